Source: an optimization exercise on an open RTL-to-GDS flow (aim: a short achievable clock period and few clock cycles per item). Production flows keep margins and buffers that such runs may drop.
At most, simulation tests tie the RTL to the original design; equivalence was not proved.
The runs stand in the order in which they began. Some may have run side by side, so a run need not build on the results above it, and the first need not be the original design.
Not every run is shown, and edits may drop behaviour that the tests do not exercise.
The RTL of run 2 was laid out without a check of its function.
Power and IR drop assume default switching activity.

==> flow/design.v <==
module add2(Pc, PcPrime);
   input [15:0] Pc;
   output [15:0] PcPrime;
   wire 	 foo;    
   adder16 a16(.A(Pc), .B (16'd2), .Cin(1'b0), .S(PcPrime), .Cout(foo));
endmodule  
module adder1(A, B, Cin, S, Cout);
   input A, B, Cin;
   output S, Cout;
   assign S = (A ^ B) ^ Cin;
   assign Cout = (A & B) | (B & Cin) | (A & Cin);
endmodule  
module adder16(A, B, Cin, S, Cout);
   input [15:0] A, B;
   input 	Cin;
   output [15:0] S;
   output 	 Cout;
   wire [3:0] 	 G, P;
   wire [2:0] 	 C;
   fourbitlookahead f1(A[3:0], B[3:0], G[0], P[0]);
   fourbitlookahead f2(A[7:4], B[7:4], G[1], P[1]);
   fourbitlookahead f3(A[11:8], B[11:8], G[2], P[2]);
   fourbitlookahead f4(A[15:12], B[15:12], G[3], P[3]);
   assign C[0] = G[0] | (P[0] & Cin);
   assign C[1] = G[1] | (P[1] & G[0]) | (P[1] & P[0] & Cin);
   assign C[2] = G[2] | (P[2] & G[1]) | (P[2] & P[1] & G[0]) | (P[2] & P[1] & P[0] & Cin);
   assign Cout = G[3] | (P[3] & G[2]) | (P[3] & P[2] & G[1]) | (P[3] & P[2] & P[1] & G[0]) | (P[3] & P[2] & P[1] & P[0] & Cin);
   adder4 a1(A[3:0], B[3:0], Cin, S[3:0]);
   adder4 a2(A[7:4], B[7:4], C[0], S[7:4]);
   adder4 a3(A[11:8], B[11:8], C[1], S[11:8]);
   adder4 a4(A[15:12], B[15:12], C[2], S[15:12]);
endmodule
module adder4(A, B, Cin, S);
   input [3:0] A, B;
   input       Cin;
   output [3:0] S;
   wire [3:0] 	C;
   adder1 a1(A[0], B[0], Cin, S[0], C[0]);
   adder1 a2(A[1], B[1], C[0], S[1], C[1]);
   adder1 a3(A[2], B[2], C[1], S[2], C[2]);
   adder1 a4(A[3], B[3], C[2], S[3], C[3]);
endmodule
module alu (A, B, Cin, Op, invA, invB, sign, Out, Ofl, Z, Cout, resultSign, pcPlusTwo);
   input [15:0] A;
   input [15:0] B;
   input 	Cin;
   input [3:0]	Op;
   input 	invA;
   input 	invB;
   input 	sign;
   input [15:0] pcPlusTwo;
   output [15:0] Out;
   output 	 Ofl;
   output 	 Z;
   output	resultSign;
	output Cout;
   wire     PG, GG, CintoMSB, sub_ofl;
   wire SignedOverflow;
   wire overflow;
   wire [15:0] out_shift, out_add, out_or, out_xor, 
                  out_and, mux4_out, out_btr, out_sub,
	       out_slbi, mux2_slbi_out;
   wire [15:0] A_new, B_new;  
   assign A_new = invA? ~A: A;
   assign B_new = invB? ~B: B;
   cla16b adder(.A(A_new), .B(B_new), .Cin(Cin), .Sum(out_add), .Cout(Cout),
                         .PG(PG), .GG(GG), .CintoMSB(CintoMSB));
   sub16b subtractor(.A(A_new), .B(B_new), .Out(out_sub), .ofl(sub_ofl));
   slbi slbi0(.Rs(A), .Imm(B), .Out(out_slbi));
  btr16b btr(.In(A_new), .Out(out_btr));
   assign out_xor = A ^ B;
   assign out_and = A & (~B);  
   shifter shift1(.In(A_new), .Cnt(B_new[3:0]), .Op(Op[1:0]), 
                      .Out(out_shift));
   mux16b4_1 muxlogic (.InA(out_add), .InB(out_sub), .InC(out_xor),
                        .InD(out_and), .S(Op[1:0]), .Out(mux4_out));
   mux16b4_1 muxlogic1 (.InA(B_new), .InB(16'b0), .InC(out_slbi), .InD(pcPlusTwo), .S(Op[1:0]), .Out(mux2_slbi_out));
   mux16b4_1 muxshift (.InA(out_shift), .InB(mux4_out), .InC(out_btr), 
          .InD(mux2_slbi_out), .S(Op[3:2]), .Out(Out));
	assign resultSign = Out[15];	 
   assign SignedOverflow = Cout ^ CintoMSB;
   assign overflow = (~sign & Cout) | (sign & SignedOverflow);
   reg oflResult;                    
   always @(*)begin
	case(Op)
	  4'b0100: oflResult = overflow;
	  4'b0101: oflResult = sub_ofl;
	  default: oflResult = 1'b0;
	endcase
   end
   assign Ofl = oflResult;
   assign Z = ~|(Out);
endmodule
module branchlogic(branchCode, A, Out);
	input [2:0] branchCode;
	input [15:0] A;
	output Out;
	reg    OutTemp;
	wire zero;
	assign zero = (|A) ? 1'b0: 1'b1;		 
	always @(*)begin
		casex(branchCode)
			3'b100: OutTemp = zero;				 
			3'b101: OutTemp = ~zero;			 
			3'b110: OutTemp = (A[15]) ? 1'b1: 1'b0;		 
			3'b111: OutTemp = (~A[15]) ? 1'b1: 1'b0;	 
			default: OutTemp = 1'b0;
		endcase
	end
   assign Out = OutTemp;
endmodule
module btr16b(In, Out);
  input [15:0] In;
  output [15:0] Out;
  assign Out = {In[0], In[1], In[2], In[3], In[4], In[5], In[6], In[7], In[8], In[9], In[10], In[11], In[12], In[13], In[14], In[15]};
endmodule
module cla16b(A, B, Cin, Sum, Cout, PG, GG, CintoMSB);
  input [15:0] A, B;
  input Cin;
  output [15:0] Sum;
  output Cout, PG, GG, CintoMSB;
  wire c4, c8, c12;
  wire [2:0] cMSB;
  wire p0, g0, p4, g4, p8, g8, p12, g12;
  assign c4 = g0 | (p0 & Cin);
  assign c8 = g4 | (p4 & c4);
  assign c12 = g8 | (p8 & c8);
  assign Cout = g12 | (p12 & c12);
  cla4b add0 (.A(A[3:0]), .B(B[3:0]), .Cin(Cin), .Sum(Sum[3:0]), 
                      .PG(p0), .GG(g0), .CintoMSB(cMSB[0]));
  cla4b add1 (.A(A[7:4]), .B(B[7:4]), .Cin(c4), .Sum(Sum[7:4]), 
                      .PG(p4), .GG(g4), .CintoMSB(cMSB[1]));
  cla4b add2 (.A(A[11:8]), .B(B[11:8]), .Cin(c8), .Sum(Sum[11:8]), 
                      .PG(p8), .GG(g8), .CintoMSB(cMSB[2]));
  cla4b add3 (.A(A[15:12]), .B(B[15:12]), .Cin(c12), .Sum(Sum[15:12]), 
                      .PG(p12), .GG(g12), .CintoMSB(CintoMSB));   
  assign PG = p0 & p4 & p8 & p12;
  assign GG = g12 | (g8 & p12) | (g4 & p12 & p8) | (g0 & p12 & p8 & p4);
endmodule
module  cla4b(A, B, Cin, Sum, PG, GG, CintoMSB);
  input [3:0] A, B;
  input Cin;
  output [3:0] Sum;
  output PG, GG, CintoMSB;
  wire c1, c2, c3;
  wire [3:0] Cout;
  wire p0, g0, p1, g1, p2, g2, p3, g3;
  assign p0 = A[0] ^ B[0];
  assign p1 = A[1] ^ B[1];
  assign p2 = A[2] ^ B[2];
  assign p3 = A[3] ^ B[3];
  assign g0 = A[0] & B[0];
  assign g1 = A[1] & B[1];
  assign g2 = A[2] & B[2];
  assign g3 = A[3] & B[3];
  assign c1 = g0 | (p0 & Cin);
  assign c2 = g1 | (p1 & c1);
  assign c3 = g2 | (p2 & c2);
  fulladder1 add0(.A(A[0]), .B(B[0]), .Cin(Cin), .S(Sum[0]), .Cout(Cout[0]));
  fulladder1 add1(.A(A[1]), .B(B[1]), .Cin(c1), .S(Sum[1]), .Cout(Cout[1]));
  fulladder1 add2(.A(A[2]), .B(B[2]), .Cin(c2), .S(Sum[2]), .Cout(Cout[2]));
  fulladder1 add3(.A(A[3]), .B(B[3]), .Cin(c3), .S(Sum[3]), .Cout(Cout[3]));
  assign PG = p0 & p1 & p2 & p3;
  assign GG = (g3 | (g2 & p3) | (g1 & p3 & p2) | (g0 & p3 & p2 & p1));
  assign CintoMSB = c3;
endmodule
module cond_set(In, Control, Zero, Ofl, Cout, Sign, Out);
   input [15:0] In;
   input [2:0] 	Control;
   input 	Zero, Ofl, Sign, Cout;
   output [15:0] Out;
   reg [15:0] 	 outTemp;
	wire lessThan;
	assign lessThan = (((~Sign) & (~Ofl)) | (Sign & Ofl)) & ~Zero;
   always @* 
	casex (Control)
      default: outTemp = In;
      3'b100: outTemp = {15'b0, Zero};
      3'b101: outTemp = {15'b0, lessThan};
      3'b110: outTemp = {15'b0, (Zero | lessThan)};
      3'b111: outTemp = {15'b0, Cout};
   endcase
   assign Out = outTemp;
endmodule  
module control(instruction, RegDst, RegWrite, ALUSrc, MemRead, MemWrite, RType,
                     MemToReg, ALUOpcode, Immediate, SetCode, BranchCode, isJump, isJumpRegister, err);
  input [15:0] instruction;
  wire [4:0] opcode;
  output reg ALUSrc, MemRead, MemWrite, MemToReg, RegWrite;
  output reg [3:0] ALUOpcode;
  output reg [1:0] RegDst;
  output reg [2:0] BranchCode;
  output reg [2:0] SetCode;
  output reg [15:0] Immediate;
  output reg isJump;
  output reg isJumpRegister;
  output reg err;
  output reg RType;
  assign opcode = instruction[15:11];
  always@(*)begin
     err = 0;
     RType = 1'b0;
     RegDst = 2'b00;
     RegWrite = 1'b0;
     ALUSrc = 1'b0;
     MemWrite = 1'b0;
     MemRead = 1'b0;
     MemToReg = 1'b0;
     Immediate = 16'b0;
     ALUOpcode = 4'b0000;
     SetCode = 3'b000;
     BranchCode = 3'b000;
     isJump = 1'b0;
     isJumpRegister = 1'b0;
    casex(opcode)
      5'b00000:begin
		RType = 1'b0;
	 	RegWrite = 1'b0;
    	 	MemWrite = 1'b0;
	 	SetCode = 3'b000;
	 	BranchCode = 3'b000;
		isJump = 1'b0;
		isJumpRegister = 1'b0;
	 MemRead = 1'b0;
      end
      5'b00001:begin
		RType = 1'b0;
	 	RegWrite = 1'b0;
        	MemWrite = 1'b0;
       	 	MemRead = 1'b0;
		SetCode = 3'b000;
		BranchCode = 3'b000;
		isJump = 1'b0;
		isJumpRegister = 1'b0;
      end
      5'b0100x:begin
		RType = 1'b0;
        	RegDst = 2'b01;
        	RegWrite = 1'b1;
        	ALUSrc = 1'b1;
        	MemWrite = 1'b0;
        	MemRead = 1'b0;
        	MemToReg = 1'b0;
        	Immediate = {{11{instruction[4]}}, instruction[4:0]};
        	ALUOpcode = {2'b01, opcode[1:0]};
		SetCode = 3'b000;
		BranchCode = 3'b000;
		isJump = 1'b0;
		isJumpRegister = 1'b0;
      end
      5'b0101x:begin
		RType = 1'b0;
        	RegDst = 2'b01;
        	RegWrite = 1'b1;
        	ALUSrc = 1'b1;
        	MemWrite = 1'b0;
        	MemRead = 1'b0;
        	MemToReg = 1'b0;
        	Immediate = {11'b0, instruction[4:0]};
        	ALUOpcode = {2'b01, opcode[1:0]};
		SetCode = 3'b000;
		BranchCode = 3'b000;
		isJump = 1'b0;
		isJumpRegister = 1'b0;
      end
      5'b101xx:begin
		RType = 1'b0;
        	RegDst = 2'b01;
        	RegWrite = 1'b1;
        	ALUSrc = 1'b1;
        	MemWrite = 1'b0;
        	MemRead = 1'b0;
        	MemToReg = 1'b0;
        	Immediate = {12'b0, instruction[3:0]};
        	ALUOpcode = {2'b00, opcode[1:0]};
		SetCode = 3'b000;
		BranchCode = 3'b000;
		isJump = 1'b0;
		isJumpRegister = 1'b0;
      end
      5'b10000:begin
		RType = 1'b1;
        	RegWrite = 1'b0;
        	ALUSrc = 1'b1;
        	MemWrite = 1'b1;
        	MemRead = 1'b0;
        	MemToReg = 1'b0;
        	Immediate = {{11{instruction[4]}}, instruction[4:0]};
        	ALUOpcode = 4'b0100;
		SetCode = 3'b000;
		BranchCode = 3'b000;
		isJump = 1'b0;
		isJumpRegister = 1'b0;	  
	  end
      5'b10001:begin
		RType = 1'b0;
		RegDst = 2'b01;
        	RegWrite = 1'b1;
        	ALUSrc = 1'b1;
        	MemWrite = 1'b0;
        	MemRead = 1'b1;
        	MemToReg = 1'b1;
        	Immediate = {{11{instruction[4]}}, instruction[4:0]};
        	ALUOpcode = 4'b0100;
		SetCode = 3'b000;
		BranchCode = 3'b000;
		isJump = 1'b0;
		isJumpRegister = 1'b0;
	 end
      5'b10011:begin
		RType = 1'b1;
		RegDst = 2'b00;
        	RegWrite = 1'b1;
        	ALUSrc = 1'b1;
        	MemWrite = 1'b1;
        	MemRead = 1'b0;
        	MemToReg = 1'b0;
        	Immediate = {{11{instruction[4]}}, instruction[4:0]};
        	ALUOpcode = 4'b0100;
		SetCode = 3'b000;
		BranchCode = 3'b000;
		isJump = 1'b0;
		isJumpRegister = 1'b0;
	end
      5'b11001:begin
		RType = 1'b1;
        	RegDst = 2'b10;
		RegWrite = 1'b1;
        	MemWrite = 1'b0;
        	MemRead = 1'b0;
        	MemToReg = 1'b0;
		ALUOpcode = 4'b1000;
		SetCode = 3'b000;
		BranchCode = 3'b000;
		isJump = 1'b0;
		isJumpRegister = 1'b0;
      end
      5'b11011:begin
		RType = 1'b1;
        	RegDst = 2'b10;
        	RegWrite = 1'b1;
        	ALUSrc = 1'b0;
        	MemWrite = 1'b0;
        	MemRead = 1'b0;
        	MemToReg = 1'b0;
        	ALUOpcode = {2'b01, instruction[1:0]};
		SetCode = 3'b000;
		BranchCode = 3'b000;
		isJump = 1'b0;
		isJumpRegister = 1'b0;
      end
      5'b11010:begin
		RType = 1'b1;
        	RegDst = 2'b10;
        	RegWrite = 1'b1;
        	ALUSrc = 1'b0;
        	MemWrite = 1'b0;
        	MemRead = 1'b0;
        	MemToReg = 1'b0;
        	ALUOpcode = {2'b00, instruction[1:0]};
		SetCode = 3'b000;
		BranchCode = 3'b000;
		isJump = 1'b0;
		isJumpRegister = 1'b0;
      end
	  5'b111x0:begin
		RType = 1'b1;
		RegDst = 2'b10;
		RegWrite = 1'b1;
        	ALUSrc = 1'b0;
        	MemWrite = 1'b0;
        	MemRead = 1'b0;
        	MemToReg = 1'b0;
		SetCode = instruction[13:11];	 
        	ALUOpcode = 4'b0101;	 
		BranchCode = 3'b000;
		isJump = 1'b0;
		isJumpRegister = 1'b0;
	  end
	  5'b11101:begin
		RType = 1'b1;
		RegDst = 2'b10;
		RegWrite = 1'b1;
        	ALUSrc = 1'b0;
        	MemWrite = 1'b0;
        	MemRead = 1'b0;
        	MemToReg = 1'b0;
		SetCode = instruction[13:11];	 
        	ALUOpcode = 4'b0101;	 
		BranchCode = 3'b000;
		isJump = 1'b0;
		isJumpRegister = 1'b0;
	  end
	  5'b11111:begin
		RType = 1'b1;
		RegDst = 2'b10;
		RegWrite = 1'b1;
        	ALUSrc = 1'b0;
        	MemWrite = 1'b0;
        	MemRead = 1'b0;
        	MemToReg = 1'b0;
		SetCode = instruction[13:11];	 
        	ALUOpcode = 4'b0100;	 
		BranchCode = 3'b000;
		isJump = 1'b0;
		isJumpRegister = 1'b0;
	  end
	  	5'b011xx:begin
		RType = 1'b0;
		RegWrite = 1'b0;
        	MemWrite = 1'b0;
       	 	MemRead = 1'b0;
                Immediate = {{8{instruction[7]}}, instruction[7:0]};
		SetCode = 3'b000;
		BranchCode = opcode[2:0];
		isJump = 1'b0;
		isJumpRegister = 1'b0;
	  end
	  5'b11000:begin
		RType = 1'b0;
		RegDst = 2'b00;
		RegWrite = 1'b1;
        	ALUSrc = 1'b1;
        	MemWrite = 1'b0;
        	MemRead = 1'b0;
        	MemToReg = 1'b0;
                Immediate = {{8{instruction[7]}}, instruction[7:0]};
        	ALUOpcode = 4'b1100;
		SetCode = 3'b000;
		BranchCode = 3'b000;
		isJump = 1'b0;
		isJumpRegister = 1'b0;
	  end
	  5'b10010:begin
		RType = 1'b0;
	     RegDst = 2'b00;
	     RegWrite = 1'b1;
	     ALUSrc = 1'b1;
	     MemWrite = 1'b0;
	     MemRead = 1'b0;
             MemToReg = 1'b0;
             Immediate = {{8{instruction[7]}}, instruction[7:0]};
             ALUOpcode = 4'b1110;
	     SetCode = 3'b000;
	     BranchCode = 3'b000;
		isJump = 1'b0;
		isJumpRegister = 1'b0;
	  end
	5'b001x0:begin
		RType = 1'b0;
		RegDst = 2'b11;
		RegWrite = instruction[12];
		ALUSrc = 1'b1;
		MemWrite = 1'b0;
		MemRead = 1'b0;
		MemToReg = 1'b0;
		Immediate = {{5{instruction[10]}}, instruction[10:0]};
		ALUOpcode = 4'b1111;
		SetCode = 3'b000;
		BranchCode = 3'b000;
		isJump = 1'b1;
		isJumpRegister = 1'b0;
	end
	5'b001x1:begin
		RType = 1'b0;
		RegDst = 2'b11;
		RegWrite = instruction[12];
		ALUSrc = 1'b1;
		MemWrite = 1'b0;
		MemRead = 1'b0;
		MemToReg = 1'b0;
		Immediate = {{8{instruction[7]}}, instruction[7:0]};
		ALUOpcode = 4'b1111;
		SetCode = 3'b000;
		BranchCode = 3'b000;
		isJump = 1'b1;
		isJumpRegister = 1'b1;
	end
      default:begin
        err = 1'b1;
      end
    endcase
  end  
endmodule
module control_ff(input [35:0] control_in,
		  input [15:0] Inst_in,
		  input clk,
		  input rst,
		  input Stall,
		  input Halt_in,
		  input RType_in,
		  output [35:0] control_out,
		  output [15:0] Inst_out,
		  output Halt_out,
		  output RType_out);
   wire [9:0] 			foo;
   reg16 r0(.readdata(control_out[15:0]), .clk(clk), .rst(rst), .writedata(control_in[15:0]), .write(~Stall));
   reg16 r1(.readdata(control_out[31:16]), .clk(clk), .rst(rst), .writedata(control_in[31:16]), .write(~Stall));
   reg16 r2(.readdata({foo, RType_out, Halt_out, control_out[35:32]}), .clk(clk), .rst(rst), .writedata({10'b0, RType_in, Halt_in, control_in[35:32]}), .write(~Stall));
   reg16 r3(.readdata(Inst_out[15:0]), .clk(clk), .rst(rst), .writedata(Inst_in[15:0]), .write(~Stall));   
endmodule  
module control_ff2(input [35:0] control_in,
		  input [15:0] Inst_in,
		  input clk,
		  input rst,
		  input Stall,
		  input Halt_in,
		  output [35:0] control_out,
		  output [15:0] Inst_out,
		  output Halt_out);
   wire [10:0] 			foo;
   reg16 r0(.readdata(control_out[15:0]), .clk(clk), .rst(rst), .writedata(control_in[15:0]), .write(~Stall));
   reg16 r1(.readdata(control_out[31:16]), .clk(clk), .rst(rst), .writedata(control_in[31:16]), .write(~Stall));
   reg16 r2(.readdata({foo, Halt_out, control_out[35:32]}), .clk(clk), .rst(rst), .writedata({11'b0, Halt_in, control_in[35:32]}), .write(~Stall));
   reg16 r3(.readdata(Inst_out[15:0]), .clk(clk), .rst(rst), .writedata(Inst_in[15:0]), .write(~Stall));   
endmodule  
module decode(Clk, Rst, Reg1, Reg2, Reg3, regToWriteTo, PcSrc, BranchCode,
		pc, imm, newPC, isJumpRegister,
	      RegWrite, RegDest, WriteData, RegVal1, RegVal2, nxtRegToWriteTo);
	wire err;
   input Clk, Rst, RegWrite;
   input [1:0] RegDest;
   input [2:0] Reg1, Reg2, Reg3;
   input [15:0] WriteData;
   input [2:0] BranchCode;
   input [15:0] pc, imm;
   input isJumpRegister;
   output [15:0] RegVal1, RegVal2;
   output [2:0]  nxtRegToWriteTo;
   output PcSrc;
   output [15:0] newPC;
   reg [2:0] 	 writeReg;
   input [2:0] 	 regToWriteTo;
	wire [15:0] JumpNewPc;
	wire [15:0] BranchNewPc;
   rf_bypass rf0(.read1data(RegVal1), .read2data(RegVal2), .clk(Clk), .rst(Rst),
		.read1regsel(Reg1), .read2regsel(Reg2), .err(err),
		.writeregsel(regToWriteTo), .writedata(WriteData), 
		.write(RegWrite)
                );
   always@(*) begin
      case(RegDest)
	2'b00:writeReg = Reg1;
	2'b01:writeReg = Reg2;
	2'b10:writeReg = Reg3;
	2'b11:writeReg = 3'b111;
      endcase
   end
   assign nxtRegToWriteTo = writeReg;
   branchlogic branchlogic0(.branchCode(BranchCode), 
			    .A(RegVal1), .Out(PcSrc));
   wire foo1, foo2, foo3, foo4;
   cla16b addjumpaddress(.A(imm), .B(RegVal1), .Cin(1'b0), .Sum(JumpNewPc), 
				.Cout(foo1), .PG(foo2), .GG(foo3), .CintoMSB(foo4));
   pc_plus2_plusimm calcbranchaddr(.pc(pc), .imm(imm), .branchAddr(BranchNewPc));
   assign newPC = isJumpRegister ? JumpNewPc : BranchNewPc;
endmodule  
module decode2execute(input [15:0] RegVal1, input[15:0] RegVal2, input[2:0] Reg2Write2, input [15:0] pcplustwoin,
		      input Clk, input Rst, input Stall, input [2:0] Reg1Sel, input [2:0] Reg2Sel,
		      output[15:0] nextRV1, output[15:0] nextRV2, output[2:0] nxtReg2Write2,
		      output [2:0] nextReg1Sel, output [2:0] nextReg2Sel, output [15:0] pcplustwoout);
      wire [6:0] foo;
     reg16 pcplus(.readdata(pcplustwoout), .clk(Clk), .rst(Rst), .writedata(pcplustwoin), .write(~Stall));
     reg16 r0(.readdata(nextRV1), .clk(Clk), .rst(Rst), .writedata(RegVal1), .write(~Stall));
     reg16 r1(.readdata(nextRV2), .clk(Clk), .rst(Rst), .writedata(RegVal2), .write(~Stall));
     reg16 r2(.readdata({foo, nextReg1Sel, nextReg2Sel, nxtReg2Write2}), .clk(Clk), .rst(Rst), .writedata({7'b0, Reg1Sel, Reg2Sel, Reg2Write2}), .write(~Stall));
endmodule  
module dff (q, d, clk, rst);
    output         q;
    input          d;
    input          clk;
    input          rst;
    reg            state;
    assign q = state;
    always @(posedge clk) begin
      state <= rst? 1'b0 : d;
    end
endmodule
module execute(Clk, Rst, Reg1, Reg2, Imm, AluSrc, AluOp, CondOp, Output, pcPlusTwo);
   input Clk, Rst;
   input [15:0] Reg1, Reg2;
   input [15:0] Imm;
   input 	AluSrc;
   input [3:0] 	AluOp;
   input [2:0] 	CondOp;
   input [15:0] pcPlusTwo;
   wire Cout;
   output [15:0] Output;
   wire [15:0] 	 aluInput2, aluOut;
   wire 	 ofl, z, resultSign;
   assign aluInput2 = AluSrc ? Imm : Reg2;
   alu alu0(.A(Reg1), .B(aluInput2), .Cin(1'b0), .Op(AluOp), 
	    .invA(1'b0), .invB(1'b0), .sign(1'b1), .Out(aluOut), 
	    .Ofl(ofl), .Z(z), .Cout(Cout), .resultSign(resultSign),
		.pcPlusTwo(pcPlusTwo));
   cond_set cond_set0(.In(aluOut), .Control(CondOp), .Zero(z), .Ofl(ofl), .Cout(Cout), .Sign(resultSign), 
			.Out(Output));
endmodule  
module execute2memory(input [15:0] AluOut, input [15:0] RegVal1, input [15:0] RegVal2,
		      input [2:0] Reg2Write2, input Clk, input Rst, input Stall,
		      output[15:0] nxtAluOut, output[15:0] nxtRV1, output[15:0] nxtRV2,
		      output[2:0] nxtReg2Write2);
   wire [12:0] 			   foo;
   reg16 r0(.readdata(nxtAluOut), .clk(Clk), .rst(Rst), .writedata(AluOut), .write(~Stall));
   reg16 r1(.readdata({foo, nxtReg2Write2}), .clk(Clk), .rst(Rst), .writedata({13'b0, Reg2Write2}), .write(~Stall));
   reg16 r2(.readdata(nxtRV1), .clk(Clk), .rst(Rst), .writedata(RegVal1), .write(~Stall));
   reg16 r3(.readdata(nxtRV2), .clk(Clk), .rst(Rst), .writedata(RegVal2), .write(~Stall));
endmodule  
module fetch(Clk, Rst, PcSrc, Immediate, Instruction, pcPlusTwo, regRS, isJumpRegister, newPC, pc, Stall, StallOut,
	     ImemAddr, ImemData, ImemReady);
   input Clk, Rst, PcSrc;
	input [15:0]	Immediate;
	input isJumpRegister, Stall;
	input [15:0]	regRS;
	input [15:0] newPC;
	output [15:0]	Instruction;
	output [15:0] pcPlusTwo;	 
	output StallOut;
	output [15:0] ImemAddr;
	input [15:0] ImemData;
	input ImemReady;
   output [15:0] pc;            
   wire [15:0] nextPc;   
   wire [15:0] realPC;
   assign realPC = PcSrc ? newPC: pc;
   assign ImemAddr = realPC;
   assign Instruction = ImemData;
   assign StallOut = ~ImemReady;
   add2 pcIncrementer(.Pc (realPC), .PcPrime (pcPlusTwo));
   assign nextPc = PcSrc ? newPC : pcPlusTwo;
   reg16 r16(.readdata(pc), .clk(Clk), .rst(Rst), .writedata(nextPc), .write(~Stall));
endmodule  
module fetch2decode(Clk, Rst,
		    RegDestIn, Reg1In, Reg2In, Reg3In,
		    Stall, Instruction, pcIn, immIn, pcplustwoin,
		    RegDestOut, Reg1Out, Reg2Out, Reg3Out,
			pcOut, immOut, pcplustwoout
		    );
   input Clk, Rst, Stall;
   input [1:0] RegDestIn;
   input [2:0] Reg1In, Reg2In, Reg3In;
   input [15:0] Instruction;
   input [15:0] pcIn;
   input [15:0] immIn;
   input [15:0] pcplustwoin;
   output [15:0] pcplustwoout;
   output [15:0] immOut;
   output [15:0] pcOut;
   output [1:0] RegDestOut;
   output [2:0] Reg1Out, Reg2Out, Reg3Out;
   wire [4:0] 	foo;
   wire [15:0] 	nextInstruction;   
   reg16 pcpls(.writedata(pcplustwoin), .readdata(pcplustwoout), .write(~Stall), .clk(Clk), .rst(Rst));
   reg16 pcreg(.writedata(pcIn), .readdata(pcOut), .write(~Stall), .clk(Clk), .rst(Rst));
   reg16 immreg(.writedata(immIn), .readdata(immOut), .write(~Stall), .clk(Clk), .rst(Rst));
   reg16 controlSignals(
			.writedata({5'b0, RegDestIn, Reg1In, Reg2In, Reg3In}), 
			.clk(Clk), .rst(Rst), 
			.readdata({foo, RegDestOut, Reg1Out, Reg2Out, Reg3Out}), 
			.write(~Stall));
   reg16 instruction(.readdata(nextInstruction), .clk(Clk), .rst(Rst), .writedata(Instruction), .write(~Stall));
endmodule  
module forwarder(MRd, WRd, XRs, XRt, MRegWrite, WRegWrite,
		 XRegVal1, XRegVal2, MRegVal, WRegVal,
		 RegVal1, RegVal2);
   input [2:0] MRd, WRd, XRs, XRt;
   input [15:0] XRegVal1, XRegVal2, MRegVal, WRegVal;
   input 	MRegWrite, WRegWrite;
   output reg [15:0] RegVal1, RegVal2;
   wire [1:0] ForwardA, ForwardB;
   assign ForwardA =  
		     (MRegWrite & MRd == XRs) ? 2'b10 :
		     (WRegWrite &   WRd == XRs) ? 2'b01 :
		     2'b00;
   assign ForwardB =  
		     (MRegWrite &   MRd == XRt) ? 2'b10 :
		     (WRegWrite &   WRd == XRt) ? 2'b01 :
		     2'b00;
   always @(*) begin
      case (ForwardA)
	2'b00: RegVal1 = XRegVal1;
	2'b01: RegVal1 = WRegVal;
	2'b10: RegVal1 = MRegVal;
	2'b11: RegVal1 = XRegVal1;
      endcase  
   end
   always @(*) begin
      case (ForwardB)
	2'b00: RegVal2 = XRegVal2;
	2'b01: RegVal2 = WRegVal;
	2'b10: RegVal2 = MRegVal;
	2'b11: RegVal2 = XRegVal2;
      endcase  
   end
endmodule  
module fourbitlookahead (A, B, G, P);
   input[3:0] A, B;
   output     G, P;
   wire [3:0] gPartial, pPartial;
   onebitlookahead o1(A[0], B[0], gPartial[0], pPartial[0]);
   onebitlookahead o2(A[1], B[1], gPartial[1], pPartial[1]);
   onebitlookahead o3(A[2], B[2], gPartial[2], pPartial[2]);
   onebitlookahead o4(A[3], B[3], gPartial[3], pPartial[3]);
   assign P = pPartial[0] & pPartial[1] & pPartial[2] & pPartial[3];
   assign G = gPartial[3] | (gPartial[2] & pPartial[3]) | (gPartial[1] & pPartial[2] & pPartial[3]) | (gPartial[0] & pPartial[1] & pPartial[2] & pPartial[3]);
endmodule
module fulladder1( A, B, Cin, S, Cout);
    input A, B, Cin;
    output S, Cout;
    wire x1_out, n1_out, n2_out;   
    xor2 x1(.in1(A), .in2(B), .out(x1_out));
    xor2 x2(.in1(x1_out), .in2(Cin), .out(S));
    nand2 n3(.in1(n2_out), .in2(n1_out), .out(Cout));
    nand2 n1(.in1(A), .in2(B), .out(n1_out));
    nand2 n2(.in1(x1_out), .in2(Cin), .out(n2_out));
endmodule
module hazarddetector(XMemRead, XRt, DRs, DRt, MRd, XRd,MRegWrite, XRegWrite, RType, IsNOP, Stall);
   input XMemRead, MRegWrite, XRegWrite, RType, IsNOP;
   input [2:0] XRt, DRs, DRt, MRd, XRd;
   output Stall;
   wire   fmem, fex;
   assign fex = XRegWrite & (XRd == DRs | (XRd == DRt && RType));
   assign fmem= MRegWrite & (MRd == DRs | (MRd == DRt && RType));
   assign Stall = ~IsNOP & ((XMemRead & (XRt == DRs | (XRt == DRt && RType))) | fex | fmem);
endmodule  
module memory(Clk, Rst, Addr, Data, MemWrite, MemRead, ReadData, Stall, Err, CacheHit,
	      DmemAddr, DmemWData, DmemRd, DmemWr, DmemRData, DmemReady);
   input Clk, Rst;
   input [15:0] Addr, Data;
   input 	MemWrite, MemRead;
   output [15:0] ReadData;
   output 	 Stall, Err, CacheHit;
   output [15:0] DmemAddr, DmemWData;
   output 	 DmemRd, DmemWr;
   input [15:0]  DmemRData;
   input 	 DmemReady;
   wire [15:0] 	 readTemp;
   wire 	 Done, readOK, writeOK;
   wire 	 laststall, lastDone;
   wire 	 actuallyDoWrite, actuallyDoRead, memStall;
   assign DmemAddr = Addr;
   assign DmemWData = Data;
   assign DmemRd = MemRead;
   assign DmemWr = MemWrite;
   assign readTemp = DmemRData;
   assign Done = (MemWrite | MemRead) & DmemReady;
   assign Stall = (MemWrite | MemRead) & ~DmemReady;
   assign CacheHit = 1'b0;
   assign Err = Done & Addr[0];
   assign ReadData = readTemp;
   assign readOK = MemRead & Done;
   assign writeOK = MemWrite & Done;
   onebitreg r0( 
		.readdata		(laststall),
		.clk			(Clk),
		.rst			(Rst),
		.writedata		(Stall),
		.write			(1'b1));
   onebitreg r1( 
		.readdata		(lastDone),
		.clk			(Clk),
		.rst			(Rst),
		.writedata		(Done),
		.write			(1'b1));
endmodule  
module memory2writeback(Clk, Rst, 
			RegWriteIn, ReadDataIn, ALUResultIn, DestRegIn, MemToRegIn, InstructionIn, Stall,
			RegWriteOut, ReadDataOut, ALUResultOut, DestRegOut, MemToRegOut, InstructionOut);
	input Clk, Rst, RegWriteIn, MemToRegIn;
	input [15:0] ReadDataIn, ALUResultIn, InstructionIn;
	input [2:0] DestRegIn;
	input Stall;
	output RegWriteOut, MemToRegOut;
	output [15:0] ReadDataOut, ALUResultOut, InstructionOut;
	output [2:0] DestRegOut;
   wire [10:0] 	     garbage;
	reg16 readData(.clk(Clk), .rst(Rst), .write(~Stall), .readdata(ReadDataOut), .writedata(ReadDataIn));
	reg16 ALUData(.clk(Clk), .rst(Rst), .write(~Stall), .readdata(ALUResultOut), .writedata(ALUResultIn));
	reg16 instruction(.clk(Clk), .rst(Rst), .write(~Stall), .readdata(InstructionOut), .writedata(InstructionIn));
	reg16 writeAndDest(.clk(Clk), .rst(Rst), .write(~Stall), 
				.readdata({garbage, MemToRegOut, DestRegOut, RegWriteOut}),
				.writedata({11'b0, MemToRegIn, DestRegIn, RegWriteIn}));
endmodule
module mux16b2_1(InA, InB, S, Out);
    input [15:0] InA, InB;
    input S;
    output [15:0] Out;
    mux4b2_1 mux0(.InA(InA[3:0]), .InB(InB[3:0]),
                    .S(S), .Out(Out[3:0]));
    mux4b2_1 mux1(.InA(InA[7:4]), .InB(InB[7:4]),
                    .S(S), .Out(Out[7:4]));
    mux4b2_1 mux2(.InA(InA[11:8]), .InB(InB[11:8]),
                    .S(S), .Out(Out[11:8]));
    mux4b2_1 mux3(.InA(InA[15:12]), .InB(InB[15:12]),
                    .S(S), .Out(Out[15:12]));
endmodule
module mux16b4_1(InA, InB, InC, InD, S, Out);
    input [15:0] InA, InB, InC, InD;
    input [1:0] S;
    output [15:0] Out;
    quadmux4_1 mux0(.InA(InA[3:0]), .InB(InB[3:0]), .InC(InC[3:0]), 
                  .InD(InD[3:0]), .S(S[1:0]), .Out(Out[3:0]));
    quadmux4_1 mux1(.InA(InA[7:4]), .InB(InB[7:4]), .InC(InC[7:4]), 
                  .InD(InD[7:4]), .S(S[1:0]), .Out(Out[7:4]));
    quadmux4_1 mux2(.InA(InA[11:8]), .InB(InB[11:8]), .InC(InC[11:8]), 
                  .InD(InD[11:8]), .S(S[1:0]), .Out(Out[11:8]));
    quadmux4_1 mux3(.InA(InA[15:12]), .InB(InB[15:12]), .InC(InC[15:12]), 
                  .InD(InD[15:12]), .S(S[1:0]), .Out(Out[15:12]));
endmodule
module mux2_1( InA, InB, S, Out);
input InA, InB, S;
output Out;
wire n3_in1, n3_in2, s_n;
not1 not_s(.in1(S), .out(s_n));
nand2 nand_1(.in1(InA), .in2(s_n), .out(n3_in1));
nand2 nand_2(.in1(InB), .in2(S), .out(n3_in2));
nand2 nand_3(.in1(n3_in1), .in2(n3_in2), .out(Out));
endmodule
module mux4_1(InA, InB, InC, InD, S, Out);
    input InA, InB, InC, InD;
    input [1:0] S;
    output Out;
    wire mux3_in1, mux3_in2;
    mux2_1 mux1(.InA(InA), .InB(InB), .S(S[0]), .Out(mux3_in1));
    mux2_1 mux2(.InA(InC), .InB(InD), .S(S[0]), .Out(mux3_in2));
    mux2_1 mux3(.InA(mux3_in1), .InB(mux3_in2), .S(S[1]), .Out(Out));
endmodule
module mux4b2_1(InA, InB, S, Out);
    input [3:0] InA, InB;
    input S;
    output [3:0] Out;
    mux2_1 mux0(.InA(InA[0]), .InB(InB[0]),
                    .S(S), .Out(Out[0]));
    mux2_1 mux1(.InA(InA[1]), .InB(InB[1]),
                    .S(S), .Out(Out[1]));
    mux2_1 mux2(.InA(InA[2]), .InB(InB[2]), 
                    .S(S), .Out(Out[2]));
    mux2_1 mux3(.InA(InA[3]), .InB(InB[3]), 
                    .S(S), .Out(Out[3]));
endmodule
module nand2 (in1,in2,out);
input in1,in2;
output out;
assign out = ~(in1 & in2);
endmodule
module not1 (in1,out);
input in1;
output out;
assign out = ~in1;
endmodule
module onebitlookahead (A, B, G, P);
	input A, B;
	output G, P;
	assign G = A & B;
	assign P = A ^ B;
endmodule
module onebitreg(readdata, clk, rst, writedata, write);
   output readdata;
   input  clk, rst, writedata, write;
   wire   actualWrite;
   assign actualWrite = (write & writedata) | (~write & readdata);
   dff data(.q (readdata), .d(actualWrite), .clk (clk), .rst (rst));
endmodule  
module pc_plus2_plusimm(pc, imm, branchAddr);
	input [15:0] pc, imm;
	output [15:0] branchAddr;
	wire [15:0] between;
	wire foo1, foo2, foo3, foo4, foo5, foo6, foo7, foo8;
	cla16b add1(.A(pc), .B(16'd2), .Cin(1'b0), .Sum(between), .Cout(foo1), 
			.PG(foo2), .GG(foo3), .CintoMSB(foo4));
	cla16b add2(.A(between), .B(imm), .Cin(1'b0), .Sum(branchAddr), .Cout(foo5), 
			.PG(foo6), .GG(foo7), .CintoMSB(foo8));
endmodule
module quadmux4_1(InA, InB, InC, InD, S, Out);
    input [3:0] InA, InB, InC, InD;
    input [1:0] S;
    output [3:0] Out;
    mux4_1 mux0(.InA(InA[0]), .InB(InB[0]), .InC(InC[0]), 
                  .InD(InD[0]), .S(S[1:0]), .Out(Out[0]));
    mux4_1 mux1(.InA(InA[1]), .InB(InB[1]), .InC(InC[1]), 
                  .InD(InD[1]), .S(S[1:0]), .Out(Out[1]));
    mux4_1 mux2(.InA(InA[2]), .InB(InB[2]), .InC(InC[2]), 
                  .InD(InD[2]), .S(S[1:0]), .Out(Out[2]));
    mux4_1 mux3(.InA(InA[3]), .InB(InB[3]), .InC(InC[3]), 
                  .InD(InD[3]), .S(S[1:0]), .Out(Out[3]));
endmodule
module reg16(readdata, clk, rst, writedata, write);
   output [15:0] readdata;
   input 	clk, rst, write;
   input [15:0] writedata;
   onebitreg r0 (.readdata(readdata[0]), .clk(clk), .rst(rst), .writedata(writedata[0]), .write(write));
   onebitreg r1 (.readdata(readdata[1]), .clk(clk), .rst(rst), .writedata(writedata[1]), .write(write));
   onebitreg r2 (.readdata(readdata[2]), .clk(clk), .rst(rst), .writedata(writedata[2]), .write(write));
   onebitreg r3 (.readdata(readdata[3]), .clk(clk), .rst(rst), .writedata(writedata[3]), .write(write));
   onebitreg r4 (.readdata(readdata[4]), .clk(clk), .rst(rst), .writedata(writedata[4]), .write(write));
   onebitreg r5 (.readdata(readdata[5]), .clk(clk), .rst(rst), .writedata(writedata[5]), .write(write));
   onebitreg r6 (.readdata(readdata[6]), .clk(clk), .rst(rst), .writedata(writedata[6]), .write(write));
   onebitreg r7 (.readdata(readdata[7]), .clk(clk), .rst(rst), .writedata(writedata[7]), .write(write));
   onebitreg r8 (.readdata(readdata[8]), .clk(clk), .rst(rst), .writedata(writedata[8]), .write(write));
   onebitreg r9 (.readdata(readdata[9]), .clk(clk), .rst(rst), .writedata(writedata[9]), .write(write));
   onebitreg r10(.readdata(readdata[10]), .clk(clk), .rst(rst), .writedata(writedata[10]), .write(write));
   onebitreg r11(.readdata(readdata[11]), .clk(clk), .rst(rst), .writedata(writedata[11]), .write(write));
   onebitreg r12(.readdata(readdata[12]), .clk(clk), .rst(rst), .writedata(writedata[12]), .write(write));
   onebitreg r13(.readdata(readdata[13]), .clk(clk), .rst(rst), .writedata(writedata[13]), .write(write));
   onebitreg r14(.readdata(readdata[14]), .clk(clk), .rst(rst), .writedata(writedata[14]), .write(write));
   onebitreg r15(.readdata(readdata[15]), .clk(clk), .rst(rst), .writedata(writedata[15]), .write(write));
endmodule  
module rf (
           read1data, read2data, err,
           clk, rst, read1regsel, read2regsel, writeregsel, writedata, write
           );
   input clk, rst;
   input [2:0] read1regsel;
   input [2:0] read2regsel;
   input [2:0] writeregsel;
   input [15:0] writedata;
   input        write;
   output [15:0] read1data;
   output [15:0] read2data;
   output        err;
   assign err = 1'b0;
   wire[127:0] readDatas;
   wire [7:0] 	 writeEnable;
   reg [15:0] 	 readDataReg1, readDataReg2;
   assign writeEnable[0] = write & (3'b000 == writeregsel);
   assign writeEnable[1] = write & (3'b001 == writeregsel);
   assign writeEnable[2] = write & (3'b010 == writeregsel);
   assign writeEnable[3] = write & (3'b011 == writeregsel);
   assign writeEnable[4] = write & (3'b100 == writeregsel);
   assign writeEnable[5] = write & (3'b101 == writeregsel);
   assign writeEnable[6] = write & (3'b110 == writeregsel);
   assign writeEnable[7] = write & (3'b111 == writeregsel);
   reg16 r0(.readdata(readDatas[15:0]), .clk(clk), .rst(rst), .writedata(writedata), .write(writeEnable[0]));
   reg16 r1(.readdata(readDatas[31:16]), .clk(clk), .rst(rst), .writedata(writedata), .write(writeEnable[1]));
   reg16 r2(.readdata(readDatas[47:32]), .clk(clk), .rst(rst), .writedata(writedata), .write(writeEnable[2]));
   reg16 r3(.readdata(readDatas[63:48]), .clk(clk), .rst(rst), .writedata(writedata), .write(writeEnable[3]));
   reg16 r4(.readdata(readDatas[79:64]), .clk(clk), .rst(rst), .writedata(writedata), .write(writeEnable[4]));
   reg16 r5(.readdata(readDatas[95:80]), .clk(clk), .rst(rst), .writedata(writedata), .write(writeEnable[5]));
   reg16 r6(.readdata(readDatas[111:96]), .clk(clk), .rst(rst), .writedata(writedata), .write(writeEnable[6]));
   reg16 r7(.readdata(readDatas[127:112]), .clk(clk), .rst(rst), .writedata(writedata), .write(writeEnable[7]));
   always @* case (read1regsel)
	       3'b000: readDataReg1 = readDatas[15:0];
	       3'b001: readDataReg1 = readDatas[31:16];
	       3'b010: readDataReg1 = readDatas[47:32];
	       3'b011: readDataReg1 = readDatas[63:48];
	       3'b100: readDataReg1 = readDatas[79:64];
	       3'b101: readDataReg1 = readDatas[95:80];
	       3'b110: readDataReg1 = readDatas[111:96];
	       3'b111: readDataReg1 = readDatas[127:112];
	     endcase  
   always @* case (read2regsel)
	       3'b000: readDataReg2 = readDatas[15:0];
	       3'b001: readDataReg2 = readDatas[31:16];
	       3'b010: readDataReg2 = readDatas[47:32];
	       3'b011: readDataReg2 = readDatas[63:48];
	       3'b100: readDataReg2 = readDatas[79:64];
	       3'b101: readDataReg2 = readDatas[95:80];
	       3'b110: readDataReg2 = readDatas[111:96];
	       3'b111: readDataReg2 = readDatas[127:112];
	     endcase  
   assign read1data = readDataReg1;
   assign read2data = readDataReg2;
endmodule
module rf_bypass (
           read1data, read2data, err,
           clk, rst, read1regsel, read2regsel, writeregsel, writedata, write
           );
   input clk, rst, write;   
   input [2:0] read1regsel, read2regsel, writeregsel;
   input [15:0] writedata;
   wire [15:0] 	read1temp, read2temp;
   output [15:0] read1data, read2data;
   output        err;
   rf rf0(.read1data (read1temp), .read2data(read2temp), .err(err), .clk(clk), .rst(rst), .read1regsel (read1regsel), .read2regsel(read2regsel), .writeregsel(writeregsel), .writedata(writedata), .write(write));
   assign read1data = (read1regsel == writeregsel) && write ? writedata : read1temp;
   assign read2data = (read2regsel == writeregsel) && write ? writedata : read2temp;
endmodule  
module shifter (In, Cnt, Op, Out);
   input [15:0] In;
   input [3:0]  Cnt;
   input [1:0]  Op;
   output [15:0] Out;
   wire [15:0] S0, S1, S2;   
   wire [15:0] mux4a_in1, mux4a_in2, mux4a_in3, mux4a_in4, mux4a_out;
   wire [15:0] mux4b_in1, mux4b_in2, mux4b_in3, mux4b_in4, mux4b_out;
   wire [15:0] mux4c_in1, mux4c_in2, mux4c_in3, mux4c_in4, mux4c_out;
   wire [15:0] mux4d_in1, mux4d_in2, mux4d_in3, mux4d_in4, mux4d_out;
   assign mux4a_in1 = {In[14:0], In[15]};
   assign mux4a_in2 = {In[14:0], 1'b0};
   assign mux4a_in3 = {In[0], In[15:1]};                   
   assign mux4a_in4 = {1'b0, In[15:1]};
   mux16b4_1 muxa(.InA(mux4a_in1), .InB(mux4a_in2), .InC(mux4a_in3),
                    .InD(mux4a_in4), .S(Op), .Out(mux4a_out));
   mux16b2_1 muxa2(.InA(In[15:0]), .InB(mux4a_out[15:0]), .S(Cnt[0]),
                    .Out(S0));      
   assign mux4b_in1 = {S0[13:0], S0[15:14]};
   assign mux4b_in2 = {S0[13:0], 2'b00};
   assign mux4b_in3 = {S0[1:0], S0[15:2]};                   
   assign mux4b_in4 = {2'b00, S0[15:2]}; 
   mux16b4_1 muxb(.InA(mux4b_in1), .InB(mux4b_in2), .InC(mux4b_in3),
                    .InD(mux4b_in4), .S(Op), .Out(mux4b_out));
   mux16b2_1 muxb2(.InA(S0[15:0]), .InB(mux4b_out[15:0]), .S(Cnt[1]),
                    .Out(S1));
   assign mux4c_in1 = {S1[11:0], S1[15:12]};	 
   assign mux4c_in2 = {S1[11:0], 4'b0000};		 
   assign mux4c_in3 = {S1[3:0], S1[15:4]};       
   assign mux4c_in4 = {4'b0000, S1[15:4]};  	 
   mux16b4_1 muxc(.InA(mux4c_in1), .InB(mux4c_in2), .InC(mux4c_in3),
                    .InD(mux4c_in4), .S(Op), .Out(mux4c_out));
   mux16b2_1 muxc2(.InA(S1[15:0]), .InB(mux4c_out[15:0]), .S(Cnt[2]),
                    .Out(S2)); 
   assign mux4d_in1 = {S2[7:0], S2[15:8]};
   assign mux4d_in2 = {S2[7:0], 8'b0000_0000};
   assign mux4d_in3 = {S2[7:0], S2[15:8]};                   
   assign mux4d_in4 = {8'b0000_0000, S2[15:8]};
   mux16b4_1 muxd(.InA(mux4d_in1), .InB(mux4d_in2), .InC(mux4d_in3),
                    .InD(mux4d_in4), .S(Op), .Out(mux4d_out));
   mux16b2_1 muxd2(.InA(S2[15:0]), .InB(mux4d_out[15:0]), .S(Cnt[3]),
                    .Out(Out));                                 
endmodule
module slbi(Rs, Imm, Out);
   input [15:0] Rs;
   input [15:0] 	Imm;
   output [15:0] Out;
   wire [15:0] 	 extImm;
   assign extImm = {8'b0, Imm[7:0]};   
   assign Out = (Rs << 4'd8) | extImm;
endmodule  
module sub16b(A, B, Out, ofl);
  input [15:0] A, B;
  output [15:0] Out;
  output ofl;
  wire foo, foo1;
  wire cout, cintomsb;
  cla16b adder1(.A(~A), .B(B), .Cin(1'b1), .Sum(Out), .Cout(cout), .PG(foo), .GG(foo1), .CintoMSB(cintomsb));
  assign ofl = cout ^ cintomsb;
endmodule
module wisc_pipe (
   imem_addr, dmem_addr, dmem_wdata, dmem_rd, dmem_wr, halt,
   clk, rst, imem_rdata, dmem_rdata, mem_ready
   );
   input clk;
   input rst;
   output [15:0] imem_addr;
   input [15:0]  imem_rdata;
   output [15:0] dmem_addr;
   output [15:0] dmem_wdata;
   output        dmem_rd;
   output        dmem_wr;
   input [15:0]  dmem_rdata;
   input         mem_ready;
   output        halt;
   wire [15:0] pcfromfetch;
   wire [15:0] pcF2D;
   wire [15:0] immF2D;
   wire [15:0] newPCfromdecode;
   wire [15:0] instrOrNop;
   wire [15:0] pcplustwof2d;
   wire [15:0] pcplustwod2e;
   wire [2:0]  ctlBranchCode;
   wire        ctlRegWrite;
   wire [1:0]  ctlRegDest;
   wire 	ctlAluSrc;
   wire [3:0] 	ctlAluOp;
   wire [2:0] 	ctlCondOp;
   wire		isJump;
   wire		isJumpRegister;
   wire 	ctlMemWrite;
   wire 	ctlMemRead;
   wire	[15:0]	pcPlusTwo;
   wire 	ctlMemToReg;
   wire [15:0] instruction;
   wire [15:0] readData1, readData2,
	       immExtend;
   wire [15:0] aluResult;
   wire        pcSrc;
   wire [15:0] memReadData;
   wire [15:0] regWriteData;
   wire Stall;
   wire [1:0] ctlRegDestNext;
   wire [2:0] ctlReg1Next, ctlReg2Next, ctlReg3Next, xReg1Sel, xReg2Sel;
   wire [35:0] controlSignals, ctlF2D, ctlD2E, ctlE2M;
   wire [31:0] d2ewire, d2mwire;
   wire [15:0] aluwire, fRegVal1, fRegVal2;
   wire        pcSrcWire, stallFD;
   wire [2:0]  reg2write2de, reg2write2em, reg2write2mw, reg2write2wd;
   wire [15:0] ALUResultm2wb, ReadDatam2wb, Instructionm2wb;
   wire 	RegWritem2wb, MemToRegm2wb, haltfd, haltde, haltem, haltmw;
   wire [15:0] instfd, instde, instem, instmw;
   wire        rtypefd, rtypede, rtypeem, rtypemw;  
   wire        stallMem, stallFetch, cacheHitMem, cacheHitFetch;
   wire        dmemErr, ctlErrWB;
   assign Stall = stallMem | stallFetch;
   assign halt = haltmw;
   fetch fetch0(.Clk(clk), .Rst(rst), .pcPlusTwo(pcPlusTwo), .pc(pcfromfetch), .StallOut(stallFetch),
		.Instruction(instruction), .Immediate(immExtend), .newPC(newPCfromdecode),
		.PcSrc(pcSrcWire|ctlF2D[34]), .regRS(readData1), .Stall(stallFD | Stall),
		.isJumpRegister(isJumpRegister),
		.ImemAddr(imem_addr), .ImemData(imem_rdata), .ImemReady(mem_ready));
   control control0(.instruction(instrOrNop), 
	   .RegDst(controlSignals[1:0]), 
	   .RegWrite(controlSignals[2]), 
	   .ALUSrc(controlSignals[3]), 
	   .MemRead(controlSignals[4]), 
	   .MemWrite(controlSignals[5]),
	   .MemToReg(controlSignals[6]), 
	   .ALUOpcode(controlSignals[10:7]), 
	   .Immediate(controlSignals[26:11]), 
	   .SetCode(controlSignals[29:27]),
           .BranchCode(controlSignals[32:30]),
	   .isJumpRegister(controlSignals[33]),
	   .isJump(controlSignals[34]),
	   .err(controlSignals[35]),
	   .RType(rtypefd));
	mux16b2_1 instrNopMux(.InA(instruction), .InB(16'b0000100000000000), 
			.S(pcSrcWire|ctlF2D[34]), .Out(instrOrNop)); 
   fetch2decode f2d(.Clk(clk), .Rst(rst), .pcIn(pcfromfetch), .pcOut(pcF2D), .pcplustwoin(pcPlusTwo),
		    .RegDestIn(controlSignals[1:0]), .immIn(controlSignals[26:11]), .immOut(immF2D),
		    .Reg1In(instruction[10:8]), .Reg2In(instruction[7:5]), .Reg3In(instruction[4:2]),
		    .Stall(stallFD | Stall), .Instruction(instrOrNop),
		    .RegDestOut(ctlRegDestNext), .pcplustwoout(pcplustwof2d),
		    .Reg1Out(ctlReg1Next), .Reg2Out(ctlReg2Next), .Reg3Out(ctlReg3Next)
		    );
   control_ff control_ff0(.control_in(controlSignals), .Inst_in(instrOrNop),
			  .clk(clk), .rst(rst), .Stall(stallFD | Stall), .Halt_in(instruction[15:11] == 5'b0),
			  .RType_in(rtypefd),
			  .control_out(ctlF2D), .Inst_out(instfd), .Halt_out(haltfd),
			  .RType_out(rtypede));
   decode decode0(.Clk(clk), .Rst(rst), .isJumpRegister(ctlF2D[33]),
		 .Reg1(ctlReg1Next), .Reg2(ctlReg2Next), .Reg3(ctlReg3Next),
		 .regToWriteTo(reg2write2wd),
		 .RegWrite(ctlRegWrite), .RegDest(ctlRegDestNext),
		 .WriteData(regWriteData),
		 .RegVal1(d2ewire[15:0]),
		 .RegVal2(d2ewire[31:16]),
		 .nxtRegToWriteTo(reg2write2de),
		 .BranchCode(ctlF2D[32:30]),
		 .PcSrc(pcSrcWire), .pc(pcF2D),
		 .imm(immF2D), .newPC(newPCfromdecode));
   decode2execute d2e(.RegVal1(d2ewire[15:0]), .RegVal2(d2ewire[31:16]), .Reg2Write2(reg2write2de),
		      .Reg1Sel(ctlReg1Next), .Reg2Sel(ctlReg2Next), .pcplustwoin(pcplustwof2d),
		      .Clk(clk), .Rst(rst), .Stall(stallFD | Stall),
		      .nextRV1(d2mwire[15:0]), .nextRV2(d2mwire[31:16]), .nxtReg2Write2(reg2write2em),
		      .nextReg1Sel(xReg1Sel), .nextReg2Sel(xReg2Sel), .pcplustwoout(pcplustwod2e));
   control_ff2 control_ff1(.control_in({36{~stallFD}} & ctlF2D), .clk(clk), .rst(rst), .Stall(Stall),
			  .Inst_in(instfd), .Halt_in(haltfd), 
			  .control_out(ctlD2E), .Inst_out(instde), .Halt_out(haltde));
   forwarder forwarder0(.MRd(reg2write2mw), .WRd(reg2write2wd), .XRs(xReg1Sel), .XRt(xReg2Sel), 
			.MRegWrite(ctlE2M[2]), .WRegWrite(ctlRegWrite),
			.XRegVal1(d2mwire[15:0]), .XRegVal2(d2mwire[31:16]), .MRegVal(aluResult), 
			.WRegVal(regWriteData), .RegVal1(fRegVal1), .RegVal2(fRegVal2));
   hazarddetector hazarddetector0(.XMemRead(ctlD2E[4]), .XRt(xReg2Sel), .DRs(ctlReg1Next),			  
				  .DRt(ctlReg2Next), .MRd(reg2write2mw), .XRd(reg2write2em), 
				  .MRegWrite(ctlE2M[2]), .XRegWrite(ctlD2E[2]), .RType(rtypede), .IsNOP(1'b0),
				  .Stall(stallFD));
   execute execute0(.Clk(clk), .Rst(rst), 
		    .Reg1(fRegVal1),
		    .Reg2(fRegVal2), 
		    .Imm(ctlD2E[26:11]),
		    .AluSrc(ctlD2E[3]), 
		    .AluOp(ctlD2E[10:7]),    
		    .CondOp(ctlD2E[29:27]),  
		    .Output(aluwire),
		    .pcPlusTwo(pcplustwod2e));
   execute2memory e2m0(.AluOut(aluwire), .RegVal1(fRegVal1), .RegVal2(fRegVal2),   
		       .Reg2Write2(reg2write2em), .Clk(clk), .Rst(rst), .Stall(Stall),
		       .nxtAluOut(aluResult), .nxtRV1(readData1), .nxtRV2(readData2),
		       .nxtReg2Write2(reg2write2mw));
   control_ff2 control_ff2(.control_in(ctlD2E), .clk(clk), .rst(rst),
			  .Inst_in(instde), .Stall(Stall), .Halt_in(haltde),
			  .control_out(ctlE2M), .Halt_out(haltem), .Inst_out(instem));
   memory memory0(.Clk(clk), .Rst(rst), 
		  .Addr(aluResult), 
		  .Data(readData2), 
		  .MemWrite((ctlE2M[5])&(~haltmw)), 
		  .MemRead(ctlE2M[4]), 
		  .ReadData(memReadData),
		  .Stall(stallMem),
		  .Err(dmemErr),
		  .CacheHit(cacheHitMem),
		  .DmemAddr(dmem_addr), .DmemWData(dmem_wdata), .DmemRd(dmem_rd),
		  .DmemWr(dmem_wr), .DmemRData(dmem_rdata), .DmemReady(mem_ready));
   control_ff2 control_ff3(.control_in(ctlE2M), .clk(clk), .rst(rst),
			  .Inst_in(instem), .Stall(Stall), .Halt_in(haltem),
			  .control_out({ctlErrWB,
					isJump,
					isJumpRegister,
					ctlBranchCode,
					ctlCondOp,
					immExtend,
					ctlAluOp,
					ctlMemToReg,
					ctlMemWrite,
					ctlMemRead,
					ctlAluSrc,
					ctlRegWrite,
					ctlRegDest}),
			   .Inst_out(instmw), .Halt_out(haltmw)					
			   );
    memory2writeback m2wb (.Clk(clk), .Rst(rst), .Stall(Stall),
            .RegWriteIn(ctlRegWrite), .ReadDataIn(memReadData), .ALUResultIn(aluResult),
            .DestRegIn(reg2write2mw), .MemToRegIn(ctlMemToReg), .InstructionIn(instmw),
            .RegWriteOut(RegWritem2wb), .ReadDataOut(ReadDatam2wb),
            .ALUResultOut(ALUResultm2wb), .DestRegOut(reg2write2wd),
            .MemToRegOut(MemToRegm2wb), .InstructionOut(Instructionm2wb));
   writeback writeback0(.AluData(ALUResultm2wb), 
			.MemoryData(ReadDatam2wb), 
			.MemToReg(ctlMemToReg),
			.Halt(haltmw),
			.WriteData(regWriteData));
endmodule  
module writeback(AluData, MemoryData, MemToReg, Halt, WriteData);
   input [15:0] AluData, MemoryData;
   input 	MemToReg;
   input 	Halt;    
   output 	[15:0] WriteData;
   assign WriteData = MemToReg ? MemoryData : AluData;
endmodule
module xor2 (in1,in2,out);
input in1,in2;
output out;
assign out = in1 ^ in2;
endmodule
==> flow/run.sh <==
#!/bin/bash
# synth_recipe.tcl (not shown) runs the flow's synth.tcl, then flattens the netlist and writes it again
# the make line also repeats each setting of config.mk as NAME=value (left out here)
make -C /OpenROAD-flow-scripts/flow DESIGN_CONFIG=/design/flow/config.mk WORK_HOME=/design/flow/orfs CLKGATE_MAP_FILE= SYNTH_SCRIPT=/design/flow/synth_recipe.tcl finish
==> flow/config.mk <==
export PLATFORM = sky130hd
export DESIGN_NAME = wisc_pipe
export DESIGN_NICKNAME = wisc_pipe
export VERILOG_FILES = /design/flow/design.v
export SDC_FILE = /design/flow/constraint.sdc
export NUM_CORES = 4
export LEC_CHECK = 0
export CAP_MARGIN = 20
export CORE_MARGIN = 2
export CORE_UTILIZATION = 40
export SLEW_MARGIN = 20
==> flow/constraint.sdc <==
create_clock -name core_clock -period 10.0 [get_ports {clk}]
set_input_delay 2.0000 -clock core_clock [delete_from_list [all_inputs] [get_ports {clk}]]
set_output_delay 2.0000 -clock core_clock [all_outputs]
set_load 0.01 [all_outputs]
==> results of run 1 <==
==> routing by layer <==
metal  global-route usage (%)  wire, um  vias to the layer above
met5                        0        10                        -
met3                     4.59      6770                      240
met1                     40.1     41300                    11347
met4                     17.1      6100                        2
li1                         -         -                    10590
met2                     47.0     43700                      964
==> synth_stat cells, drive strengths merged (17+ instances only) <==
master,number,area [sq um]
nand2b,27,169
fa,44,881
a211oi,210,1580
xnor2,41,382
dfxtp,371,7430
ha,91,1140
a41oi,20,183
nor3,51,255
clkbuf,205,771
a21oi,221,1110
nand3,36,180
nor2b,33,206
o21ai,100,504
mux4,43,968
buf,106,652
nand2,295,1110
o211ai,49,373
mux2i,105,1050
a22oi,43,328
mux2,26,293
a21o,23,173
xor2,23,216
inv,118,445
nand4,26,178
and2,17,106
nor2,380,1430
a211o,22,194
==> stage by stage <==
stage | worst slack [ps] | cells
floorplan | 2560 | 3002
global placement | 1580 | 3623
detailed placement | 1500 | 3623
CTS | 875 | 3705
global route | 239 | 3705
finish | 837 | 3706
==> final timing paths <==
| path | from | to | slack [ps] |
|---|---|---|---|
| worst max-delay path | register | imem_addr[15] | 840 |
| worst min-delay path | register | register | 460 |
| worst max register to register | register | register | 2120 |
| worst min register to register | register | register | 460 |
==> where the power goes <==
group | switching (mW) | internal (mW)
combinational | 0.553 | 0.311
sequential | 0.0646 | 1.53
clock | 0.705 | 1.10
total | 1.32 | 2.94
==> logic make-up after synthesis <==
logic type	Yosys count	synth area share, %
AO/OA/AOI/OAI	912	25.9
XOR/XNOR	64	2.43
adder cells (fa/ha/maj)	135	8.20
buffers and inverters	431	7.62
flip-flops	371	30.2
multiplexers	174	9.40
AND/OR/NAND/NOR	915	16.3
==> cell type report <==
cell class	count	area [sq um]
Clock inverter	26	393
Clock buffer	56	1250
Multi-Input combinational cell	2200	15400
Sequential cell	371	7440
Antenna cell	1	2.50
Inverter	120	453
Timing Repair Buffer	150	1350
Tap cell	782	978
Fill cell	5902	33300
==> critical path, cell delays in order (launching register included) <==
cell	delay, ps
dfxtp_2	670
buf_4	380
nor2b_1	440
a221o_1	230
nand2_1	50
o2bb2ai_1	140
a21oi_1	530
a31o_2	240
a21oi_1	60
o21bai_1	160
a21oi_1	90
o21ai_0	290
nand2_1	100
a2111oi_0	410
a211oi_1	160
fa_1	480
fa_1	460
fa_1	450
xnor2_1	140
a21oi_1	190
xnor2_1	180
mux2_2	220
clkdlybuf4s50_1	530
==> out/results.tsv, run 1 <==
metric	value	unit
status	finished clean	
setup_tns	0	ps
criticalPathCategory	reg -> out	
yosysWarnings	8	
grt_pass1_vias	21960	
p_per_area	156	nW/um^2
overflow	0	
fin_nets	3057	
clkTransAtPathRegs	60	ps
grt_pass1_wl	146	mm
drive_gt1_share	9.44	%
clockBufferDepth	3	
coreArea	60600	sq um
cts_tree	yes	
ir_worst_vdd	0.000123	V
power_leakage	9.84	nW
antenna_found_initial	1	
clk_latency	600	ps
r2r_cells	25	
final_common_cell	nor2_1	
finalWeightedCongestion	1.03	
ys_async_sr_fraction	0	%
drv_slew	0	
relSlewSlack	21.8	%
vias	23143	
io_buffers	85	
drtAntennaViolNets	0	
syn_area_per_cell	8.20	sq um
via_per_inst	6.24	
synth.yosys.seq_area_share	30.2	%
dpl_cell_area	25600	sq um
syn_inst	3002	
clock-root-buffer	clkbuf_16	
crit_fanout	21	
synth_edf_count	0	
wl_per_cell	26.4	um
die_area	63600	sq um
synth-seq-cells	371	
cts_resized	0	
tightest_slew	1140	ps
rows	90	
holdBufCountCts	0	
drv_cap	0	
yosysUniqueCellTypes	97	
synth_ff_type	dfxtp_1	
final_cell_area	27300	sq um
clock_skew	35.5	ps
fin_crit	9160	ps
cts.sinks	371	
drt_drc_violations_left	0	
start_util	40.7	%
startpoint_type	register	
areaGrowthSynthToFinish	10.8	%
setup_viol	0	
whs	456	ps
grt_max_degree	205	
setup.worst_path.end_class	output port	
hold_depth	2	
firstDrtPassIters	6	
synth_area	24600	sq um
grtUsageTotal	30.2	%
hold_path_class	reg -> reg	
hold_viol	0	
worstPathRequired	8000	ps
numCtsBuffers	44	
fin_crit_sh	91.6	%
drtIter0Drc	2430	
fin_util	45.0	%
finalWirelength	97.8	mm
htree_num_levels	2	
post_cts.repair.setup_buffers	0	
die_h	252	um
power	4.26	mW
final_cell_mix	373 x nor2_1, 364 x dfxtp_1, 294 x nand2_1, 220 x a21oi_1, 210 x a211oi_1	
critPathArrivalTime	7160	ps
fmax	109	MHz
ios	86	
dieWidth	252	um
grt_setup_unrepaired	no	
dpl.hpwl	71.5	mm
Testbench counts, summed over its fixed seeds: cycles 62,453, instrs 39,926.
==> run 2: changes to the inputs <==
==> flow/design.v (replaced) <==
module wisc_pipe (
   imem_addr, dmem_addr, dmem_wdata, dmem_rd, dmem_wr, halt,
   clk, rst, imem_rdata, dmem_rdata, mem_ready
   );
   input clk;
   input rst;
   output [15:0] imem_addr;
   input [15:0]  imem_rdata;
   output [15:0] dmem_addr;
   output [15:0] dmem_wdata;
   output        dmem_rd;
   output        dmem_wr;
   input [15:0]  dmem_rdata;
   input         mem_ready;
   output        halt;
   reg [15:0] pc;
   reg        stopped;           
   reg        halt_q;
   reg        d_v;               
   reg [15:0] d_ir;
   reg [15:0] d_pc2;             
   reg        d_pt;              
   reg        x_v;               
   reg        x_we;
   reg [2:0]  x_dst;
   reg        x_rd, x_wr;
   reg [15:0] x_a, x_b, x_imm, x_addr, x_eval;
   reg        x_useimm, x_inva, x_invb;
   reg        x_early;           
   reg        x_addt;            
   reg        r_add, r_xor, r_andn, r_rol, r_sll, r_ror, r_srl, r_btr,
              r_seq, r_slt, r_sle, r_sco, r_slbi, r_ev, r_ld;
   reg [15:0] rf [0:7];
   wire [15:0] xop  = x_useimm ? x_imm : x_b;
   wire [15:0] xa   = x_a ^ {16{x_inva}};
   wire [15:0] xb   = xop ^ {16{x_invb}};
   wire        xcin = x_inva | x_invb;
   wire [16:0] xsum = {1'b0, xa} + {1'b0, xb} + {16'b0, xcin};
   wire [3:0]  xsh  = xop[3:0];
   wire [31:0] rol2 = {x_a, x_a} << xsh;
   wire [31:0] ror2 = {x_a, x_a} >> xsh;
   wire        xeq  = (x_a == x_b);
   wire        xlt  = (x_a[15] ^ x_b[15]) ? x_a[15] : xsum[15];
   reg  [15:0] xbtr;
   integer     k;
   always @(*) for (k = 0; k < 16; k = k + 1) xbtr[k] = x_a[15-k];
   wire [15:0] x_res =
        ({16{r_add}}  & xsum[15:0])
      | ({16{r_xor}}  & (x_a ^ xop))
      | ({16{r_andn}} & (x_a & ~xop))
      | ({16{r_rol}}  & rol2[31:16])
      | ({16{r_sll}}  & (x_a << xsh))
      | ({16{r_ror}}  & ror2[15:0])
      | ({16{r_srl}}  & (x_a >> xsh))
      | ({16{r_btr}}  & xbtr)
      | ({16{r_seq}}  & {15'b0, xeq})
      | ({16{r_slt}}  & {15'b0, xlt})
      | ({16{r_sle}}  & {15'b0, xlt | xeq})
      | ({16{r_sco}}  & {15'b0, xsum[16]})
      | ({16{r_slbi}} & {x_a[7:0], x_imm[7:0]})
      | ({16{r_ev}}   & x_eval)
      | ({16{r_ld}}   & dmem_rdata);
   wire [15:0] xp = xa ^ xb;
   wire [15:0] xo = xa | xb;
   wire        xsum_zero = (xp[0] == xcin) & (xp[15:1] == xo[14:0]);
   wire x_mem   = x_rd | x_wr;
   wire stall_x = x_mem & ~mem_ready;
   wire [4:0] op  = d_ir[15:11];
   wire [2:0] rs  = d_ir[10:8];
   wire [2:0] rt  = d_ir[7:5];
   wire [2:0] rdr = d_ir[4:2];
   wire [15:0] s5 = {{11{d_ir[4]}}, d_ir[4:0]};
   wire [15:0] z5 = {11'b0, d_ir[4:0]};
   wire [15:0] s8 = {{8{d_ir[7]}}, d_ir[7:0]};
   wire i_halt  = (op == 5'b00000);
   wire i_addi  = (op == 5'b01000);
   wire i_subi  = (op == 5'b01001);
   wire i_xori  = (op == 5'b01010);
   wire i_andni = (op == 5'b01011);
   wire i_shi   = (op[4:2] == 3'b101);
   wire i_st    = (op == 5'b10000);
   wire i_ld    = (op == 5'b10001);
   wire i_stu   = (op == 5'b10011);
   wire i_btr   = (op == 5'b11001);
   wire i_arith = (op == 5'b11011);
   wire i_shr   = (op == 5'b11010);
   wire i_set   = (op[4:2] == 3'b111);
   wire i_br    = (op[4:2] == 3'b011);
   wire i_lbi   = (op == 5'b11000);
   wire i_slbi  = (op == 5'b10010);
   wire i_jal   = (op == 5'b00110);
   wire i_jr    = (op == 5'b00101);
   wire i_jalr  = (op == 5'b00111);
   wire i_mem   = i_st | i_ld | i_stu;
   wire i_jreg  = i_jr | i_jalr;
   wire i_link  = i_jal | i_jalr;
   wire use_rs = i_addi | i_subi | i_xori | i_andni | i_shi | i_mem | i_btr |
                 i_arith | i_shr | i_set | i_br | i_slbi | i_jreg;
   wire use_rt = i_st | i_stu | i_arith | i_shr | i_set;
   reg        d_we;
   reg [2:0]  d_dst;
   always @(*) begin
      d_we  = 1'b0;
      d_dst = rt;
      if (i_addi | i_subi | i_xori | i_andni | i_shi | i_ld) begin
         d_we = 1'b1; d_dst = rt;
      end else if (i_btr | i_arith | i_shr | i_set) begin
         d_we = 1'b1; d_dst = rdr;
      end else if (i_stu | i_lbi | i_slbi) begin
         d_we = 1'b1; d_dst = rs;
      end else if (i_link) begin
         d_we = 1'b1; d_dst = 3'd7;
      end
   end
   wire xw    = x_v & x_we;
   wire xw_rs = xw & (x_dst == rs);
   wire xw_rt = xw & (x_dst == rt);
   wire [15:0] rf_rs = rf[rs];
   wire [15:0] rf_rt = rf[rt];
   wire [15:0] rsv   = xw_rs ? x_eval : rf_rs;    
   wire br_eqne  = ~op[1];                         
   wire rs_zero  = (xw_rs & ~x_early) ? xsum_zero : (rsv == 16'h0000);
   wire rs_neg   = rsv[15];
   reg  br_taken;
   always @(*) begin
      case (op[1:0])
         2'b00: br_taken = rs_zero;
         2'b01: br_taken = ~rs_zero;
         2'b10: br_taken = rs_neg;
         default: br_taken = ~rs_neg;
      endcase
   end
   wire rs_late = xw_rs & ~x_early;
   wire haz_d   = d_v & rs_late &
                  (i_mem | i_jreg | (i_br & ~(br_eqne & x_addt)));
   wire [15:0] agu     = rsv + s5;
   wire [15:0] jr_tgt  = rsv + s8;
   wire [15:0] br_tgt  = d_pc2 + s8;
   wire        br_miss = i_br & (br_taken != d_pt) & (d_ir[7:0] != 8'h00);
   wire        redir_d = d_v & ~rs_late & (br_miss | i_jreg) |
                         d_v & rs_late & i_br & br_eqne & x_addt & br_miss;
   wire [15:0] tgt_d   = i_jreg ? jr_tgt : (br_taken ? br_tgt : d_pc2);
   wire hold_d = haz_d | stall_x;
   wire [15:0] iw   = imem_rdata;
   wire [15:0] pc2  = pc + 16'd2;
   wire        f_j  = (iw[15:13] == 3'b001) & ~iw[11];    
   wire        f_br = (iw[15:13] == 3'b011);
   wire        f_pt = f_j | (f_br & (iw[7] | iw[11]));
   wire [15:0] f_tj = pc2 + {{5{iw[10]}}, iw[10:0]};
   wire [15:0] f_tb = pc2 + {{8{iw[7]}}, iw[7:0]};
   wire [15:0] f_tgt = f_j ? f_tj : f_tb;
   wire f_go = ~stopped & ~haz_d & mem_ready;     
   always @(posedge clk) begin
      if (rst) begin
         pc      <= 16'h0000;
         stopped <= 1'b0;
         halt_q  <= 1'b0;
         d_v     <= 1'b0;
         d_pt    <= 1'b0;
      end else begin
         if (redir_d)
            pc <= tgt_d;
         else if (f_go)
            pc <= f_pt ? f_tgt : pc2;
         if (~hold_d) begin
            d_v  <= mem_ready & ~redir_d & ~stopped & ~(d_v & i_halt);
            d_ir <= iw;
            d_pc2 <= pc2;
            d_pt <= f_pt;
            if (d_v & i_halt) begin
               stopped <= 1'b1;
               halt_q  <= 1'b1;
            end
         end
      end
   end
   always @(posedge clk) begin
      if (rst) begin
         x_v  <= 1'b0;
         x_we <= 1'b0;
         x_rd <= 1'b0;
         x_wr <= 1'b0;
         x_early <= 1'b0;
         x_addt <= 1'b0;
      end else if (~stall_x) begin
         x_v  <= d_v & ~haz_d;
         x_we <= d_v & ~haz_d & d_we;
         x_rd <= d_v & ~haz_d & i_ld;
         x_wr <= d_v & ~haz_d & (i_st | i_stu);
         x_early <= i_lbi | i_link | i_stu;
         x_addt  <= i_addi | i_subi | i_arith & (d_ir[1:0] == 2'b00 || d_ir[1:0] == 2'b01);
      end
   end
   always @(posedge clk) begin
      if (~stall_x) begin
         x_dst  <= d_dst;
         x_a    <= xw_rs ? x_res : rf_rs;
         x_b    <= xw_rt ? x_res : rf_rt;
         x_addr <= agu;
         x_eval <= i_lbi ? s8 : i_link ? d_pc2 : agu;
         x_imm  <= i_shi ? {12'b0, d_ir[3:0]} :
                   (i_xori | i_andni) ? z5 :
                   i_slbi ? {8'b0, d_ir[7:0]} : s5;
         x_useimm <= ~(i_arith | i_shr | i_set);
         x_inva <= i_subi | (i_arith & d_ir[1:0] == 2'b01);
         x_invb <= i_set & (op[1:0] != 2'b11);
         r_add  <= i_addi | i_subi | (i_arith & ~d_ir[1]);
         r_xor  <= i_xori | (i_arith & d_ir[1:0] == 2'b10);
         r_andn <= i_andni | (i_arith & d_ir[1:0] == 2'b11);
         r_rol  <= (i_shi & op[1:0] == 2'b00) | (i_shr & d_ir[1:0] == 2'b00);
         r_sll  <= (i_shi & op[1:0] == 2'b01) | (i_shr & d_ir[1:0] == 2'b01);
         r_ror  <= (i_shi & op[1:0] == 2'b10) | (i_shr & d_ir[1:0] == 2'b10);
         r_srl  <= (i_shi & op[1:0] == 2'b11) | (i_shr & d_ir[1:0] == 2'b11);
         r_btr  <= i_btr;
         r_seq  <= i_set & op[1:0] == 2'b00;
         r_slt  <= i_set & op[1:0] == 2'b01;
         r_sle  <= i_set & op[1:0] == 2'b10;
         r_sco  <= i_set & op[1:0] == 2'b11;
         r_slbi <= i_slbi;
         r_ev   <= i_lbi | i_link | i_stu;
         r_ld   <= i_ld;
      end
   end
   always @(posedge clk) begin
      if (x_we)
         rf[x_dst] <= x_res;
   end
   assign imem_addr  = pc;
   assign dmem_addr  = x_addr;
   assign dmem_wdata = x_b;
   assign dmem_rd    = x_rd;
   assign dmem_wr    = x_wr;
   assign halt       = halt_q;
endmodule
==> out/results.tsv, run 2 <==
metric	value	unit	change
status	finished clean		
drt_drc_violations_left	0		unchanged
top_register	rf		
setup.worst_path.end_class	register		
tightest_slew	1210	ps	+65.7 ps
dieWidth	227	um	-10%
n_antenna_cell	0		-1
final_cell_area	22500	sq um	-18%
drtAntennaViolNets	0		unchanged
clkTransAtPathRegs	60	ps	about the same
synth.yosys.seq_area_share	41.4	%	+11 points
grt_pass1_wl	98.1	mm	-33%
met2_length	31.7	mm	-27%
startpoint_type	register		
synth_edf_count	254		+254
ys_top_cells_by_count	254 x edfxtp_1, 193 x nand2_1, 159 x nor2_1, 148 x mux2i_1, 128 x a21oi_1		
yosysUniqueCellTypes	77		-21%
cp_slowest_stage_delay	660	ps	about the same
wl_met3	4.03	mm	-41%
cts.sinks	285		-23%
vias	16114		-30%
fmax	185	MHz	+70%
dpl.hpwl	48.1	mm	-33%
final_common_cell	edfxtp_1		
fin_nets	2143		-30%
syn_inst	1970		-34%
fin_crit	5390	ps	-3770 ps
criticalPathCategory	reg -> reg		
hold_depth	2		unchanged
die_h	227	um	-10%
synth_area	19900	sq um	-19%
clock-root-buffer	clkbuf_16		
grt_pass1_vias	15706		-28%
drv_slew	0		unchanged
finalWirelength	66.2	mm	-32%
met1Wirelength	28.1	mm	-32%
via_per_inst	5.99		-4.1%
cts_tree	yes		
synth-seq-cells	285		-23%
synth_area_leader_cell	edfxtp_1		
firstDrtPassIters	5		-1
yosysMostFrequentCell	edfxtp_1		
power_switching	1.38	mW	+4.4%
grt_max_degree	79		-61%
synth.top_cell.area_share	38.3	%	+8.2 points
drive_gt1_share	7.90	%	-1.5 points
grt_setup_unrepaired	no		
p_per_area	180	nW/um^2	+15%
critPathArrivalTime	5660	ps	-1500 ps
r2r_cells	15		-40%
post_cts.repair.setup_buffers	0		unchanged
setup_tns	0	ps	unchanged
numCtsBuffers	30		-32%
relSlewSlack	18.9	%	-2.9 points
power	4.05	mW	-5.1%
largest_reg_flops	128		
areaGrowthSynthToFinish	13.0	%	
power_frac_clock	29.7	%	-13 points
pwr-share-seq	40.7	%	+3.3 points
swShare	34.1	%	+3.1 points
setup_viol	0		unchanged
final_cell_mix	254 x edfxtp_1, 193 x nand2_1, 159 x nor2_1, 147 x mux2i_1, 128 x a21oi_1		
clk_latency	580	ps	-20 ps
routed.top_layer	met4		
drv_cap	0		unchanged
slowest_stage	edfxtp_1		
finalWeightedCongestion	0.933		-9.4%
fin_crit_sh	53.9	%	-38 points
clockBufferDepth	3		unchanged
htree_num_levels	1		-1
clock_skew	12.5	ps	-23.1 ps
crit_fanout	36		+71%
io_buffers	85		unchanged
worstPathRequired	10270	ps	+2270 ps
overflow	0		unchanged
grtUsageTotal	25.4	%	-4.8 points
hold_viol	0		unchanged
holdBufCountCts	0		unchanged
power_leakage	8.76	nW	-11%
coreArea	49100	sq um	-19%
start_util	40.6	%	-0.083 points
power_frac_comb	29.6	%	+9.3 points
ys_async_sr_fraction	0	%	unchanged
yosys-top-cells-area	edfxtp_1 38%, mux2i_1 7.4%, ha_1 6.4%		
antenna_found_initial	1		unchanged
p_int	2.67	mW	-9.3%
rows	81		-10%
dpl_cell_area	21400	sq um	-17%
hold_path_class	reg -> reg		
drtIter0Drc	1460		-40%
synth_ff_type	edfxtp_1		
die_area	51500	sq um	-19%
cts_resized	0		unchanged
path_cells	mux2i_4 -> buf_4 -> xnor2_1 -> fa_1 -> fa_1 -> nand3_1 -> a21o_1 -> a21oi_1 -> o21ai_0 -> a31oi_1 -> o41ai_1 -> o31a_1 -> a21oi_1 -> a211oi_1 -> inv_1		
yosysWarnings	1		-7
wl_per_cell	24.6	um	-6.8%
ir_worst_vdd	0.000189	V	+54%
ios	86		unchanged
syn_area_per_cell	10.1	sq um	+23%
run 2: layout make-up:
type / count / area [sq um]
fillers: 4665 / 26600
repair buffers: 119 / 1110
clock inverters: 17 / 240
well taps: 664 / 831
clock buffers: 39 / 836
multi-input cells: 1496 / 10900
flip-flops and latches: 285 / 8250
inverters: 70 / 265
run 2: power groups by stage:
stage | Combinational, mW | Clock (mW) | Sequential, mW
6_report | 1.20 | 1.20 | 1.65
5_1_grt | 1.31 | 1.27 | 1.65
4_1_cts | 1.19 | 1.22 | 1.63
3_5_place_dp | 1.18 | 0 | 1.66
3_3_place_gp | 1.17 | 0 | 1.66
2_1_floorplan | 0.809 | 0 | 1.55
run 2: stage by stage:
step | util [%] | setup WS (ps) | cells | hold slack [ps]
finish | 45.8 | 4610 | 2690 | 472
global route | 45.8 | 4270 | 2690 | 483
CTS | 45.8 | 4650 | 2690 | 476
detailed placement | 43.6 | 4230 | 2634 | 464
global placement | 43.6 | 4270 | 2633 | 440
floorplan | - | 4560 | 1970 | 427
run 2: worst paths after layout:
kind	from	endpoint	slack, ps
setup reg to reg	x_useimm$_DFFE_PN_	rf[6][0]$_DFFE_PP_	4610
hold / removal	x_addt$_SDFFE_PP0N_	x_addt$_SDFFE_PP0N_	470
hold reg to reg	x_addt$_SDFFE_PP0N_	x_addt$_SDFFE_PP0N_	470
setup / recovery	x_useimm$_DFFE_PN_	rf[6][0]$_DFFE_PP_	4610
run 2: worst max-delay path, delay by kind of cell (launching register included):
kind / cells / cell delay [ps]
AO/OA/AOI/OAI: 8 / 1980
adder cells (fa/ha/maj): 2 / 990
XOR/XNOR: 1 / 200
AND/OR/NAND/NOR: 1 / 140
multiplexers: 1 / 300
buffers and inverters: 2 / 770
flip-flops: 1 / 660
run 2: per-layer routing:
metal,up-vias,global-route usage [%]
li1,7437,-
met1,7982,34.0
met2,565,43.0
met3,130,2.92
met4,0,8.69
met5,-,0
run 2: cells by family (layout without fill, tap and decap cells):
kind of cell             Yosys count  in the layout  share of synthesized area [%]
AO/OA/AOI/OAI                    477            477                           15.6
multiplexers                     207            207                           13.0
AND/OR/NAND/NOR                  564            564                           13.0
adder cells (fa/ha/maj)          107            107                           6.90
XOR/XNOR                         141            141                           6.21
buffers and inverters            189            245                           3.85
flip-flops                       285            285                           41.4
==> run 3: changes to the inputs <==
==> flow/design.v (replaced) <==
module wisc_pipe (
   imem_addr, dmem_addr, dmem_wdata, dmem_rd, dmem_wr, halt,
   clk, rst, imem_rdata, dmem_rdata, mem_ready
   );
   input clk;
   input rst;
   output [15:0] imem_addr;
   input [15:0]  imem_rdata;
   output [15:0] dmem_addr;
   output [15:0] dmem_wdata;
   output        dmem_rd;
   output        dmem_wr;
   input [15:0]  dmem_rdata;
   input         mem_ready;
   output        halt;
   function [11:0] pdec;
      input [15:0] w;
      reg we, br, ld, st, stu, jreg, hlt, lbi, link;
      reg [2:0] dst;
      reg [4:0] o;
      begin
         o    = w[15:11];
         br   = (o[4:2] == 3'b011);
         ld   = (o == 5'b10001);
         st   = (o == 5'b10000) | (o == 5'b10011);
         stu  = (o == 5'b10011);
         jreg = (o == 5'b00101) | (o == 5'b00111);
         hlt  = (o == 5'b00000);
         lbi  = (o == 5'b11000);
         link = (o == 5'b00110) | (o == 5'b00111);
         we   = 1'b0;
         dst  = w[7:5];
         if ((o[4:2] == 3'b010) | (o[4:2] == 3'b101) | ld) begin
            we = 1'b1; dst = w[7:5];
         end else if ((o == 5'b11001) | (o[4:1] == 4'b1101) | (o[4:2] == 3'b111)) begin
            we = 1'b1; dst = w[4:2];
         end else if (stu | lbi | (o == 5'b10010)) begin
            we = 1'b1; dst = w[10:8];
         end else if (link) begin
            we = 1'b1; dst = 3'd7;
         end
         pdec = {we, dst, br, ld, st, stu, jreg, hlt, lbi, link};
      end
   endfunction
   reg [15:0] pc;
   reg        stopped;           
   reg        halt_q;
   reg        d_v;               
   reg [15:0] d_ir;
   reg [15:0] d_pc2;             
   reg        d_pt;              
   reg        d_we, d_br, d_ld, d_st, d_stu, d_jreg, d_halt, d_lbi, d_link;
   reg [2:0]  d_dst;
   reg [7:0]  d_rs_oh, d_rt_oh;  
   reg        d_fxrs, d_fxrt;    
   reg        x_v;               
   reg        x_we;
   reg [2:0]  x_dst;
   reg        x_rd, x_wr;
   reg [15:0] x_a, x_b, x_sd, x_imm, x_addr, x_eval;
   reg        x_useimm, x_inva, x_invb;
   reg        x_early;           
   reg        x_addt;            
   reg        r_add, r_xor, r_andn, r_rol, r_sll, r_ror, r_srl, r_btr,
              r_seq, r_slt, r_sle, r_sco, r_slbi, r_ev, r_ld;
   reg [15:0] rf [0:7];
   wire [15:0] xop  = x_useimm ? x_imm : x_b;
   wire [15:0] xa   = x_a ^ {16{x_inva}};
   wire [15:0] xb   = xop ^ {16{x_invb}};
   wire        xcin = x_inva | x_invb;
   wire [16:0] xsum = {1'b0, xa} + {1'b0, xb} + {16'b0, xcin};
   wire [3:0]  xsh  = xop[3:0];
   wire [31:0] rol2 = {x_a, x_a} << xsh;
   wire [31:0] ror2 = {x_a, x_a} >> xsh;
   wire        xeq  = (x_a == x_b);
   wire        xlt  = (x_a[15] ^ x_b[15]) ? x_a[15] : xsum[15];
   reg  [15:0] xbtr;
   integer     k;
   always @(*) for (k = 0; k < 16; k = k + 1) xbtr[k] = x_a[15-k];
   wire [15:0] x_res =
        ({16{r_add}}  & xsum[15:0])
      | ({16{r_xor}}  & (x_a ^ xop))
      | ({16{r_andn}} & (x_a & ~xop))
      | ({16{r_rol}}  & rol2[31:16])
      | ({16{r_sll}}  & (x_a << xsh))
      | ({16{r_ror}}  & ror2[15:0])
      | ({16{r_srl}}  & (x_a >> xsh))
      | ({16{r_btr}}  & xbtr)
      | ({16{r_seq}}  & {15'b0, xeq})
      | ({16{r_slt}}  & {15'b0, xlt})
      | ({16{r_sle}}  & {15'b0, xlt | xeq})
      | ({16{r_sco}}  & {15'b0, xsum[16]})
      | ({16{r_slbi}} & {x_a[7:0], x_imm[7:0]})
      | ({16{r_ev}}   & x_eval)
      | ({16{r_ld}}   & dmem_rdata);
   wire [15:0] xp = xa ^ xb;
   wire [15:0] xo = xa | xb;
   wire        xsum_zero = (xp[0] == xcin) & (xp[15:1] == xo[14:0]);
   wire x_mem   = x_rd | x_wr;
   wire stall_x = x_mem & ~mem_ready;
   wire [4:0] op  = d_ir[15:11];
   wire [15:0] s5 = {{11{d_ir[4]}}, d_ir[4:0]};
   wire [15:0] z5 = {11'b0, d_ir[4:0]};
   wire [15:0] s8 = {{8{d_ir[7]}}, d_ir[7:0]};
   wire i_addi  = (op == 5'b01000);
   wire i_subi  = (op == 5'b01001);
   wire i_xori  = (op == 5'b01010);
   wire i_andni = (op == 5'b01011);
   wire i_shi   = (op[4:2] == 3'b101);
   wire i_btr   = (op == 5'b11001);
   wire i_arith = (op == 5'b11011);
   wire i_shr   = (op == 5'b11010);
   wire i_set   = (op[4:2] == 3'b111);
   wire i_slbi  = (op == 5'b10010);
   reg [15:0] rf_rs, rf_rt;
   integer j;
   always @(*) begin
      rf_rs = 16'h0000;
      rf_rt = 16'h0000;
      for (j = 0; j < 8; j = j + 1) begin
         rf_rs = rf_rs | (rf[j] & {16{d_rs_oh[j]}});
         rf_rt = rf_rt | (rf[j] & {16{d_rt_oh[j]}});
      end
   end
   wire [15:0] rsv = d_fxrs ? x_eval : rf_rs;    
   wire rs_late    = d_fxrs & ~x_early;
   wire br_eqne  = ~op[1];                         
   wire rs_zero  = rs_late ? xsum_zero : (rsv == 16'h0000);
   wire rs_neg   = rsv[15];
   reg  br_taken;
   always @(*) begin
      case (op[1:0])
         2'b00: br_taken = rs_zero;
         2'b01: br_taken = ~rs_zero;
         2'b10: br_taken = rs_neg;
         default: br_taken = ~rs_neg;
      endcase
   end
   wire haz_d = d_v & rs_late &
                (d_ld | d_st | d_jreg | (d_br & ~(br_eqne & x_addt)));
   wire [5:0]  agu_lo  = {1'b0, rsv[4:0]} + {1'b0, d_ir[4:0]};
   wire [10:0] agu_hi  = (agu_lo[5] & ~d_ir[4]) ? rsv[15:5] + 11'd1 :
                         (~agu_lo[5] & d_ir[4]) ? rsv[15:5] - 11'd1 :
                         rsv[15:5];
   wire [15:0] agu     = {agu_hi, agu_lo[4:0]};
   wire [8:0]  jr_lo   = {1'b0, rsv[7:0]} + {1'b0, d_ir[7:0]};
   wire [7:0]  jr_hi   = (jr_lo[8] & ~d_ir[7]) ? rsv[15:8] + 8'd1 :
                         (~jr_lo[8] & d_ir[7]) ? rsv[15:8] - 8'd1 :
                         rsv[15:8];
   wire [15:0] jr_tgt  = {jr_hi, jr_lo[7:0]};
   wire [15:0] br_tgt  = d_pc2 + s8;
   wire        br_miss = d_br & (br_taken != d_pt) & (d_ir[7:0] != 8'h00);
   wire        redir_d = d_v & ~rs_late & (br_miss | d_jreg) |
                         d_v & rs_late & d_br & br_eqne & x_addt & br_miss;
   wire [15:0] tgt_d   = d_jreg ? jr_tgt : (br_taken ? br_tgt : d_pc2);
   wire hold_d = haz_d | stall_x;
   wire [15:0] iw   = imem_rdata;
   wire [11:0] f_dec = pdec(iw);
   wire [15:0] pc2  = pc + 16'd2;
   wire        f_j  = (iw[15:13] == 3'b001) & ~iw[11];    
   wire        f_br = (iw[15:13] == 3'b011);
   wire        f_pt = f_j | (f_br & (iw[7] | iw[11]));
   wire [8:0]  fb_lo = {1'b0, pc2[7:0]} + {1'b0, iw[7:0]};
   wire [7:0]  fb_hi = (fb_lo[8] & ~iw[7]) ? pc2[15:8] + 8'd1 :
                       (~fb_lo[8] & iw[7]) ? pc2[15:8] - 8'd1 :
                       pc2[15:8];
   wire [11:0] fj_lo = {1'b0, pc2[10:0]} + {1'b0, iw[10:0]};
   wire [4:0]  fj_hi = (fj_lo[11] & ~iw[10]) ? pc2[15:11] + 5'd1 :
                       (~fj_lo[11] & iw[10]) ? pc2[15:11] - 5'd1 :
                       pc2[15:11];
   wire [15:0] f_tgt = f_j ? {fj_hi, fj_lo[10:0]} : {fb_hi, fb_lo[7:0]};
   wire f_go = ~stopped & ~haz_d & mem_ready;     
   always @(posedge clk) begin
      if (rst) begin
         pc      <= 16'h0000;
         stopped <= 1'b0;
         halt_q  <= 1'b0;
         d_v     <= 1'b0;
         d_fxrs  <= 1'b0;
         d_fxrt  <= 1'b0;
      end else begin
         if (redir_d)
            pc <= tgt_d;
         else if (f_go)
            pc <= f_pt ? f_tgt : pc2;
         if (~hold_d) begin
            d_v  <= mem_ready & ~redir_d & ~stopped & ~(d_v & d_halt);
            if (d_v & d_halt) begin
               stopped <= 1'b1;
               halt_q  <= 1'b1;
            end
         end
         if (~stall_x) begin
            d_fxrs <= ~haz_d & d_v & d_we & (d_dst == iw[10:8]);
            d_fxrt <= ~haz_d & d_v & d_we & (d_dst == iw[7:5]);
         end
      end
   end
   always @(posedge clk) begin
      if (~hold_d) begin
         d_ir  <= iw;
         d_pc2 <= pc2;
         d_pt  <= f_pt;
         {d_we, d_dst, d_br, d_ld, d_st, d_stu, d_jreg, d_halt, d_lbi, d_link} <= f_dec;
         d_rs_oh <= 8'b1 << iw[10:8];
         d_rt_oh <= 8'b1 << iw[7:5];
      end
   end
   always @(posedge clk) begin
      if (rst) begin
         x_v  <= 1'b0;
         x_we <= 1'b0;
         x_rd <= 1'b0;
         x_wr <= 1'b0;
         x_early <= 1'b0;
         x_addt <= 1'b0;
      end else if (~stall_x) begin
         x_v  <= d_v & ~haz_d;
         x_we <= d_v & ~haz_d & d_we;
         x_rd <= d_v & ~haz_d & d_ld;
         x_wr <= d_v & ~haz_d & d_st;
         x_early <= d_lbi | d_link | d_stu;
         x_addt  <= i_addi | i_subi | i_arith & ~d_ir[1];
      end
   end
   always @(posedge clk) begin
      if (~stall_x) begin
         x_dst  <= d_dst;
         x_a    <= d_fxrs ? x_res : rf_rs;
         x_b    <= d_fxrt ? x_res : rf_rt;
         x_addr <= agu;
         x_eval <= d_lbi ? s8 : d_link ? d_pc2 : agu;
         x_imm  <= i_shi ? {12'b0, d_ir[3:0]} :
                   (i_xori | i_andni) ? z5 :
                   i_slbi ? {8'b0, d_ir[7:0]} : s5;
         x_useimm <= ~(i_arith | i_shr | i_set);
         x_inva <= i_subi | (i_arith & d_ir[1:0] == 2'b01);
         x_invb <= i_set & (op[1:0] != 2'b11);
         r_add  <= i_addi | i_subi | (i_arith & ~d_ir[1]);
         r_xor  <= i_xori | (i_arith & d_ir[1:0] == 2'b10);
         r_andn <= i_andni | (i_arith & d_ir[1:0] == 2'b11);
         r_rol  <= (i_shi & op[1:0] == 2'b00) | (i_shr & d_ir[1:0] == 2'b00);
         r_sll  <= (i_shi & op[1:0] == 2'b01) | (i_shr & d_ir[1:0] == 2'b01);
         r_ror  <= (i_shi & op[1:0] == 2'b10) | (i_shr & d_ir[1:0] == 2'b10);
         r_srl  <= (i_shi & op[1:0] == 2'b11) | (i_shr & d_ir[1:0] == 2'b11);
         r_btr  <= i_btr;
         r_seq  <= i_set & op[1:0] == 2'b00;
         r_slt  <= i_set & op[1:0] == 2'b01;
         r_sle  <= i_set & op[1:0] == 2'b10;
         r_sco  <= i_set & op[1:0] == 2'b11;
         r_slbi <= i_slbi;
         r_ev   <= d_lbi | d_link | d_stu;
         r_ld   <= d_ld;
      end
   end
   always @(posedge clk) begin
      if (~stall_x & d_st)
         x_sd <= d_fxrt ? x_res : rf_rt;
   end
   always @(posedge clk) begin
      if (x_we)
         rf[x_dst] <= x_res;
   end
   assign imem_addr  = pc;
   assign dmem_addr  = x_addr;
   assign dmem_wdata = x_sd;
   assign dmem_rd    = x_rd;
   assign dmem_wr    = x_wr;
   assign halt       = halt_q;
endmodule
--- a/flow/config.mk
+++ b/flow/config.mk
@@ -8,4 +8,5 @@
 export CAP_MARGIN = 20
 export CORE_MARGIN = 2
 export CORE_UTILIZATION = 40
+export SETUP_SLACK_MARGIN = 5
 export SLEW_MARGIN = 20
==> out/results.tsv, run 3 <==
metric	value	unit	change
path_cells	buf_4 -> mux2i_4 -> buf_12 -> xor2_1 -> fa_1 -> inv_1 -> fa_1 -> a21o_1 -> a21o_1 -> a2111oi_1 -> o31ai_1 -> a21o_1 -> a21o_1 -> a31oi_1 -> xnor2_1 -> a221oi_2 -> inv_1		
drv_cap	0		unchanged
final_cell_area	23400	sq um	+4.1%
clock_skew	10.8	ps	-1.63 ps
antenna_found_initial	0		-1
cp_top_family	compound AO/OA/AOI/OAI gates		
coreArea	51400	sq um	+4.8%
grt_pass1_vias	16456		+4.8%
synth.top_cell.area_share	42.7	%	+4.3 points
final_common_cell	edfxtp_1		
fmax	203	MHz	+9.7%
grt_max_degree	83		+5.1%
die_area	53900	sq um	+4.6%
clkTransAtPathRegs	60	ps	about the same
firstDrtPassIters	9		+4
regToRegSetupSlack	5080	ps	+480 ps
htree_num_levels	1		unchanged
die_h	232	um	+2.3%
criticalPathCategory	reg -> reg		
yosys.area_share.xor_xnor	6.38	%	+0.17 points
areaGrowthSynthToFinish	12.2	%	
holdBufCountCts	0		unchanged
rows	83		+2.5%
start_util	40.5	%	about the same
r2r-end	rf[2][14]$_DFFE_PP_		
startpoint_type	register		
numCtsBuffers	31		+3.3%
syn_inst	2038		+3.5%
synth_area_leader_cell	edfxtp_1		
fin_util	45.5	%	-0.33 points
grt_pass1_wl	106	mm	+8.4%
drt_drc_violations_left	0		unchanged
largest_reg_flops	128		unchanged
relSlewSlack	26.8	%	+7.8 points
fin_crit	4920	ps	-478 ps
power_leakage	8.82	nW	+0.59%
fin_nets	2187		+2.1%
synth-seq-cells	321		+13%
overflow	0		unchanged
synth_edf_count	296		+17%
cts.sinks	321		+13%
finalWeightedCongestion	0.982		+5.3%
slowest_stage	a2111oi_1		
top_register	rf		
final_cell_mix	296 x edfxtp_1, 148 x nand2_1, 128 x nor2_1, 118 x o21ai_0, 116 x a21oi_1		
setup.worst_path.end_class	register		
use_met2	40.4	%	-2.6 points
hold_depth	2		unchanged
worstPathRequired	10290	ps	+20 ps
p_per_area	177	nW/um^2	-1.5%
synthAdderAreaFrac	6.03	%	-0.88 points
synthSimpleGateAreaFrac	13.2	%	+0.25 points
crit_fanout	47		+31%
place_ws	4340	ps	+109 ps
dpl.hpwl	51.6	mm	+7.2%
dieWidth	232	um	+2.3%
ir_worst_vdd	0.000159	V	-16%
io_buffers	85		unchanged
via_per_inst	6.23		+4.1%
status	finished clean		
n_antenna_cell	0		unchanged
grtUsageTotal	26.3	%	+0.82 points
synth_ff_type	edfxtp_1		
hold_start	x_addt$_SDFFE_PP0N_		
synth.yosys.seq_area_share	45.1	%	+3.6 points
synth_area	20800	sq um	+4.7%
hold-path-endpoint	x_addt$_SDFFE_PP0N_		
hold_path_class	reg -> reg		
grt_setup_unrepaired	yes		
critPathBufInv	4		+2
ios	86		unchanged
ys_async_sr_fraction	0	%	unchanged
ys_top_cells_by_count	296 x edfxtp_1, 148 x nand2_1, 129 x nor2_1, 118 x o21ai_0, 116 x a21oi_1		
cts_tree	yes		
wl_per_cell	26.2	um	+6.5%
synth-compound-area-share	19.1	%	+3.5 points
setup_viol	0		unchanged
clockBufferDepth	3		unchanged
vias	17210		+6.8%
drtAntennaViolNets	0		unchanged
yosysUniqueCellTypes	91		+18%
yosysMostFrequentCell	edfxtp_1		
gr-usage-met3	3.19	%	+0.28 points
drv_slew	0		unchanged
fin_cells	2761		+2.6%
grt_use_met1	36.9	%	+2.9 points
setup_tns	0	ps	unchanged
drive_gt1_share	7.11	%	-0.79 points
critPathMostFrequentCell	a21o_1		
clk_latency	590	ps	about the same
dp.cells	2695		+2.3%
r2r-start	x_useimm$_DFFE_PN_		
setup_slack	5080	ps	+478 ps
syn_area_per_cell	10.2	sq um	+1.2%
yosys-top-cells-area	edfxtp_1 43%, ha_1 5.4%, mux2i_1 4.8%		
synthMuxAreaShare	5.61	%	-7.4 points
startpoint	x_useimm$_DFFE_PN_		
finalWirelength	72.3	mm	+9.3%
r2r_cells	17		+2
fin_crit_sh	49.2	%	-4.8 points
dpl_cell_area	22200	sq um	+3.9%
yosysWarnings	1		unchanged
hold_viol	0		unchanged
tightest_slew	1100	ps	-110 ps
critPathArrivalTime	5210	ps	-450 ps
clock-root-buffer	clkbuf_16		
synth_top_family_by_area	compound AO/OA/AOI/OAI gates		
grt-busiest-layer	met2		
drtIter0Drc	2285		+57%
cp_slowest_stage_delay	560	ps	-100 ps
## run 3: cell types whose count changed after synthesis, moves of 23 or more
cell | before | now
nor2_1 | 159 | 129
o21ai_0 | 90 | 118
mux2i_1 | 148 | 100
nand2_1 | 193 | 148
inv_1 | 69 | 92
edfxtp_1 | 254 | 296
a22oi_1 | 38 | 107
mux4_2 | 40 | 0
nand4_1 | 8 | 37
## run 3: worst max path at each step
stage,endpoint,slack [ps],depth (start not counted)
6_report,rf[2][14]$_DFFE_PP_,5080,17
4_1_cts,rf[1][13]$_DFFE_PP_,4970,13
3_5_place_dp,pc[9]$_SDFFE_PP0P_,4340,10
2_1_floorplan,rf[0][14]$_DFFE_PP_,5090,19
5_1_grt,pc[13]$_SDFFE_PP0P_,4980,13
3_3_place_gp,pc[9]$_SDFFE_PP0P_,4400,10
## run 3: per-layer routing
metal	wire length [um]	part of all wire, %
met1	31000	43
met2	31900	44
met3	5910	8.2
met4	3530	4.9
met5	0	0
## run 3: what timing repair did
action	CTS	global route
setup endpoints to repair	80	68
gates resized for setup	6	15
setup buffers	7	2
pin swaps	1	1
## run 3: kinds of logic after synthesis
| group | after synthesis |
|---|---|
| AO/OA/AOI/OAI | 575 |
| XOR/XNOR | 148 |
| adder cells (fa/ha/maj) | 98 |
| buffers and inverters | 235 |
| flip-flops | 321 |
| multiplexers | 115 |
| AND/OR/NAND/NOR | 546 |
## run 3: final cells by class
cell class	instances	area, sq um
multi-input cells	1482	10600
well taps	680	851
repair buffers	129	1200
inverters	92	349
clock inverters	20	198
fillers	4842	28000
clock buffers	37	798
flip-flops and latches	321	9390
## run 3: power breakdown
| part | switching (mW) | internal, mW |
|---|---|---|
| logic | 0.742 | 0.467 |
| clock network | 0.512 | 0.650 |
| registers | 0.157 | 1.62 |
| total | 1.41 | 2.74 |
## run 3: worst reg2reg max path: stages (launching register included)
cell       delay (ps)
edfxtp_1          340
buf_4             190
mux2i_4           270
buf_12            260
xor2_1            270
fa_1              240
inv_1              60
fa_1              400
a21o_1            170
a21o_1            210
a2111oi_1         560
o31ai_1           220
a21o_1            220
a21o_1            210
a31oi_1           220
xnor2_1           140
a221oi_2          430
inv_1             230
## run 3: metrics by stage
step	hold slack, ps	total power, mW
6_report	470	4.15
5_1_grt	493	4.32
4_1_cts	464	4.13
3_3_place_gp	442	2.95
2_1_floorplan	432	2.51
3_5_place_dp	449	2.96
Testbench counts for the RTL of run 3, summed over its fixed seeds: cycles 42,736, instrs 39,926.
==> run 4: changes to the inputs <==
==> flow/flow/run.sh (new file) <==
#!/bin/bash
set -euo pipefail
bash standard.sh SETUP_SLACK_MARGIN=${MARGIN:-7} TNS_END_PERCENT=100 finish > standard_finish.log 2>&1
==> flow/standard.sh (new file) <==
#!/bin/bash
# synth_recipe.tcl (not shown) runs the flow's synth.tcl, then flattens the netlist and writes it again
# the make line also repeats each setting of config.mk as NAME=value (left out here)
make -C /OpenROAD-flow-scripts/flow DESIGN_CONFIG=/design/flow/config.mk WORK_HOME=/design/flow/orfs CLKGATE_MAP_FILE= SYNTH_SCRIPT=/design/flow/synth_recipe.tcl "${@:-finish}"
--- a/flow/config.mk
+++ b/flow/config.mk
@@ -8,5 +8,4 @@
 export CAP_MARGIN = 20
 export CORE_MARGIN = 2
 export CORE_UTILIZATION = 40
-export SETUP_SLACK_MARGIN = 5
 export SLEW_MARGIN = 20
removed: flow/run.sh
==> out/results.tsv, run 4 <==
metric	value	unit	change
status	finished clean		
firstDrtPassIters	6		-3
synth-seq-cells	321		unchanged
worstPathRequired	10460	ps	+170 ps
cp_slowest_stage_delay	380	ps	-180 ps
clkTransAtPathRegs	70	ps	about the same
gr-usage-met3	3.70	%	+0.50 points
synth_area_leader_cell	edfxtp_1		
nFillCells	4462		-7.8%
setup_tns	0	ps	unchanged
relSlewSlack	27.6	%	+0.83 points
critPathBufInv	4		unchanged
start_util	40.5	%	unchanged
use_met2	43.2	%	+2.9 points
regToRegSetupSlack	5790	ps	+710 ps
syn_area_per_cell	10.2	sq um	unchanged
dpl.hpwl	51.9	mm	+0.64%
ir_worst_vdd	0.000149	V	-6.3%
power_frac_clock	27.9	%	about the same
antenna_found_initial	0		unchanged
clockBufferDepth	3		unchanged
power_leakage	10.2	nW	+16%
dp.cells	2691		-0.15%
cts_tree	yes		
synth_ff_type	edfxtp_1		
synth.yosys.seq_area_share	45.1	%	unchanged
yosysWarnings	1		unchanged
yosysUniqueCellTypes	91		unchanged
numCtsBuffers	31		unchanged
fin_crit	4230	ps	-686 ps
finalWeightedCongestion	1.00		+2.3%
die_h	232	um	unchanged
p_int	3.17	mW	+16%
finalWirelength	78.8	mm	+8.9%
yosysMostFrequentCell	edfxtp_1		
cts.sinks	321		unchanged
wl_per_cell	26.9	um	+2.8%
pwr-share-seq	37.1	%	-5.7 points
htree_num_levels	1		unchanged
tightest_slew	1090	ps	-12.4 ps
dpl_cell_area	22600	sq um	+1.6%
ios	86		unchanged
hold_viol	0		unchanged
clock-root-buffer	clkbuf_16		
drive_gt1_share	28.5	%	+21 points
yosys-top-cells-area	edfxtp_1 43%, ha_1 5.4%, mux2i_1 4.8%		
drt_drc_violations_left	0		unchanged
clock_skew	32.8	ps	+21.9 ps
regArea	9440	sq um	+0.56%
final_cell_area	27000	sq um	+16%
fin_nets	2349		+7.4%
dieWidth	232	um	unchanged
setup.worst_path.end_class	register		
drv_slew	0		unchanged
overflow	0		unchanged
fin_crit_sh	42.3	%	-6.9 points
die_area	53900	sq um	unchanged
clk_latency	600	ps	about the same
drtAntennaViolNets	0		unchanged
ys_top_cells_by_count	296 x edfxtp_1, 148 x nand2_1, 129 x nor2_1, 118 x o21ai_0, 116 x a21oi_1		
via_per_inst	6.27		+0.60%
startpoint_type	input pin		
ys_async_sr_fraction	0	%	unchanged
drtIter0Drc	2293		+0.35%
slowest_stage	fa_2		
final_common_cell	edfxtp_1		
grt-busiest-layer	met2		
criticalPathCategory	in -> reg		
grt_use_met1	38.8	%	+1.9 points
rows	83		unchanged
synth_edf_count	296		unchanged
multi_input_area	12400	sq um	+17%
synth_area	20800	sq um	unchanged
power_switching	1.64	mW	+16%
power_frac_comb	34.9	%	+5.8 points
crit_fanout	4		-91%
power	4.81	mW	+16%
critPathArrivalTime	4690	ps	-520 ps
cp_top_family	compound AO/OA/AOI/OAI gates		
n_antenna_cell	0		unchanged
grt_setup_unrepaired	yes		
grtUsageTotal	28.0	%	+1.8 points
fin_cells	2924		+5.9%
drv_cap	0		unchanged
holdBufCountCts	0		unchanged
p_per_area	178	nW/um^2	+0.38%
top_register	rf		
fmax	236	MHz	+16%
grt_pass1_vias	17658		+7.3%
syn_inst	2038		unchanged
final_cell_mix	296 x edfxtp_1, 143 x nand2_1, 131 x buf_4, 120 x nor2_1, 103 x a22oi_1		
largest_reg_flops	128		unchanged
grt_pass1_wl	113	mm	+6.7%
setup_viol	0		unchanged
io_buffers	85		unchanged
path_cells	buf_6 -> ha_4 -> fa_2 -> a21oi_4 -> o21bai_2 -> buf_6 -> nor4_4 -> buf_4 -> buf_4 -> nor4_2 -> a32o_1 -> nor3_2 -> xor2_1 -> nor2_1 -> xnor2_1 -> o22ai_1		
coreArea	51400	sq um	unchanged
vias	18336		+6.5%
synth.top_cell.area_share	42.7	%	unchanged
hold_path_class	reg -> reg		
areaGrowthSynthToFinish	29.6	%	
swShare	34.0	%	about the same
grt_max_degree	59		-29%
==> run 4: changes by cell type in the layout (fill, tap and decap cells not counted), sizes merged, moves of 6 or more <==
| cell | change |
|---|---|
| clkbuf | +7 |
| clkinvlp | +7 |
| clkdlybuf4s50 | -65 |
| clkinv | -6 |
| buf | +204 |
==> run 4: logic make-up after synthesis <==
kind of cell               count (synthesis)  synth area share [%]
muxes                                    115                  5.61
adders and majority gates                 98                  6.03
xor gates and xnor gates                 148                  6.38
and+or+nand+nor                          546                  13.2
DFF                                      321                  45.1
buffers and inverters                    235                  4.62
AOI/OAI and AO/OA                        575                  19.1
==> run 4: path summary, 6_finish.rpt <==
| kind | cells past startpoint | to | startpoint |
|---|---|---|---|
| worst max-delay path | 16 | pc[13]$_SDFFE_PP0P_ | imem_rdata[0] |
| worst min-delay path | 2 | x_addt$_SDFFE_PP0N_ | x_addt$_SDFFE_PP0N_ |
| worst max register to register | 18 | rf[0][14]$_DFFE_PP_ | x_useimm$_DFFE_PN_ |
| worst min register to register | 2 | x_addt$_SDFFE_PP0N_ | x_addt$_SDFFE_PP0N_ |
==> run 4: area by class of cell <==
cell class	instances	area share, %
timing repair buffer	287	10.1
tap	680	3.15
multi-input combinational	1485	45.9
clock inverter	22	1.25
inverter	92	1.55
timing repair inverter	1	0.0324
sequential	321	34.9
clock buffer	36	3.14
==> run 4: power by group through the flow <==
stage               clock [mW]  sequential [mW]  combinational, mW
floorplan                    0             1.70              0.872
detailed placement           0             1.81               1.21
CTS                       1.36             1.77               1.49
finish                    1.34             1.78               1.68
global route              1.41             1.78               1.78
global placement             0             1.81               1.20
==> run 4: what timing repair did <==
action                     in CTS  in global routing
gates cloned                    9                  3
gates resized for setup       498                183
setup endpoints to repair     440                372
setup buffers                 124                 39
pin swaps                      83                 81
==> run 4: worst min-delay path, stage by stage (launching register included) <==
cell and delay [ps]:
dfxtp_1 310, nand2_1 50, a21oi_1 50
==> run 4: per-layer routing <==
layer | routed length [um] | up-vias
met5 | 0 | -
met4 | 4350 | 0
met3 | 7030 | 223
met2 | 35200 | 1103
met1 | 32200 | 8938
li1 | - | 8072
==> run 4: metrics by stage <==
| stage | worst slack [ps] | hold WS [ps] | utilization (%) |
|---|---|---|---|
| floorplan | 5490 | 432 | - |
| global placement | 4510 | 444 | 44.0 |
| detailed placement | 4390 | 455 | 44.0 |
| CTS | 5740 | 466 | 50.5 |
| global route | 5680 | 500 | 52.6 |
| finish | 5770 | 465 | 52.6 |
==> run 5: changes to the inputs <==
--- a/flow/design.v
+++ b/flow/design.v
@@ -42,6 +42,24 @@
          pdec = {we, dst, br, ld, st, stu, jreg, hlt, lbi, link};
       end
    endfunction
+   function [12:0] ksadd12;
+      input [11:0] a, b;
+      reg [11:0] g, p, gn, pn;
+      integer i, d;
+      begin
+         g = a & b;
+         p = a ^ b;
+         for (d = 1; d < 12; d = d * 2) begin
+            gn = g; pn = p;
+            for (i = d; i < 12; i = i + 1) begin
+               gn[i] = g[i] | (p[i] & g[i-d]);
+               pn[i] = p[i] & p[i-d];
+            end
+            g = gn; p = pn;
+         end
+         ksadd12 = {g[11], (a ^ b) ^ {g[10:0], 1'b0}};
+      end
+   endfunction
    reg [15:0] pc;
    reg        stopped;           
    reg        halt_q;
@@ -53,34 +71,36 @@
    reg [2:0]  d_dst;
    reg [7:0]  d_rs_oh, d_rt_oh;  
    reg        d_fxrs, d_fxrt;    
+   reg        d_fwrs, d_fwrt;    
+   reg        w_we;              
+   reg [2:0]  w_dst;
+   reg [15:0] w_val;
    reg        x_v;               
    reg        x_we;
    reg [2:0]  x_dst;
    reg        x_rd, x_wr;
-   reg [15:0] x_a, x_b, x_sd, x_imm, x_addr, x_eval;
-   reg        x_useimm, x_inva, x_invb;
+   reg [15:0] x_a, x_b, x_sd, x_addr, x_eval;
    reg        x_early;           
    reg        x_addt;            
-   reg        r_add, r_xor, r_andn, r_rol, r_sll, r_ror, r_srl, r_btr,
+   reg        r_add, r_sub, r_xor, r_andn, r_rol, r_sll, r_ror, r_srl, r_btr,
               r_seq, r_slt, r_sle, r_sco, r_slbi, r_ev, r_ld;
    reg [15:0] rf [0:7];
-   wire [15:0] xop  = x_useimm ? x_imm : x_b;
-   wire [15:0] xa   = x_a ^ {16{x_inva}};
-   wire [15:0] xb   = xop ^ {16{x_invb}};
-   wire        xcin = x_inva | x_invb;
-   wire [16:0] xsum = {1'b0, xa} + {1'b0, xb} + {16'b0, xcin};
-   wire [3:0]  xsh  = xop[3:0];
+   wire [16:0] xs_add = {1'b0, x_a} + {1'b0, x_b};
+   wire [15:0] xs_dif = x_a + ~x_b + 16'd1;
+   wire [15:0] xs_sub = ~(x_a + ~x_b);
+   wire [3:0]  xsh  = x_b[3:0];
    wire [31:0] rol2 = {x_a, x_a} << xsh;
    wire [31:0] ror2 = {x_a, x_a} >> xsh;
    wire        xeq  = (x_a == x_b);
-   wire        xlt  = (x_a[15] ^ x_b[15]) ? x_a[15] : xsum[15];
+   wire        xlt  = (x_a[15] ^ x_b[15]) ? x_a[15] : xs_dif[15];
    reg  [15:0] xbtr;
    integer     k;
    always @(*) for (k = 0; k < 16; k = k + 1) xbtr[k] = x_a[15-k];
    wire [15:0] x_res =
-        ({16{r_add}}  & xsum[15:0])
-      | ({16{r_xor}}  & (x_a ^ xop))
-      | ({16{r_andn}} & (x_a & ~xop))
+        ({16{r_add}}  & xs_add[15:0])
+      | ({16{r_sub}}  & xs_sub)
+      | ({16{r_xor}}  & (x_a ^ x_b))
+      | ({16{r_andn}} & (x_a & ~x_b))
       | ({16{r_rol}}  & rol2[31:16])
       | ({16{r_sll}}  & (x_a << xsh))
       | ({16{r_ror}}  & ror2[15:0])
@@ -89,13 +109,13 @@
       | ({16{r_seq}}  & {15'b0, xeq})
       | ({16{r_slt}}  & {15'b0, xlt})
       | ({16{r_sle}}  & {15'b0, xlt | xeq})
-      | ({16{r_sco}}  & {15'b0, xsum[16]})
-      | ({16{r_slbi}} & {x_a[7:0], x_imm[7:0]})
+      | ({16{r_sco}}  & {15'b0, xs_add[16]})
+      | ({16{r_slbi}} & {x_a[7:0], x_b[7:0]})
       | ({16{r_ev}}   & x_eval)
       | ({16{r_ld}}   & dmem_rdata);
-   wire [15:0] xp = xa ^ xb;
-   wire [15:0] xo = xa | xb;
-   wire        xsum_zero = (xp[0] == xcin) & (xp[15:1] == xo[14:0]);
+   wire [15:0] xp = x_a ^ x_b;
+   wire [15:0] xo = x_a | x_b;
+   wire        xsum_zero = r_sub ? xeq : (~xp[0] & (xp[15:1] == xo[14:0]));
    wire x_mem   = x_rd | x_wr;
    wire stall_x = x_mem & ~mem_ready;
    wire [4:0] op  = d_ir[15:11];
@@ -122,7 +142,9 @@
          rf_rt = rf_rt | (rf[j] & {16{d_rt_oh[j]}});
       end
    end
-   wire [15:0] rsv = d_fxrs ? x_eval : rf_rs;    
+   wire [15:0] rs_rw = d_fwrs ? w_val : rf_rs;
+   wire [15:0] rt_rw = d_fwrt ? w_val : rf_rt;
+   wire [15:0] rsv = d_fxrs ? x_eval : rs_rw;    
    wire rs_late    = d_fxrs & ~x_early;
    wire br_eqne  = ~op[1];                         
    wire rs_zero  = rs_late ? xsum_zero : (rsv == 16'h0000);
@@ -160,11 +182,13 @@
    wire        f_j  = (iw[15:13] == 3'b001) & ~iw[11];    
    wire        f_br = (iw[15:13] == 3'b011);
    wire        f_pt = f_j | (f_br & (iw[7] | iw[11]));
-   wire [8:0]  fb_lo = {1'b0, pc2[7:0]} + {1'b0, iw[7:0]};
+   wire [12:0] fb_s  = ksadd12({4'b0, pc2[7:0]}, {4'b0, iw[7:0]});
+   wire [8:0]  fb_lo = fb_s[8:0];
    wire [7:0]  fb_hi = (fb_lo[8] & ~iw[7]) ? pc2[15:8] + 8'd1 :
                        (~fb_lo[8] & iw[7]) ? pc2[15:8] - 8'd1 :
                        pc2[15:8];
-   wire [11:0] fj_lo = {1'b0, pc2[10:0]} + {1'b0, iw[10:0]};
+   wire [12:0] fj_s  = ksadd12({1'b0, pc2[10:0]}, {1'b0, iw[10:0]});
+   wire [11:0] fj_lo = fj_s[11:0];
    wire [4:0]  fj_hi = (fj_lo[11] & ~iw[10]) ? pc2[15:11] + 5'd1 :
                        (~fj_lo[11] & iw[10]) ? pc2[15:11] - 5'd1 :
                        pc2[15:11];
@@ -178,6 +202,8 @@
          d_v     <= 1'b0;
          d_fxrs  <= 1'b0;
          d_fxrt  <= 1'b0;
+         d_fwrs  <= 1'b0;
+         d_fwrt  <= 1'b0;
       end else begin
          if (redir_d)
             pc <= tgt_d;
@@ -190,9 +216,19 @@
                halt_q  <= 1'b1;
             end
          end
-         if (~stall_x) begin
-            d_fxrs <= ~haz_d & d_v & d_we & (d_dst == iw[10:8]);
-            d_fxrt <= ~haz_d & d_v & d_we & (d_dst == iw[7:5]);
+         if (stall_x) begin
+            d_fwrs <= 1'b0;
+            d_fwrt <= 1'b0;
+         end else if (haz_d) begin
+            d_fxrs <= 1'b0;
+            d_fxrt <= 1'b0;
+            d_fwrs <= d_fxrs;
+            d_fwrt <= d_fxrt;
+         end else begin
+            d_fxrs <= d_v & d_we & (d_dst == iw[10:8]);
+            d_fxrt <= d_v & d_we & (d_dst == iw[7:5]);
+            d_fwrs <= x_v & x_we & (x_dst == iw[10:8]);
+            d_fwrt <= x_v & x_we & (x_dst == iw[7:5]);
          end
       end
    end
@@ -226,17 +262,10 @@
    always @(posedge clk) begin
       if (~stall_x) begin
          x_dst  <= d_dst;
-         x_a    <= d_fxrs ? x_res : rf_rs;
-         x_b    <= d_fxrt ? x_res : rf_rt;
          x_addr <= agu;
          x_eval <= d_lbi ? s8 : d_link ? d_pc2 : agu;
-         x_imm  <= i_shi ? {12'b0, d_ir[3:0]} :
-                   (i_xori | i_andni) ? z5 :
-                   i_slbi ? {8'b0, d_ir[7:0]} : s5;
-         x_useimm <= ~(i_arith | i_shr | i_set);
-         x_inva <= i_subi | (i_arith & d_ir[1:0] == 2'b01);
-         x_invb <= i_set & (op[1:0] != 2'b11);
-         r_add  <= i_addi | i_subi | (i_arith & ~d_ir[1]);
+         r_add  <= i_addi | (i_arith & d_ir[1:0] == 2'b00);
+         r_sub  <= i_subi | (i_arith & d_ir[1:0] == 2'b01);
          r_xor  <= i_xori | (i_arith & d_ir[1:0] == 2'b10);
          r_andn <= i_andni | (i_arith & d_ir[1:0] == 2'b11);
          r_rol  <= (i_shi & op[1:0] == 2'b00) | (i_shr & d_ir[1:0] == 2'b00);
@@ -254,12 +283,26 @@
       end
    end
    always @(posedge clk) begin
+      x_a <= d_fxrs ? x_res : rs_rw;
+      x_b <= i_shi ? {12'b0, d_ir[3:0]} :
+             (i_xori | i_andni) ? z5 :
+             i_slbi ? {8'b0, d_ir[7:0]} :
+             (i_addi | i_subi) ? s5 :
+             d_fxrt ? x_res : rt_rw;
+   end
+   always @(posedge clk) begin
       if (~stall_x & d_st)
-         x_sd <= d_fxrt ? x_res : rf_rt;
-   end
-   always @(posedge clk) begin
-      if (x_we)
-         rf[x_dst] <= x_res;
+         x_sd <= d_fxrt ? x_res : rt_rw;
+   end
+   always @(posedge clk) begin
+      if (rst)
+         w_we <= 1'b0;
+      else
+         w_we <= x_we & ~stall_x;
+      w_dst <= x_dst;
+      w_val <= x_res;
+      if (w_we)
+         rf[w_dst] <= w_val;
    end
    assign imem_addr  = pc;
    assign dmem_addr  = x_addr;
==> flow/flow/run.sh (replaced) <==
#!/bin/bash
# The standard layout (standard.sh: standard synthesis and ORFS steps),
# with two knobs changed for a faster layout; the SDC is unchanged:
#  - the port buffers are buf_4 cells (the default choice is a weak
#    delay buffer, slow on the output paths).
set -euo pipefail
bash standard.sh SETUP_SLACK_MARGIN=7 TNS_END_PERCENT=100 \
  "BUFFER_PORTS_ARGS=-buffer_cell sky130_fd_sc_hd__buf_4" finish > standard_finish.log 2>&1
==> out/results.tsv, run 5 <==
metric	value	unit	change
status	finished clean		
clock_skew	28.6	ps	-4.11 ps
power_leakage	10.8	nW	+5.3%
start_util	40.7	%	+0.15 points
cts_tree	yes		
relSlewSlack	28.5	%	+0.94 points
criticalPathCategory	in -> reg		
critPathArrivalTime	4480	ps	-210 ps
power_frac_clock	26.9	%	-1.0 points
via_per_inst	6.34		+1.2%
final_cell_area	28400	sq um	+5.0%
yosysUniqueCellTypes	96		+5.5%
p_per_area	180	nW/um^2	+0.89%
clkTransAtPathRegs	60	ps	about the same
fin_crit_sh	40.5	%	-1.8 points
synth.yosys.seq_area_share	42.8	%	-2.2 points
final_cell_mix	253 x edfxtp_1, 225 x buf_4, 156 x nand2_1, 150 x nor2_1, 127 x a22oi_1		
n_antenna_cell	0		unchanged
multi_input_area	13200	sq um	+6.2%
grtUsageTotal	29.6	%	+1.6 points
numCtsBuffers	37		+19%
vias	20036		+9.3%
largest_reg_flops	128		unchanged
fin_util	53.8	%	+1.2 points
cp_slowest_stage_delay	340	ps	-40 ps
syn_area_per_cell	9.75	sq um	-4.6%
htree_num_levels	2		+1
tightest_slew	1070	ps	-14.1 ps
ys_async_sr_fraction	0	%	unchanged
holdBufCountCts	0		unchanged
critPathMostFrequentCell	buf_4		
nFillCells	4517		+1.2%
dp.cells	2853		+6.0%
drtAntennaViolNets	0		unchanged
rows	84		+1.2%
yosys-top-cells-area	edfxtp_1 35%, dfxtp_1 7.5%, ha_1 5.3%		
dieWidth	236	um	+1.5%
fmax	247	MHz	+4.5%
grt_pass1_vias	19568		+11%
hold_viol	0		unchanged
die_area	55500	sq um	+3.0%
cts.sinks	333		+3.7%
synth.top_cell.area_share	35.4	%	-7.3 points
finalWeightedCongestion	0.975		-3.0%
grt_max_degree	51		-14%
startpoint_type	input pin		
wl_per_cell	26.9	um	-0.21%
fin_nets	2573		+9.5%
yosysMostFrequentCell	edfxtp_1		
drv_slew	0		unchanged
areaGrowthSynthToFinish	32.2	%	
crit_fanout	5		+1
ios	86		unchanged
cp_top_family	compound AO/OA/AOI/OAI gates		
p_int	3.30	mW	+3.9%
drt_drc_violations_left	0		unchanged
power_switching	1.80	mW	+10%
clk_latency	570	ps	-30 ps
final_common_cell	edfxtp_1		
die_h	236	um	+1.5%
grt_setup_unrepaired	yes		
ir_worst_vdd	0.000139	V	-7.0%
drive_gt1_share	31.4	%	+2.9 points
critPathBufInv	4		unchanged
syn_inst	2201		+8.0%
swShare	35.3	%	+1.3 points
top_register	rf		
hold_path_class	reg -> reg		
synth_ff_type	edfxtp_1		
synth-seq-cells	333		+3.7%
path_cells	buf_8 -> ha_4 -> fa_2 -> a21oi_2 -> nand4b_1 -> and3_4 -> buf_4 -> o21ai_2 -> o22a_1 -> buf_4 -> buf_4 -> nor3_1 -> a21oi_1 -> xnor2_1 -> o211ai_1 -> a21oi_1		
synth_edf_count	253		-15%
antenna_found_initial	1		+1
grt_pass1_wl	125	mm	+10%
fin_cells	3158		+8.0%
regArea	9330	sq um	-1.2%
finalWirelength	84.9	mm	+7.8%
drtIter0Drc	2683		+17%
yosysWarnings	1		unchanged
io_buffers	85		unchanged
ys_top_cells_by_count	253 x edfxtp_1, 165 x nand2_1, 157 x nor2_1, 149 x a21oi_1, 149 x a22oi_1		
synth_area_leader_cell	edfxtp_1		
dpl.hpwl	53.8	mm	+3.6%
clock-root-buffer	clkbuf_16		
fin_crit	4050	ps	-180 ps
overflow	0		unchanged
setup_viol	0		unchanged
worstPathRequired	10430	ps	-30 ps
setup_tns	0	ps	unchanged
synth_area	21500	sq um	+3.0%
firstDrtPassIters	6		unchanged
dpl_cell_area	23100	sq um	+2.1%
slowest_stage	fa_2		
clockBufferDepth	3		unchanged
setup.worst_path.end_class	register		
pwr-share-seq	36.2	%	-0.9 points
whs	462	ps	-2.76 ps
drv_cap	0		unchanged
coreArea	52800	sq um	+2.6%
power_frac_comb	36.9	%	+2.0 points
[run 5: worst paths after layout]
path                       startpoint                   to  slack, ps  depth (start not counted)
max                     imem_rdata[0]  pc[13]$_SDFFE_PP0P_       5950                         16
min                x_dst[0]$_DFFE_PN_     w_dst[0]$_DFF_P_        460                          0
max reg2reg  d_rs_oh[0]$_SDFFCE_PP0N_  pc[13]$_SDFFE_PP0P_       6080                         16
min reg2reg        x_dst[0]$_DFFE_PN_     w_dst[0]$_DFF_P_        460                          0
[run 5: kinds of logic after synthesis]
group,after synthesis,share of synthesized area (%)
xor gates and xnor gates,111,4.59
DFF,333,42.8
muxes,106,5.96
and+or+nand+nor,631,14.5
AOI/OAI and AO/OA,666,21.3
adders and majority gates,96,5.77
buffers and inverters,258,4.99
[run 5: timing repair]
item,4_1_cts,5_1_grt
pin swaps,140,75
setup endpoints to repair,228,157
gates cloned,11,0
setup buffers,195,32
gates resized for setup,406,95
[run 5: metal layers]
layer  global-route usage, %  wire length, um
met5                       0               13
met4                    15.4             4730
met3                    5.43             7550
met2                    47.2            38400
met1                    38.4            34200
[run 5: layout make-up]
class	count	area share, %
Timing Repair inverter	1	0.0265
Inverter	100	1.46
Timing Repair Buffer	352	12.0
Tap cell	688	3.03
Multi-Input combinational cell	1617	46.4
Clock buffer	51	3.59
Sequential cell	333	32.9
Clock inverter	16	0.666
[run 5: power by group through the flow]
stage | logic, mW | registers, mW | clock network [mW]
after floorplan | 0.923 | 1.77 | 0
after global placement | 1.22 | 1.89 | 0
after detailed placement | 1.22 | 1.90 | 0
after CTS | 1.73 | 1.83 | 1.39
after global routing | 1.97 | 1.85 | 1.44
final | 1.88 | 1.84 | 1.37
[run 5: stage by stage]
stage / worst slack, ps / total power, mW
floorplan: 5750 / 2.69
global placement: 5030 / 3.11
detailed placement: 4890 / 3.12
finish: 5950 / 5.10
global route: 5800 / 5.26
CTS: 6030 / 4.95
Testbench counts for the RTL of run 5, summed over its fixed seeds: cycles 42,736, instrs 39,926.
==> run 6: changes to the inputs <==
--- a/flow/design.v
+++ b/flow/design.v
@@ -42,24 +42,6 @@
          pdec = {we, dst, br, ld, st, stu, jreg, hlt, lbi, link};
       end
    endfunction
-   function [12:0] ksadd12;
-      input [11:0] a, b;
-      reg [11:0] g, p, gn, pn;
-      integer i, d;
-      begin
-         g = a & b;
-         p = a ^ b;
-         for (d = 1; d < 12; d = d * 2) begin
-            gn = g; pn = p;
-            for (i = d; i < 12; i = i + 1) begin
-               gn[i] = g[i] | (p[i] & g[i-d]);
-               pn[i] = p[i] & p[i-d];
-            end
-            g = gn; p = pn;
-         end
-         ksadd12 = {g[11], (a ^ b) ^ {g[10:0], 1'b0}};
-      end
-   endfunction
    reg [15:0] pc;
    reg        stopped;           
    reg        halt_q;
@@ -67,6 +49,7 @@
    reg [15:0] d_ir;
    reg [15:0] d_pc2;             
    reg        d_pt;              
+   reg [15:0] d_btgt;            
    reg        d_we, d_br, d_ld, d_st, d_stu, d_jreg, d_halt, d_lbi, d_link;
    reg [2:0]  d_dst;
    reg [7:0]  d_rs_oh, d_rt_oh;  
@@ -81,13 +64,18 @@
    reg        x_rd, x_wr;
    reg [15:0] x_a, x_b, x_sd, x_addr, x_eval;
    reg        x_early;           
+   reg        x_jr;              
+   reg [15:0] x_jt;
    reg        x_addt;            
    reg        r_add, r_sub, r_xor, r_andn, r_rol, r_sll, r_ror, r_srl, r_btr,
-              r_seq, r_slt, r_sle, r_sco, r_slbi, r_ev, r_ld;
+              r_seq, r_slt, r_sle, r_sco, r_slbi, r_ev, r_stu, r_ld;
    reg [15:0] rf [0:7];
-   wire [16:0] xs_add = {1'b0, x_a} + {1'b0, x_b};
-   wire [15:0] xs_dif = x_a + ~x_b + 16'd1;
-   wire [15:0] xs_sub = ~(x_a + ~x_b);
+   wire [16:0] xs_add, xs_dif_c, xs_sub_c;
+   wp_add16 u_xadd (.a(x_a), .b(x_b),  .ci(1'b0), .s(xs_add));
+   wp_add16 u_xdif (.a(x_a), .b(~x_b), .ci(1'b1), .s(xs_dif_c));
+   wp_add16 u_xsub (.a(x_a), .b(~x_b), .ci(1'b0), .s(xs_sub_c));
+   wire [15:0] xs_dif = xs_dif_c[15:0];
+   wire [15:0] xs_sub = ~xs_sub_c[15:0];
    wire [3:0]  xsh  = x_b[3:0];
    wire [31:0] rol2 = {x_a, x_a} << xsh;
    wire [31:0] ror2 = {x_a, x_a} >> xsh;
@@ -112,6 +100,7 @@
       | ({16{r_sco}}  & {15'b0, xs_add[16]})
       | ({16{r_slbi}} & {x_a[7:0], x_b[7:0]})
       | ({16{r_ev}}   & x_eval)
+      | ({16{r_stu}}  & x_addr)
       | ({16{r_ld}}   & dmem_rdata);
    wire [15:0] xp = x_a ^ x_b;
    wire [15:0] xo = x_a | x_b;
@@ -144,7 +133,8 @@
    end
    wire [15:0] rs_rw = d_fwrs ? w_val : rf_rs;
    wire [15:0] rt_rw = d_fwrt ? w_val : rf_rt;
-   wire [15:0] rsv = d_fxrs ? x_eval : rs_rw;    
+   wire [15:0] x_early_val = r_stu ? x_addr : x_eval;
+   wire [15:0] rsv = d_fxrs ? x_early_val : rs_rw;    
    wire rs_late    = d_fxrs & ~x_early;
    wire br_eqne  = ~op[1];                         
    wire rs_zero  = rs_late ? xsum_zero : (rsv == 16'h0000);
@@ -160,39 +150,31 @@
    end
    wire haz_d = d_v & rs_late &
                 (d_ld | d_st | d_jreg | (d_br & ~(br_eqne & x_addt)));
-   wire [5:0]  agu_lo  = {1'b0, rsv[4:0]} + {1'b0, d_ir[4:0]};
-   wire [10:0] agu_hi  = (agu_lo[5] & ~d_ir[4]) ? rsv[15:5] + 11'd1 :
-                         (~agu_lo[5] & d_ir[4]) ? rsv[15:5] - 11'd1 :
-                         rsv[15:5];
-   wire [15:0] agu     = {agu_hi, agu_lo[4:0]};
-   wire [8:0]  jr_lo   = {1'b0, rsv[7:0]} + {1'b0, d_ir[7:0]};
-   wire [7:0]  jr_hi   = (jr_lo[8] & ~d_ir[7]) ? rsv[15:8] + 8'd1 :
-                         (~jr_lo[8] & d_ir[7]) ? rsv[15:8] - 8'd1 :
-                         rsv[15:8];
-   wire [15:0] jr_tgt  = {jr_hi, jr_lo[7:0]};
-   wire [15:0] br_tgt  = d_pc2 + s8;
+   wire [15:0] agu, jr_tgt;
+   wp_adds5 u_agu (.b(rsv), .i(d_ir[4:0]), .s(agu));
+   wp_adds8 u_jrt (.b(rsv), .i(d_ir[7:0]), .s(jr_tgt));
+   wire [15:0] br_tgt  = d_btgt;
+   wire        i_j     = (op == 5'b00100) | (op == 5'b00110);    
+   wire [16:0] j_sum;
+   wp_add16 u_jt (.a(d_pc2), .b({{5{d_ir[10]}}, d_ir[10:0]}), .ci(1'b0), .s(j_sum));
+   wire [15:0] j_tgt   = j_sum[15:0];
    wire        br_miss = d_br & (br_taken != d_pt) & (d_ir[7:0] != 8'h00);
-   wire        redir_d = d_v & ~rs_late & (br_miss | d_jreg) |
-                         d_v & rs_late & d_br & br_eqne & x_addt & br_miss;
-   wire [15:0] tgt_d   = d_jreg ? jr_tgt : (br_taken ? br_tgt : d_pc2);
+   wire        redir_x = x_v & x_jr;
+   wire        redir_d = ~redir_x & d_v & i_j |
+                         ~redir_x & d_v & ~rs_late & br_miss |
+                         ~redir_x & d_v & rs_late & d_br & br_eqne & x_addt & br_miss;
+   wire [15:0] tgt_d   = i_j ? j_tgt : (br_taken ? br_tgt : d_pc2);
    wire hold_d = haz_d | stall_x;
    wire [15:0] iw   = imem_rdata;
    wire [11:0] f_dec = pdec(iw);
    wire [15:0] pc2  = pc + 16'd2;
-   wire        f_j  = (iw[15:13] == 3'b001) & ~iw[11];    
    wire        f_br = (iw[15:13] == 3'b011);
-   wire        f_pt = f_j | (f_br & (iw[7] | iw[11]));
-   wire [12:0] fb_s  = ksadd12({4'b0, pc2[7:0]}, {4'b0, iw[7:0]});
-   wire [8:0]  fb_lo = fb_s[8:0];
-   wire [7:0]  fb_hi = (fb_lo[8] & ~iw[7]) ? pc2[15:8] + 8'd1 :
-                       (~fb_lo[8] & iw[7]) ? pc2[15:8] - 8'd1 :
-                       pc2[15:8];
-   wire [12:0] fj_s  = ksadd12({1'b0, pc2[10:0]}, {1'b0, iw[10:0]});
-   wire [11:0] fj_lo = fj_s[11:0];
-   wire [4:0]  fj_hi = (fj_lo[11] & ~iw[10]) ? pc2[15:11] + 5'd1 :
-                       (~fj_lo[11] & iw[10]) ? pc2[15:11] - 5'd1 :
-                       pc2[15:11];
-   wire [15:0] f_tgt = f_j ? {fj_hi, fj_lo[10:0]} : {fb_hi, fb_lo[7:0]};
+   wire        f_pt = f_br & (iw[7] | iw[11]);
+   wire [15:0] f_tgt;
+   wire [7:0]  ph_p1 = pc2[15:8] + 8'd1;
+   wire [7:0]  ph_m1 = pc2[15:8] - 8'd1;
+   wp_btgt u_ftgt (.lo(pc2[7:0]), .hi(pc2[15:8]), .hip(ph_p1), .him(ph_m1),
+                   .i(iw[7:0]), .s(f_tgt));
    wire f_go = ~stopped & ~haz_d & mem_ready;     
    always @(posedge clk) begin
       if (rst) begin
@@ -205,11 +187,15 @@
          d_fwrs  <= 1'b0;
          d_fwrt  <= 1'b0;
       end else begin
-         if (redir_d)
+         if (redir_x)
+            pc <= x_jt;
+         else if (redir_d)
             pc <= tgt_d;
          else if (f_go)
             pc <= f_pt ? f_tgt : pc2;
-         if (~hold_d) begin
+         if (redir_x)
+            d_v  <= 1'b0;
+         else if (~hold_d) begin
             d_v  <= mem_ready & ~redir_d & ~stopped & ~(d_v & d_halt);
             if (d_v & d_halt) begin
                stopped <= 1'b1;
@@ -237,6 +223,7 @@
          d_ir  <= iw;
          d_pc2 <= pc2;
          d_pt  <= f_pt;
+         d_btgt <= f_tgt;
          {d_we, d_dst, d_br, d_ld, d_st, d_stu, d_jreg, d_halt, d_lbi, d_link} <= f_dec;
          d_rs_oh <= 8'b1 << iw[10:8];
          d_rt_oh <= 8'b1 << iw[7:5];
@@ -250,11 +237,13 @@
          x_wr <= 1'b0;
          x_early <= 1'b0;
          x_addt <= 1'b0;
+         x_jr <= 1'b0;
       end else if (~stall_x) begin
-         x_v  <= d_v & ~haz_d;
-         x_we <= d_v & ~haz_d & d_we;
-         x_rd <= d_v & ~haz_d & d_ld;
-         x_wr <= d_v & ~haz_d & d_st;
+         x_v  <= d_v & ~haz_d & ~redir_x;
+         x_we <= d_v & ~haz_d & ~redir_x & d_we;
+         x_rd <= d_v & ~haz_d & ~redir_x & d_ld;
+         x_wr <= d_v & ~haz_d & ~redir_x & d_st;
+         x_jr <= d_v & ~haz_d & ~redir_x & d_jreg;
          x_early <= d_lbi | d_link | d_stu;
          x_addt  <= i_addi | i_subi | i_arith & ~d_ir[1];
       end
@@ -263,7 +252,8 @@
       if (~stall_x) begin
          x_dst  <= d_dst;
          x_addr <= agu;
-         x_eval <= d_lbi ? s8 : d_link ? d_pc2 : agu;
+         x_jt   <= jr_tgt;
+         x_eval <= d_lbi ? s8 : d_pc2;
          r_add  <= i_addi | (i_arith & d_ir[1:0] == 2'b00);
          r_sub  <= i_subi | (i_arith & d_ir[1:0] == 2'b01);
          r_xor  <= i_xori | (i_arith & d_ir[1:0] == 2'b10);
@@ -278,7 +268,8 @@
          r_sle  <= i_set & op[1:0] == 2'b10;
          r_sco  <= i_set & op[1:0] == 2'b11;
          r_slbi <= i_slbi;
-         r_ev   <= d_lbi | d_link | d_stu;
+         r_ev   <= d_lbi | d_link;
+         r_stu  <= d_stu;
          r_ld   <= d_ld;
       end
    end
@@ -311,3 +302,41 @@
    assign dmem_wr    = x_wr;
    assign halt       = halt_q;
 endmodule
+module wp_add16 (a, b, ci, s);
+   input [15:0] a, b;
+   input        ci;
+   output [16:0] s;
+   assign s = {1'b0, a} + {1'b0, b} + {16'b0, ci};
+endmodule
+module wp_adds5 (b, i, s);
+   input [15:0] b;
+   input [4:0]  i;
+   output [15:0] s;
+   wire [5:0] lo = {1'b0, b[4:0]} + {1'b0, i};
+   wire up = lo[5] & ~i[4];
+   wire dn = ~lo[5] & i[4];
+   wire [10:0] hp = b[15:5] + 11'd1;
+   wire [10:0] hm = b[15:5] - 11'd1;
+   assign s = {({11{up}} & hp) | ({11{dn}} & hm) | ({11{~up & ~dn}} & b[15:5]),
+               lo[4:0]};
+endmodule
+module wp_adds8 (b, i, s);
+   input [15:0] b;
+   input [7:0]  i;
+   output [15:0] s;
+   wire [8:0] lo = {1'b0, b[7:0]} + {1'b0, i};
+   wire up = lo[8] & ~i[7];
+   wire dn = ~lo[8] & i[7];
+   wire [7:0] hp = b[15:8] + 8'd1;
+   wire [7:0] hm = b[15:8] - 8'd1;
+   assign s = {({8{up}} & hp) | ({8{dn}} & hm) | ({8{~up & ~dn}} & b[15:8]),
+               lo[7:0]};
+endmodule
+module wp_btgt (lo, hi, hip, him, i, s);
+   input [7:0] lo, hi, hip, him, i;
+   output [15:0] s;
+   wire [8:0] l = {1'b0, lo} + {1'b0, i};
+   wire up = l[8] & ~i[7];
+   wire dn = ~l[8] & i[7];
+   assign s = {({8{up}} & hip) | ({8{dn}} & him) | ({8{~up & ~dn}} & hi), l[7:0]};
+endmodule
==> flow/flow/run.sh (replaced) <==
#!/bin/bash
# The standard layout (standard.sh), with knobs changed for a faster
# layout; the SDC is unchanged:
#  - synthesis maps adders with ABC like the rest of the logic instead of
#    extracting full/half-adder cells (ADDER_MAP_FILE empty); registers are
#    the standard synthesis's;
#  - the port buffers are buf_4 cells (the default choice is a weak
#    delay buffer, slow on the output paths).
set -euo pipefail
bash standard.sh ADDER_MAP_FILE= SETUP_SLACK_MARGIN=7 TNS_END_PERCENT=100 \
  "BUFFER_PORTS_ARGS=-buffer_cell sky130_fd_sc_hd__buf_4" finish > standard_finish.log 2>&1
--- a/flow/config.mk
+++ b/flow/config.mk
@@ -9,3 +9,4 @@
 export CORE_MARGIN = 2
 export CORE_UTILIZATION = 40
 export SLEW_MARGIN = 20
+export SYNTH_HIERARCHICAL = 1
==> out/results.tsv, run 6 <==
metric	value	unit	change
status	finished clean		
setup_viol	0		unchanged
numCtsBuffers	40		+8.1%
gr-usage-met3	4.85	%	-0.58 points
power	5.43	mW	+6.6%
final_common_cell	edfxtp_1		
die_area	62200	sq um	+12%
clk_latency	590	ps	+20 ps
worst-path-stages	9		-7
grt_max_degree	69		+35%
drtAntennaViolNets	0		unchanged
worstPathRequired	10440	ps	about the same
syn_area_per_cell	9.62	sq um	-1.4%
rows	89		+6.0%
cts.sinks	370		+11%
grt_pass1_vias	21417		+9.4%
drv_cap	0		unchanged
finalWeightedCongestion	0.992		+1.8%
wl_per_cell	27.5	um	+2.1%
cts_tree	yes		
final_cell_area	31000	sq um	+9.3%
syn_inst	2506		+14%
grt_setup_unrepaired	yes		
startpoint_type	input pin		
hold_path_class	reg -> reg		
top_register	rf		
use_met2	46.6	%	-0.56 points
htree_num_levels	2		unchanged
synth_area	24100	sq um	+12%
n_antenna_cell	0		unchanged
grt_use_met1	39.8	%	+1.4 points
coreArea	59200	sq um	+12%
regToRegSetupSlack	6110	ps	+30 ps
clkTransAtPathRegs	60	ps	about the same
start_util	40.7	%	about the same
firstDrtPassIters	6		unchanged
relSlewSlack	26.5	%	-2.1 points
via_per_inst	6.50		+2.5%
clockBufferDepth	3		unchanged
ios	86		unchanged
criticalPathCategory	in -> reg		
setup.worst_path.end_class	register		
overflow	0		unchanged
grt-busiest-layer	met2		
startpoint	dmem_rdata[2]		
grtUsageTotal	29.5	%	-0.13 points
r2r-start	x_a[0]$_DFF_P_		
dpl_cell_area	25500	sq um	+11%
whs	438	ps	-23.7 ps
finalWirelength	96.3	mm	+13%
power_leakage	11.2	nW	+4.3%
nFillCells	5223		+16%
io_buffers	85		unchanged
dieWidth	249	um	+5.8%
path_cells	buf_6 -> a222oi_1 -> o2111ai_1 -> a311oi_1 -> o311ai_1 -> a221oi_2 -> buf_4 -> a21oi_4 -> mux2_4		
grt_pass1_wl	140	mm	+12%
cp_top_family	compound AO/OA/AOI/OAI gates		
fmax	257	MHz	+3.9%
fin_crit_sh	39.0	%	-1.5 points
fin_crit	3900	ps	-151 ps
dpl.hpwl	59.9	mm	+11%
tightest_slew	1100	ps	+31.1 ps
areaGrowthSynthToFinish	28.7	%	
fin_nets	2738		+6.4%
critPathBufInv	2		-2
hold_viol	0		unchanged
holdBufCountCts	0		unchanged
hold_depth	0		unchanged
drtIter0Drc	3235		+21%
multi_input_area	14500	sq um	+9.9%
clock-root-buffer	clkbuf_16		
r2r_cells	14		-2
p_per_area	175	nW/um^2	-2.4%
drive_gt1_share	29.5	%	-1.9 points
ir_worst_vdd	0.000108	V	-23%
regArea	10400	sq um	+12%
final_cell_mix	289 x edfxtp_1, 207 x buf_4, 190 x nor2_1, 187 x nand2_1, 133 x a22oi_1		
largest_reg_flops	128		unchanged
cp_slowest_stage_delay	740	ps	+400 ps
crit_fanout	2		-3
drt_drc_violations_left	0		unchanged
vias	22814		+14%
yosysWarnings	7		+6
slowest_stage	a222oi_1		
die_h	249	um	+5.8%
setup_tns	0	ps	unchanged
critPathArrivalTime	4340	ps	-140 ps
drv_slew	0		unchanged
clock_skew	52.2	ps	+23.6 ps
crit_end	x_b[2]$_DFF_P_		
antenna_found_initial	0		-1
r2r-end	x_b[9]$_SDFF_PP0_		
## run 6: how the worst min path moves through the flow
stage,endpoint,slack (ps),startpoint
floorplan,w_dst[1]$_DFF_P_,410,x_dst[1]$_DFFE_PN_
global placement,w_dst[2]$_DFF_P_,430,x_dst[2]$_DFFE_PN_
detailed placement,w_dst[0]$_DFF_P_,430,x_dst[0]$_DFFE_PN_
CTS,w_dst[0]$_DFF_P_,440,x_dst[0]$_DFFE_PN_
global route,w_dst[0]$_DFF_P_,450,x_dst[0]$_DFFE_PN_
finish,w_dst[0]$_DFF_P_,440,x_dst[0]$_DFFE_PN_
## run 6: routing by layer
metal	share of wire, %	up-vias
met4	5.0	0
met2	46	1518
li1	-	9897
met5	0	-
met1	39	11101
met3	10	298
## run 6: through the flow
stage	setup WS [ps]	util, %	cells
global placement	5200	43.1	3213
finish	6100	52.3	3508
detailed placement	5020	43.1	3213
CTS	6360	50.5	3461
floorplan	6150	-	2511
global route	6070	52.3	3508
## run 6: cell type report
type                    instances  share of cell area (%)
repair buffers                337                    11.3
clock inverters                19                   0.750
repair inverters                1                  0.0161
multi-input cells            1880                    46.6
well taps                     773                    3.12
flip-flops and latches        370                    33.6
inverters                      73                    1.07
clock buffers                  55                    3.51
## run 6: power breakdown
group | internal [mW] | switching [mW]
clock network | 0.851 | 0.645
logic | 0.824 | 1.03
registers | 1.84 | 0.244
total | 3.52 | 1.92
## run 6: repair_timing
item	CTS	global route
gates cloned	16	4
buffers inserted	158	43
pin swaps	93	77
endpoints found under the setup margin	252	162
resized for setup	329	141
Testbench counts for the RTL of run 6, summed over its fixed seeds: cycles 43,926, instrs 39,926.
==> run 7: changes to the inputs <==
--- a/flow/design.v
+++ b/flow/design.v
@@ -70,38 +70,23 @@
    reg        r_add, r_sub, r_xor, r_andn, r_rol, r_sll, r_ror, r_srl, r_btr,
               r_seq, r_slt, r_sle, r_sco, r_slbi, r_ev, r_stu, r_ld;
    reg [15:0] rf [0:7];
-   wire [16:0] xs_add, xs_dif_c, xs_sub_c;
-   wp_add16 u_xadd (.a(x_a), .b(x_b),  .ci(1'b0), .s(xs_add));
-   wp_add16 u_xdif (.a(x_a), .b(~x_b), .ci(1'b1), .s(xs_dif_c));
-   wp_add16 u_xsub (.a(x_a), .b(~x_b), .ci(1'b0), .s(xs_sub_c));
-   wire [15:0] xs_dif = xs_dif_c[15:0];
-   wire [15:0] xs_sub = ~xs_sub_c[15:0];
-   wire [3:0]  xsh  = x_b[3:0];
-   wire [31:0] rol2 = {x_a, x_a} << xsh;
-   wire [31:0] ror2 = {x_a, x_a} >> xsh;
-   wire        xeq  = (x_a == x_b);
-   wire        xlt  = (x_a[15] ^ x_b[15]) ? x_a[15] : xs_dif[15];
-   reg  [15:0] xbtr;
-   integer     k;
-   always @(*) for (k = 0; k < 16; k = k + 1) xbtr[k] = x_a[15-k];
-   wire [15:0] x_res =
-        ({16{r_add}}  & xs_add[15:0])
-      | ({16{r_sub}}  & xs_sub)
-      | ({16{r_xor}}  & (x_a ^ x_b))
-      | ({16{r_andn}} & (x_a & ~x_b))
-      | ({16{r_rol}}  & rol2[31:16])
-      | ({16{r_sll}}  & (x_a << xsh))
-      | ({16{r_ror}}  & ror2[15:0])
-      | ({16{r_srl}}  & (x_a >> xsh))
-      | ({16{r_btr}}  & xbtr)
-      | ({16{r_seq}}  & {15'b0, xeq})
-      | ({16{r_slt}}  & {15'b0, xlt})
-      | ({16{r_sle}}  & {15'b0, xlt | xeq})
-      | ({16{r_sco}}  & {15'b0, xs_add[16]})
-      | ({16{r_slbi}} & {x_a[7:0], x_b[7:0]})
-      | ({16{r_ev}}   & x_eval)
-      | ({16{r_stu}}  & x_addr)
-      | ({16{r_ld}}   & dmem_rdata);
+   wire [15:0] alu_res;
+   wire        xeq;
+   wp_alu u_alu (.a(x_a), .b(x_b),
+                 .r_add(r_add), .r_sub(r_sub), .r_xor(r_xor), .r_andn(r_andn),
+                 .r_rol(r_rol), .r_sll(r_sll), .r_ror(r_ror), .r_srl(r_srl),
+                 .r_btr(r_btr), .r_seq(r_seq), .r_slt(r_slt), .r_sle(r_sle),
+                 .r_sco(r_sco), .r_slbi(r_slbi), .res(alu_res), .eq(xeq));
+   wire [15:0] x_res, xa_n, xb_n, xsd_n;
+   wire        b_useimm = i_shi | i_xori | i_andni | i_slbi | i_addi | i_subi;
+   wire [15:0] b_imm = i_shi ? {12'b0, d_ir[3:0]} :
+                       (i_xori | i_andni) ? z5 :
+                       i_slbi ? {8'b0, d_ir[7:0]} : s5;
+   wp_xnext u_xnext (.alu_res(alu_res), .x_eval(x_eval), .x_addr(x_addr),
+                     .ld_data(dmem_rdata), .r_ev(r_ev), .r_stu(r_stu), .r_ld(r_ld),
+                     .rs_rw(rs_rw), .rt_rw(rt_rw), .fxrs(d_fxrs), .fxrt(d_fxrt),
+                     .b_useimm(b_useimm), .b_imm(b_imm),
+                     .res(x_res), .a_n(xa_n), .b_n(xb_n), .sd_n(xsd_n));
    wire [15:0] xp = x_a ^ x_b;
    wire [15:0] xo = x_a | x_b;
    wire        xsum_zero = r_sub ? xeq : (~xp[0] & (xp[15:1] == xo[14:0]));
@@ -160,7 +145,7 @@
    wire [15:0] j_tgt   = j_sum[15:0];
    wire        br_miss = d_br & (br_taken != d_pt) & (d_ir[7:0] != 8'h00);
    wire        redir_x = x_v & x_jr;
-   wire        redir_d = ~redir_x & d_v & i_j |
+   wire        redir_d = ~redir_x & d_v & i_j & ~d_pt |
                          ~redir_x & d_v & ~rs_late & br_miss |
                          ~redir_x & d_v & rs_late & d_br & br_eqne & x_addt & br_miss;
    wire [15:0] tgt_d   = i_j ? j_tgt : (br_taken ? br_tgt : d_pc2);
@@ -169,12 +154,16 @@
    wire [11:0] f_dec = pdec(iw);
    wire [15:0] pc2  = pc + 16'd2;
    wire        f_br = (iw[15:13] == 3'b011);
-   wire        f_pt = f_br & (iw[7] | iw[11]);
+   wire        f_j  = (iw[15:13] == 3'b001) & ~iw[11];    
+   wire        f_pt = f_j | (f_br & (iw[7] | iw[11]));
    wire [15:0] f_tgt;
-   wire [7:0]  ph_p1 = pc2[15:8] + 8'd1;
-   wire [7:0]  ph_m1 = pc2[15:8] - 8'd1;
-   wp_btgt u_ftgt (.lo(pc2[7:0]), .hi(pc2[15:8]), .hip(ph_p1), .him(ph_m1),
-                   .i(iw[7:0]), .s(f_tgt));
+   wire [7:0]  ph = pc2[15:8];
+   wire [7:0]  ph_m4 = ph - 8'd4, ph_m3 = ph - 8'd3, ph_m2 = ph - 8'd2,
+               ph_m1 = ph - 8'd1, ph_p1 = ph + 8'd1, ph_p2 = ph + 8'd2,
+               ph_p3 = ph + 8'd3, ph_p4 = ph + 8'd4;
+   wp_ftgt u_ftgt (.lo(pc2[7:0]), .ph(ph), .ph_p1(ph_p1), .ph_p2(ph_p2),
+                   .ph_p3(ph_p3), .ph_p4(ph_p4), .ph_m1(ph_m1), .ph_m2(ph_m2),
+                   .ph_m3(ph_m3), .ph_m4(ph_m4), .iw(iw), .tgt(f_tgt));
    wire f_go = ~stopped & ~haz_d & mem_ready;     
    always @(posedge clk) begin
       if (rst) begin
@@ -274,16 +263,12 @@
       end
    end
    always @(posedge clk) begin
-      x_a <= d_fxrs ? x_res : rs_rw;
-      x_b <= i_shi ? {12'b0, d_ir[3:0]} :
-             (i_xori | i_andni) ? z5 :
-             i_slbi ? {8'b0, d_ir[7:0]} :
-             (i_addi | i_subi) ? s5 :
-             d_fxrt ? x_res : rt_rw;
+      x_a <= xa_n;
+      x_b <= xb_n;
    end
    always @(posedge clk) begin
       if (~stall_x & d_st)
-         x_sd <= d_fxrt ? x_res : rt_rw;
+         x_sd <= xsd_n;
    end
    always @(posedge clk) begin
       if (rst)
@@ -340,3 +325,72 @@
    wire dn = ~l[8] & i[7];
    assign s = {({8{up}} & hip) | ({8{dn}} & him) | ({8{~up & ~dn}} & hi), l[7:0]};
 endmodule
+module wp_alu (a, b, r_add, r_sub, r_xor, r_andn, r_rol, r_sll, r_ror, r_srl,
+               r_btr, r_seq, r_slt, r_sle, r_sco, r_slbi, res, eq);
+   input [15:0] a, b;
+   input r_add, r_sub, r_xor, r_andn, r_rol, r_sll, r_ror, r_srl,
+         r_btr, r_seq, r_slt, r_sle, r_sco, r_slbi;
+   output [15:0] res;
+   output eq;
+   wire [16:0] xs_add, xs_dif_c, xs_sub_c;
+   wp_add16 u_xadd (.a(a), .b(b),  .ci(1'b0), .s(xs_add));
+   wp_add16 u_xdif (.a(a), .b(~b), .ci(1'b1), .s(xs_dif_c));
+   wp_add16 u_xsub (.a(a), .b(~b), .ci(1'b0), .s(xs_sub_c));
+   wire [15:0] xs_dif = xs_dif_c[15:0];
+   wire [15:0] xs_sub = ~xs_sub_c[15:0];
+   wire [3:0]  xsh  = b[3:0];
+   wire [31:0] rol2 = {a, a} << xsh;
+   wire [31:0] ror2 = {a, a} >> xsh;
+   assign eq = (a == b);
+   wire        xlt  = (a[15] ^ b[15]) ? a[15] : xs_dif[15];
+   reg  [15:0] xbtr;
+   integer     k;
+   always @(*) for (k = 0; k < 16; k = k + 1) xbtr[k] = a[15-k];
+   assign res =
+        ({16{r_add}}  & xs_add[15:0])
+      | ({16{r_sub}}  & xs_sub)
+      | ({16{r_xor}}  & (a ^ b))
+      | ({16{r_andn}} & (a & ~b))
+      | ({16{r_rol}}  & rol2[31:16])
+      | ({16{r_sll}}  & (a << xsh))
+      | ({16{r_ror}}  & ror2[15:0])
+      | ({16{r_srl}}  & (a >> xsh))
+      | ({16{r_btr}}  & xbtr)
+      | ({16{r_seq}}  & {15'b0, eq})
+      | ({16{r_slt}}  & {15'b0, xlt})
+      | ({16{r_sle}}  & {15'b0, xlt | eq})
+      | ({16{r_sco}}  & {15'b0, xs_add[16]})
+      | ({16{r_slbi}} & {a[7:0], b[7:0]})
+;
+endmodule
+module wp_xnext (alu_res, x_eval, x_addr, ld_data, r_ev, r_stu, r_ld,
+                 rs_rw, rt_rw, fxrs, fxrt, b_useimm, b_imm,
+                 res, a_n, b_n, sd_n);
+   input [15:0] alu_res, x_eval, x_addr, ld_data, rs_rw, rt_rw, b_imm;
+   input r_ev, r_stu, r_ld, fxrs, fxrt, b_useimm;
+   output [15:0] res, a_n, b_n, sd_n;
+   assign res = alu_res | ({16{r_ev}} & x_eval) | ({16{r_stu}} & x_addr) |
+                ({16{r_ld}} & ld_data);
+   assign a_n  = fxrs ? res : rs_rw;
+   assign sd_n = fxrt ? res : rt_rw;
+   assign b_n  = b_useimm ? b_imm : sd_n;
+endmodule
+module wp_ftgt (lo, ph, ph_p1, ph_p2, ph_p3, ph_p4, ph_m1, ph_m2, ph_m3, ph_m4,
+                iw, tgt);
+   input [7:0] lo, ph, ph_p1, ph_p2, ph_p3, ph_p4, ph_m1, ph_m2, ph_m3, ph_m4;
+   input [15:0] iw;
+   output [15:0] tgt;
+   wire        f_j  = (iw[15:13] == 3'b001) & ~iw[11];
+   wire [8:0]  l    = {1'b0, lo} + {1'b0, iw[7:0]};
+   wire [2:0]  hk   = f_j ? iw[10:8] : {3{iw[7]}};
+   wire [7:0]  hs   = 8'b1 << hk;
+   wire [7:0]  hi0 = ({8{hs[0]}} & ph)    | ({8{hs[1]}} & ph_p1) |
+                     ({8{hs[2]}} & ph_p2) | ({8{hs[3]}} & ph_p3) |
+                     ({8{hs[4]}} & ph_m4) | ({8{hs[5]}} & ph_m3) |
+                     ({8{hs[6]}} & ph_m2) | ({8{hs[7]}} & ph_m1);
+   wire [7:0]  hi1 = ({8{hs[0]}} & ph_p1) | ({8{hs[1]}} & ph_p2) |
+                     ({8{hs[2]}} & ph_p3) | ({8{hs[3]}} & ph_p4) |
+                     ({8{hs[4]}} & ph_m3) | ({8{hs[5]}} & ph_m2) |
+                     ({8{hs[6]}} & ph_m1) | ({8{hs[7]}} & ph);
+   assign tgt = {({8{l[8]}} & hi1) | ({8{~l[8]}} & hi0), l[7:0]};
+endmodule
==> out/results.tsv, run 7 <==
metric	value	unit	change
top_register	rf		
areaGrowthSynthToFinish	32.0	%	
clock_skew	38.0	ps	-14.2 ps
relSlewSlack	17.6	%	-8.9 points
holdBufCountCts	0		unchanged
clockBufferDepth	3		unchanged
tightest_slew	1230	ps	+129 ps
wl_met3	12.0	mm	+21%
drive_gt1_share	34.6	%	+5.1 points
setup_viol	0		unchanged
antenna_found_initial	0		unchanged
grtUsageTotal	29.8	%	+0.29 points
met2_length	47.4	mm	+7.9%
drt_drc_violations_left	0		unchanged
clock-root-buffer	clkbuf_16		
setup_tns	0	ps	unchanged
overflow	0		unchanged
fin_crit	4140	ps	+247 ps
status	finished clean		
crit_fanout	28		+26
synth_area	26300	sq um	+9.1%
startpoint_type	input pin		
ios	86		unchanged
hold_viol	0		unchanged
yosysWarnings	8		+1
power_frac_clock	26.8	%	-0.7 points
fmax	241	MHz	-6.0%
n_antenna_cell	0		unchanged
met1Wirelength	42.8	mm	+14%
ir_worst_vdd	0.000109	V	+1.3%
htree_num_levels	2		unchanged
dp.cells	3530		+9.9%
final_common_cell	edfxtp_1		
finalWirelength	107	mm	+11%
critPathArrivalTime	4650	ps	+310 ps
multi_input_area	17000	sq um	+17%
grt_max_degree	68		-1.4%
p_per_area	170	nW/um^2	-2.8%
grt_setup_unrepaired	yes		
setup.worst_path.end_class	register		
syn_inst	2740		+9.3%
power_leakage	12.5	nW	+11%
clk_latency	610	ps	+20 ps
coreArea	64700	sq um	+9.2%
startpoint	imem_rdata[8]		
io_buffers	85		unchanged
via_per_inst	6.57		+1.0%
regArea	10400	sq um	+0.12%
start_util	40.6	%	-0.055 points
numCtsBuffers	41		+2.5%
fin_cells	3909		+11%
rows	93		+4.5%
nFillCells	5553		+6.3%
slowest_stage	nor3_1		
hold_path_class	reg -> reg		
swShare	36.0	%	+0.71 points
wl_per_cell	27.5	um	about the same
criticalPathCategory	in -> reg		
power_switching	2.13	mW	+11%
drv_slew	0		unchanged
drtAntennaViolNets	0		unchanged
hold_start	x_dst[0]$_DFFE_PN_		
r2r-start	d_rs_oh[2]$_SDFFCE_PP0N_		
cp_top_family	compound AO/OA/AOI/OAI gates		
p_int	3.79	mW	+7.6%
grt_pass1_wl	153	mm	+9.3%
finalWeightedCongestion	0.950		-4.3%
drtIter0Drc	3781		+17%
pwr-share-seq	35.4	%	-3.0 points
final_cell_mix	289 x edfxtp_1, 250 x buf_4, 203 x nand2_1, 203 x nor2_1, 151 x xnor2_1		
firstDrtPassIters	13		+7
syn_area_per_cell	9.59	sq um	-0.25%
dieWidth	260	um	+4.4%
power_frac_comb	37.8	%	+3.7 points
path_cells	buf_6 -> nor3_1 -> mux2_4 -> buf_4 -> a222oi_1 -> o21a_1 -> mux2i_2 -> nor2_1 -> a21oi_1 -> o211ai_1 -> o211ai_1 -> a32o_1		
fin_crit_sh	41.4	%	+2.5 points
worstPathRequired	10510	ps	+70 ps
cp_slowest_stage_delay	670	ps	-70 ps
vias	25683		+13%
critPathMostFrequentCell	o211ai_1		
cts.sinks	370		unchanged
largest_reg_flops	128		unchanged
drv_cap	0		unchanged
die_h	260	um	+4.4%
cts_tree	yes		
routed.top_layer	met4		
dpl.hpwl	66.5	mm	+11%
critPathBufInv	2		unchanged
grt_pass1_vias	23747		+11%
fin_nets	3056		+12%
clkTransAtPathRegs	60	ps	about the same
die_area	67800	sq um	+8.9%
-- run 7: cell type report --
class / instances / area share [%]
repair buffers: 429 / 12.6
multi-input cells: 2080 / 48.9
clock buffers: 52 / 3.35
well taps: 855 / 3.08
flip-flops and latches: 370 / 30.1
clock inverters: 24 / 0.754
inverters: 99 / 1.28
-- run 7: power by group through the flow --
stage | Combinational [mW] | Clock, mW | Sequential, mW
after floorplan | 1.13 | 0 | 2.02
after global placement | 1.45 | 0 | 2.17
after detailed placement | 1.46 | 0 | 2.18
after CTS | 1.92 | 1.59 | 2.08
after global routing | 2.34 | 1.66 | 2.10
final | 2.23 | 1.59 | 2.09
-- run 7: final timing paths --
| path | cells past startpoint | slack [ps] | to |
|---|---|---|---|
| setup reg to reg | 13 | 5880 | pc[13]$_SDFFE_PP0P_ |
| setup / recovery | 12 | 5860 | pc[13]$_SDFFE_PP0P_ |
| hold reg to reg | 0 | 460 | w_dst[0]$_DFF_P_ |
| hold / removal | 0 | 460 | w_dst[0]$_DFF_P_ |
-- run 7: layer usage --
metal  global-route usage [%]  vias up
met5                        0        -
met4                     12.4        0
met3                     5.98      314
met2                     45.8     1793
met1                     40.9    12551
li1                         -    11025
-- run 7: metrics by stage --
stage          worst slack (ps)  total power, mW  hold WS (ps)  area (sq um)  utilization (%)
6_report                   5860             5.91           459         34700             53.6
5_1_grt                    5810             6.10           465         34700             53.6
4_1_cts                    6000             5.59           454         32600             50.3
3_5_place_dp               4730             3.64           439         27800             42.9
3_3_place_gp               4740             3.62           444         27800             42.9
2_1_floorplan              5530             3.15           407         26800                -
-- run 7: worst reg2reg max path: cells and delay by family (launching register included) --
kind / cells / cell delay, ps
and+or+nand+nor: 3 / 1260
buffers and inverters: 3 / 490
xor gates and xnor gates: 1 / 330
DFF: 1 / 500
AOI/OAI and AO/OA: 6 / 1390
-- run 7: timing repair --
action | in CTS | in global routing
endpoints found under the setup margin | 309 | 166
pin swaps | 111 | 140
gates resized for setup | 398 | 246
setup buffers | 186 | 99
cloned | 11 | 7
Testbench counts for the RTL of run 7, summed over its fixed seeds: cycles 43,182, instrs 39,926.
==> run 8: changes to the inputs <==
--- a/flow/design.v
+++ b/flow/design.v
@@ -152,15 +152,16 @@
    wire hold_d = haz_d | stall_x;
    wire [15:0] iw   = imem_rdata;
    wire [11:0] f_dec = pdec(iw);
-   wire [15:0] pc2  = pc + 16'd2;
+   wire [15:0] pc2;
+   wire [7:0]  ph, ph_m4, ph_m3, ph_m2, ph_m1, ph_p1, ph_p2, ph_p3, ph_p4;
+   wp_pcinc u_pcinc (.pc(pc), .pc2(pc2), .ph_m4(ph_m4), .ph_m3(ph_m3),
+                     .ph_m2(ph_m2), .ph_m1(ph_m1), .ph_p1(ph_p1), .ph_p2(ph_p2),
+                     .ph_p3(ph_p3), .ph_p4(ph_p4));
+   assign ph = pc2[15:8];
    wire        f_br = (iw[15:13] == 3'b011);
    wire        f_j  = (iw[15:13] == 3'b001) & ~iw[11];    
    wire        f_pt = f_j | (f_br & (iw[7] | iw[11]));
    wire [15:0] f_tgt;
-   wire [7:0]  ph = pc2[15:8];
-   wire [7:0]  ph_m4 = ph - 8'd4, ph_m3 = ph - 8'd3, ph_m2 = ph - 8'd2,
-               ph_m1 = ph - 8'd1, ph_p1 = ph + 8'd1, ph_p2 = ph + 8'd2,
-               ph_p3 = ph + 8'd3, ph_p4 = ph + 8'd4;
    wp_ftgt u_ftgt (.lo(pc2[7:0]), .ph(ph), .ph_p1(ph_p1), .ph_p2(ph_p2),
                    .ph_p3(ph_p3), .ph_p4(ph_p4), .ph_m1(ph_m1), .ph_m2(ph_m2),
                    .ph_m3(ph_m3), .ph_m4(ph_m4), .iw(iw), .tgt(f_tgt));
@@ -338,30 +339,17 @@
    wp_add16 u_xsub (.a(a), .b(~b), .ci(1'b0), .s(xs_sub_c));
    wire [15:0] xs_dif = xs_dif_c[15:0];
    wire [15:0] xs_sub = ~xs_sub_c[15:0];
-   wire [3:0]  xsh  = b[3:0];
-   wire [31:0] rol2 = {a, a} << xsh;
-   wire [31:0] ror2 = {a, a} >> xsh;
    assign eq = (a == b);
    wire        xlt  = (a[15] ^ b[15]) ? a[15] : xs_dif[15];
-   reg  [15:0] xbtr;
-   integer     k;
-   always @(*) for (k = 0; k < 16; k = k + 1) xbtr[k] = a[15-k];
-   assign res =
-        ({16{r_add}}  & xs_add[15:0])
+   wire [15:0] misc;
+   wp_misc u_misc (.a(a), .b(b), .r_xor(r_xor), .r_andn(r_andn), .r_rol(r_rol),
+                   .r_sll(r_sll), .r_ror(r_ror), .r_srl(r_srl), .r_btr(r_btr),
+                   .r_slbi(r_slbi), .res(misc));
+   assign res = misc
+      | ({16{r_add}}  & xs_add[15:0])
       | ({16{r_sub}}  & xs_sub)
-      | ({16{r_xor}}  & (a ^ b))
-      | ({16{r_andn}} & (a & ~b))
-      | ({16{r_rol}}  & rol2[31:16])
-      | ({16{r_sll}}  & (a << xsh))
-      | ({16{r_ror}}  & ror2[15:0])
-      | ({16{r_srl}}  & (a >> xsh))
-      | ({16{r_btr}}  & xbtr)
-      | ({16{r_seq}}  & {15'b0, eq})
-      | ({16{r_slt}}  & {15'b0, xlt})
-      | ({16{r_sle}}  & {15'b0, xlt | eq})
-      | ({16{r_sco}}  & {15'b0, xs_add[16]})
-      | ({16{r_slbi}} & {a[7:0], b[7:0]})
-;
+      | {15'b0, (r_seq & eq) | (r_slt & xlt) | (r_sle & (xlt | eq)) |
+                (r_sco & xs_add[16])};
 endmodule
 module wp_xnext (alu_res, x_eval, x_addr, ld_data, r_ev, r_stu, r_ld,
                  rs_rw, rt_rw, fxrs, fxrt, b_useimm, b_imm,
@@ -394,3 +382,39 @@
                      ({8{hs[6]}} & ph_m1) | ({8{hs[7]}} & ph);
    assign tgt = {({8{l[8]}} & hi1) | ({8{~l[8]}} & hi0), l[7:0]};
 endmodule
+module wp_misc (a, b, r_xor, r_andn, r_rol, r_sll, r_ror, r_srl, r_btr, r_slbi,
+                res);
+   input [15:0] a, b;
+   input r_xor, r_andn, r_rol, r_sll, r_ror, r_srl, r_btr, r_slbi;
+   output [15:0] res;
+   wire [3:0]  xsh  = b[3:0];
+   wire [31:0] rol2 = {a, a} << xsh;
+   wire [31:0] ror2 = {a, a} >> xsh;
+   reg  [15:0] xbtr;
+   integer     k;
+   always @(*) for (k = 0; k < 16; k = k + 1) xbtr[k] = a[15-k];
+   assign res =
+        ({16{r_xor}}  & (a ^ b))
+      | ({16{r_andn}} & (a & ~b))
+      | ({16{r_rol}}  & rol2[31:16])
+      | ({16{r_sll}}  & (a << xsh))
+      | ({16{r_ror}}  & ror2[15:0])
+      | ({16{r_srl}}  & (a >> xsh))
+      | ({16{r_btr}}  & xbtr)
+      | ({16{r_slbi}} & {a[7:0], b[7:0]});
+endmodule
+module wp_pcinc (pc, pc2, ph_m4, ph_m3, ph_m2, ph_m1, ph_p1, ph_p2, ph_p3, ph_p4);
+   input [15:0] pc;
+   output [15:0] pc2;
+   output [7:0] ph_m4, ph_m3, ph_m2, ph_m1, ph_p1, ph_p2, ph_p3, ph_p4;
+   assign pc2 = pc + 16'd2;
+   wire [7:0] ph = pc2[15:8];
+   assign ph_m4 = ph - 8'd4;
+   assign ph_m3 = ph - 8'd3;
+   assign ph_m2 = ph - 8'd2;
+   assign ph_m1 = ph - 8'd1;
+   assign ph_p1 = ph + 8'd1;
+   assign ph_p2 = ph + 8'd2;
+   assign ph_p3 = ph + 8'd3;
+   assign ph_p4 = ph + 8'd4;
+endmodule
==> out/results.tsv, run 8 <==
metric	value	unit	change
status	finished clean		
grtUsageTotal	27.6	%	-2.2 points
grt_pass1_vias	23149		-2.5%
ios	86		unchanged
setup.worst_path.end_class	register		
antenna_found_initial	2		+2
grt_setup_unrepaired	yes		
power	6.29	mW	+6.4%
dieWidth	262	um	+0.67%
cts.sinks	370		unchanged
power_frac_comb	39.3	%	+1.5 points
final_common_cell	edfxtp_1		
yosysWarnings	8		unchanged
finalWirelength	99.0	mm	-7.8%
cts_tree	yes		
pwr-share-seq	35.5	%	about the same
hold_path_class	reg -> reg		
dpl.hpwl	62.0	mm	-6.9%
holdBufCountCts	0		unchanged
vias	24962		-2.8%
power_frac_clock	25.1	%	-1.7 points
setup_slack	6210	ps	+356 ps
fmax	264	MHz	+9.4%
routed.top_layer	met5		
numCtsBuffers	39		-4.9%
grt_max_degree	79		+16%
tightest_slew	1270	ps	+38.4 ps
drtAntennaViolNets	0		unchanged
met2_length	46.0	mm	-2.9%
p_per_area	185	nW/um^2	+8.6%
p_int	3.98	mW	+5.2%
clockBufferDepth	3		unchanged
via_per_inst	6.45		-1.8%
power_leakage	12.2	nW	-2.7%
synth_area	26600	sq um	+1.4%
place_ws	5040	ps	+309 ps
fin_crit_sh	37.9	%	-3.6 points
drive_gt1_share	32.4	%	-2.2 points
setup_tns	0	ps	unchanged
swShare	36.7	%	+0.71 points
htree_num_levels	2		unchanged
firstDrtPassIters	8		-5
criticalPathCategory	in -> reg		
die_area	68700	sq um	+1.4%
hold_viol	0		unchanged
wl_met3	8.96	mm	-25%
fin_crit	3790	ps	-356 ps
crit_fanout	5		-82%
clk_latency	590	ps	-20 ps
startpoint_type	input pin		
finalWeightedCongestion	0.933		-1.8%
overflow	0		unchanged
drv_cap	0		unchanged
r2r_cells	14		+1
rows	94		+1.1%
fin_util	51.6	%	-2.0 points
clock_skew	39.9	ps	+1.86 ps
top_register	rf		
grt_pass1_wl	146	mm	-5.1%
hold_depth	0		unchanged
ir_worst_vdd	0.000111	V	+1.6%
relSlewSlack	15.2	%	-2.3 points
drt_drc_violations_left	0		unchanged
coreArea	65900	sq um	+1.8%
start_util	40.5	%	-0.17 points
worstPathRequired	10410	ps	-100 ps
die_h	262	um	+0.67%
largest_reg_flops	128		unchanged
clkTransAtPathRegs	60	ps	about the same
syn_area_per_cell	9.66	sq um	+0.68%
drtIter0Drc	3415		-9.7%
power_switching	2.31	mW	+8.5%
syn_inst	2759		+0.69%
drv_slew	0		unchanged
io_buffers	85		unchanged
setup_viol	0		unchanged
met1Wirelength	39.7	mm	-7.2%
final_cell_mix	289 x edfxtp_1, 243 x buf_4, 202 x nor2_1, 175 x nand2_1, 164 x xnor2_1		
wl_per_cell	25.6	um	-6.9%
clock-root-buffer	clkbuf_16		
areaGrowthSynthToFinish	27.6	%	
critPathArrivalTime	4200	ps	-450 ps
fin_nets	3008		-1.6%
==> run 8: critical path, stage by stage <==
cell and delay [ps]:
buf_12 100, nor4b_4 340, buf_12 170, mux2i_4 350, mux2_4 330, a222oi_1 290
and3_1 220, mux2i_2 80, mux2i_1 190, a311oi_2 120
==> run 8: power by group through the flow <==
| stage | clock network [mW] | logic, mW | registers (mW) |
|---|---|---|---|
| global placement | 0 | 1.71 | 2.27 |
| global route | 1.66 | 2.62 | 2.25 |
| detailed placement | 0 | 1.74 | 2.27 |
| floorplan | 0 | 1.36 | 2.12 |
| CTS | 1.59 | 2.21 | 2.22 |
| finish | 1.58 | 2.48 | 2.24 |
==> run 8: final timing paths <==
kind / start / to / slack [ps]
setup / recovery: imem_rdata[15] / pc[13]$_SDFFE_PP0P_ / 6210
hold / removal: x_dst[0]$_DFFE_PN_ / w_dst[0]$_DFF_P_ / 450
setup reg to reg: d_rs_oh[3]$_SDFFCE_PP0N_ / pc[4]$_SDFFE_PP0P_ / 6270
hold reg to reg: x_dst[0]$_DFFE_PN_ / w_dst[0]$_DFF_P_ / 450
==> run 8: through the flow <==
stage,area [sq um],cells,hold WS (ps)
2_1_floorplan,27000,2763,407
3_3_place_gp,27800,3531,445
3_5_place_dp,27800,3532,434
4_1_cts,32600,3805,450
5_1_grt,34000,3868,477
6_report,34000,3870,455
==> run 8: routing by layer <==
layer  up-vias  GRT usage (%)
met2      1497           44.7
met5         -              0
met3       276           4.14
met1     12290           37.4
met4         4           10.1
li1      10895              -
==> run 8: cell type report <==
type / instances / area (sq um)
fillers: 5758 / 31900
repair buffers: 394 / 3910
flip-flops and latches: 370 / 10400
inverters: 83 / 332
multi-input cells: 2085 / 16900
clock inverters: 27 / 392
diodes: 2 / 5.00
well taps: 864 / 1080
clock buffers: 45 / 1020
==> run 8: timing repair <==
action                     4_1_cts  5_1_grt
buffers inserted               189       60
resized for setup              408      186
pin swaps                      119      110
gates cloned                    12        3
setup endpoints to repair      321      264
Testbench counts for the RTL of run 8, summed over its fixed seeds: cycles 43,182, instrs 39,926.
==> run 9: changes to the inputs <==
--- a/flow/design.v
+++ b/flow/design.v
@@ -49,7 +49,6 @@
    reg [15:0] d_ir;
    reg [15:0] d_pc2;             
    reg        d_pt;              
-   reg [15:0] d_btgt;            
    reg        d_we, d_br, d_ld, d_st, d_stu, d_jreg, d_halt, d_lbi, d_link;
    reg [2:0]  d_dst;
    reg [7:0]  d_rs_oh, d_rt_oh;  
@@ -64,8 +63,6 @@
    reg        x_rd, x_wr;
    reg [15:0] x_a, x_b, x_sd, x_addr, x_eval;
    reg        x_early;           
-   reg        x_jr;              
-   reg [15:0] x_jt;
    reg        x_addt;            
    reg        r_add, r_sub, r_xor, r_andn, r_rol, r_sll, r_ror, r_srl, r_btr,
               r_seq, r_slt, r_sle, r_sco, r_slbi, r_ev, r_stu, r_ld;
@@ -137,18 +134,34 @@
                 (d_ld | d_st | d_jreg | (d_br & ~(br_eqne & x_addt)));
    wire [15:0] agu, jr_tgt;
    wp_adds5 u_agu (.b(rsv), .i(d_ir[4:0]), .s(agu));
-   wp_adds8 u_jrt (.b(rsv), .i(d_ir[7:0]), .s(jr_tgt));
-   wire [15:0] br_tgt  = d_btgt;
+   wire [15:0] jr_q [0:9];
+   genvar gq;
+   generate
+      for (gq = 0; gq < 8; gq = gq + 1) begin : g_jr
+         wp_adds8 u_jr (.b(rf[gq]), .i(d_ir[7:0]), .s(jr_q[gq]));
+      end
+   endgenerate
+   wp_adds8 u_jr_x (.b(x_early_val), .i(d_ir[7:0]), .s(jr_q[8]));
+   wp_adds8 u_jr_w (.b(w_val),       .i(d_ir[7:0]), .s(jr_q[9]));
+   reg  [15:0] jr_rf;
+   integer q;
+   always @(*) begin
+      jr_rf = 16'h0000;
+      for (q = 0; q < 8; q = q + 1)
+         jr_rf = jr_rf | (jr_q[q] & {16{d_rs_oh[q]}});
+   end
+   assign jr_tgt = d_fxrs ? jr_q[8] : d_fwrs ? jr_q[9] : jr_rf;
+   wire [15:0] br_tgt;
+   wp_adds8 u_brt (.b(d_pc2), .i(d_ir[7:0]), .s(br_tgt));
    wire        i_j     = (op == 5'b00100) | (op == 5'b00110);    
    wire [16:0] j_sum;
    wp_add16 u_jt (.a(d_pc2), .b({{5{d_ir[10]}}, d_ir[10:0]}), .ci(1'b0), .s(j_sum));
    wire [15:0] j_tgt   = j_sum[15:0];
    wire        br_miss = d_br & (br_taken != d_pt) & (d_ir[7:0] != 8'h00);
-   wire        redir_x = x_v & x_jr;
-   wire        redir_d = ~redir_x & d_v & i_j & ~d_pt |
-                         ~redir_x & d_v & ~rs_late & br_miss |
-                         ~redir_x & d_v & rs_late & d_br & br_eqne & x_addt & br_miss;
-   wire [15:0] tgt_d   = i_j ? j_tgt : (br_taken ? br_tgt : d_pc2);
+   wire        redir_d = d_v & i_j & ~d_pt |
+                         d_v & ~rs_late & (br_miss | d_jreg) |
+                         d_v & rs_late & d_br & br_eqne & x_addt & br_miss;
+   wire [15:0] tgt_d   = d_jreg ? jr_tgt : i_j ? j_tgt : (br_taken ? br_tgt : d_pc2);
    wire hold_d = haz_d | stall_x;
    wire [15:0] iw   = imem_rdata;
    wire [11:0] f_dec = pdec(iw);
@@ -177,15 +190,11 @@
          d_fwrs  <= 1'b0;
          d_fwrt  <= 1'b0;
       end else begin
-         if (redir_x)
-            pc <= x_jt;
-         else if (redir_d)
+         if (redir_d)
             pc <= tgt_d;
          else if (f_go)
             pc <= f_pt ? f_tgt : pc2;
-         if (redir_x)
-            d_v  <= 1'b0;
-         else if (~hold_d) begin
+         if (~hold_d) begin
             d_v  <= mem_ready & ~redir_d & ~stopped & ~(d_v & d_halt);
             if (d_v & d_halt) begin
                stopped <= 1'b1;
@@ -213,7 +222,6 @@
          d_ir  <= iw;
          d_pc2 <= pc2;
          d_pt  <= f_pt;
-         d_btgt <= f_tgt;
          {d_we, d_dst, d_br, d_ld, d_st, d_stu, d_jreg, d_halt, d_lbi, d_link} <= f_dec;
          d_rs_oh <= 8'b1 << iw[10:8];
          d_rt_oh <= 8'b1 << iw[7:5];
@@ -227,13 +235,11 @@
          x_wr <= 1'b0;
          x_early <= 1'b0;
          x_addt <= 1'b0;
-         x_jr <= 1'b0;
       end else if (~stall_x) begin
-         x_v  <= d_v & ~haz_d & ~redir_x;
-         x_we <= d_v & ~haz_d & ~redir_x & d_we;
-         x_rd <= d_v & ~haz_d & ~redir_x & d_ld;
-         x_wr <= d_v & ~haz_d & ~redir_x & d_st;
-         x_jr <= d_v & ~haz_d & ~redir_x & d_jreg;
+         x_v  <= d_v & ~haz_d;
+         x_we <= d_v & ~haz_d & d_we;
+         x_rd <= d_v & ~haz_d & d_ld;
+         x_wr <= d_v & ~haz_d & d_st;
          x_early <= d_lbi | d_link | d_stu;
          x_addt  <= i_addi | i_subi | i_arith & ~d_ir[1];
       end
@@ -242,7 +248,6 @@
       if (~stall_x) begin
          x_dst  <= d_dst;
          x_addr <= agu;
-         x_jt   <= jr_tgt;
          x_eval <= d_lbi ? s8 : d_pc2;
          r_add  <= i_addi | (i_arith & d_ir[1:0] == 2'b00);
          r_sub  <= i_subi | (i_arith & d_ir[1:0] == 2'b01);
@@ -370,17 +375,24 @@
    output [15:0] tgt;
    wire        f_j  = (iw[15:13] == 3'b001) & ~iw[11];
    wire [8:0]  l    = {1'b0, lo} + {1'b0, iw[7:0]};
-   wire [2:0]  hk   = f_j ? iw[10:8] : {3{iw[7]}};
-   wire [7:0]  hs   = 8'b1 << hk;
-   wire [7:0]  hi0 = ({8{hs[0]}} & ph)    | ({8{hs[1]}} & ph_p1) |
-                     ({8{hs[2]}} & ph_p2) | ({8{hs[3]}} & ph_p3) |
-                     ({8{hs[4]}} & ph_m4) | ({8{hs[5]}} & ph_m3) |
-                     ({8{hs[6]}} & ph_m2) | ({8{hs[7]}} & ph_m1);
-   wire [7:0]  hi1 = ({8{hs[0]}} & ph_p1) | ({8{hs[1]}} & ph_p2) |
-                     ({8{hs[2]}} & ph_p3) | ({8{hs[3]}} & ph_p4) |
-                     ({8{hs[4]}} & ph_m3) | ({8{hs[5]}} & ph_m2) |
-                     ({8{hs[6]}} & ph_m1) | ({8{hs[7]}} & ph);
-   assign tgt = {({8{l[8]}} & hi1) | ({8{~l[8]}} & hi0), l[7:0]};
+   reg  [7:0]  hj0, hj1;
+   always @(*) begin
+      case (iw[10:8])
+         3'd0: begin hj0 = ph;    hj1 = ph_p1; end
+         3'd1: begin hj0 = ph_p1; hj1 = ph_p2; end
+         3'd2: begin hj0 = ph_p2; hj1 = ph_p3; end
+         3'd3: begin hj0 = ph_p3; hj1 = ph_p4; end
+         3'd4: begin hj0 = ph_m4; hj1 = ph_m3; end
+         3'd5: begin hj0 = ph_m3; hj1 = ph_m2; end
+         3'd6: begin hj0 = ph_m2; hj1 = ph_m1; end
+         default: begin hj0 = ph_m1; hj1 = ph; end
+      endcase
+   end
+   wire [7:0]  hb0 = iw[7] ? ph_m1 : ph;
+   wire [7:0]  hb1 = iw[7] ? ph : ph_p1;
+   wire [7:0]  hi0 = f_j ? hj0 : hb0;
+   wire [7:0]  hi1 = f_j ? hj1 : hb1;
+   assign tgt = {l[8] ? hi1 : hi0, l[7:0]};
 endmodule
 module wp_misc (a, b, r_xor, r_andn, r_rol, r_sll, r_ror, r_srl, r_btr, r_slbi,
                 res);
==> out/results.tsv, run 9 <==
metric	value	unit	change
criticalPathCategory	reg -> reg		
grtUsageTotal	29.7	%	+2.2 points
drt_drc_violations_left	0		unchanged
grt_setup_unrepaired	yes		
tightest_slew	1170	ps	-104 ps
syn_inst	3726		+35%
dpl.hpwl	83.6	mm	+35%
drv_slew	0		unchanged
cp_slowest_stage_delay	450	ps	+100 ps
slowest_stage	o21ai_1		
yosysWarnings	9		+1
hold_viol	0		unchanged
nFillCells	7635		+33%
coreArea	83300	sq um	+26%
crit_fanout	26		+21
startpoint_type	register		
synth_area	33500	sq um	+26%
r2r_cells	14		unchanged
p_per_area	150	nW/um^2	-19%
die_area	86000	sq um	+25%
grt_pass1_vias	30180		+30%
start_util	40.2	%	-0.28 points
htree_num_levels	2		unchanged
via_per_inst	6.52		+1.1%
drv_cap	0		unchanged
status	finished clean		
r2r-start	d_ir[7]$_DFFE_PN_		
power_leakage	15.2	nW	+24%
worstPathRequired	10510	ps	+100 ps
hold-path-endpoint	w_dst[2]$_DFF_P_		
finalWeightedCongestion	0.980		+5.0%
critPathArrivalTime	4150	ps	-50 ps
clock-root-buffer	clkbuf_16		
clockBufferDepth	3		unchanged
setup_tns	0	ps	unchanged
setup_viol	0		unchanged
final_common_cell	xnor2_1		
n_antenna_cell	0		-2
cts_tree	yes		
multi_input_area	24000	sq um	+43%
drtAntennaViolNets	0		unchanged
fin_crit_sh	36.5	%	-1.4 points
fmax	274	MHz	+3.9%
clkTransAtPathRegs	70	ps	about the same
ir_worst_vdd	0.000102	V	-8.3%
relSlewSlack	21.5	%	+6.3 points
r2r-end	pc[9]$_SDFFE_PP0P_		
fin_nets	3950		+31%
cts.sinks	337		-8.9%
vias	32773		+31%
cp_top_family	compound AO/OA/AOI/OAI gates		
fin_crit	3650	ps	-143 ps
antenna_found_initial	1		-1
fin_cells	5025		+30%
rows	106		+13%
largest_reg_flops	128		unchanged
die_h	293	um	+12%
syn_area_per_cell	8.98	sq um	-7.0%
dieWidth	293	um	+12%
firstDrtPassIters	9		+1
regArea	9420	sq um	-9.3%
drive_gt1_share	28.5	%	-3.9 points
clk_latency	600	ps	about the same
regToRegSetupSlack	6350	ps	+80 ps
ios	86		unchanged
drtIter0Drc	4662		+37%
overflow	0		unchanged
clock_skew	45.4	ps	+5.48 ps
hold_start	x_dst[2]$_DFFE_PN_		
setup.worst_path.end_class	register		
path_cells	buf_12 -> buf_16 -> xor2_1 -> or3b_1 -> o21ai_4 -> buf_12 -> mux2i_1 -> xnor2_1 -> a22oi_1 -> nand4_1 -> mux2i_1 -> o21ai_1 -> a2bb2oi_1 -> a221oi_2		
finalWirelength	134	mm	+35%
dp.cells	4686		+33%
wl_per_cell	26.6	um	+4.0%
grt_max_degree	64		-19%
numCtsBuffers	40		+2.6%
grt_pass1_wl	197	mm	+35%
areaGrowthSynthToFinish	24.9	%	
final_cell_mix	290 x xnor2_1, 257 x edfxtp_1, 251 x nand2_1, 240 x nor2_1, 204 x a22oi_1		
critPathBufInv	3		+1
hold_depth	0		unchanged
top_register	rf		
hold_path_class	reg -> reg		
io_buffers	85		unchanged
[run 9: area by class of cell]
cell class | instances | area share, %
Multi-Input combinational cell | 3003 | 57.5
Sequential cell | 337 | 22.6
Timing Repair Buffer | 410 | 12.1
Tap cell | 1080 | 3.23
Clock buffer | 51 | 2.60
Inverter | 123 | 1.17
Clock inverter | 21 | 0.797
[run 9: per-layer routing]
layer / GRT usage, % / vias to the layer above / share of wire, %
met1: 40.8 / 15852 / 41
met5: 0 / - / 0
li1: - / 14475 / -
met4: 13.4 / 0 / 5.2
met2: 45.7 / 2003 / 44
met3: 5.14 / 443 / 9.9
[run 9: worst register-to-register path, cell delays in order (launching register included)]
cell and delay [ps]:
edfxtp_1 370, buf_12 230, buf_16 210, xor2_1 230, or3b_1 420, o21ai_4 170, buf_12 160, mux2i_1 250
xnor2_1 160, a22oi_1 110, nand4_1 160, mux2i_1 160, o21ai_1 450, a2bb2oi_1 170, a221oi_2 300
[run 9: repair_timing]
| action | CTS | global route |
|---|---|---|
| gates resized for setup | 487 | 180 |
| setup endpoints to repair | 163 | 158 |
| cloned | 37 | 2 |
| buffers inserted | 178 | 50 |
| hold buffers | 0 | 0 |
| pin swaps | 127 | 110 |
[run 9: worst max-delay path by stage]
| stage | cells after the start | from | endpoint |
|---|---|---|---|
| floorplan | 12 | d_ir[2]$_DFFE_PN_ | pc[13]$_SDFFE_PP0P_ |
| global placement | 10 | d_fxrs$_SDFFE_PP0N_ | pc[1]$_SDFFE_PP0P_ |
| detailed placement | 10 | d_fxrs$_SDFFE_PP0N_ | pc[3]$_SDFFE_PP0P_ |
| CTS | 12 | imem_rdata[5] | pc[14]$_SDFFE_PP0P_ |
| global route | 12 | imem_rdata[2] | pc[13]$_SDFFE_PP0P_ |
| finish | 14 | d_ir[7]$_DFFE_PN_ | pc[9]$_SDFFE_PP0P_ |
[run 9: report_power, final]
part	leakage, nW	internal (mW)	total [mW]	switching [mW]
clock network	0.684	0.979	1.63	0.649
registers	3.29	1.66	1.94	0.279
logic	11.2	1.23	2.70	1.46
[run 9: stage by stage]
step	power, mW	cell area (sq um)	setup WS, ps	util (%)	hold slack [ps]
2_1_floorplan	3.33	33600	5870	-	407
3_3_place_gp	3.90	34600	5120	41.6	432
3_5_place_dp	3.92	34600	5050	41.6	434
4_1_cts	6.04	40500	6420	48.6	445
5_1_grt	6.47	41800	6250	50.2	455
6_report	6.26	41800	6350	50.2	447
Testbench counts for the RTL of run 9, summed over its fixed seeds: cycles 42,736, instrs 39,926.
==> run 10: changes to the inputs <==
--- a/flow/design.v
+++ b/flow/design.v
@@ -63,6 +63,8 @@
    reg        x_rd, x_wr;
    reg [15:0] x_a, x_b, x_sd, x_addr, x_eval;
    reg        x_early;           
+   reg        x_jr;              
+   reg [15:0] x_jt;
    reg        x_addt;            
    reg        r_add, r_sub, r_xor, r_andn, r_rol, r_sll, r_ror, r_srl, r_btr,
               r_seq, r_slt, r_sle, r_sco, r_slbi, r_ev, r_stu, r_ld;
@@ -118,6 +120,10 @@
    wire [15:0] x_early_val = r_stu ? x_addr : x_eval;
    wire [15:0] rsv = d_fxrs ? x_early_val : rs_rw;    
    wire rs_late    = d_fxrs & ~x_early;
+   wire [15:0] zp_p = rsv ^ s5;
+   wire [15:0] zp_o = rsv | s5;
+   wire        zp_zero  = i_subi ? (rsv == s5) : (~zp_p[0] & (zp_p[15:1] == zp_o[14:0]));
+   wire        zp_valid = d_v & (i_addi | i_subi) & ~rs_late;
    wire br_eqne  = ~op[1];                         
    wire rs_zero  = rs_late ? xsum_zero : (rsv == 16'h0000);
    wire rs_neg   = rsv[15];
@@ -134,23 +140,7 @@
                 (d_ld | d_st | d_jreg | (d_br & ~(br_eqne & x_addt)));
    wire [15:0] agu, jr_tgt;
    wp_adds5 u_agu (.b(rsv), .i(d_ir[4:0]), .s(agu));
-   wire [15:0] jr_q [0:9];
-   genvar gq;
-   generate
-      for (gq = 0; gq < 8; gq = gq + 1) begin : g_jr
-         wp_adds8 u_jr (.b(rf[gq]), .i(d_ir[7:0]), .s(jr_q[gq]));
-      end
-   endgenerate
-   wp_adds8 u_jr_x (.b(x_early_val), .i(d_ir[7:0]), .s(jr_q[8]));
-   wp_adds8 u_jr_w (.b(w_val),       .i(d_ir[7:0]), .s(jr_q[9]));
-   reg  [15:0] jr_rf;
-   integer q;
-   always @(*) begin
-      jr_rf = 16'h0000;
-      for (q = 0; q < 8; q = q + 1)
-         jr_rf = jr_rf | (jr_q[q] & {16{d_rs_oh[q]}});
-   end
-   assign jr_tgt = d_fxrs ? jr_q[8] : d_fwrs ? jr_q[9] : jr_rf;
+   wp_adds8 u_jrt (.b(rsv), .i(d_ir[7:0]), .s(jr_tgt));
    wire [15:0] br_tgt;
    wp_adds8 u_brt (.b(d_pc2), .i(d_ir[7:0]), .s(br_tgt));
    wire        i_j     = (op == 5'b00100) | (op == 5'b00110);    
@@ -158,10 +148,11 @@
    wp_add16 u_jt (.a(d_pc2), .b({{5{d_ir[10]}}, d_ir[10:0]}), .ci(1'b0), .s(j_sum));
    wire [15:0] j_tgt   = j_sum[15:0];
    wire        br_miss = d_br & (br_taken != d_pt) & (d_ir[7:0] != 8'h00);
-   wire        redir_d = d_v & i_j & ~d_pt |
-                         d_v & ~rs_late & (br_miss | d_jreg) |
-                         d_v & rs_late & d_br & br_eqne & x_addt & br_miss;
-   wire [15:0] tgt_d   = d_jreg ? jr_tgt : i_j ? j_tgt : (br_taken ? br_tgt : d_pc2);
+   wire        redir_x = x_v & x_jr;
+   wire        redir_d = ~redir_x & d_v & i_j & ~d_pt |
+                         ~redir_x & d_v & ~rs_late & br_miss |
+                         ~redir_x & d_v & rs_late & d_br & br_eqne & x_addt & br_miss;
+   wire [15:0] tgt_d   = i_j ? j_tgt : (br_taken ? br_tgt : d_pc2);
    wire hold_d = haz_d | stall_x;
    wire [15:0] iw   = imem_rdata;
    wire [11:0] f_dec = pdec(iw);
@@ -173,7 +164,8 @@
    assign ph = pc2[15:8];
    wire        f_br = (iw[15:13] == 3'b011);
    wire        f_j  = (iw[15:13] == 3'b001) & ~iw[11];    
-   wire        f_pt = f_j | (f_br & (iw[7] | iw[11]));
+   wire        f_zp = zp_valid & (iw[15:12] == 4'b0110) & (iw[10:8] == d_ir[7:5]);
+   wire        f_pt = f_j | (f_br & (f_zp ? (iw[11] ^ zp_zero) : (iw[7] | iw[11])));
    wire [15:0] f_tgt;
    wp_ftgt u_ftgt (.lo(pc2[7:0]), .ph(ph), .ph_p1(ph_p1), .ph_p2(ph_p2),
                    .ph_p3(ph_p3), .ph_p4(ph_p4), .ph_m1(ph_m1), .ph_m2(ph_m2),
@@ -190,11 +182,15 @@
          d_fwrs  <= 1'b0;
          d_fwrt  <= 1'b0;
       end else begin
-         if (redir_d)
+         if (redir_x)
+            pc <= x_jt;
+         else if (redir_d)
             pc <= tgt_d;
          else if (f_go)
             pc <= f_pt ? f_tgt : pc2;
-         if (~hold_d) begin
+         if (redir_x)
+            d_v  <= 1'b0;
+         else if (~hold_d) begin
             d_v  <= mem_ready & ~redir_d & ~stopped & ~(d_v & d_halt);
             if (d_v & d_halt) begin
                stopped <= 1'b1;
@@ -235,11 +231,13 @@
          x_wr <= 1'b0;
          x_early <= 1'b0;
          x_addt <= 1'b0;
+         x_jr <= 1'b0;
       end else if (~stall_x) begin
-         x_v  <= d_v & ~haz_d;
-         x_we <= d_v & ~haz_d & d_we;
-         x_rd <= d_v & ~haz_d & d_ld;
-         x_wr <= d_v & ~haz_d & d_st;
+         x_v  <= d_v & ~haz_d & ~redir_x;
+         x_we <= d_v & ~haz_d & ~redir_x & d_we;
+         x_rd <= d_v & ~haz_d & ~redir_x & d_ld;
+         x_wr <= d_v & ~haz_d & ~redir_x & d_st;
+         x_jr <= d_v & ~haz_d & ~redir_x & d_jreg;
          x_early <= d_lbi | d_link | d_stu;
          x_addt  <= i_addi | i_subi | i_arith & ~d_ir[1];
       end
@@ -248,6 +246,7 @@
       if (~stall_x) begin
          x_dst  <= d_dst;
          x_addr <= agu;
+         x_jt   <= jr_tgt;
          x_eval <= d_lbi ? s8 : d_pc2;
          r_add  <= i_addi | (i_arith & d_ir[1:0] == 2'b00);
          r_sub  <= i_subi | (i_arith & d_ir[1:0] == 2'b01);
==> out/results.tsv, run 10 <==
metric	value	unit	change
yosysWarnings	9		unchanged
drive_gt1_share	32.4	%	+3.8 points
largest_reg_flops	128		unchanged
critPathArrivalTime	4120	ps	-30 ps
synth_area	27500	sq um	-18%
grt_pass1_vias	25134		-17%
ir_worst_vdd	0.000159	V	+56%
clock-root-buffer	clkbuf_16		
drv_slew	0		unchanged
setup_tns	0	ps	unchanged
drv_cap	0		unchanged
drtIter0Drc	3518		-25%
final_cell_mix	273 x edfxtp_1, 247 x nand2_1, 230 x buf_4, 204 x nor2_1, 191 x xnor2_1		
startpoint_type	register		
die_h	266	um	-9.2%
io_buffers	85		unchanged
hold_viol	0		unchanged
ios	86		unchanged
p_per_area	173	nW/um^2	+16%
cts_tree	yes		
syn_area_per_cell	9.27	sq um	+3.2%
drt_drc_violations_left	0		unchanged
r2r_cells	15		+1
grtUsageTotal	30.7	%	+0.95 points
hold_depth	0		unchanged
numCtsBuffers	41		+2.5%
setup_viol	0		unchanged
coreArea	68300	sq um	-18%
start_util	40.2	%	+0.070 points
fmax	275	MHz	+0.20%
cts.sinks	354		+5.0%
grt_max_degree	72		+13%
fin_crit	3640	ps	-7.37 ps
areaGrowthSynthToFinish	28.7	%	
syn_inst	2968		-20%
die_area	70900	sq um	-18%
nFillCells	6059		-21%
clockBufferDepth	3		unchanged
n_antenna_cell	0		unchanged
final_common_cell	edfxtp_1		
tightest_slew	1130	ps	-36.3 ps
final_cell_area	35400	sq um	-15%
power_leakage	12.8	nW	-16%
dieWidth	266	um	-9.2%
firstDrtPassIters	6		-3
rows	96		-9.4%
dpl_cell_area	28600	sq um	-18%
hold_path_class	reg -> reg		
antenna_found_initial	2		+1
via_per_inst	6.56		+0.61%
drtAntennaViolNets	0		unchanged
wl_per_cell	27.5	um	+3.5%
fin_crit_sh	36.4	%	-0.074 points
clk_latency	590	ps	about the same
clkTransAtPathRegs	60	ps	about the same
crit_fanout	36		+38%
htree_num_levels	2		unchanged
top_register	rf		
overflow	0		unchanged
finalWirelength	113	mm	-15%
criticalPathCategory	reg -> reg		
relSlewSlack	24.3	%	+2.8 points
power	6.13	mW	-2.1%
dpl.hpwl	69.3	mm	-17%
grt_pass1_wl	165	mm	-16%
vias	26995		-18%
fin_nets	3234		-18%
finalWeightedCongestion	0.951		-2.9%
worstPathRequired	10480	ps	-30 ps
clock_skew	22.6	ps	-22.8 ps
status	finished clean		
grt_setup_unrepaired	yes		
setup.worst_path.end_class	register		
-- run 10: cell count changes in the layout (fill, tap and decap cells not counted), moves of 20 or more --
cell	change
a21oi_1	-48
nor2b_1	-30
o211ai_1	-20
xnor2_1	-99
and3_1	-34
maj3_2	-30
mux2i_1	-112
nand2b_1	-26
xor2_1	-89
a22oi_1	-55
buf_4	+39
nor2_1	-36
-- run 10: report_power, final --
group	internal (mW)	switching (mW)
clock network	0.887	0.646
registers	1.78	0.281
logic	1.15	1.40
-- run 10: through the flow --
step | utilization (%) | std cells | setup slack (ps) | hold WS, ps
after floorplan | - | 2972 | 6220 | 407
after global placement | 41.8 | 3753 | 5440 | 437
after detailed placement | 41.8 | 3753 | 5360 | 429
after CTS | 50.1 | 4057 | 6540 | 448
after global routing | 51.8 | 4114 | 6200 | 462
final | 51.8 | 4114 | 6360 | 441
-- run 10: worst paths after layout --
kind,start,endpoint,slack (ps)
setup / recovery,r_stu$_DFFE_PN_,pc[10]$_SDFFE_PP0P_,6360
hold / removal,x_dst[0]$_DFFE_PN_,w_dst[0]$_DFF_P_,440
setup reg to reg,r_stu$_DFFE_PN_,pc[10]$_SDFFE_PP0P_,6360
hold reg to reg,x_dst[0]$_DFFE_PN_,w_dst[0]$_DFF_P_,440
-- run 10: area by class of cell --
cell class                 count  area, sq um  share of cell area [%]
clock inverter                25          258                   0.728
inverter                     122          479                    1.35
sequential                   354         9950                    28.1
multi-input combinational   2269        18000                    51.0
tap                          882         1100                    3.12
clock buffer                  51         1120                    3.18
timing repair buffer         411         4460                    12.6
-- run 10: worst max-delay path: stages, from the launching register on --
cell and delay, ps:
edfxtp_1 380, buf_12 280, mux2i_1 350, a21oi_1 170
o21ai_4 160, inv_1 310, nor4_1 430, o22ai_2 160
o211ai_1 250, o21ai_2 80, buf_6 130, a21oi_4 140
buf_6 120, buf_12 130, nand3_1 120, a311oi_2 250
-- run 10: metal layers --
metal | track usage [%] | wire length [um]
met1 | 42.3 | 46300
met3 | 5.30 | 11100
met4 | 10.6 | 4210
met5 | 0 | 21
met2 | 48.4 | 51500
-- run 10: what timing repair did --
| item | 4_1_cts | 5_1_grt |
|---|---|---|
| setup endpoints to repair | 180 | 178 |
| pin swaps | 138 | 101 |
| resized for setup | 489 | 157 |
| cloned | 22 | 1 |
| hold buffers | 0 | 0 |
| buffers inserted | 206 | 56 |
Testbench counts for the RTL of run 10, summed over its fixed seeds: cycles 41,729, instrs 39,926.
==> run 11: changes to the inputs <==
--- a/flow/design.v
+++ b/flow/design.v
@@ -63,8 +63,6 @@
    reg        x_rd, x_wr;
    reg [15:0] x_a, x_b, x_sd, x_addr, x_eval;
    reg        x_early;           
-   reg        x_jr;              
-   reg [15:0] x_jt;
    reg        x_addt;            
    reg        r_add, r_sub, r_xor, r_andn, r_rol, r_sll, r_ror, r_srl, r_btr,
               r_seq, r_slt, r_sle, r_sco, r_slbi, r_ev, r_stu, r_ld;
@@ -140,7 +138,23 @@
                 (d_ld | d_st | d_jreg | (d_br & ~(br_eqne & x_addt)));
    wire [15:0] agu, jr_tgt;
    wp_adds5 u_agu (.b(rsv), .i(d_ir[4:0]), .s(agu));
-   wp_adds8 u_jrt (.b(rsv), .i(d_ir[7:0]), .s(jr_tgt));
+   wire [15:0] jr_q [0:9];
+   genvar gq;
+   generate
+      for (gq = 0; gq < 8; gq = gq + 1) begin : g_jr
+         wp_adds8 u_jr (.b(rf[gq]), .i(d_ir[7:0]), .s(jr_q[gq]));
+      end
+   endgenerate
+   wp_adds8 u_jr_x (.b(x_early_val), .i(d_ir[7:0]), .s(jr_q[8]));
+   wp_adds8 u_jr_w (.b(w_val),       .i(d_ir[7:0]), .s(jr_q[9]));
+   reg  [15:0] jr_rf;
+   integer q;
+   always @(*) begin
+      jr_rf = 16'h0000;
+      for (q = 0; q < 8; q = q + 1)
+         jr_rf = jr_rf | (jr_q[q] & {16{d_rs_oh[q]}});
+   end
+   assign jr_tgt = d_fxrs ? jr_q[8] : d_fwrs ? jr_q[9] : jr_rf;
    wire [15:0] br_tgt;
    wp_adds8 u_brt (.b(d_pc2), .i(d_ir[7:0]), .s(br_tgt));
    wire        i_j     = (op == 5'b00100) | (op == 5'b00110);    
@@ -148,11 +162,10 @@
    wp_add16 u_jt (.a(d_pc2), .b({{5{d_ir[10]}}, d_ir[10:0]}), .ci(1'b0), .s(j_sum));
    wire [15:0] j_tgt   = j_sum[15:0];
    wire        br_miss = d_br & (br_taken != d_pt) & (d_ir[7:0] != 8'h00);
-   wire        redir_x = x_v & x_jr;
-   wire        redir_d = ~redir_x & d_v & i_j & ~d_pt |
-                         ~redir_x & d_v & ~rs_late & br_miss |
-                         ~redir_x & d_v & rs_late & d_br & br_eqne & x_addt & br_miss;
-   wire [15:0] tgt_d   = i_j ? j_tgt : (br_taken ? br_tgt : d_pc2);
+   wire        redir_d = d_v & i_j & ~d_pt |
+                         d_v & ~rs_late & (br_miss | d_jreg) |
+                         d_v & rs_late & d_br & br_eqne & x_addt & br_miss;
+   wire [15:0] tgt_d   = d_jreg ? jr_tgt : i_j ? j_tgt : (br_taken ? br_tgt : d_pc2);
    wire hold_d = haz_d | stall_x;
    wire [15:0] iw   = imem_rdata;
    wire [11:0] f_dec = pdec(iw);
@@ -182,15 +195,11 @@
          d_fwrs  <= 1'b0;
          d_fwrt  <= 1'b0;
       end else begin
-         if (redir_x)
-            pc <= x_jt;
-         else if (redir_d)
+         if (redir_d)
             pc <= tgt_d;
          else if (f_go)
             pc <= f_pt ? f_tgt : pc2;
-         if (redir_x)
-            d_v  <= 1'b0;
-         else if (~hold_d) begin
+         if (~hold_d) begin
             d_v  <= mem_ready & ~redir_d & ~stopped & ~(d_v & d_halt);
             if (d_v & d_halt) begin
                stopped <= 1'b1;
@@ -231,13 +240,11 @@
          x_wr <= 1'b0;
          x_early <= 1'b0;
          x_addt <= 1'b0;
-         x_jr <= 1'b0;
       end else if (~stall_x) begin
-         x_v  <= d_v & ~haz_d & ~redir_x;
-         x_we <= d_v & ~haz_d & ~redir_x & d_we;
-         x_rd <= d_v & ~haz_d & ~redir_x & d_ld;
-         x_wr <= d_v & ~haz_d & ~redir_x & d_st;
-         x_jr <= d_v & ~haz_d & ~redir_x & d_jreg;
+         x_v  <= d_v & ~haz_d;
+         x_we <= d_v & ~haz_d & d_we;
+         x_rd <= d_v & ~haz_d & d_ld;
+         x_wr <= d_v & ~haz_d & d_st;
          x_early <= d_lbi | d_link | d_stu;
          x_addt  <= i_addi | i_subi | i_arith & ~d_ir[1];
       end
@@ -246,7 +253,6 @@
       if (~stall_x) begin
          x_dst  <= d_dst;
          x_addr <= agu;
-         x_jt   <= jr_tgt;
          x_eval <= d_lbi ? s8 : d_pc2;
          r_add  <= i_addi | (i_arith & d_ir[1:0] == 2'b00);
          r_sub  <= i_subi | (i_arith & d_ir[1:0] == 2'b01);
==> out/results.tsv, run 11 <==
metric	value	unit	change
hold_path_class	reg -> reg		
fin_util	51.4	%	-0.40 points
clockBufferDepth	3		unchanged
coreArea	83300	sq um	+22%
ios	86		unchanged
grt_setup_unrepaired	yes		
crit_fanout	6		-83%
cts.sinks	337		-4.8%
holdBufCountCts	0		unchanged
drv_cap	0		unchanged
hold_depth	0		unchanged
top_register	rf		
hold_start	d_stu$_DFFE_PN_		
vias	33840		+25%
syn_area_per_cell	8.85	sq um	-4.5%
regToRegSetupSlack	5990	ps	-370 ps
fin_nets	4092		+27%
htree_num_levels	2		unchanged
grt_pass1_wl	199	mm	+21%
grtUsageTotal	30.3	%	-0.42 points
worstPathRequired	10470	ps	about the same
clk_latency	590	ps	about the same
fmax	249	MHz	-9.3%
critPathArrivalTime	4480	ps	+360 ps
overflow	0		unchanged
fin_crit_sh	40.1	%	+3.7 points
grt_max_degree	87		+21%
drtIter0Drc	4166		+18%
dieWidth	293	um	+10%
drt_drc_violations_left	0		unchanged
setup_tns	0	ps	unchanged
drv_slew	0		unchanged
ir_worst_vdd	0.000119	V	-25%
die_h	293	um	+10%
hold_viol	0		unchanged
clock_skew	26.2	ps	+3.64 ps
slowest_stage	edfxtp_1		
r2r-end	pc[7]$_SDFFE_PP0P_		
drive_gt1_share	30.3	%	-2.1 points
yosysWarnings	9		unchanged
cp_slowest_stage_delay	430	ps	about the same
synth_area	33500	sq um	+22%
r2r-start	d_ir[2]$_DFFE_PN_		
start_util	40.2	%	-0.052 points
areaGrowthSynthToFinish	27.9	%	
dpl.hpwl	87.4	mm	+26%
clkTransAtPathRegs	60	ps	about the same
relSlewSlack	25.4	%	+1.1 points
setup.worst_path.end_class	register		
finalWirelength	139	mm	+23%
final_cell_area	42800	sq um	+21%
final_common_cell	xnor2_1		
dpl_cell_area	34600	sq um	+21%
startpoint	d_ir[2]$_DFFE_PN_		
p_per_area	153	nW/um^2	-12%
via_per_inst	6.55		-0.17%
criticalPathCategory	reg -> reg		
cts_tree	yes		
startpoint_type	register		
finalWeightedCongestion	0.950		about the same
path_cells	buf_12 -> buf_16 -> a221o_2 -> buf_6 -> o211ai_1 -> nand4_2 -> maj3_2 -> maj3_2 -> xor2_1 -> a22oi_1 -> nand4_1 -> mux2i_2 -> o211ai_1 -> o21ai_1 -> a211oi_2 -> o21ai_1 -> a31oi_1		
clock-root-buffer	clkbuf_16		
r2r_cells	17		+2
io_buffers	85		unchanged
syn_inst	3784		+27%
final_cell_mix	301 x xnor2_1, 263 x buf_4, 258 x nand2_1, 257 x edfxtp_1, 230 x nor2_1		
fin_crit	4010	ps	+371 ps
tightest_slew	1120	ps	-10.5 ps
status	finished clean		
setup_viol	0		unchanged
firstDrtPassIters	10		+4
hold-path-endpoint	r_stu$_DFFE_PN_		
grt_pass1_vias	30588		+22%
largest_reg_flops	128		unchanged
antenna_found_initial	2		unchanged
numCtsBuffers	39		-4.9%
rows	106		+10%
power_leakage	15.6	nW	+22%
die_area	86000	sq um	+21%
wl_per_cell	27.0	um	-2.0%
drtAntennaViolNets	0		unchanged
[run 11: worst max path at each step]
stage / slack, ps / endpoint / depth (start not counted)
global route: 5860 / pc[7]$_SDFFE_PP0P_ / 17
detailed placement: 4910 / pc[13]$_SDFFE_PP0P_ / 11
global placement: 4990 / pc[13]$_SDFFE_PP0P_ / 11
CTS: 6200 / pc[13]$_SDFFE_PP0P_ / 18
finish: 5990 / pc[7]$_SDFFE_PP0P_ / 17
floorplan: 5700 / pc[13]$_SDFFE_PP0P_ / 14
[run 11: final cells by class]
class                           count  area [sq um]
Antenna cell                        1          2.50
Clock buffer                       50          1070
Clock inverter                     19           299
Fill cell                        7455         40500
Inverter                          135           534
Multi-Input combinational cell   3043         24300
Sequential cell                   337          9430
Tap cell                         1080          1350
Timing Repair Buffer              501          5870
[run 11: per-stage QoR]
| stage | hold WS [ps] | total power, mW | cells | worst slack, ps |
|---|---|---|---|---|
| after CTS | 450 | 6.21 | 5032 | 6200 |
| after global placement | 436 | 4.15 | 4740 | 4990 |
| after global routing | 476 | 6.78 | 5165 | 5860 |
| after detailed placement | 435 | 4.16 | 4740 | 4910 |
| after floorplan | 407 | 3.50 | 3788 | 5700 |
| final | 450 | 6.55 | 5166 | 5990 |
[run 11: timing repair]
action | in CTS | in global routing
pin swaps | 156 | 166
cloned | 27 | 10
setup buffers | 196 | 123
gates resized for setup | 465 | 271
setup endpoints to repair | 232 | 160
[run 11: metal layers]
| layer | part of all wire [%] | track usage, % |
|---|---|---|
| met2 | 45 | 47.5 |
| met1 | 39 | 39.5 |
| met5 | 0.017 | 0 |
| met4 | 6.7 | 16.8 |
| met3 | 9.6 | 5.23 |
[run 11: report_power, final]
part           switching, mW  leakage, nW  total [mW]  internal [mW]
combinational           1.61         11.6        2.97           1.37
sequential             0.325         3.28        2.01           1.68
clock                  0.624        0.661        1.56          0.940
total                   2.56         15.6        6.55           3.99
[run 11: critical path: cells and delay by family, from the launching register on]
family | cells | cell delay [ps]
compound gates | 8 | 1370
simple gates | 2 | 460
mux | 1 | 370
fa+ha+maj | 2 | 650
flops | 1 | 430
buf+inv | 3 | 450
xor+xnor | 1 | 140
Testbench counts for the RTL of run 11, summed over its fixed seeds: cycles 41,283, instrs 39,926.
==> run 12: changes to the inputs <==
--- a/flow/design.v
+++ b/flow/design.v
@@ -63,9 +63,11 @@
    reg        x_rd, x_wr;
    reg [15:0] x_a, x_b, x_sd, x_addr, x_eval;
    reg        x_early;           
+   reg        x_jr;              
+   reg [15:0] x_jt;
    reg        x_addt;            
    reg        r_add, r_sub, r_xor, r_andn, r_rol, r_sll, r_ror, r_srl, r_btr,
-              r_seq, r_slt, r_sle, r_sco, r_slbi, r_ev, r_stu, r_ld;
+              r_seq, r_slt, r_sle, r_sco, r_slbi, r_ev, r_ld;
    reg [15:0] rf [0:7];
    wire [15:0] alu_res;
    wire        xeq;
@@ -79,8 +81,8 @@
    wire [15:0] b_imm = i_shi ? {12'b0, d_ir[3:0]} :
                        (i_xori | i_andni) ? z5 :
                        i_slbi ? {8'b0, d_ir[7:0]} : s5;
-   wp_xnext u_xnext (.alu_res(alu_res), .x_eval(x_eval), .x_addr(x_addr),
-                     .ld_data(dmem_rdata), .r_ev(r_ev), .r_stu(r_stu), .r_ld(r_ld),
+   wp_xnext u_xnext (.alu_res(alu_res), .x_eval(x_eval),
+                     .ld_data(dmem_rdata), .r_ev(r_ev), .r_ld(r_ld),
                      .rs_rw(rs_rw), .rt_rw(rt_rw), .fxrs(d_fxrs), .fxrt(d_fxrt),
                      .b_useimm(b_useimm), .b_imm(b_imm),
                      .res(x_res), .a_n(xa_n), .b_n(xb_n), .sd_n(xsd_n));
@@ -115,8 +117,7 @@
    end
    wire [15:0] rs_rw = d_fwrs ? w_val : rf_rs;
    wire [15:0] rt_rw = d_fwrt ? w_val : rf_rt;
-   wire [15:0] x_early_val = r_stu ? x_addr : x_eval;
-   wire [15:0] rsv = d_fxrs ? x_early_val : rs_rw;    
+   wire [15:0] rsv = d_fxrs ? x_eval : rs_rw;    
    wire rs_late    = d_fxrs & ~x_early;
    wire [15:0] zp_p = rsv ^ s5;
    wire [15:0] zp_o = rsv | s5;
@@ -138,23 +139,7 @@
                 (d_ld | d_st | d_jreg | (d_br & ~(br_eqne & x_addt)));
    wire [15:0] agu, jr_tgt;
    wp_adds5 u_agu (.b(rsv), .i(d_ir[4:0]), .s(agu));
-   wire [15:0] jr_q [0:9];
-   genvar gq;
-   generate
-      for (gq = 0; gq < 8; gq = gq + 1) begin : g_jr
-         wp_adds8 u_jr (.b(rf[gq]), .i(d_ir[7:0]), .s(jr_q[gq]));
-      end
-   endgenerate
-   wp_adds8 u_jr_x (.b(x_early_val), .i(d_ir[7:0]), .s(jr_q[8]));
-   wp_adds8 u_jr_w (.b(w_val),       .i(d_ir[7:0]), .s(jr_q[9]));
-   reg  [15:0] jr_rf;
-   integer q;
-   always @(*) begin
-      jr_rf = 16'h0000;
-      for (q = 0; q < 8; q = q + 1)
-         jr_rf = jr_rf | (jr_q[q] & {16{d_rs_oh[q]}});
-   end
-   assign jr_tgt = d_fxrs ? jr_q[8] : d_fwrs ? jr_q[9] : jr_rf;
+   wp_adds8 u_jrt (.b(rsv), .i(d_ir[7:0]), .s(jr_tgt));
    wire [15:0] br_tgt;
    wp_adds8 u_brt (.b(d_pc2), .i(d_ir[7:0]), .s(br_tgt));
    wire        i_j     = (op == 5'b00100) | (op == 5'b00110);    
@@ -162,10 +147,11 @@
    wp_add16 u_jt (.a(d_pc2), .b({{5{d_ir[10]}}, d_ir[10:0]}), .ci(1'b0), .s(j_sum));
    wire [15:0] j_tgt   = j_sum[15:0];
    wire        br_miss = d_br & (br_taken != d_pt) & (d_ir[7:0] != 8'h00);
-   wire        redir_d = d_v & i_j & ~d_pt |
-                         d_v & ~rs_late & (br_miss | d_jreg) |
-                         d_v & rs_late & d_br & br_eqne & x_addt & br_miss;
-   wire [15:0] tgt_d   = d_jreg ? jr_tgt : i_j ? j_tgt : (br_taken ? br_tgt : d_pc2);
+   wire        redir_x = x_v & x_jr;
+   wire        redir_d = ~redir_x & d_v & i_j & ~d_pt |
+                         ~redir_x & d_v & ~rs_late & br_miss |
+                         ~redir_x & d_v & rs_late & d_br & br_eqne & x_addt & br_miss;
+   wire [15:0] tgt_d   = i_j ? j_tgt : (br_taken ? br_tgt : d_pc2);
    wire hold_d = haz_d | stall_x;
    wire [15:0] iw   = imem_rdata;
    wire [11:0] f_dec = pdec(iw);
@@ -195,11 +181,15 @@
          d_fwrs  <= 1'b0;
          d_fwrt  <= 1'b0;
       end else begin
-         if (redir_d)
+         if (redir_x)
+            pc <= x_jt;
+         else if (redir_d)
             pc <= tgt_d;
          else if (f_go)
             pc <= f_pt ? f_tgt : pc2;
-         if (~hold_d) begin
+         if (redir_x)
+            d_v  <= 1'b0;
+         else if (~hold_d) begin
             d_v  <= mem_ready & ~redir_d & ~stopped & ~(d_v & d_halt);
             if (d_v & d_halt) begin
                stopped <= 1'b1;
@@ -240,11 +230,13 @@
          x_wr <= 1'b0;
          x_early <= 1'b0;
          x_addt <= 1'b0;
+         x_jr <= 1'b0;
       end else if (~stall_x) begin
-         x_v  <= d_v & ~haz_d;
-         x_we <= d_v & ~haz_d & d_we;
-         x_rd <= d_v & ~haz_d & d_ld;
-         x_wr <= d_v & ~haz_d & d_st;
+         x_v  <= d_v & ~haz_d & ~redir_x;
+         x_we <= d_v & ~haz_d & ~redir_x & d_we;
+         x_rd <= d_v & ~haz_d & ~redir_x & d_ld;
+         x_wr <= d_v & ~haz_d & ~redir_x & d_st;
+         x_jr <= d_v & ~haz_d & ~redir_x & d_jreg;
          x_early <= d_lbi | d_link | d_stu;
          x_addt  <= i_addi | i_subi | i_arith & ~d_ir[1];
       end
@@ -253,7 +245,8 @@
       if (~stall_x) begin
          x_dst  <= d_dst;
          x_addr <= agu;
-         x_eval <= d_lbi ? s8 : d_pc2;
+         x_jt   <= jr_tgt;
+         x_eval <= d_stu ? agu : d_lbi ? s8 : d_pc2;
          r_add  <= i_addi | (i_arith & d_ir[1:0] == 2'b00);
          r_sub  <= i_subi | (i_arith & d_ir[1:0] == 2'b01);
          r_xor  <= i_xori | (i_arith & d_ir[1:0] == 2'b10);
@@ -268,8 +261,7 @@
          r_sle  <= i_set & op[1:0] == 2'b10;
          r_sco  <= i_set & op[1:0] == 2'b11;
          r_slbi <= i_slbi;
-         r_ev   <= d_lbi | d_link;
-         r_stu  <= d_stu;
+         r_ev   <= d_lbi | d_link | d_stu;
          r_ld   <= d_ld;
       end
    end
@@ -361,13 +353,13 @@
       | {15'b0, (r_seq & eq) | (r_slt & xlt) | (r_sle & (xlt | eq)) |
                 (r_sco & xs_add[16])};
 endmodule
-module wp_xnext (alu_res, x_eval, x_addr, ld_data, r_ev, r_stu, r_ld,
+module wp_xnext (alu_res, x_eval, ld_data, r_ev, r_ld,
                  rs_rw, rt_rw, fxrs, fxrt, b_useimm, b_imm,
                  res, a_n, b_n, sd_n);
-   input [15:0] alu_res, x_eval, x_addr, ld_data, rs_rw, rt_rw, b_imm;
-   input r_ev, r_stu, r_ld, fxrs, fxrt, b_useimm;
+   input [15:0] alu_res, x_eval, ld_data, rs_rw, rt_rw, b_imm;
+   input r_ev, r_ld, fxrs, fxrt, b_useimm;
    output [15:0] res, a_n, b_n, sd_n;
-   assign res = alu_res | ({16{r_ev}} & x_eval) | ({16{r_stu}} & x_addr) |
+   assign res = alu_res | ({16{r_ev}} & x_eval) |
                 ({16{r_ld}} & ld_data);
    assign a_n  = fxrs ? res : rs_rw;
    assign sd_n = fxrt ? res : rt_rw;
==> out/results.tsv, run 12 <==
metric	value	unit	change
status	finished clean		
grt_pass1_vias	25364		-17%
syn_area_per_cell	9.26	sq um	+4.7%
slowest_stage	or3_4		
grtUsageTotal	28.6	%	-1.7 points
holdBufCountCts	0		unchanged
cts_tree	yes		
cts.sinks	353		+4.7%
power_leakage	12.7	nW	-18%
drtIter0Drc	3501		-16%
place_ws	4980	ps	+72.7 ps
criticalPathCategory	reg -> reg		
clk_latency	600	ps	about the same
whs	441	ps	-8.36 ps
setup_viol	0		unchanged
grt_pass1_wl	157	mm	-21%
ios	86		unchanged
drive_gt1_share	32.4	%	+2.1 points
grt_max_degree	74		-15%
setup_slack	6360	ps	+372 ps
antenna_found_initial	2		unchanged
rows	96		-9.4%
power	5.91	mW	-9.7%
synth_area	27800	sq um	-17%
clock-root-buffer	clkbuf_16		
fin_cells	4171		-19%
path_cells	buf_6 -> buf_8 -> buf_4 -> a22oi_1 -> and3_1 -> a211o_1 -> nand4_4 -> or4_4 -> a2111oi_4 -> a31oi_4 -> mux2i_4 -> or3_4 -> a211oi_2		
fin_crit_sh	36.4	%	-3.7 points
die_h	267	um	-8.8%
numCtsBuffers	39		unchanged
fmax	275	MHz	+10%
top_register	rf		
p_per_area	167	nW/um^2	+9.3%
drv_cap	0		unchanged
final_common_cell	nor2_1		
regArea	9910	sq um	+5.1%
critPathArrivalTime	4110	ps	-370 ps
cp_top_family	simple AND/OR/NAND/NOR gates		
drt_drc_violations_left	0		unchanged
finalWeightedCongestion	0.937		-1.4%
clock_skew	36.7	ps	+10.5 ps
coreArea	68700	sq um	-18%
multi_input_area	18700	sq um	-23%
clkTransAtPathRegs	60	ps	about the same
cp_slowest_stage_delay	480	ps	+50 ps
dpl.hpwl	66.9	mm	-23%
drtAntennaViolNets	0		unchanged
fin_crit	3640	ps	-372 ps
via_per_inst	6.43		-1.8%
largest_reg_flops	128		unchanged
startpoint_type	register		
nFillCells	6162		-17%
worstPathRequired	10480	ps	about the same
fin_nets	3243		-21%
start_util	40.4	%	+0.22 points
overflow	0		unchanged
io_buffers	85		unchanged
firstDrtPassIters	7		-3
tightest_slew	1220	ps	+101 ps
clockBufferDepth	3		unchanged
finalWirelength	107	mm	-23%
dpl_cell_area	29000	sq um	-16%
ir_worst_vdd	0.0000997	V	-16%
hold_path_class	reg -> reg		
grt_setup_unrepaired	yes		
hold_viol	0		unchanged
drv_slew	0		unchanged
dieWidth	267	um	-8.8%
yosysWarnings	9		unchanged
critPathBufInv	3		unchanged
final_cell_area	35400	sq um	-17%
final_cell_mix	276 x nor2_1, 272 x edfxtp_1, 232 x buf_4, 221 x nand2_1, 180 x xnor2_1		
syn_inst	2998		-21%
crit_fanout	8		+2
setup.worst_path.end_class	register		
dp.cells	3835		-19%
areaGrowthSynthToFinish	27.4	%	
die_area	71500	sq um	-17%
relSlewSlack	18.6	%	-6.8 points
fin_util	51.5	%	+0.066 points
vias	26838		-21%
setup_tns	0	ps	unchanged
wl_per_cell	25.7	um	-4.9%
htree_num_levels	2		unchanged
==> run 12: changes by cell type in the layout (fill, tap and decap cells not counted), moves of 46 or more <==
| cell | change |
|---|---|
| inv_1 | -51 |
| mux2i_1 | -61 |
| xnor2_1 | -121 |
| nor2_1 | +46 |
| xor2_1 | -90 |
| a22oi_1 | -80 |
==> run 12: report_power, final <==
part	internal [mW]	switching, mW	total (mW)
Combinational	1.10	1.33	2.44
Clock	0.794	0.636	1.43
Sequential	1.77	0.279	2.04
Total	3.66	2.25	5.91
==> run 12: layout make-up <==
type	instances	share of cell area [%]
Sequential cell	353	28.0
Tap cell	931	3.29
Clock inverter	18	0.531
Inverter	87	1.08
Multi-Input combinational cell	2331	52.9
Timing Repair Buffer	396	11.2
Antenna cell	1	0.00708
Clock buffer	54	3.04
==> run 12: repair_timing <==
action	in CTS	in global routing
buffers inserted	188	59
resized for setup	408	229
gates cloned	16	0
setup endpoints to repair	276	183
pin swaps	100	103
hold endpoints to repair	0	0
==> run 12: worst paths after layout <==
kind                                  from                  to  slack [ps]  cells past startpoint
setup / recovery  d_rs_oh[7]$_SDFFCE_PN0N_  pc[6]$_SDFFE_PP0P_        6360                     13
hold / removal          x_dst[2]$_DFFE_PN_    w_dst[2]$_DFF_P_         440                      0
setup reg to reg  d_rs_oh[7]$_SDFFCE_PN0N_  pc[6]$_SDFFE_PP0P_        6360                     13
hold reg to reg         x_dst[2]$_DFFE_PN_    w_dst[2]$_DFF_P_         440                      0
==> run 12: metal layers <==
| layer | global-route usage (%) | up-vias | wire length [um] |
|---|---|---|---|
| met5 | 0 | - | 13 |
| met4 | 13.6 | 2 | 5780 |
| met3 | 4.34 | 340 | 9240 |
| met2 | 45.8 | 1617 | 48900 |
| met1 | 37.9 | 13134 | 43000 |
| li1 | - | 11745 | - |
Testbench counts for the RTL of run 12, summed over its fixed seeds: cycles 41,729, instrs 39,926.
==> run 13: changes to the inputs <==
--- a/flow/config.mk
+++ b/flow/config.mk
@@ -7,6 +7,6 @@
 export LEC_CHECK = 0
 export CAP_MARGIN = 20
 export CORE_MARGIN = 2
-export CORE_UTILIZATION = 40
+export CORE_UTILIZATION = 55
 export SLEW_MARGIN = 20
 export SYNTH_HIERARCHICAL = 1
==> out/results.tsv, run 13 <==
metric	value	unit	change
status	finished clean		
clock-root-buffer	clkbuf_16		
multi_input_area	18600	sq um	-0.46%
ios	86		unchanged
final_common_cell	edfxtp_1		
drv_slew	0		unchanged
cts_tree	yes		
rows	82		-15%
setup.worst_path.end_class	register		
drtIter0Drc	3454		-1.3%
hold_depth	0		unchanged
htree_num_levels	2		unchanged
hold_viol	0		unchanged
r2r-start	d_rs_oh[0]$_SDFFCE_PP0N_		
die_area	52300	sq um	-27%
antenna_found_initial	2		unchanged
power_leakage	12.7	nW	-0.28%
r2r-end	pc[5]$_SDFFE_PP0P_		
critPathBufInv	5		+2
critPathMostFrequentCell	buf_12		
regArea	9910	sq um	unchanged
ir_worst_vdd	0.000131	V	+31%
final_cell_mix	272 x edfxtp_1, 271 x nor2_1, 233 x buf_4, 220 x nand2_1, 176 x xnor2_1		
startpoint_type	register		
largest_reg_flops	128		unchanged
start_util	55.6	%	+15 points
synth_area	27800	sq um	unchanged
syn_inst	2998		unchanged
setup_tns	0	ps	unchanged
dieWidth	229	um	-14%
syn_area_per_cell	9.26	sq um	unchanged
hold_path_class	reg -> reg		
hold_start	x_dst[0]$_DFFE_PN_		
cp_slowest_stage_delay	460	ps	-20 ps
setup_slack	6230	ps	-136 ps
hold-path-endpoint	w_dst[0]$_DFF_P_		
grt_pass1_vias	25299		-0.26%
overflow	0		unchanged
cts.sinks	353		unchanged
finalWeightedCongestion	0.968		+3.3%
criticalPathCategory	reg -> reg		
wl_per_cell	27.8	um	+8.6%
grt_max_degree	74		unchanged
path_cells	buf_12 -> a22oi_2 -> nand4_1 -> a2bb2oi_1 -> buf_4 -> a2111oi_4 -> nand4_1 -> o41ai_4 -> buf_6 -> o31ai_4 -> buf_12 -> buf_12 -> o211ai_1 -> o2111ai_1 -> a211oi_2		
clockBufferDepth	3		unchanged
r2r_cells	15		+2
clk_latency	600	ps	about the same
cp_top_family	compound AO/OA/AOI/OAI gates		
worstPathRequired	10480	ps	about the same
clock_skew	38.1	ps	+1.39 ps
critPathArrivalTime	4250	ps	+140 ps
place_ws	4760	ps	-216 ps
fin_nets	3239		-0.12%
slowest_stage	edfxtp_1		
vias	27336		+1.9%
fmax	265	MHz	-3.6%
via_per_inst	7.00		+8.7%
relSlewSlack	24.2	%	+5.5 points
grt_setup_unrepaired	yes		
grtUsageTotal	39.3	%	+11 points
finalWirelength	109	mm	+1.7%
routed.top_layer	met5		
dpl_cell_area	28600	sq um	-1.4%
firstDrtPassIters	7		unchanged
drtAntennaViolNets	0		unchanged
final_cell_area	35000	sq um	-1.1%
drive_gt1_share	32.5	%	+0.10 points
crit_fanout	7		-1
dpl.hpwl	67.4	mm	+0.77%
n_antenna_cell	0		-1
grt_pass1_wl	158	mm	+0.52%
drv_cap	0		unchanged
setup_viol	0		unchanged
tightest_slew	1130	ps	-91.3 ps
met1Wirelength	41.3	mm	-4.0%
coreArea	50000	sq um	-27%
yosysWarnings	9		unchanged
fin_crit	3770	ps	+136 ps
numCtsBuffers	39		unchanged
top_register	rf		
die_h	229	um	-14%
holdBufCountCts	0		unchanged
met2_length	49.4	mm	+0.90%
clkTransAtPathRegs	60	ps	about the same
fin_util	70.0	%	+19 points
p_per_area	169	nW/um^2	+1.2%
io_buffers	85		unchanged
drt_drc_violations_left	0		unchanged
wl_met3	12.0	mm	+30%
regToRegSetupSlack	6230	ps	-140 ps
nFillCells	3795		-38%
areaGrowthSynthToFinish	26.0	%	
fin_crit_sh	37.7	%	+1.4 points
[run 13: stage by stage]
stage	total power [mW]	cells	hold WS, ps
floorplan	3.28	3002	407
global placement	3.77	3566	449
detailed placement	3.80	3566	451
CTS	5.64	3846	455
global route	6.12	3907	473
finish	5.92	3907	464
[run 13: how the worst max path moves through the flow]
| stage | from | end | slack (ps) | cells past startpoint |
|---|---|---|---|---|
| 6_report | d_rs_oh[0]$_SDFFCE_PP0N_ | pc[5]$_SDFFE_PP0P_ | 6230 | 15 |
| 5_1_grt | d_rs_oh[1]$_SDFFCE_PP0N_ | pc[12]$_SDFFE_PP0P_ | 6180 | 14 |
| 4_1_cts | d_rs_oh[0]$_SDFFCE_PP0N_ | pc[7]$_SDFFE_PP0P_ | 6360 | 16 |
| 3_5_place_dp | imem_rdata[15] | pc[3]$_SDFFE_PP0P_ | 4760 | 8 |
| 3_3_place_gp | imem_rdata[15] | d_pt$_DFFE_PN_ | 4830 | 8 |
| 2_1_floorplan | imem_rdata[3] | pc[11]$_SDFFE_PP0P_ | 6150 | 12 |
[run 13: repair_timing]
item                       4_1_cts  5_1_grt
pin swaps                      157      107
setup buffers                  197       57
gates resized for setup        446      179
cloned                          11        3
setup endpoints to repair      286      193
[run 13: power breakdown]
part	internal, mW	total, mW	switching (mW)
Clock	0.795	1.43	0.633
Combinational	1.10	2.43	1.33
Sequential	1.77	2.06	0.293
[run 13: area by class of cell]
class	instances	share of cell area, %
clock inverter	13	0.354
clock buffer	59	3.23
sequential	353	28.3
tap	672	2.40
multi-input combinational	2329	53.2
inverter	87	1.03
timing repair inverter	1	0.0215
timing repair buffer	393	11.5
[run 13: routing by layer]
metal | vias to the layer above | GRT usage, %
met2 | 1873 | 62.4
met1 | 13296 | 52.1
met4 | 4 | 17.9
li1 | 11757 | -
met5 | - | 0
met3 | 406 | 7.56
==> run 14: changes to the inputs <==
--- a/flow/flow/run.sh
+++ b/flow/flow/run.sh
@@ -7,5 +7,5 @@
 #  - the port buffers are buf_4 cells (the default choice is a weak
 #    delay buffer, slow on the output paths).
 set -euo pipefail
-bash standard.sh ADDER_MAP_FILE= SETUP_SLACK_MARGIN=7 TNS_END_PERCENT=100 \
+bash standard.sh ADDER_MAP_FILE= SETUP_SLACK_MARGIN=9 TNS_END_PERCENT=100 \
   "BUFFER_PORTS_ARGS=-buffer_cell sky130_fd_sc_hd__buf_4" finish > standard_finish.log 2>&1
--- a/flow/config.mk
+++ b/flow/config.mk
@@ -7,6 +7,6 @@
 export LEC_CHECK = 0
 export CAP_MARGIN = 20
 export CORE_MARGIN = 2
-export CORE_UTILIZATION = 55
+export CORE_UTILIZATION = 40
 export SLEW_MARGIN = 20
 export SYNTH_HIERARCHICAL = 1
==> out/results.tsv, run 14 <==
metric	value	unit	change
status	finished clean		
hold_viol	0		unchanged
drtIter0Drc	3555		+2.9%
yosysWarnings	9		unchanged
hold_path_class	reg -> reg		
wl_per_cell	26.9	um	-3.3%
multi_input_area	20000	sq um	+7.5%
clk_latency	590	ps	about the same
fin_nets	3448		+6.5%
final_cell_mix	295 x buf_4, 272 x edfxtp_1, 263 x nor2_1, 202 x nand2_1, 176 x buf_6		
slowest_stage	or4_1		
cts_tree	yes		
regArea	9920	sq um	about the same
grt_max_degree	74		unchanged
critPathBufInv	6		+1
finalWirelength	118	mm	+8.3%
drv_slew	0		unchanged
coreArea	68700	sq um	+38%
synth_area	27800	sq um	unchanged
pwr-share-seq	33.0	%	-1.8 points
final_cell_area	39800	sq um	+14%
place_ws	4930	ps	+165 ps
nFillCells	5587		+47%
overflow	0		unchanged
firstDrtPassIters	9		+2
power_frac_clock	24.2	%	about the same
drive_gt1_share	41.2	%	+8.7 points
die_area	71500	sq um	+37%
crit_fanout	26		+19
power_frac_comb	42.8	%	+1.7 points
grt_pass1_vias	26601		+5.1%
swShare	37.8	%	-0.33 points
tightest_slew	1020	ps	-107 ps
syn_inst	2998		unchanged
worstPathRequired	10490	ps	about the same
p_per_area	157	nW/um^2	-7.2%
grt_setup_unrepaired	yes		
final_common_cell	buf_4		
path_cells	buf_12 -> or4_1 -> a221oi_2 -> nand4b_1 -> nor4_4 -> buf_4 -> o21ai_1 -> o41ai_4 -> buf_4 -> o31ai_4 -> buf_4 -> buf_12 -> buf_16 -> o211ai_1 -> o2111ai_2 -> a211oi_2		
power_leakage	14.6	nW	+16%
setup_tns	0	ps	unchanged
setup_slack	6310	ps	+85.4 ps
areaGrowthSynthToFinish	43.4	%	
drt_drc_violations_left	0		unchanged
numCtsBuffers	41		+5.1%
critPathArrivalTime	4180	ps	-70 ps
n_antenna_cell	0		unchanged
cp_slowest_stage_delay	530	ps	+70 ps
dieWidth	267	um	+17%
fin_crit	3690	ps	-85.4 ps
power	6.25	mW	+5.5%
dpl.hpwl	68.6	mm	+1.8%
dpl_cell_area	29700	sq um	+3.8%
die_h	267	um	+17%
clkTransAtPathRegs	60	ps	about the same
cts.sinks	353		unchanged
drtAntennaViolNets	0		unchanged
criticalPathCategory	reg -> reg		
htree_num_levels	2		unchanged
syn_area_per_cell	9.26	sq um	unchanged
io_buffers	85		unchanged
holdBufCountCts	0		unchanged
clockBufferDepth	3		unchanged
setup.worst_path.end_class	register		
fmax	271	MHz	+2.3%
ios	86		unchanged
largest_reg_flops	128		unchanged
ir_worst_vdd	0.000123	V	-5.8%
clock-root-buffer	clkbuf_16		
rows	96		+17%
cp_top_family	compound AO/OA/AOI/OAI gates		
start_util	40.4	%	-15 points
grt_pass1_wl	169	mm	+7.1%
antenna_found_initial	2		unchanged
finalWeightedCongestion	0.952		-1.6%
p_int	3.89	mW	+6.1%
power_switching	2.36	mW	+4.6%
via_per_inst	6.48		-7.4%
fin_util	57.9	%	-12 points
relSlewSlack	31.6	%	+7.4 points
drv_cap	0		unchanged
setup_viol	0		unchanged
fin_crit_sh	36.9	%	-0.85 points
critPathMostFrequentCell	buf_4		
startpoint_type	register		
top_register	rf		
grtUsageTotal	31.1	%	-8.2 points
clock_skew	25.0	ps	-13.1 ps
vias	28345		+3.7%
## run 14: layer usage
| layer | vias to the layer above | GRT usage (%) | share of wire (%) |
|---|---|---|---|
| li1 | 12177 | - | - |
| met1 | 14014 | 40.7 | 39 |
| met2 | 1807 | 50.3 | 46 |
| met3 | 345 | 5.31 | 9.7 |
| met4 | 2 | 13.7 | 5.4 |
| met5 | - | 0 | 0.011 |
## run 14: timing repair
item	4_1_cts	5_1_grt
setup buffers	319	115
cloned	39	8
setup endpoints to repair	539	540
gates resized for setup	639	217
pin swaps	218	165
## run 14: final timing paths
check	from	to	slack [ps]	cells past startpoint
min reg2reg	x_addt$_SDFFE_PP0N_	x_addt$_SDFFE_PP0N_	480	2
max reg2reg	x_b[1]$_DFF_P_	pc[5]$_SDFFE_PP0P_	6310	16
max	x_b[1]$_DFF_P_	pc[5]$_SDFFE_PP0P_	6310	16
min	x_addt$_SDFFE_PP0N_	x_addt$_SDFFE_PP0N_	480	2
## run 14: final cells by class
cell class,instances,area share [%]
clock buffer,57,2.88
clock inverter,19,0.453
timing repair buffer,599,17.6
multi-input combinational,2331,50.3
sequential,353,24.9
inverter,87,0.940
tap,931,2.93
## run 14: power groups by stage
stage / clock, mW / combinational [mW] / sequential (mW)
after floorplan: 0 / 1.39 / 1.96
after global placement: 0 / 1.73 / 2.10
after detailed placement: 0 / 1.76 / 2.11
after CTS: 1.51 / 2.39 / 2.04
after global routing: 1.57 / 2.81 / 2.07
final: 1.51 / 2.68 / 2.06
## run 14: metrics by stage
stage | hold slack (ps) | cells
2_1_floorplan | 407 | 3002
3_3_place_gp | 446 | 3820
3_5_place_dp | 454 | 3820
4_1_cts | 467 | 4254
5_1_grt | 508 | 4377
6_report | 477 | 4377
## run 14: worst reg2reg max path: cells and delay by family, from the launching register on
| family | cells | cell delay [ps] |
|---|---|---|
| compound gates | 7 | 1320 |
| buf+inv | 6 | 970 |
| simple gates | 3 | 970 |
| flops | 1 | 350 |

-- afterwards: timing with drivers on the ports --
The results above use ideal ports. As a check the final layouts listed here were re-extracted and re-timed, cells and wires unchanged.
Step 1: set_driving_cell puts a clkbuf_16 on clk and a buf_2 on each other input, an assumption about the parent block.
Step 2 also shifts input and output timing later by t, the mid clock arrival at the registers, as if the neighbouring blocks saw the same clock.
a / b / c = ideal ports / drivers / drivers and shift; a / b = the first two.
run | shift t [ns] | setup slack, ns | worst setup path at the end | worst data-port slew with drivers (ns)
run 1 | 0.644 | 0.837 / 0.776 / 1.420 | register to output | 0.05
run 2 | 0.637 | 4.607 / 4.607 / 4.200 | input to register | 0.04
run 3 | 0.639 | 5.085 / 5.085 / 4.549 | input to register | 0.05
run 4 | 0.635 | 5.771 / 5.791 / 5.156 | input to register | 0.05
run 5 | 0.609 | 5.951 / 5.966 / 5.357 | input to register | 0.06
run 6 | 0.625 | 6.102 / 6.107 / 5.498 | input to register | 0.19
run 7 | 0.655 | 5.855 / 5.878 / 5.235 | input to register | 0.06
run 8 | 0.617 | 6.211 / 6.217 / 5.600 | input to register | 0.06
run 9 | 0.636 | 6.354 / 6.354 / 5.728 | input to register | 0.08
run 10 | 0.637 | 6.361 / 6.361 / 5.764 | input to register | 0.17
run 11 | 0.639 | 5.990 / 5.990 / 5.674 | input to register | 0.07
run 12 | 0.635 | 6.362 / 6.362 / 5.782 | input to register | 0.10
run 13 | 0.643 | 6.226 / 6.226 / 5.758 | input to register | 0.05
run 14 | 0.639 | 6.312 / 6.312 / 5.725 | input to register | 0.31
After both steps every run listed still meets setup and hold. The setup slack of run 9, which loses most, moves by 0.000 ns with the drivers and by -0.626 ns with both steps.
